Source: an optimization exercise on an open RTL-to-GDS flow (aim: small area). Production flows keep margins and buffers that such runs may drop.
RTL that was checked went through simulation tests only; none was proved equivalent to the original.
Runs are listed by start time; runs that overlapped did not see each other's results, and the first one shown may already differ from the original design.
Some runs may be left out. An edit can pass the tests and still lose a function that they never use.
Only the layout flow was run in run 2; the RTL was not checked for function there.
Power is estimated from default activity; no workload was simulated.

[flow/config.mk]
export PLATFORM = sky130hd
export DESIGN_NAME = pqr5_core_top
export DESIGN_NICKNAME = pqr5_core_top
export VERILOG_FILES = /design/flow/design.v
export SDC_FILE = /design/flow/constraint.sdc
export NUM_CORES = 4
export LEC_CHECK = 0
export CAP_MARGIN = 35
export CORE_MARGIN = 2
export CORE_UTILIZATION = 40
export PLACE_DENSITY = 0.6
export SLEW_MARGIN = 35
[flow/constraint.sdc]
create_clock -name core_clock -period 10.0 [get_ports {clk}]
set_input_delay 2.0000 -clock core_clock [delete_from_list [all_inputs] [get_ports {clk}]]
set_output_delay 2.0000 -clock core_clock [all_outputs]
set_load 0.01 [all_outputs]
[flow/design.v]
package pqr5_core_pkg ;
localparam int   RSIZE  = 32 ;   
localparam int   DSIZE  = RSIZE ;   
localparam [1:0] BYTE   = 2'b00 ;   
localparam [1:0] HWORD  = 2'b01 ;   
localparam [1:0] WORD   = 2'b10 ;   
localparam [6:0] OP_LUI     = 7'b011_0111 ;   
localparam [6:0] OP_AUIPC   = 7'b001_0111 ;   
localparam [6:0] OP_JAL     = 7'b110_1111 ;   
localparam [6:0] OP_JALR    = 7'b110_0111 ;   
localparam [6:0] OP_BRANCH  = 7'b110_0011 ;   
localparam [6:0] OP_LOAD    = 7'b000_0011 ;   
localparam [6:0] OP_STORE   = 7'b010_0011 ;   
localparam [6:0] OP_ALU     = 7'b011_0011 ;   
localparam [6:0] OP_ALUI    = 7'b001_0011 ;   
localparam [2:0] F3_ADDX  = 3'b000 ;
localparam [2:0] F3_SUB   = 3'b000 ;
localparam [2:0] F3_SLTX  = 3'b010 ;
localparam [2:0] F3_SLTUX = 3'b011 ;
localparam [2:0] F3_XORX  = 3'b100 ;
localparam [2:0] F3_ORX   = 3'b110 ;
localparam [2:0] F3_ANDX  = 3'b111 ;
localparam [2:0] F3_SLLX  = 3'b001 ;
localparam [2:0] F3_SRXX  = 3'b101 ;
localparam [2:0] F3_JALR = 3'b000 ;
localparam [2:0] F3_BEQ  = 3'b000 ;
localparam [2:0] F3_BNE  = 3'b001 ;
localparam [2:0] F3_BLT  = 3'b100 ;
localparam [2:0] F3_BGE  = 3'b101 ;  
localparam [2:0] F3_BLTU = 3'b110 ;
localparam [2:0] F3_BGEU = 3'b111 ;
localparam [2:0] F3_LB   = 3'b000 ;
localparam [2:0] F3_LH   = 3'b001 ;
localparam [2:0] F3_LW   = 3'b010 ;
localparam [2:0] F3_LBU  = 3'b100 ;
localparam [2:0] F3_LHU  = 3'b101 ;
localparam [2:0] F3_SB   = 3'b000 ;
localparam [2:0] F3_SH   = 3'b001 ;
localparam [2:0] F3_SW   = 3'b010 ;
localparam [3:0] ALU_ADD  = 4'b0000 ;
localparam [3:0] ALU_SUB  = 4'b0001 ;
localparam [3:0] ALU_SLT  = 4'b010? ;
localparam [3:0] ALU_SLTU = 4'b011? ;
localparam [3:0] ALU_XOR  = 4'b100? ;
localparam [3:0] ALU_OR   = 4'b110? ;
localparam [3:0] ALU_AND  = 4'b111? ;
localparam [3:0] ALU_SLL  = 4'b001? ;
localparam [3:0] ALU_SRL  = 4'b1010 ;
localparam [3:0] ALU_SRA  = 4'b1011 ;
localparam [3:0] ALU_ILLG = 4'b1111 ;   
endpackage
module call_stack #(
   parameter  DPT   = 8  ,          
   parameter  DW    = 32 ,          
   localparam PTRW  = $clog2(DPT)   
)(
   input  logic            clk         ,   
   input  logic            aresetn     ,   
   input  logic            i_rbk_en       ,   
   input  logic [PTRW-1:0] i_rbk_ptr      ,   
   input  logic            i_rbk_full     ,   
   input  logic            i_rbk_incr_ptr ,   
   input  logic [1:0]      i_spec_state   ,   
   output logic [PTRW-1:0] o_stack_ptr ,   
   input  logic            i_push_en   ,   
   input  logic [DW-1:0]   i_push_data ,   
   output logic            o_full      ,   
   output logic            o_alm_full  ,   
   input  logic            i_pop_en    ,   
   output logic [DW-1:0]   o_pop_data  ,   
   output logic            o_empty         
);
localparam [PTRW:0] MAX_CNT = 2**(PTRW);
logic [DW-1:0]   stack [DPT];       
logic [PTRW-1:0] top_ptr_ff;        
logic [PTRW-1:0] top_ptr_m1;        
logic [PTRW-1:0] wr_ptr;            
logic            wr_en;             
logic [DW-1:0]   wr_data;           
logic [PTRW:0]   count_ff;          
logic            push_en, pop_en;   
logic [DW-1:0]   spare_buff[2];     
logic [PTRW-1:0] rbk_ptr_p1;
logic [PTRW-1:0] top_ptr_post_rbk;
always_ff @(posedge clk or negedge aresetn) begin
   if (!aresetn) begin
      top_ptr_ff <= '0 ;
      count_ff   <= '0 ;
   end  
   else if (i_rbk_en) begin
      top_ptr_ff <= top_ptr_post_rbk ;
      count_ff   <= i_rbk_full? MAX_CNT : {1'b0, top_ptr_post_rbk} ;   
   end
   else begin
      if      (push_en) top_ptr_ff <= top_ptr_ff + 1 ;   
      else if (pop_en)  top_ptr_ff <= top_ptr_ff - 1 ;   
      if      (push_en && !o_full) count_ff <= count_ff + 1 ;   
      else if (pop_en)             count_ff <= count_ff - 1 ;   
   end
end
assign rbk_ptr_p1       = i_rbk_ptr + 1 ;
assign top_ptr_post_rbk = i_rbk_incr_ptr? rbk_ptr_p1 : i_rbk_ptr ;
logic rbk_en_ff    ;   
logic rbk_en_gated ;   
logic rbk_en_extnd ;   
logic rbk_cyc_ff   ;   
logic is_rbk_2cyc;
assign is_rbk_2cyc = (i_spec_state == 2'b10);   
always_ff @(posedge clk or negedge aresetn) begin
   if (!aresetn) begin
      rbk_en_ff  <= 1'b0;
      rbk_cyc_ff <= 1'b0;
   end  
   else begin
      rbk_en_ff  <= is_rbk_2cyc? i_rbk_en : 1'b0 ;   
      rbk_cyc_ff <= i_rbk_en? 1'b1 : 1'b0 ;          
   end 
end
assign rbk_en_gated = i_rbk_en && (i_spec_state != 2'b00);   
assign rbk_en_extnd = rbk_en_gated | rbk_en_ff ;             
logic [PTRW-1:0] curr_rbk_ptr;            
logic            curr_rbk_sbuff_addr;     
logic [DW-1:0]   curr_rbk_sbuff;          
logic [PTRW-1:0] nxt_rbk_ptr_ff;          
logic            nxt_rbk_sbuff_addr_ff;   
always_comb begin
   if (~rbk_cyc_ff) begin
      case (i_spec_state)
         2'b01  : begin curr_rbk_ptr = i_rbk_ptr+0; curr_rbk_sbuff_addr = 1'b0; end
         2'b10  : begin curr_rbk_ptr = i_rbk_ptr+0; curr_rbk_sbuff_addr = 1'b1; end
         2'b11  : begin curr_rbk_ptr = i_rbk_ptr-1; curr_rbk_sbuff_addr = 1'b0; end
         default: begin curr_rbk_ptr = i_rbk_ptr+0; curr_rbk_sbuff_addr = 1'b0; end
      endcase  
   end
   else begin
      curr_rbk_ptr        = nxt_rbk_ptr_ff        ;
      curr_rbk_sbuff_addr = nxt_rbk_sbuff_addr_ff ;
   end 
end
assign curr_rbk_sbuff = spare_buff[curr_rbk_sbuff_addr];
always_ff @(posedge clk or negedge aresetn) begin
   if (!aresetn) begin
      nxt_rbk_ptr_ff        <= '0 ;
      nxt_rbk_sbuff_addr_ff <= '0 ;
   end  
   else if (i_rbk_en) begin
      nxt_rbk_ptr_ff        <= is_rbk_2cyc? rbk_ptr_p1 : nxt_rbk_ptr_ff ;   
      nxt_rbk_sbuff_addr_ff <= 1'b0 ;   
   end
end
always_ff @(posedge clk) begin
   if (wr_en) stack[wr_ptr] <= wr_data;
end
always_comb begin
   if (rbk_en_extnd) begin
      wr_ptr  = curr_rbk_ptr  ; 
      wr_data = curr_rbk_sbuff;
   end
   else begin
      wr_ptr  = top_ptr_ff ;
      wr_data = i_push_data;  
   end
end
assign wr_en = rbk_en_extnd | push_en ;   
assign top_ptr_m1 = top_ptr_ff-1 ;
assign o_pop_data = stack[top_ptr_m1]  ;
assign push_en     = i_push_en           ;   
assign pop_en      = i_pop_en & ~o_empty ;   
assign o_full     = (count_ff[PTRW] == 1'b1);   
assign o_empty    = (count_ff == 0);
assign o_alm_full = &count_ff[PTRW-1:0];   
always_ff @(posedge clk or negedge aresetn) begin
   if (!aresetn) begin
      spare_buff[0] <= '0 ;
      spare_buff[1] <= '0 ;
   end  
   else if (push_en && !i_rbk_en) begin
      spare_buff[0] <= stack[wr_ptr];
      spare_buff[1] <= spare_buff[0];
   end
end
assign o_stack_ptr = top_ptr_ff ;
endmodule
module ras_predictor #(
   parameter  ST_DPT   = 8,         
   parameter  ST_DW    = 32,            
   localparam ST_PTRW  = $clog2(ST_DPT)    
)(
   input  logic               clk           ,   
   input  logic               aresetn       ,   
   input  logic               i_st_rbk_en       ,   
   input  logic [ST_PTRW-1:0] i_st_rbk_ptr      ,   
   input  logic               i_st_rbk_full     ,   
   input  logic               i_st_rbk_incr_ptr ,   
   input  logic               i_is_call_fu        ,   
   input  logic               i_is_call_du        ,   
   input  logic               i_is_ret_taken_du   ,   
   input  logic [32-1:0]   i_pc          ,   
   input  logic               i_stall       ,   
   input  logic               i_is_call     ,   
   input  logic               i_is_ret      ,   
   input  logic               i_instr_valid ,   
   output logic [ST_PTRW-1:0] o_st_snap_ptr ,   
   output logic               o_st_snap_full,   
   output logic [32-1:0]   o_ret_addr    ,   
   output logic               o_ret_taken   ,   
   output logic               o_flush           
);
logic               is_call_valid       ;   
logic               is_ret_valid        ;   
logic               ret_taken           ;   
logic               ret_taken_rg        ;   
logic               ras_flush_rg        ;   
logic [32-1:0]   ret_addr_on_call    ;   
logic [32-1:0]   ret_addr_on_ret     ;   
logic [32-1:0]   ret_addr_on_ret_rg  ;   
logic               push_en, pop_en     ;   
logic               st_full,st_empty    ;   
logic               st_alm_full         ;   
logic [ST_PTRW-1:0] curr_st_ptr         ;   
logic [1:0]         cpu_spec_state      ;   
call_stack #(
   .DPT (ST_DPT),
   .DW  (ST_DW)
)  inst_call_stack (
   .clk            (clk),
   .aresetn        (aresetn),
   .i_rbk_en       (i_st_rbk_en),
   .i_rbk_ptr      (i_st_rbk_ptr),
   .i_rbk_full     (i_st_rbk_full),
   .i_rbk_incr_ptr (i_st_rbk_incr_ptr),
   .i_spec_state   (cpu_spec_state),
   .o_stack_ptr    (curr_st_ptr),
   .i_push_en      (push_en),
   .i_push_data    (ret_addr_on_call),
   .o_full         (st_full),
   .o_alm_full     (st_alm_full),
   .i_pop_en       (pop_en),
   .o_pop_data     (ret_addr_on_ret),
   .o_empty        (st_empty)
);
assign is_call_valid    = i_is_call & i_instr_valid ;
assign is_ret_valid     = i_is_ret  & i_instr_valid ;
assign push_en          = is_call_valid  & ~i_stall & ~ras_flush_rg ;
assign pop_en           = is_ret_valid   & ~i_stall & ~ras_flush_rg ;
assign ret_addr_on_call = i_pc + 32'(4);   
always_comb begin
   if   (i_is_ret_taken_du && i_is_call_fu) cpu_spec_state = 2'b11;
   else                                     cpu_spec_state = {1'b0, i_is_call_du} + {1'b0, i_is_call_fu};
end
logic [ST_PTRW-1:0] curr_st_ptr_p1;
logic [ST_PTRW-1:0] curr_st_ptr_m1;
always_ff @(posedge clk or negedge aresetn) begin
   if (!aresetn) begin
      o_st_snap_ptr <= '0;
      o_st_snap_full<= 1'b0;
   end
   else if (!i_stall) begin 
      o_st_snap_ptr <= i_is_call? curr_st_ptr_p1 : (ret_taken? curr_st_ptr_m1 : curr_st_ptr);
      o_st_snap_full<= i_is_call? st_alm_full : st_full ;
   end
end
assign curr_st_ptr_p1 = curr_st_ptr + 1;
assign curr_st_ptr_m1 = curr_st_ptr - 1;
always_ff @(posedge clk or negedge aresetn) begin
   if (!aresetn) begin
      ret_addr_on_ret_rg <= '0;
      ret_taken_rg       <= '0;
   end
   else if (!i_stall) begin 
      ret_addr_on_ret_rg <= ret_addr_on_ret ;   
      ret_taken_rg       <= ret_taken       ;   
   end
end
assign o_ret_addr  = ret_addr_on_ret_rg ;
assign o_ret_taken = ret_taken_rg       ;
assign ret_taken   = (is_ret_valid && !st_empty);   
always_ff @(posedge clk or negedge aresetn) begin
   if (!aresetn) begin
      ras_flush_rg <= 1'b0;
   end
   else begin
      if      (ras_flush_rg) begin ras_flush_rg <= 1'b0      ; end   
      else if (!i_stall)     begin ras_flush_rg <= ret_taken ; end   
   end
end
assign o_flush = ras_flush_rg ;
endmodule
module bhistory_table#(
   parameter  TGT    = "blkram",   
   parameter  DPT    = 64      ,   
   parameter  RSTVAL = 2'b10   ,   
   localparam ADW    = $clog2(DPT),   
   localparam DPT_2N = 2**ADW         
)
(
   input  logic           clk       ,   
   input  logic           aresetn   ,   
   input  logic           i_wren    ,   
   input  logic [ADW-1:0] i_waddr   ,   
   input  logic [1:0]     i_wdata   ,   
   input  logic           i_rden0  ,   
   input  logic [ADW-1:0] i_raddr0 ,   
   output logic [1:0]     o_rdata0 ,   
   input  logic           i_rden1  ,   
   input  logic [ADW-1:0] i_raddr1 ,   
   output logic [1:0]     o_rdata1     
);
logic [DPT_2N-1:0][1:0] ram ;   
logic [1:0] rdata0_rg, rdata1_rg ;   
always_ff @(posedge clk or negedge aresetn) begin
   if (!aresetn) begin
      ram <= {DPT_2N{RSTVAL}};
   end else begin
      for (integer i=0; i<DPT_2N; i=i+1) begin
         if (i_wren && (i_waddr == i[ADW-1:0])) ram[i] <= i_wdata ;
      end
   end
end
always_ff @(posedge clk) begin
   if (i_rden0) begin      
      rdata0_rg <= ram[i_raddr0];
   end
end
always_ff @(posedge clk) begin
   if (i_rden1) begin      
      rdata1_rg <= ram[i_raddr1];
   end
end
assign o_rdata0 = rdata0_rg ;
assign o_rdata1 = rdata1_rg ;
endmodule
module pqGshare_bpredictor#(
   parameter  GHRW     = (8+2),       
   parameter  BHT_IDW  = 8,    
   parameter  BHT_TYPE = "flops",   
   parameter  BHT_BIAS = 2'b10,   
   localparam BHT_DPT  = 2**BHT_IDW,  
   localparam BPCW     = BHT_IDW+2    
)(
   input  logic             clk               ,   
   input  logic             aresetn           ,   
   input  logic [32-1:0] i_req_pc          ,   
   input  logic             i_stall           ,   
   input  logic             i_is_op_jal       ,   
   input  logic             i_is_op_branch    ,   
   input  logic [32-1:0] i_immJ            ,   
   input  logic [32-1:0] i_immB            ,   
   input  logic             i_instr_valid     ,   
   output logic [32-1:0] o_branch_pc       ,   
   output logic             o_pred_btaken     ,   
   output logic [GHRW-1:0]  o_ghr_snapshot    ,   
   output logic             o_flush           ,   
   input  logic             i_upd_ghr         ,   
   input  logic             i_upd_bht         ,   
   input  logic [BPCW-1:0]  i_upd_idx_pc      ,   
   input  logic [GHRW-1:0]  i_upd_idx_ghr     ,   
   input  logic             i_actual_btaken       
);
logic [BPCW-1:0]    req_pc_lower    ;   
logic [BHT_IDW-1:0] req_idx         ;   
logic               req_en          ;   
logic               is_valid_branch ;   
logic               is_valid_jal    ;   
logic [1:0]         bhist           ;   
logic               is_bhist_taken  ;   
logic               en_bht_ff       ;   
logic               en_b_flush_ff   ;   
logic               is_jal_ff       ;   
logic               en_jal_flush_ff ;   
logic               bp_flush        ;   
logic [BPCW-1:0]    upd_pc_lower    ;   
logic [BHT_IDW-1:0] upd_idx         ;   
logic               upd_en          ;   
logic [1:0]         old_bhist       ;   
logic               upd_en_ff       ;   
logic [BHT_IDW-1:0] upd_idx_ff      ;   
logic               actual_btaken_ff;   
logic [1:0]         upd_bhist       ;   
logic [GHRW-1:0]    ghr_ff          ;   
logic [GHRW-1:0]    ghr_p1_ff       ;   
bhistory_table#(
   .TGT    (BHT_TYPE),
   .DPT    (BHT_DPT) ,
   .RSTVAL (BHT_BIAS) 
) inst_bhistory_table (
   .clk       (clk),
   .aresetn   (aresetn),
   .i_wren    (upd_en_ff) ,
   .i_waddr   (upd_idx_ff),
   .i_wdata   (upd_bhist) ,
   .i_rden0   (req_en)    ,
   .i_raddr0  (req_idx)   ,
   .o_rdata0  (bhist)     ,
   .i_rden1   (upd_en)    ,
   .i_raddr1  (upd_idx)   ,
   .o_rdata1  (old_bhist)
);
assign is_valid_branch = i_instr_valid & i_is_op_branch ;
assign is_valid_jal = i_instr_valid & i_is_op_jal ;
assign req_pc_lower = i_req_pc[BPCW-1:0];
assign req_idx      = hash_bht(req_pc_lower, ghr_ff);
assign req_en       = is_valid_branch & ~i_stall ;
always_ff @(posedge clk or negedge aresetn) begin
   if (!aresetn) begin
      en_bht_ff <= 1'b0 ; 
      is_jal_ff <= 1'b0 ;
      ghr_p1_ff <= '0   ;
   end  
   else if (!i_stall) begin
      en_bht_ff <= is_valid_branch ;   
      is_jal_ff <= is_valid_jal    ;
      ghr_p1_ff <= ghr_ff          ;
   end
end
always_ff @(posedge clk or negedge aresetn) begin
   if (!aresetn) begin
      en_b_flush_ff <= 1'b0 ; 
   end  
   else begin
      if      (bp_flush) begin en_b_flush_ff <= 1'b0            ; end   
      else if (!i_stall) begin en_b_flush_ff <= is_valid_branch ; end   
   end
end
always_ff @(posedge clk or negedge aresetn) begin
   if (!aresetn) begin
      en_jal_flush_ff <= 1'b0 ; 
   end  
   else begin
      if      (bp_flush) begin en_jal_flush_ff <= 1'b0         ; end   
      else if (!i_stall) begin en_jal_flush_ff <= is_valid_jal ; end   
   end
end
assign is_bhist_taken = (bhist[1] == 1'b1);                                      
assign o_pred_btaken  = (is_bhist_taken && en_bht_ff)     || is_jal_ff       ;   
assign bp_flush       = (is_bhist_taken && en_b_flush_ff) || en_jal_flush_ff ;   
assign o_flush        =  bp_flush ;
logic [32-1:0] req_pc_offset ;   
logic [32-1:0] branch_pc     ;   
always_comb begin   
   if      (i_is_op_jal)    begin req_pc_offset = i_immJ ; end   
   else if (i_is_op_branch) begin req_pc_offset = i_immB ; end   
   else                     begin req_pc_offset = '0     ; end   
end
assign branch_pc = i_req_pc + req_pc_offset ;
logic [32-1:0] branch_pc_rg ;   
always_ff @(posedge clk or negedge aresetn) begin
   if (!aresetn) begin
      branch_pc_rg <=  '0 ;
   end
   else if (!i_stall) begin  
      branch_pc_rg <= branch_pc ;
   end
end
assign o_branch_pc = branch_pc_rg ;
assign o_ghr_snapshot = ghr_p1_ff ;
always_ff @(posedge clk or negedge aresetn) begin
   if (!aresetn) begin
      ghr_ff <= '0;   
   end  
   else if (i_upd_ghr) begin
      ghr_ff <= {ghr_ff[GHRW-2:0], i_actual_btaken};   
   end
end
assign upd_pc_lower = i_upd_idx_pc ;
assign upd_idx      = hash_bht(upd_pc_lower, i_upd_idx_ghr);
assign upd_en       = i_upd_bht ; 
always_comb begin
   case ({actual_btaken_ff, old_bhist})
      3'b000  : upd_bhist = 2'b00 ;   
      3'b001  : upd_bhist = 2'b00 ;
      3'b010  : upd_bhist = 2'b01 ;
      3'b011  : upd_bhist = 2'b10 ;
      3'b100  : upd_bhist = 2'b01 ;
      3'b101  : upd_bhist = 2'b10 ;
      3'b110  : upd_bhist = 2'b11 ;
      default : upd_bhist = 2'b11 ;   
   endcase  
end
always_ff @(posedge clk or negedge aresetn) begin
   if (!aresetn) begin
      upd_idx_ff       <= '0   ;
      upd_en_ff        <= 1'b0 ;
      actual_btaken_ff <= 1'b0 ;
   end
   else begin
      upd_idx_ff       <= upd_idx ;
      upd_en_ff        <= upd_en  ;
      actual_btaken_ff <= i_actual_btaken ;
   end
end
function automatic logic [BHT_IDW-1:0] hash_bht (
   input logic [BPCW-1:0] pc,   
   input logic [GHRW-1:0] ghr
);
    logic [BHT_IDW-1:0] pc_part  ;
    logic [BHT_IDW-1:0] ghr_fold ;
begin
    pc_part = pc[BPCW-1:2];
    ghr_fold = '0;
    for (integer i=0; i<GHRW; i++) begin
        ghr_fold = ghr_fold ^ (ghr[i] << (i % BHT_IDW));
    end
    hash_bht = pc_part ^ ghr_fold;
end
endfunction
endmodule
module static_bpredictor (  
   input  logic             clk               ,   
   input  logic             aresetn           ,   
   input  logic [32-1:0] i_pc              ,   
   input  logic             i_stall           ,   
   input  logic             i_is_op_jal       ,   
   input  logic             i_is_op_branch    ,   
   input  logic [32-1:0] i_immJ            ,   
   input  logic [32-1:0] i_immB            ,   
   input  logic             i_instr_valid     ,   
   output logic [32-1:0] o_branch_pc       ,   
   output logic             o_branch_taken    ,   
   output logic             o_flush               
);
logic [32-1:0] pc_offset ;   
logic [32-1:0] branch_pc ;   
always_comb begin   
   if      (i_is_op_jal)    begin pc_offset = i_immJ ; end   
   else if (i_is_op_branch) begin pc_offset = i_immB ; end   
   else                     begin pc_offset = '0     ; end   
end
assign branch_pc = i_pc + pc_offset ;
logic branch_taken ;
assign branch_taken = (i_is_op_jal || (i_is_op_branch && i_immB[31])) & i_instr_valid ;  
logic             branch_taken_rg ;   
logic [32-1:0] branch_pc_rg    ;   
always_ff @(posedge clk or negedge aresetn) begin
   if (!aresetn) begin
      branch_taken_rg <= 1'b0 ;
      branch_pc_rg    <=  '0  ;
   end
   else if (!i_stall) begin 
      branch_taken_rg <= branch_taken ; 
      branch_pc_rg    <= branch_pc    ;
   end
end
assign o_branch_taken = branch_taken_rg ;
assign o_branch_pc    = branch_pc_rg    ;
logic bp_flush_rg ;
always_ff @(posedge clk or negedge aresetn) begin
   if (!aresetn) begin
      bp_flush_rg <= 1'b0 ;
   end
   else begin
      if      (bp_flush_rg) begin bp_flush_rg <= 1'b0         ; end   
      else if (!i_stall)    begin bp_flush_rg <= branch_taken ; end   
   end
end
assign o_flush = bp_flush_rg ;
endmodule
import pqr5_core_pkg :: * ;
module fetch_unit #(
   parameter PC_INIT         = 32'h0000_0000        ,   
   parameter EN_BPREDICT_DYN = 1,   
   parameter BHT_IDW         = 8        ,   
   parameter BHT_TYPE        = "flops"       ,   
   parameter BHT_BIAS        = 2'b10       ,   
   parameter GHRW            = (8+2)           ,   
   parameter EN_RAS          = 1         ,   
   parameter RAS_DPT         = 8        ,   
   localparam BPCW           = BHT_IDW+2       ,   
   localparam RPTW           = $clog2(RAS_DPT)     
)
(   
   input  logic             clk                ,   
   input  logic             aresetn            ,   
   output logic [32-1:0] o_imem_pc          ,   
   output logic             o_imem_pc_valid    ,   
   input  logic             i_imem_stall       ,   
   input  logic [32-1:0] i_imem_pc          ,   
   input  logic [32-1:0] i_imem_pkt         ,   
   input  logic             i_imem_pkt_valid   ,   
   output logic             o_imem_stall       ,   
   output logic             o_imem_flush       ,   
   output logic [32-1:0] o_du_pc            ,   
   output logic [32-1:0] o_du_instr         ,   
   output logic             o_du_br_taken      ,   
   output logic [GHRW-1:0]  o_du_ghr_snapshot  ,   
   input  logic             i_ras_rbk_en       ,   
   input  logic [RPTW-1:0]  i_ras_rbk_ptr      ,   
   input  logic             i_ras_rbk_full     ,   
   input  logic             i_ras_rbk_incr_ptr ,   
   input  logic             i_du_is_call       ,   
   input  logic             i_du_is_ret_taken  ,   
   output logic             o_du_is_call       ,   
   output logic [32-1:0] o_du_ras_ret_addr  ,   
   output logic             o_du_ras_ret_taken ,   
   output logic [RPTW-1:0]  o_du_ras_snap_ptr  ,   
   output logic             o_du_ras_snap_full ,   
   output logic             o_du_bubble        ,   
   input  logic             i_du_stall         ,   
   input  logic             i_exu_bp_upd_ghr   ,   
   input  logic             i_exu_bp_upd_bht   ,   
   input  logic [BPCW-1:0]  i_exu_bp_idx_pc    ,   
   input  logic [GHRW-1:0]  i_exu_bp_idx_ghr   ,   
   input  logic             i_exu_bp_sts_btaken,   
   input  logic             i_exu_bu_flush     ,   
   input  logic [32-1:0] i_exu_bu_pc            
);
logic [32-1:0] pc_rg              ;   
logic             pc_valid_rg        ;   
logic             pc_rst_flag_rg     ;   
logic [32-1:0] pc_plus_four       ;   
logic [32-1:0] nxt_pc             ;   
logic [32-1:0] instr_rg [1]       ;   
logic             instr_valid_rg [1] ;   
logic [32-1:0] instr_pc_rg [1]    ;   
logic             branch_taken       ;   
logic             bp_flush           ;   
logic [32-1:0] branch_pc          ;   
logic [32-1:0] instr              ;   
logic             instr_valid        ;   
logic [32-1:0] instr_pc           ;   
logic [6:0]       op                 ;   
logic [2:0]       funct3             ;   
logic [32-1:0] immJ, immB         ;   
logic             is_op_jal          ;   
logic             is_op_branch       ;   
logic [4:0]       rs0, rdt             ;   
logic             is_call, is_ret      ;   
logic [32-1:0] ras_ret_addr         ;   
logic             ras_ret_taken        ;   
logic is_call_rg, is_ret_rg            ;   
logic             ras_flush            ;   
logic             stall           ;   
logic             fu_stall_ext    ;   
logic             flush           ;   
logic             bu_or_ras_flush ;   
logic             bu_or_bp_flush  ;   
logic             bp_or_ras_flush ;   
logic             fu_flush_ext    ;   
always_ff @(posedge clk or negedge aresetn) begin
   if (!aresetn) begin
      pc_rg          <= '0   ; 
      pc_valid_rg    <= 1'b0 ; 
      pc_rst_flag_rg <= 1'b1 ;         
   end   
   else begin
      if      (i_exu_bu_flush) begin pc_rg <= i_exu_bu_pc ; end   
      else if (bp_flush)       begin pc_rg <= branch_pc   ; end   
      else if (ras_flush)      begin pc_rg <= ras_ret_addr; end   
      else if (!i_imem_stall)  begin pc_rg <= nxt_pc      ; end   
      if (!i_imem_stall) begin pc_valid_rg <= 1'b1 ;  end   
      if (!i_imem_stall) begin pc_rst_flag_rg <= 1'b0 ; end              
   end
end 
assign pc_plus_four = pc_rg + 32'(4) ;
assign nxt_pc       = pc_rst_flag_rg ? PC_INIT : pc_plus_four ;
always_ff @(posedge clk or negedge aresetn) begin
   if (!aresetn) begin
      instr_rg      [0] <= 32'h0000_0013 ;
      instr_valid_rg[0] <= 1'b0       ;
      instr_pc_rg   [0] <= PC_INIT    ;
   end
   else begin 
      if (!stall) begin instr_rg[0] <= i_imem_pkt ; end   
      if      (flush)                     begin instr_valid_rg[0] <= 1'b0 ; end               
      else if (bp_or_ras_flush && !stall) begin instr_valid_rg[0] <= 1'b0 ; end               
      else if (!stall)                    begin instr_valid_rg[0] <= i_imem_pkt_valid ; end   
      if (!stall) begin instr_pc_rg[0] <= i_imem_pc ; end             
   end
end
generate
if (!EN_BPREDICT_DYN) begin : GEN_BPREDICT_STT
   static_bpredictor inst_static_bpredictor(
      .clk            (clk)          ,
      .aresetn        (aresetn)      ,
      .i_pc           (instr_pc)     ,            
      .i_stall        (stall)        ,
      .i_is_op_jal    (is_op_jal)    ,    
      .i_is_op_branch (is_op_branch) ,   
      .i_immJ         (immJ)         ,      
      .i_immB         (immB)         , 
      .i_instr_valid  (instr_valid & ~bu_or_ras_flush),   
      .o_branch_pc    (branch_pc)    ,  
      .o_branch_taken (branch_taken) ,
      .o_flush        (bp_flush)
   );
end else begin : GEN_BPREDICT_DYN
   pqGshare_bpredictor#(
      .GHRW     (GHRW),
      .BHT_IDW  (BHT_IDW),
      .BHT_TYPE (BHT_TYPE),
      .BHT_BIAS (BHT_BIAS)
   ) inst_pqGshare_bpredictor (
      .clk            (clk)          ,
      .aresetn        (aresetn)      ,
      .i_req_pc       (instr_pc)     ,   
      .i_stall        (stall)        ,
      .i_is_op_jal    (is_op_jal)    ,    
      .i_is_op_branch (is_op_branch) ,  
      .i_immJ         (immJ)         ,      
      .i_immB         (immB)         ,  
      .i_instr_valid  (instr_valid & ~bu_or_ras_flush),   
      .o_branch_pc    (branch_pc)    ,
      .o_pred_btaken  (branch_taken) ,
      .o_ghr_snapshot (o_du_ghr_snapshot),   
      .o_flush        (bp_flush)     ,
      .i_upd_ghr      (i_exu_bp_upd_ghr),
      .i_upd_bht      (i_exu_bp_upd_bht),
      .i_upd_idx_pc   (i_exu_bp_idx_pc) ,
      .i_upd_idx_ghr  (i_exu_bp_idx_ghr),
      .i_actual_btaken(i_exu_bp_sts_btaken)
   );
end   
endgenerate
generate
if (EN_RAS) begin : GEN_RAS
ras_predictor #(
   .ST_DPT (RAS_DPT),
   .ST_DW  (32)
)  inst_ras_predictor (
   .clk               (clk),
   .aresetn           (aresetn),
   .i_st_rbk_en       (i_ras_rbk_en),
   .i_st_rbk_ptr      (i_ras_rbk_ptr),
   .i_st_rbk_full     (i_ras_rbk_full),
   .i_st_rbk_incr_ptr (i_ras_rbk_incr_ptr),
   .i_is_call_fu      (is_call_rg & instr_valid_rg[0]),   
   .i_is_call_du      (i_du_is_call),                     
   .i_is_ret_taken_du (i_du_is_ret_taken),                
   .i_pc              (instr_pc),
   .i_stall           (stall),
   .i_is_call         (is_call),
   .i_is_ret          (is_ret),
   .i_instr_valid     (instr_valid & ~bu_or_bp_flush),   
   .o_st_snap_ptr     (o_du_ras_snap_ptr),
   .o_st_snap_full    (o_du_ras_snap_full),
   .o_ret_addr        (ras_ret_addr),
   .o_ret_taken       (ras_ret_taken),
   .o_flush           (ras_flush)
);
assign rs0     = instr[19:15];
assign rdt     = instr[11:7];
assign is_call = ((op == OP_JALR) || (op == OP_JAL)) && (rdt == 5'd1);
assign is_ret  =  (op == OP_JALR) && (rs0 == 5'd1)   && (rdt == 5'd0);
always_ff @(posedge clk or negedge aresetn) begin
   if (!aresetn) begin
      is_call_rg <= 1'b0;
      is_ret_rg  <= 1'b0;
   end
   else if (!stall) begin 
      is_call_rg <= is_call ;
      is_ret_rg  <= is_ret  ;              
   end
end
end   
else begin : NO_RAS
   assign is_call_rg = 1'b0 ;   
   assign is_ret_rg  = 1'b0 ;   
   assign ras_flush  = 1'b0 ;   
end
endgenerate
assign instr        = i_imem_pkt        ;
assign instr_valid  = i_imem_pkt_valid  ;
assign instr_pc     = i_imem_pc         ;
assign immJ         = {{(32-20){instr[31]}}, instr[19:12], instr[20], instr[30:21], 1'b0} ;
assign immB         = {{(32-12){instr[31]}}, instr[7], instr[30:25], instr[11:8], 1'b0}   ;
assign op           = instr[6:0]        ;
assign funct3       = instr[14:12]      ;
assign is_op_jal    = (op == OP_JAL)    ;  
assign is_op_branch = (op == OP_BRANCH) && (funct3 != 3'b010) && (funct3 != 3'b011) ;
assign stall        = i_du_stall & instr_valid_rg[0] ;   
assign fu_stall_ext = stall        ;
assign o_imem_stall = fu_stall_ext ;   
assign flush           = i_exu_bu_flush             ;   
assign bu_or_ras_flush = flush    | ras_flush       ;
assign bu_or_bp_flush  = flush    | bp_flush        ; 
assign bp_or_ras_flush = bp_flush | ras_flush       ;
assign fu_flush_ext    = flush    | bp_or_ras_flush ;   
assign o_imem_flush    = fu_flush_ext               ;   
assign o_imem_pc       = pc_rg        ;
assign o_imem_pc_valid = pc_valid_rg  ;
assign o_du_pc       =  instr_pc_rg[0]    ; 
assign o_du_instr    =  instr_rg[0]       ;
assign o_du_br_taken =  branch_taken      ;
assign o_du_bubble   = ~instr_valid_rg[0] ;   
assign o_du_is_call       = is_call_rg    ;
assign o_du_ras_ret_addr  = ras_ret_addr  ;
assign o_du_ras_ret_taken = ras_ret_taken ;
endmodule
module opfwd_control (
   input  logic [32-1:0] i_rf_op0            ,   
   input  logic [32-1:0] i_rf_op1            ,   
   input  logic [32-1:0] i_du_pc             ,   
   input  logic [4:0]       i_du_rs0            ,   
   input  logic [4:0]       i_du_rs0_cpy        ,   
   input  logic [4:0]       i_du_rs1            ,   
   input  logic [4:0]       i_du_rs1_cpy        ,   
   input  logic             i_du_is_i_type      ,   
   input  logic [11:0]      i_du_i_type_imm     ,   
   input  logic             i_du_is_u_type      ,   
   input  logic [19:0]      i_du_u_type_imm     ,   
   input  logic             i_du_is_lui         ,   
   input  logic             i_du_instr_rsb      ,   
   input  logic             i_du_instr_risb     ,   
   input  logic [32-1:0] i_exu_result        ,   
   input  logic [4:0]       i_exu_rdt           ,   
   input  logic             i_exu_rdt_not_x0    ,   
   input  logic             i_exu_instr_riuj    ,   
   input  logic [32-1:0] i_dmem_load_data    ,   
   input  logic [32-1:0] i_maccu_wbdata      ,   
   input  logic             i_is_load           ,   
   input  logic [4:0]       i_maccu_rdt         ,   
   input  logic             i_maccu_rdt_not_x0  ,   
   input  logic             i_maccu_instr_riuj  ,   
   input  logic [32-1:0] i_wbu_result        ,   
   input  logic [4:0]       i_wbu_rdt           ,   
   input  logic             i_wbu_rdt_not_x0    ,   
   input  logic             i_wbu_instr_riuj    ,   
   output logic [32-1:0] o_fwd_op0           ,   
   output logic [32-1:0] o_fwd_op1               
);
logic [32-1:0] maccu_result           ;   
logic             is_exu_rdt_not_x0      ;   
logic             is_maccu_rdt_not_x0    ;   
logic             is_wbu_rdt_not_x0      ;   
logic             is_du_instr_rsb        ;   
logic             is_du_instr_risb       ;   
logic             is_exu_instr_riuj      ;   
logic             is_maccu_instr_riuj    ;   
logic             is_wbu_instr_riuj      ;   
logic             is_du_exu_op0_raw      ;   
logic             is_du_exu_op1_raw      ;   
logic             is_du_maccu_op0_raw    ;   
logic             is_du_maccu_op1_raw    ;   
logic             is_du_wbu_op0_raw      ;   
logic             is_du_wbu_op1_raw      ;   
logic [2:0]       is_op0_raw, is_op1_raw ;   
logic [32-1:0] rf_bypass_op0, rf_bypass_op1 ;   
logic [32-1:0] immI, immU ;                     
logic [32-1:0] DU_imm_op0 ;
logic             is_du_req_op0_bypass ;
assign is_du_req_op0_bypass = i_du_is_u_type;
assign DU_imm_op0           = i_du_is_lui? '0 : i_du_pc ;   
assign rf_bypass_op0        = is_du_req_op0_bypass? DU_imm_op0 : i_rf_op0 ;
logic [32-1:0] DU_imm_op1 ;
logic             is_du_req_op1_bypass ;
assign is_du_req_op1_bypass = i_du_is_i_type | i_du_is_u_type ;
assign DU_imm_op1           = i_du_is_i_type? immI : immU ;
assign rf_bypass_op1        = is_du_req_op1_bypass? DU_imm_op1 : i_rf_op1 ;
assign immI = {{(32-12){i_du_i_type_imm[11]}}, i_du_i_type_imm} ;   
assign immU = {i_du_u_type_imm, {(32-20){1'b0}}} ;   
assign is_du_exu_op0_raw = (is_exu_instr_riuj && is_du_instr_risb && (i_du_rs0 == i_exu_rdt) && is_exu_rdt_not_x0);
assign is_du_exu_op1_raw = (is_exu_instr_riuj && is_du_instr_rsb  && (i_du_rs1 == i_exu_rdt) && is_exu_rdt_not_x0);
assign maccu_result  = (i_is_load)? i_dmem_load_data : i_maccu_wbdata ;  
assign is_du_maccu_op0_raw = (is_maccu_instr_riuj && is_du_instr_risb && (i_du_rs0_cpy == i_maccu_rdt) && is_maccu_rdt_not_x0);
assign is_du_maccu_op1_raw = (is_maccu_instr_riuj && is_du_instr_rsb &&  (i_du_rs1_cpy == i_maccu_rdt) && is_maccu_rdt_not_x0);
assign is_du_wbu_op0_raw = (is_wbu_instr_riuj && is_du_instr_risb && (i_du_rs0_cpy == i_wbu_rdt) && is_wbu_rdt_not_x0);
assign is_du_wbu_op1_raw = (is_wbu_instr_riuj && is_du_instr_rsb &&  (i_du_rs1_cpy == i_wbu_rdt) && is_wbu_rdt_not_x0);
logic [32-1:0] fwd_op0_pre ;
always_comb begin 
   casez (is_op0_raw)
      3'b1??  : begin fwd_op0_pre = i_exu_result  ; end   
      3'b01?  : begin fwd_op0_pre = maccu_result  ; end   
      default : begin fwd_op0_pre = i_wbu_result  ; end   
   endcase
end
always_comb begin
   if (is_op0_raw == 3'b000) o_fwd_op0 = rf_bypass_op0 ;
   else                      o_fwd_op0 = fwd_op0_pre   ;
end
assign is_op0_raw = {is_du_exu_op0_raw, is_du_maccu_op0_raw, is_du_wbu_op0_raw} ;
logic [32-1:0] fwd_op1_pre ;
always_comb begin 
   casez (is_op1_raw)
      3'b1??  : begin fwd_op1_pre = i_exu_result  ; end   
      3'b01?  : begin fwd_op1_pre = maccu_result  ; end   
      default : begin fwd_op1_pre = i_wbu_result  ; end   
   endcase
end
always_comb begin
   if (is_op1_raw == 3'b000) o_fwd_op1 = rf_bypass_op1 ;
   else                      o_fwd_op1 = fwd_op1_pre   ;
end
assign is_op1_raw = {is_du_exu_op1_raw, is_du_maccu_op1_raw, is_du_wbu_op1_raw} ;
assign is_exu_rdt_not_x0   = i_exu_rdt_not_x0   ;
assign is_maccu_rdt_not_x0 = i_maccu_rdt_not_x0 ;
assign is_wbu_rdt_not_x0   = i_wbu_rdt_not_x0   ;
assign is_du_instr_rsb     = i_du_instr_rsb     ;
assign is_du_instr_risb    = i_du_instr_risb    ;
assign is_exu_instr_riuj   = i_exu_instr_riuj   ;
assign is_maccu_instr_riuj = i_maccu_instr_riuj ;
assign is_wbu_instr_riuj   = i_wbu_instr_riuj   ;
endmodule
module rf_rdctl (
   input  logic       i_du_rf_rden  ,   
   input  logic [4:0] i_du_rs0      ,   
   input  logic [4:0] i_du_rs1      ,   
   input  logic [4:0] i_pkt2exu_rs0 ,   
   input  logic [4:0] i_pkt2exu_rs1 ,   
   input  logic       i_du_stall    ,   
   input  logic [4:0] i_wbk_rdt     ,   
   input  logic       i_wbk_en      ,   
   output logic       o_rf_rden0    ,   
   output logic       o_rf_rden1    ,   
   output logic [4:0] o_rf_rs0_addr ,   
   output logic [4:0] o_rf_rs1_addr     
);
logic is_wbk_rdt_eq_pkt2exu_rs0, is_wbk_rdt_eq_pkt2exu_rs1;
logic rdbk_en_rs0, rdbk_en_rs1;
assign is_wbk_rdt_eq_pkt2exu_rs0 = (i_wbk_rdt == i_pkt2exu_rs0);           
assign is_wbk_rdt_eq_pkt2exu_rs1 = (i_wbk_rdt == i_pkt2exu_rs1);           
assign rdbk_en_rs0               = i_wbk_en & is_wbk_rdt_eq_pkt2exu_rs0;   
assign rdbk_en_rs1               = i_wbk_en & is_wbk_rdt_eq_pkt2exu_rs1;   
assign o_rf_rden0    = i_du_stall? rdbk_en_rs0 : i_du_rf_rden ;              
assign o_rf_rden1    = i_du_stall? rdbk_en_rs1 : i_du_rf_rden ;              
assign o_rf_rs0_addr = (i_du_stall && rdbk_en_rs0)? i_wbk_rdt : i_du_rs0 ;   
assign o_rf_rs1_addr = (i_du_stall && rdbk_en_rs1)? i_wbk_rdt : i_du_rs1 ;   
endmodule
module bram_dp_r2w1#(
   parameter  DTW = 32,   
   parameter  DPT = 32,   
   localparam ADW    = $clog2(DPT),   
   localparam DPT_2N = 2**ADW         
)
(
   input  logic clk,
   input  logic           i_wren  ,   
   input  logic [ADW-1:0] i_waddr ,   
   input  logic [DTW-1:0] i_wdata ,   
   input  logic           i_rden0  ,   
   input  logic [ADW-1:0] i_raddr0 ,   
   output logic [DTW-1:0] o_rdata0 ,   
   input  logic           i_rden1  ,   
   input  logic [ADW-1:0] i_raddr1 ,   
   output logic [DTW-1:0] o_rdata1     
);
(* ram_style = "block" *)
logic [DTW-1:0] ram [DPT_2N]         ;   
logic [DTW-1:0] rdata0_rg, rdata1_rg ;   
always_ff @(posedge clk) begin
   if (i_wren) begin
      ram[i_waddr] <= i_wdata ;
   end
end
always_ff @(posedge clk) begin
   if (i_rden0) begin      
      rdata0_rg <= ram[i_raddr0];
   end
end
always_ff @(posedge clk) begin
   if (i_rden1) begin      
      rdata1_rg <= ram[i_raddr1];
   end
end
assign o_rdata0 = rdata0_rg ;
assign o_rdata1 = rdata1_rg ;
endmodule
import pqr5_core_pkg :: * ;
module regfile #(
   parameter IS_RF_ON_BRAM = 0   
)(
   input  logic             clk        ,   
   input  logic             aresetn    ,   
   input  logic             i_rden0    ,   
   input  logic [4:0]       i_rs0_addr ,   
   output logic [32-1:0] o_rs0_data ,   
   input  logic             i_rden1    ,   
   input  logic [4:0]       i_rs1_addr ,   
   output logic [32-1:0] o_rs1_data ,   
   input  logic             i_wren     ,   
   input  logic [4:0]       i_rdt_addr ,   
   input  logic [32-1:0] i_rdt_data     
);
logic wren ;                          
logic rden0, rden1 ;                  
logic [32-1:0] reg_file [1:31] ;   
generate
if (IS_RF_ON_BRAM) begin : GEN_RF_ON_BRAM
logic [32-1:0] rdata0, rdata1 ;   
bram_dp_r2w1 #(
   .DTW (32),
   .DPT (32)
)  inst_bram_regfile (
   .clk      (clk),
   .i_wren   (wren),
   .i_waddr  (i_rdt_addr),
   .i_wdata  (i_rdt_data),
   .i_rden0  (rden0),      
   .i_raddr0 (i_rs0_addr),
   .o_rdata0 (rdata0),
   .i_rden1  (rden1),  
   .i_raddr1 (i_rs1_addr),
   .o_rdata1 (rdata1)
);
assign wren  = i_wren  ;   
assign rden0 = i_rden0 ;
assign rden1 = i_rden1 ;
logic is_rs0_not_x0_rg ;
always_ff @(posedge clk) begin
   if (rden0) begin      
      is_rs0_not_x0_rg <= |i_rs0_addr ;
   end
end
assign o_rs0_data = is_rs0_not_x0_rg? rdata0 : '0 ;   
logic is_rs1_not_x0_rg ;
always_ff @(posedge clk) begin
   if (rden1) begin      
      is_rs1_not_x0_rg <= |i_rs1_addr ;
   end
end
assign o_rs1_data = is_rs1_not_x0_rg? rdata1 : '0 ;   
end else begin : GEN_RF_ON_FLOPS
logic [32-1:0] rs0_data_rg   ;   
logic [32-1:0] rs1_data_rg   ;   
assign wren  = i_wren  ;   
assign rden0 = i_rden0 ;
assign rden1 = i_rden1 ;
always_ff @(posedge clk) begin
   if (wren) begin
      reg_file[i_rdt_addr] <= i_rdt_data ;
   end
end
always_ff @(posedge clk) begin
   if (rden0) begin      
      if (~|i_rs0_addr) begin rs0_data_rg <= '0                   ; end   
      else              begin rs0_data_rg <= reg_file[i_rs0_addr] ; end
   end
end
assign o_rs0_data = rs0_data_rg ;
always_ff @(posedge clk) begin
   if (rden1) begin
      if (~|i_rs1_addr) begin rs1_data_rg <= '0                   ; end   
      else              begin rs1_data_rg <= reg_file[i_rs1_addr] ; end
   end
end
assign o_rs1_data = rs1_data_rg ;
end   
endgenerate
endmodule
import pqr5_core_pkg :: * ;
module decode_unit #(
   parameter PC_INIT = 32'h0000_0000,   
   parameter GHRW    = (8+2),      
   parameter RPTW    = ($clog2(8))       
)
(
   input  logic             clk                ,   
   input  logic             aresetn            ,   
   input  logic [32-1:0] i_fu_pc            ,   
   input  logic [32-1:0] i_fu_instr         ,   
   input  logic             i_fu_br_taken      ,   
   input  logic [GHRW-1:0]  i_fu_ghr_snapshot  ,   
   input  logic             i_fu_is_call       ,   
   input  logic [32-1:0] i_fu_ras_ret_addr  ,   
   input  logic             i_fu_ras_ret_taken ,   
   input  logic [RPTW-1:0]  i_fu_ras_snap_ptr  ,   
   input  logic             i_fu_ras_snap_full ,   
   input  logic             i_fu_bubble        ,   
   output logic             o_fu_stall         ,   
   output logic             o_rf_rden          ,   
   output logic [4:0]       o_rf_rs0           ,   
   output logic [4:0]       o_rf_rs1           ,   
   input  logic             i_exu_bu_flush     ,   
   output logic             o_exu_bu_br_taken  ,   
   output logic [GHRW-1:0]  o_exu_ghr_snapshot ,   
   output logic [32-1:0] o_exu_pc           ,   
   output logic             o_exu_bubble       ,   
   output logic             o_exu_pkt_valid    ,   
   input  logic             i_exu_stall        ,   
   output logic             o_exu_is_call      ,   
   output logic [32-1:0] o_exu_ras_ret_addr ,   
   output logic             o_exu_ras_ret_taken,   
   output logic [RPTW-1:0]  o_exu_ras_snap_ptr ,   
   output logic             o_exu_ras_snap_full,   
   output logic             o_exu_is_alu_op    ,   
   output logic [3:0]       o_exu_alu_opcode   ,   
   output logic [4:0]       o_exu_rs0          ,   
   output logic [4:0]       o_exu_rs0_cpy_ff   ,   
   output logic [4:0]       o_exu_rs1          ,   
   output logic [4:0]       o_exu_rs1_cpy_ff   ,   
   output logic [4:0]       o_exu_rdt          ,   
   output logic             o_exu_rdt_not_x0   ,   
   output logic [2:0]       o_exu_funct3       ,   
   output logic             o_exu_is_r_type    ,   
   output logic             o_exu_is_i_type    ,   
   output logic             o_exu_is_s_type    ,   
   output logic             o_exu_is_b_type    ,   
   output logic             o_exu_is_u_type    ,   
   output logic             o_exu_is_rsb       ,   
   output logic             o_exu_is_risb      ,   
   output logic             o_exu_is_riuj      ,   
   output logic             o_exu_is_jalr      ,   
   output logic             o_exu_is_j_or_jalr ,   
   output logic             o_exu_is_load      ,   
   output logic             o_exu_is_lui       ,   
   output logic [11:0]      o_exu_i_type_imm   ,   
   output logic [11:0]      o_exu_s_type_imm   ,   
   output logic [11:0]      o_exu_b_type_imm   ,   
   output logic [19:0]      o_exu_u_type_imm       
);
logic [4:0]       rf_reg_src0         ;   
logic [4:0]       rf_reg_src1         ;   
logic [6:0]       fu_opcode           ;   
logic [2:0]       fu_funct3           ;   
logic [6:0]       fu_funct7           ;   
logic [5:0]       instr_type          ;   
logic [5:0]       instr_type_rg       ;   
logic             is_rsb              ;   
logic             is_rsb_rg           ;   
logic             is_risb             ;   
logic             is_risb_rg          ;   
logic             is_jal              ;   
logic             is_jalr             ;   
logic             is_jalr_rg          ;   
logic             is_j_or_jalr        ;   
logic             is_j_or_jalr_rg     ;   
logic             is_load             ;   
logic             is_load_rg          ;   
logic             is_alur             ;   
logic             is_alui             ;   
logic             is_alui_rg          ;   
logic             is_lui              ;   
logic             is_lui_rg           ;   
logic             is_auipc            ;   
logic             is_lui_or_auipc     ;   
logic             is_sli_sri          ;   
logic             is_illegal          ;   
logic             is_alu_op           ;   
logic             is_alu_op_rg        ;   
logic [3:0]       alu_opcode          ;   
logic [3:0]       alu_opcode_rg       ;   
logic             is_r_type           ;   
logic             is_i_type           ;   
logic             is_s_type           ;   
logic             is_b_type           ;   
logic             is_u_type           ;   
logic             is_j_type           ;   
logic [4:0]       reg_src0, reg_src1  ;   
logic [4:0]       reg_dest            ;   
logic [6:0]       du_opcode           ;   
logic [2:0]       funct3              ;   
logic [6:0]       funct7              ;   
logic [32-1:0] du_pc_rg            ;   
logic [32-1:0] du_instr_rg         ;   
logic             du_bubble_rg        ;   
logic             du_pkt_valid_rg     ;   
logic             du_br_taken_rg      ;   
logic             stall               ;   
logic             du_stall_ext        ;   
logic             flush               ;   
always_ff @(posedge clk or negedge aresetn) begin
   if (!aresetn) begin
      instr_type_rg   <= 6'b000000 ;   
      is_risb_rg      <= 1'b0 ; 
      is_rsb_rg       <= 1'b0 ;
      is_jalr_rg      <= 1'b0 ;
      is_j_or_jalr_rg <= 1'b0 ;
      is_load_rg      <= 1'b0 ;
      is_lui_rg       <= 1'b0 ;
      is_alui_rg      <= 1'b0 ;
   end
   else begin 
      if (!stall) begin
         instr_type_rg   <= instr_type   ;
         is_risb_rg      <= is_risb      ;
         is_rsb_rg       <= is_rsb       ;
         is_jalr_rg      <= is_jalr      ;
         is_j_or_jalr_rg <= is_j_or_jalr ;
         is_load_rg      <= is_load      ; 
         is_alui_rg      <= is_alui      ; 
         is_lui_rg       <= is_lui       ;
      end                   
   end
end
always_comb begin
   case (fu_opcode)  
      OP_ALU    : begin 
                     instr_type = 6'b100000    ;   
                     is_risb    = ~i_fu_bubble ;
                     is_rsb     = ~i_fu_bubble ; 
                  end
      OP_JALR,
      OP_LOAD,
      OP_ALUI   : begin 
                     instr_type = 6'b010000    ;   
                     is_risb    = ~i_fu_bubble ; 
                     is_rsb     = 1'b0         ; 
                  end
      OP_STORE  : begin 
                     instr_type = 6'b001000    ;   
                     is_risb    = ~i_fu_bubble ; 
                     is_rsb     = ~i_fu_bubble ;
                  end
      OP_BRANCH : begin 
                     instr_type = 6'b000100    ;   
                     is_risb    = ~i_fu_bubble ; 
                     is_rsb     = ~i_fu_bubble ; 
                  end
      OP_LUI,
      OP_AUIPC  : begin 
                     instr_type = 6'b000010    ;   
                     is_risb    = 1'b0         ; 
                     is_rsb     = 1'b0         ; 
                  end
      OP_JAL    : begin 
                     instr_type = 6'b000001    ;   
                     is_risb    = 1'b0         ; 
                     is_rsb     = 1'b0         ;
                  end
      default   : begin 
                     instr_type = 6'b000000    ;   
                     is_risb    = 1'b0         ; 
                     is_rsb     = 1'b0         ; 
                  end  
   endcase
end
assign is_jal          = (fu_opcode == OP_JAL)  ;
assign is_jalr         = (fu_opcode == OP_JALR) ;
assign is_j_or_jalr    = (is_jal || is_jalr)    ;
assign is_load         = (fu_opcode == OP_LOAD) ;
assign is_alur         = (fu_opcode == OP_ALU)  ;
assign is_alui         = (fu_opcode == OP_ALUI) ;
assign is_lui          = (fu_opcode == OP_LUI)  ;
assign is_auipc        = (fu_opcode == OP_AUIPC);
assign is_lui_or_auipc = (is_lui || is_auipc)   ;
assign is_sli_sri      = (fu_funct3 == F3_SLLX || fu_funct3 == F3_SRXX);
assign is_illegal      = ~|(instr_type);
always_ff @(posedge clk or negedge aresetn) begin
   if (!aresetn) begin
      is_alu_op_rg  <= 1'b0 ;
      alu_opcode_rg <= '0   ;
   end
   else begin 
      if (!stall) begin
         is_alu_op_rg  <= is_alu_op  ;
         alu_opcode_rg <= alu_opcode ;
      end 
   end
end
assign is_alu_op  = (is_alur || is_alui || is_lui_or_auipc);
always_comb begin
   case ({is_lui_or_auipc, (is_alui && !is_sli_sri)})
      2'b10   : alu_opcode = ALU_ADD ;                    
      2'b01   : alu_opcode = {fu_funct3, 1'b0} ;          
      default : alu_opcode = {fu_funct3, fu_funct7[5]};   
   endcase
end
always_ff @(posedge clk or negedge aresetn) begin
   if      (!aresetn) begin du_pc_rg <= PC_INIT ; end
   else if (!stall)   begin du_pc_rg <= i_fu_pc ; end   
end
always_ff @(posedge clk or negedge aresetn) begin
   if      (!aresetn) begin du_instr_rg <= 32'h0000_0013 ; end
   else if (!stall)   begin du_instr_rg <= i_fu_instr ; end   
end
always_ff @(posedge clk or negedge aresetn) begin
   if      (!aresetn) begin du_bubble_rg <= 1'b1        ; end
   else if (flush)    begin du_bubble_rg <= 1'b1        ; end   
   else if (!stall)   begin du_bubble_rg <= i_fu_bubble ; end   
end
always_ff @(posedge clk or negedge aresetn) begin
   if      (!aresetn) begin du_pkt_valid_rg <= 1'b0         ; end
   else if (flush)    begin du_pkt_valid_rg <= 1'b0         ; end   
   else if (!stall)   begin du_pkt_valid_rg <= ~i_fu_bubble ; end   
end
always_ff @(posedge clk or negedge aresetn) begin
   if      (!aresetn) begin du_br_taken_rg <= 1'b0          ; end
   else if (!stall)   begin du_br_taken_rg <= i_fu_br_taken ; end   
end
logic [GHRW-1:0] du_ghr_snapshot_rg ;   
always_ff @(posedge clk or negedge aresetn) begin
   if      (!aresetn) begin du_ghr_snapshot_rg <= '0 ; end
   else if (!stall)   begin du_ghr_snapshot_rg <= i_fu_ghr_snapshot ; end   
end
logic             du_is_call_rg      ;   
logic [32-1:0] du_ras_ret_addr_rg ;   
logic             du_ras_ret_taken_rg;   
logic [RPTW-1:0]  du_ras_snap_ptr_rg ;   
logic             du_ras_snap_full_rg;   
always_ff @(posedge clk or negedge aresetn) begin
   if (!aresetn) begin
      du_is_call_rg       <= 1'b0;
      du_ras_ret_addr_rg  <= '0  ;
      du_ras_ret_taken_rg <= 1'b0;
      du_ras_snap_ptr_rg  <= '0  ;
      du_ras_snap_full_rg <= 1'b0;
   end
   else if (!stall) begin   
      du_is_call_rg       <= i_fu_is_call       ;
      du_ras_ret_addr_rg  <= i_fu_ras_ret_addr  ;
      du_ras_ret_taken_rg <= i_fu_ras_ret_taken ;
      du_ras_snap_ptr_rg  <= i_fu_ras_snap_ptr  ;
      du_ras_snap_full_rg <= i_fu_ras_snap_full ;           
   end
end
always_ff @(posedge clk or negedge aresetn) begin
   if (!aresetn) begin 
      o_exu_rs0_cpy_ff <= '0; 
      o_exu_rs1_cpy_ff <= '0;
   end 
   else if (!stall)   begin
      o_exu_rs0_cpy_ff <= i_fu_instr[19:15]; 
      o_exu_rs1_cpy_ff <= i_fu_instr[24:20]; 
   end
end
assign stall        = i_exu_stall & du_pkt_valid_rg ;   
assign du_stall_ext = stall        ;
assign o_fu_stall   = du_stall_ext ;   
assign flush = i_exu_bu_flush ;   
assign fu_opcode  = i_fu_instr[6:0]    ;
assign fu_funct3  = i_fu_instr[14:12]  ;
assign fu_funct7  = i_fu_instr[31:25]  ;
assign reg_src0   = du_instr_rg[19:15] ;
assign reg_src1   = du_instr_rg[24:20] ;
assign reg_dest   = du_instr_rg[11:7]  ;
assign du_opcode  = du_instr_rg[6:0]   ;
assign is_r_type  = instr_type_rg[5]   ;
assign is_i_type  = instr_type_rg[4]   ;
assign is_s_type  = instr_type_rg[3]   ;
assign is_b_type  = instr_type_rg[2]   ;
assign is_u_type  = instr_type_rg[1]   ;
assign is_j_type  = instr_type_rg[0]   ;
assign funct3     = du_instr_rg[14:12] ;
assign funct7     = du_instr_rg[31:25] ;
assign o_rf_rden   = ~i_fu_bubble      ;   
assign rf_reg_src0 = i_fu_instr[19:15] ; 
assign rf_reg_src1 = i_fu_instr[24:20] ;
assign o_rf_rs0    = rf_reg_src0       ;   
assign o_rf_rs1    = rf_reg_src1       ;   
assign o_exu_pc           = du_pc_rg        ;
assign o_exu_bubble       = du_bubble_rg    ;
assign o_exu_pkt_valid    = du_pkt_valid_rg ;
assign o_exu_bu_br_taken  = du_br_taken_rg  ;
assign o_exu_ghr_snapshot = du_ghr_snapshot_rg ;
assign o_exu_is_alu_op    = is_alu_op_rg  ;
assign o_exu_alu_opcode   = alu_opcode_rg ;
assign o_exu_rs0          = reg_src0      ;
assign o_exu_rs1          = reg_src1      ;
assign o_exu_rdt          = reg_dest      ;
assign o_exu_rdt_not_x0   = |reg_dest     ;
assign o_exu_funct3       = funct3        ;
assign o_exu_is_r_type    = is_r_type  ;
assign o_exu_is_i_type    = is_i_type  ;
assign o_exu_is_s_type    = is_s_type  ;
assign o_exu_is_b_type    = is_b_type  ;
assign o_exu_is_u_type    = is_u_type  ;
assign o_exu_is_rsb       = is_rsb_rg  ;
assign o_exu_is_risb      = is_risb_rg ; 
assign o_exu_is_riuj      = is_r_type | is_i_type | is_u_type | is_j_type ;   
assign o_exu_is_jalr      = is_jalr_rg ;
assign o_exu_is_j_or_jalr = is_j_or_jalr_rg ;
assign o_exu_is_load      = is_load_rg ;
assign o_exu_is_lui       = is_lui_rg  ;
assign o_exu_is_call      = du_is_call_rg       ;
assign o_exu_ras_ret_addr = du_ras_ret_addr_rg  ;
assign o_exu_ras_ret_taken= du_ras_ret_taken_rg ;
assign o_exu_ras_snap_ptr = du_ras_snap_ptr_rg  ;
assign o_exu_ras_snap_full= du_ras_snap_full_rg ;
assign o_exu_i_type_imm   = {du_instr_rg[31:20]}                                                       ;
assign o_exu_s_type_imm   = {du_instr_rg[31:25], du_instr_rg[11:7]}                                    ;
assign o_exu_b_type_imm   = {du_instr_rg[31], du_instr_rg[7], du_instr_rg[30:25], du_instr_rg[11:8]}   ;
assign o_exu_u_type_imm   = {du_instr_rg[31:12]}                                                       ;
endmodule
import pqr5_core_pkg :: * ;
module exu_branch_unit #(
   parameter PC_INIT         = 32'h0000_0000,           
   parameter GHRW            = (8+2),              
   parameter BPCW            = 8+2          
)
(
   input  logic             clk              ,   
   input  logic             aresetn          ,   
   input  logic             i_stall          ,   
   input  logic [32-1:0] i_pc             ,   
   input  logic             i_bubble         ,   
   input  logic             i_is_b_type      ,   
   input  logic             i_is_jalr        ,   
   input  logic             i_is_j_or_jalr   ,   
   input  logic [2:0]       i_funct3         ,   
   input  logic [11:0]      i_immI           ,   
   input  logic [11:0]      i_immB           ,   
   input  logic [32-1:0] i_op0            ,   
   input  logic [32-1:0] i_op1            ,   
   input  logic             i_op0_lt_op1     ,   
   input  logic             i_sign_op0_lt_op1,   
   input  logic             i_branch_taken   ,   
   input  logic [32-1:0] i_ras_ret_addr   ,   
   input  logic             i_ras_ret_taken  ,   
   output logic             o_is_ras_mispred ,   
   input  logic [GHRW-1:0]  i_bp_ghr_snapshot,   
   output logic             o_bp_upd_ghr     ,   
   output logic             o_bp_upd_bht     ,   
   output logic [BPCW-1:0]  o_bp_idx_pc      ,   
   output logic [GHRW-1:0]  o_bp_idx_ghr     ,   
   output logic             o_bp_sts_btaken  ,   
   output logic [32-1:0] o_nxt_instr_pc   ,   
   output logic             o_bubble         ,   
   output logic             o_branch_taken   ,   
   output logic [32-1:0] o_branch_pc      ,   
   output logic             o_flush              
);
logic [32-1:0] nxt_instr_pc_rg               ;   
logic             branch_taken, branch_taken_rg ;   
logic             bp_branch_taken_rg            ;   
logic             en_branch_comp_rg             ;   
logic [32-1:0] branch_pc, branch_pc_rg       ;   
logic             bubble, bubble_rg             ;   
logic             flush                         ;   
logic [32-1:0] immI, immB                    ;   
logic [32-1:0] pc_plus_4                     ;   
logic [32-1:0] pc_plus_immB                  ;   
logic [32-1:0] op0_plus_immI                 ;   
logic [32-1:0] jalr_branch_addr              ;   
logic             is_op0_eq_op1, is_op0_lt_op1  ;   
logic             is_sign_op0_lt_op1            ;   
logic             is_branch_taken_diff          ;   
logic             ovr_bp_sts_btaken_rg          ;   
logic is_ras_pred_true ;   
always_ff @(posedge clk or negedge aresetn) begin
   if (!aresetn) begin
      nxt_instr_pc_rg    <= PC_INIT   ;
      bubble_rg          <= 1'b1      ;
      branch_taken_rg    <= 1'b0      ;
      bp_branch_taken_rg <= 1'b0      ;
      branch_pc_rg       <= PC_INIT   ;  
      ovr_bp_sts_btaken_rg <= 1'b0    ;
   end
   else if (!i_stall) begin 
      nxt_instr_pc_rg    <= pc_plus_4      ;
      bubble_rg          <= bubble         ;  
      branch_taken_rg    <= branch_taken   ;
      bp_branch_taken_rg <= i_ras_ret_taken? is_ras_pred_true : i_branch_taken ;
      branch_pc_rg       <= branch_pc      ;
      ovr_bp_sts_btaken_rg <= i_ras_ret_taken;   
   end
end
assign is_ras_pred_true = (i_ras_ret_addr == jalr_branch_addr);
assign o_is_ras_mispred = i_ras_ret_taken & ~is_ras_pred_true ;   
always_ff @(posedge clk or negedge aresetn) begin
   if (!aresetn) begin
      en_branch_comp_rg  <= 1'b0;
   end
   else if (flush)    begin en_branch_comp_rg <= 1'b0      ; end   
   else if (!i_stall) begin en_branch_comp_rg <= ~i_bubble ; end
end
always_comb begin
   case ({i_is_j_or_jalr, i_is_b_type})
      2'b10   : begin
                   branch_taken = 1'b1 ;
                end
      2'b01   : begin
                   case (i_funct3)
                      F3_BEQ  : branch_taken =  is_op0_eq_op1      ;                
                      F3_BNE  : branch_taken = ~is_op0_eq_op1      ; 
                      F3_BLT  : branch_taken =  is_sign_op0_lt_op1 ;
                      F3_BGE  : branch_taken = ~is_sign_op0_lt_op1 ;
                      F3_BLTU : branch_taken =  is_op0_lt_op1      ;
                      F3_BGEU : branch_taken = ~is_op0_lt_op1      ;
                      default : branch_taken =  1'b0               ;   
                   endcase
                end
      default : branch_taken = 1'b0 ;   
   endcase
end
assign is_op0_eq_op1        = (i_op0 == i_op1)  ;   
assign is_op0_lt_op1        = i_op0_lt_op1      ;   
assign is_sign_op0_lt_op1   = i_sign_op0_lt_op1 ;   
always_comb begin
   case ({i_is_jalr, i_is_b_type})
      2'b10   : branch_pc = jalr_branch_addr ;
      2'b01   : branch_pc = branch_taken ? pc_plus_immB : pc_plus_4 ;
      default : branch_pc = pc_plus_4 ;
   endcase
end
assign jalr_branch_addr = op0_plus_immI & {{32-1{1'b1}}, 1'b0} ;   
assign is_branch_taken_diff = branch_taken_rg ^ bp_branch_taken_rg     ;   
assign flush                = is_branch_taken_diff & en_branch_comp_rg ;   
assign bubble = i_is_j_or_jalr ? i_bubble : 1'b1 ;   
assign immI          = {{(32-12){i_immI[11]}}, i_immI}             ;   
assign immB          = {{(32-12){i_immB[11]}}, i_immB[10:0], 1'b0} ;   
assign pc_plus_4     = i_pc  + 32'(4) ;
assign op0_plus_immI = i_op0 + immI      ;
assign pc_plus_immB  = i_pc  + immB      ;
assign o_nxt_instr_pc = nxt_instr_pc_rg ;
assign o_branch_taken = branch_taken_rg ;
assign o_branch_pc    = branch_pc_rg    ;
assign o_bubble       = bubble_rg       ;
assign o_flush        = flush           ;
logic is_legal_branch     ;   
logic upd_ghr, upd_ghr_ff ;   
logic upd_bht, upd_bht_ff ;   
assign is_legal_branch = i_is_b_type && (i_funct3 != 3'b010) && (i_funct3 != 3'b011);
assign upd_ghr = (i_is_j_or_jalr || is_legal_branch) & ~i_bubble ;   
assign upd_bht = is_legal_branch & ~i_bubble ;                       
always_ff @(posedge clk or negedge aresetn) begin
   if (!aresetn) begin
      upd_ghr_ff <= 1'b0 ;
      upd_bht_ff <= 1'b0 ;
   end
   else begin 
      upd_ghr_ff <= i_stall ? 1'b0 : upd_ghr ;   
      upd_bht_ff <= i_stall ? 1'b0 : upd_bht ;   
   end
end
logic [BPCW-1:0] bp_idx_pc_rg  ;
logic [GHRW-1:0] bp_idx_ghr_rg ;
always_ff @(posedge clk or negedge aresetn) begin
   if (!aresetn) begin
      bp_idx_pc_rg  <= '0 ;
      bp_idx_ghr_rg <= '0 ;
   end
   else if (!i_stall) begin 
      bp_idx_pc_rg  <= i_pc[BPCW-1:0]    ; 
      bp_idx_ghr_rg <= i_bp_ghr_snapshot ;
   end
end
assign o_bp_upd_ghr    = upd_ghr_ff      ;
assign o_bp_upd_bht    = upd_bht_ff      ;
assign o_bp_idx_pc     = bp_idx_pc_rg    ;
assign o_bp_idx_ghr    = bp_idx_ghr_rg   ;
assign o_bp_sts_btaken = ovr_bp_sts_btaken_rg? 1'b1 : branch_taken_rg;   
endmodule
import pqr5_core_pkg :: * ;
module alu (
   input  logic             clk                 ,   
   input  logic             aresetn             ,   
   input  logic             i_stall             ,   
   input  logic             i_bubble            ,   
   input  logic             i_is_alu_op         ,   
   input  logic [32-1:0] i_op0               ,   
   input  logic [32-1:0] i_op1               ,   
   input  logic [3:0]       i_opcode            ,   
   output logic [32-1:0] o_result            ,   
   output logic             o_op0_lt_op1        ,   
   output logic             o_sign_op0_lt_op1   ,   
   output logic             o_bubble                
);
logic [32-1:0] result             ;   
logic             is_op0_lt_op1      ;   
logic             is_sign_op0_lt_op1 ;   
logic             bubble             ;   
always_comb begin
   casez (i_opcode)
      ALU_ADD  : result = i_op0 + i_op1 ; 
      ALU_SUB  : result = i_op0 - i_op1 ;
      ALU_SLT  : result = {{32-1{1'b0}}, is_sign_op0_lt_op1} ;
      ALU_SLTU : result = {{32-1{1'b0}}, is_op0_lt_op1} ;
      ALU_XOR  : result = i_op0 ^ i_op1 ;
      ALU_OR   : result = i_op0 | i_op1 ;
      ALU_AND  : result = i_op0 & i_op1 ;
      ALU_SLL  : result = i_op0 << i_op1[4:0] ;
      ALU_SRL  : result = i_op0 >> i_op1[4:0] ;
      ALU_SRA  : result = (signed'(i_op0)) >>> i_op1[4:0] ;
      default  : result = '0 ;   
   endcase
end
assign is_op0_lt_op1      = (i_op0 < i_op1) ;                     
assign is_sign_op0_lt_op1 = (signed'(i_op0) < signed'(i_op1)) ;   
assign bubble             = i_is_alu_op? i_bubble : 1'b1 ;   
logic [32-1:0] result_rg ;   
logic             bubble_rg ;   
always_ff @(posedge clk or negedge aresetn) begin
   if (!aresetn) begin
      result_rg <= '0   ;
      bubble_rg <= 1'b1 ;       
   end
   else if (!i_stall) begin
      result_rg <= result ;
      bubble_rg <= bubble ;
   end
end
assign o_result          = result_rg          ;
assign o_op0_lt_op1      = is_op0_lt_op1      ;
assign o_sign_op0_lt_op1 = is_sign_op0_lt_op1 ;
assign o_bubble          = bubble_rg          ;
endmodule
import pqr5_core_pkg :: * ;
module loadstore_unit (
   input  logic             clk         ,   
   input  logic             aresetn     ,   
   input  logic             i_stall     ,   
   input  logic             i_bubble    ,   
   input  logic             i_is_s_type ,   
   input  logic             i_is_load   ,   
   input  logic [2:0]       i_funct3    ,   
   input  logic [11:0]      i_immI      ,   
   input  logic [11:0]      i_immS      ,   
   input  logic [32-1:0] i_op0       ,   
   input  logic [32-1:0] i_op1       ,   
   output logic             o_mem_cmd   ,   
   output logic [32-1:0] o_mem_addr  ,   
   output logic [1:0]       o_mem_size  ,   
   output logic [32-1:0] o_mem_data  ,   
   output logic             o_bubble        
);
localparam LOAD  = 1'b0 ;
localparam STORE = 1'b1 ;
logic             mem_cmd_rg              ;   
logic [32-1:0] mem_addr_rg             ;   
logic [1:0]       mem_size_rg             ;   
logic [32-1:0] mem_data_rg             ;   
logic             bubble, bubble_rg       ;   
logic [32-1:0] immI, immS              ;   
logic [32-1:0] load_addr, store_addr   ;   
logic [32-1:0] store_data              ;   
logic [1:0]       memacc_size             ;   
logic             is_op_load, is_op_store ;   
always_ff @(posedge clk or negedge aresetn) begin
   if (!aresetn) begin
      mem_cmd_rg  <= LOAD  ; 
      mem_addr_rg <= '0    ;
      mem_size_rg <= BYTE  ;
      mem_data_rg <= '0    ;
      bubble_rg   <= 1'b1  ;            
   end
   else if (!i_stall) begin 
      mem_cmd_rg  <= is_op_store ;      
      mem_addr_rg <= is_op_store ? store_addr : load_addr ;  
      mem_size_rg <= memacc_size ;
      mem_data_rg <= is_op_store ? store_data : '0 ;
      bubble_rg   <= bubble ;          
   end
end
always_comb begin
   case (memacc_size)
      BYTE    : store_data = i_op1[7:0]  << (8 * store_addr[$clog2(32/8)-1:0]) ;   
      HWORD   : store_data = i_op1[15:0] << (8 * store_addr[$clog2(32/8)-1:0]) ;   
      WORD    : store_data = i_op1 ;                                        
      default : store_data = i_op1 ;                                        
   endcase      
end
assign is_op_load  = i_is_load    ;
assign is_op_store = i_is_s_type  ;
assign memacc_size = i_funct3[1:0];
assign bubble      = (is_op_load || is_op_store)? i_bubble : 1'b1 ;   
assign immI        = {{(32-12){i_immI[11]}}, i_immI} ;   
assign immS        = {{(32-12){i_immS[11]}}, i_immS} ;   
assign load_addr   = i_op0 + immI ;
assign store_addr  = i_op0 + immS ;
assign o_mem_cmd   = mem_cmd_rg  ;
assign o_mem_addr  = mem_addr_rg ;
assign o_mem_size  = mem_size_rg ;
assign o_mem_data  = mem_data_rg ;
assign o_bubble    = bubble_rg   ;
endmodule
import pqr5_core_pkg :: * ;
module execution_unit #(
   parameter PC_INIT         = 32'h0000_0000,           
   parameter GHRW            = (8+2) ,             
   parameter BPCW            = 8+2,         
   parameter RPTW            = ($clog2(8))               
)
(
   input  logic             clk                 ,   
   input  logic             aresetn             ,   
   input  logic [32-1:0] i_op0               ,   
   input  logic [32-1:0] i_op1               ,   
   output logic             o_exu_bu_flush      ,   
   output logic [32-1:0] o_exu_bu_pc         ,   
   input  logic             i_exu_bu_pred_btaken,   
   input  logic [GHRW-1:0]  i_du_ghr_snapshot   ,   
   output logic             o_bp_upd_ghr        ,   
   output logic             o_bp_upd_bht        ,   
   output logic [BPCW-1:0]  o_bp_idx_pc         ,   
   output logic [GHRW-1:0]  o_bp_idx_ghr        ,   
   output logic             o_bp_sts_btaken     ,   
   input  logic [32-1:0] i_du_pc             ,   
   input  logic             i_du_bubble         ,   
   input  logic             i_du_pkt_valid      ,   
   output logic             o_du_stall          ,   
   input  logic             i_du_is_call        ,   
   input  logic [32-1:0] i_du_ras_ret_addr   ,   
   input  logic             i_du_ras_ret_taken  ,   
   input  logic [RPTW-1:0]  i_du_ras_snap_ptr   ,   
   input  logic             i_du_ras_snap_full  ,   
   output logic             o_ras_rbk_en        ,   
   output logic [RPTW-1:0]  o_ras_rbk_ptr       ,   
   output logic             o_ras_rbk_full      ,   
   output logic             o_ras_rbk_incr_ptr  ,   
   input  logic             i_du_is_alu_op      ,   
   input  logic [3:0]       i_du_alu_opcode     ,   
   input  logic [4:0]       i_du_rs0            ,   
   input  logic [4:0]       i_du_rs1            ,   
   input  logic [4:0]       i_du_rdt            ,   
   input  logic             i_du_rdt_not_x0     ,   
   input  logic [2:0]       i_du_funct3         ,   
   input  logic             i_du_is_r_type      ,   
   input  logic             i_du_is_i_type      ,   
   input  logic             i_du_is_s_type      ,   
   input  logic             i_du_is_b_type      ,   
   input  logic             i_du_is_riuj        ,   
   input  logic             i_du_is_jalr        ,   
   input  logic             i_du_is_jal_or_jalr ,   
   input  logic             i_du_is_load        ,   
   input  logic [11:0]      i_du_i_type_imm     ,   
   input  logic [11:0]      i_du_s_type_imm     ,   
   input  logic [11:0]      i_du_b_type_imm     ,   
   output logic             o_maccu_is_riuj     ,   
   output logic [2:0]       o_maccu_funct3      ,   
   output logic             o_maccu_bubble      ,   
   input  logic             i_maccu_stall       ,   
   output logic [4:0]       o_maccu_rdt_addr    ,   
   output logic [32-1:0] o_maccu_rdt_data    ,   
   output logic             o_maccu_rdt_not_x0  ,   
   output logic             o_maccu_is_macc_op  ,   
   output logic             o_maccu_macc_cmd    ,   
   output logic [32-1:0] o_maccu_macc_addr   ,   
   output logic [1:0]       o_maccu_macc_size   ,   
   output logic [32-1:0] o_maccu_macc_data       
);
logic [32-1:0] bu_result          ;   
logic             bu_bubble          ;   
logic             bu_branch_taken    ;   
logic [32-1:0] bu_branch_pc       ;   
logic             bu_flush           ;   
logic [3:0]       alu_opcode         ;   
logic [32-1:0] alu_op0, alu_op1   ;   
logic [32-1:0] alu_result         ;   
logic             alu_bubble         ;   
logic             lsu_mem_cmd        ;   
logic [32-1:0] lsu_mem_addr       ;   
logic [1:0]       lsu_mem_size       ;   
logic [32-1:0] lsu_mem_data       ;   
logic             lsu_bubble         ;   
logic             du_bubble          ;   
logic [2:0]       exu_funct3_rg      ;   
logic             exu_is_riuj_rg     ;   
logic [4:0]       exu_rdt_rg         ;   
logic             exu_rdt_not_x0_rg  ;   
logic             exu_bubble         ;   
logic             exu_bubble_rg      ;   
logic [32-1:0] exu_result         ;   
logic             bubble_insert      ;   
logic             is_exu_instr_load    ;   
logic             is_src_eq_dest       ;   
logic             is_du_rs0_eq_exu_rdt ;   
logic             is_du_rs1_eq_exu_rdt ;   
logic             is_du_rsx_eq_exu_rdt ;   
logic             is_exu_rdt_not_x0    ;   
logic [3:0]       is_du_instr_risb     ;   
logic             is_du_instr_valid    ;   
logic             is_exu_result_wb     ;   
logic             is_exu_result_mem    ;   
logic             is_pipe_inlock       ;   
logic             stall         ;   
logic             exu_stall_ext ;   
logic             op0_lt_op1      ;   
logic             sign_op0_lt_op1 ;   
logic             is_ras_mispred  ;   
exu_branch_unit #(
   .PC_INIT         (PC_INIT),
   .GHRW            (GHRW),
   .BPCW            (BPCW)
)  inst_exu_branch_unit (
   .clk               (clk)     ,
   .aresetn           (aresetn) ,
   .i_stall           (stall)             ,
   .i_pc              (i_du_pc)           ,    
   .i_bubble          (du_bubble)         ,  
   .i_is_b_type       (i_du_is_b_type)    ,  
   .i_is_jalr         (i_du_is_jalr)      ,
   .i_is_j_or_jalr    (i_du_is_jal_or_jalr),
   .i_funct3          (i_du_funct3)       ,    
   .i_immI            (i_du_i_type_imm)   ,    
   .i_immB            (i_du_b_type_imm)   ,    
   .i_op0             (i_op0)             ,    
   .i_op1             (i_op1)             ,  
   .i_op0_lt_op1      (op0_lt_op1)        ,  
   .i_sign_op0_lt_op1 (sign_op0_lt_op1)   ,
   .i_branch_taken    (i_exu_bu_pred_btaken) ,
   .i_ras_ret_addr    (i_du_ras_ret_addr) ,
   .i_ras_ret_taken   (i_du_ras_ret_taken),
   .o_is_ras_mispred  (is_ras_mispred),
   .i_bp_ghr_snapshot (i_du_ghr_snapshot),
   .o_bp_upd_ghr      (o_bp_upd_ghr)    ,
   .o_bp_upd_bht      (o_bp_upd_bht)    ,
   .o_bp_idx_pc       (o_bp_idx_pc)     ,
   .o_bp_idx_ghr      (o_bp_idx_ghr)    ,
   .o_bp_sts_btaken   (o_bp_sts_btaken) ,
   .o_nxt_instr_pc    (bu_result)       ,  
   .o_bubble          (bu_bubble)       , 
   .o_branch_taken    (bu_branch_taken) ,
   .o_branch_pc       (bu_branch_pc)    , 
   .o_flush           (bu_flush)      
);
alu inst_alu (
   .clk               (clk)            , 
   .aresetn           (aresetn)        ,
   .i_stall           (stall)          ,
   .i_bubble          (du_bubble)      ,
   .i_is_alu_op       (i_du_is_alu_op) ,  
   .i_op0             (alu_op0)        , 
   .i_op1             (alu_op1)        , 
   .i_opcode          (alu_opcode)     ,
   .o_result          (alu_result)     ,
   .o_op0_lt_op1      (op0_lt_op1)     ,
   .o_sign_op0_lt_op1 (sign_op0_lt_op1) ,
   .o_bubble          (alu_bubble)
);
loadstore_unit inst_loadstore_unit (
   .clk         (clk)     ,
   .aresetn     (aresetn) ,
   .i_stall     (stall)           ,
   .i_bubble    (du_bubble)       ,
   .i_is_s_type (i_du_is_s_type)  ,
   .i_is_load   (i_du_is_load)    ,
   .i_funct3    (i_du_funct3)     ,
   .i_immI      (i_du_i_type_imm) ,
   .i_immS      (i_du_s_type_imm) ,
   .i_op0       (i_op0)           ,    
   .i_op1       (i_op1)           , 
   .o_mem_cmd   (lsu_mem_cmd)  ,
   .o_mem_addr  (lsu_mem_addr) ,
   .o_mem_size  (lsu_mem_size) ,
   .o_mem_data  (lsu_mem_data) ,    
   .o_bubble    (lsu_bubble)   
);
assign bubble_insert = bu_flush | is_pipe_inlock   ;
assign du_bubble     = i_du_bubble | bubble_insert ;
always_comb begin
   case ({i_du_is_jal_or_jalr, i_du_is_alu_op, i_du_is_s_type, i_du_is_load})
      4'b1000,
      4'b0100,
      4'b0010,
      4'b0001 : exu_bubble = du_bubble ;
      default : exu_bubble = 1'b1      ;   
   endcase   
end
always_ff @(posedge clk or negedge aresetn) begin
   if      (!aresetn) begin exu_bubble_rg <= 1'b1       ; end
   else if (!stall)   begin exu_bubble_rg <= exu_bubble ; end 
end
assign alu_op1    = i_op1 ;
assign alu_op0    = i_op0 ;
assign alu_opcode = i_du_alu_opcode ;
always_ff @(posedge clk or negedge aresetn) begin
   if (!aresetn) begin 
      exu_is_riuj_rg    <= 1'b0 ;
      exu_funct3_rg     <= 3'h0 ;
      exu_rdt_rg        <= '0   ; 
      exu_rdt_not_x0_rg <= 1'b0 ;
   end
   else if (!stall) begin   
      exu_is_riuj_rg    <= i_du_is_riuj & ~exu_bubble ; 
      exu_funct3_rg     <= i_du_funct3     ;
      exu_rdt_rg        <= i_du_rdt        ;  
      exu_rdt_not_x0_rg <= i_du_rdt_not_x0 ;
   end 
end
logic [RPTW-1:0] ras_rbk_ptr_rg      ;   
logic            ras_rbk_full_rg     ;   
logic            ras_rbk_incr_ptr_rg ;   
always_ff @(posedge clk or negedge aresetn) begin
   if (!aresetn) begin 
      ras_rbk_ptr_rg      <= '0;
      ras_rbk_full_rg     <= 1'b0;
      ras_rbk_incr_ptr_rg <= 1'b0;
   end
   else if (!stall) begin
      ras_rbk_ptr_rg      <= i_du_ras_snap_ptr;
      ras_rbk_full_rg     <= i_du_ras_snap_full;
      ras_rbk_incr_ptr_rg <= is_ras_mispred;   
   end 
end
assign o_ras_rbk_en       = bu_flush            ;   
assign o_ras_rbk_ptr      = ras_rbk_ptr_rg      ;
assign o_ras_rbk_full     = ras_rbk_full_rg     ; 
assign o_ras_rbk_incr_ptr = ras_rbk_incr_ptr_rg ;
always_comb begin
   case ({bu_bubble, alu_bubble})       
      2'b01   : exu_result = bu_result  ;
      2'b10   : exu_result = alu_result ;      
      default : exu_result = alu_result ;
   endcase   
end 
assign is_exu_result_wb  = ~bu_bubble | ~alu_bubble ;    
assign is_exu_result_mem = ~lsu_bubble  ;                
always_comb begin
   case (is_du_instr_risb)
      4'b1000 ,  
      4'b0010 ,  
      4'b0001 : is_src_eq_dest = is_du_rsx_eq_exu_rdt && is_exu_rdt_not_x0 ;   
      4'b0100 : is_src_eq_dest = is_du_rs0_eq_exu_rdt && is_exu_rdt_not_x0 ;   
      default : is_src_eq_dest = 1'b0 ;   
   endcase
end
assign is_du_rs0_eq_exu_rdt = (i_du_rs0 == exu_rdt_rg) ;
assign is_du_rs1_eq_exu_rdt = (i_du_rs1 == exu_rdt_rg) ;
assign is_du_rsx_eq_exu_rdt = is_du_rs0_eq_exu_rdt | is_du_rs1_eq_exu_rdt ;
assign is_exu_rdt_not_x0    = exu_rdt_not_x0_rg ;
assign is_du_instr_risb     = {i_du_is_r_type, i_du_is_i_type, i_du_is_s_type, i_du_is_b_type} ;
assign is_du_instr_valid    = i_du_pkt_valid ;
assign is_exu_instr_load    = ~lsu_mem_cmd  ;
assign is_pipe_inlock = (is_exu_result_mem && is_exu_instr_load && is_du_instr_valid && is_src_eq_dest) ;
assign stall         = i_maccu_stall           ;   
assign exu_stall_ext = stall | is_pipe_inlock  ;   
assign o_du_stall    = exu_stall_ext           ;   
assign o_exu_bu_flush = bu_flush     ;
assign o_exu_bu_pc    = bu_branch_pc ;
assign o_maccu_funct3     = exu_funct3_rg     ;
assign o_maccu_is_riuj    = exu_is_riuj_rg    ;
assign o_maccu_bubble     = exu_bubble_rg     ;
assign o_maccu_rdt_addr   = exu_rdt_rg        ;
assign o_maccu_rdt_data   = exu_result        ;
assign o_maccu_rdt_not_x0 = exu_rdt_not_x0_rg ;
assign o_maccu_is_macc_op = is_exu_result_mem ;
assign o_maccu_macc_cmd   = lsu_mem_cmd       ;
assign o_maccu_macc_addr  = lsu_mem_addr      ;
assign o_maccu_macc_size  = lsu_mem_size      ;
assign o_maccu_macc_data  = lsu_mem_data      ;
endmodule
import pqr5_core_pkg :: * ;
module memory_access_unit #(
   parameter PC_INIT = 32'h0000_0000   
)
( 
   input  logic             clk                ,   
   input  logic             aresetn            ,   
   input  logic             i_exu_is_riuj      ,   
   input  logic [2:0]       i_exu_funct3       ,   
   input  logic             i_exu_bubble       ,   
   output logic             o_exu_stall        ,   
   input  logic [4:0]       i_exu_rdt_addr     ,   
   input  logic [32-1:0] i_exu_rdt_data     ,   
   input  logic             i_exu_rdt_not_x0   ,   
   input  logic             i_exu_is_macc_op   ,   
   input  logic             i_exu_macc_cmd     ,   
   input  logic [32-1:0] i_exu_macc_addr    ,   
   input  logic [1:0]       i_exu_macc_size    ,   
   input  logic [32-1:0] i_exu_macc_data    ,   
   output logic             o_dmem_wen         ,   
   output logic [32-1:0] o_dmem_addr        ,   
   output logic [1:0]       o_dmem_size        ,   
   output logic [32-1:0] o_dmem_wdata       ,   
   output logic             o_dmem_req         ,   
   input  logic             i_dmem_stall       ,   
   output logic             o_dmem_flush       ,   
   output logic             o_wbu_is_riuj      ,   
   output logic [2:0]       o_wbu_funct3       ,   
   output logic             o_wbu_bubble       ,   
   input  logic             i_wbu_stall        ,   
   output logic [4:0]       o_wbu_rdt_addr     ,   
   output logic [32-1:0] o_wbu_rdt_data     ,   
   output logic             o_wbu_rdt_not_x0   ,   
   output logic             o_wbu_is_macc      ,   
   output logic             o_wbu_is_load      ,   
   output logic             o_wbu_is_dwback    ,   
   output logic [$clog2(32/8)-1:0] o_wbu_macc_addr_lsb    
);
localparam LOAD  = 1'b0 ;
localparam STORE = 1'b1 ;
logic             exu_bubble          ;   
logic [2:0]       maccu_funct3_rg     ;   
logic             maccu_is_riuj_rg    ;   
logic             maccu_bubble_rg     ;   
logic [4:0]       rdt_addr_rg         ;   
logic [32-1:0] rdt_data_rg         ;   
logic             rdt_not_x0_rg       ;   
logic             is_macc             ;   
logic             is_macc_rg          ;   
logic             is_cmd_load         ;   
logic             is_load             ;   
logic             is_load_rg          ;   
logic             is_store            ;   
logic             is_dwback           ;   
logic             is_dwback_rg        ;   
logic [$clog2(32/8)-1:0] macc_addr_lsb_rg    ;   
logic             stall           ;   
logic             maccu_stall_ext ;   
always_ff @(posedge clk or negedge aresetn) begin
   if (!aresetn) begin
      maccu_is_riuj_rg    <= 1'b0       ;
      maccu_funct3_rg     <= 3'h0       ;
      maccu_bubble_rg     <= 1'b1       ;
      rdt_addr_rg         <= '0         ;  
      rdt_data_rg         <= '0         ;
      rdt_not_x0_rg       <= 1'b0       ;
      is_macc_rg          <= 1'b0       ;
      is_load_rg          <= 1'b0       ;
      is_dwback_rg        <= 1'b0       ;
      macc_addr_lsb_rg    <= '0         ;
   end
   else if (!stall) begin   
      maccu_is_riuj_rg    <= i_exu_is_riuj & ~exu_bubble ;
      maccu_funct3_rg     <= i_exu_funct3     ;
      maccu_bubble_rg     <= exu_bubble       ;
      rdt_addr_rg         <= i_exu_rdt_addr   ;  
      rdt_data_rg         <= i_exu_rdt_data   ;
      rdt_not_x0_rg       <= i_exu_rdt_not_x0 ;
      is_macc_rg          <= is_macc          ;  
      is_load_rg          <= is_load          ;
      is_dwback_rg        <= is_dwback        ;
      macc_addr_lsb_rg    <= i_exu_macc_addr[$clog2(32/8)-1:0];
   end
end
assign exu_bubble  =  i_exu_bubble | i_wbu_stall ;     
assign is_macc     =  i_exu_is_macc_op & ~exu_bubble ;
assign is_cmd_load =  (i_exu_macc_cmd == LOAD);
assign is_load     =  is_macc &&  is_cmd_load ;
assign is_store    =  is_macc && !is_cmd_load ;
assign is_dwback   = ~i_exu_is_macc_op & ~exu_bubble ;
assign stall           = (i_wbu_stall | i_dmem_stall) & ~maccu_bubble_rg ;   
assign maccu_stall_ext = stall           ;  
assign o_exu_stall     = maccu_stall_ext ;   
assign o_dmem_wen   = is_store ;
assign o_dmem_addr  = i_exu_macc_addr ;
assign o_dmem_size  = i_exu_macc_size ;
assign o_dmem_wdata = i_exu_macc_data ;
assign o_dmem_req   = is_macc ;
assign o_dmem_flush = 1'b0 ;   
assign o_wbu_is_riuj       = maccu_is_riuj_rg    ;
assign o_wbu_funct3        = maccu_funct3_rg     ;
assign o_wbu_bubble        = maccu_bubble_rg     ;
assign o_wbu_rdt_addr      = rdt_addr_rg         ;
assign o_wbu_rdt_data      = rdt_data_rg         ;
assign o_wbu_rdt_not_x0    = rdt_not_x0_rg       ;
assign o_wbu_is_macc       = is_macc_rg          ;
assign o_wbu_is_load       = is_load_rg          ;
assign o_wbu_is_dwback     = is_dwback_rg        ;
assign o_wbu_macc_addr_lsb = macc_addr_lsb_rg    ;
endmodule
import pqr5_core_pkg :: * ;
module writeback_unit #(
   parameter PC_INIT = 32'h0000_0000   
)
(
   input  logic             clk                   ,   
   input  logic             aresetn               ,   
   input  logic [32-1:0] i_dmem_rdata          ,   
   input  logic             i_dmem_ack            ,   
   output logic             o_dmem_stall          ,   
   output logic [32-1:0] o_load_data           ,   
   input  logic             i_maccu_is_riuj       ,   
   input  logic [2:0]       i_maccu_funct3        ,   
   input  logic             i_maccu_bubble        ,   
   output logic             o_maccu_stall         ,   
   input  logic [4:0]       i_maccu_rdt_addr      ,   
   input  logic [32-1:0] i_maccu_rdt_data      ,   
   input  logic             i_maccu_rdt_not_x0    ,   
   input  logic             i_maccu_is_macc       ,   
   input  logic             i_maccu_is_load       ,   
   input  logic             i_maccu_is_dwback     ,   
   input  logic [$clog2(32/8)-1:0] i_maccu_macc_addr_lsb ,   
   output logic             o_rf_wren             ,   
   output logic [4:0]       o_rf_rdt_addr         ,   
   output logic [32-1:0] o_rf_rdt_data         ,   
   output logic             o_is_riuj             ,   
   output logic             o_rdt_wren            ,   
   output logic [4:0]       o_rdt_addr            ,   
   output logic [32-1:0] o_rdt_data            ,   
   output logic             o_rdt_not_x0          ,   
   output logic             o_pkt_valid           ,   
   input  logic             i_stall                   
);
logic             wbu_is_riuj_rg    ;   
logic             wbu_pkt_valid_rg  ;   
logic             is_dmem_acc      ;   
logic             is_dmem_acc_load ;   
logic             is_dir_writeback ;   
logic             is_usig_macc     ;   
logic [$clog2(32/8)-1:0] maddr_lsb        ;   
logic [1:0]       msize            ;   
logic [7:0]       load_byte        ;   
logic [15:0]      load_hword       ;   
logic [31:0]      load_word        ;   
logic [32-1:0] load_data        ;   
logic             rdt_wren         ;   
logic [4:0]       rdt_addr         ;   
logic [32-1:0] rdt_data         ;   
logic             rdt_wren_rg      ;   
logic [4:0]       rdt_addr_rg      ;   
logic [32-1:0] rdt_data_rg      ;   
logic             rdt_not_x0_rg    ;   
logic             ext_stall        ;   
logic             dmem_stall_ext   ;   
logic             dmem_acc_stall   ;   
logic             pipe_stall       ;   
logic             wbu_stall_ext    ;   
always_ff @(posedge clk or negedge aresetn) begin
   if (!aresetn) begin
      wbu_is_riuj_rg   <= 1'b0       ;
      wbu_pkt_valid_rg <= 1'b0       ;      
   end
   else if (!pipe_stall) begin
      wbu_is_riuj_rg   <= i_maccu_is_riuj & ~i_maccu_bubble ;
      wbu_pkt_valid_rg <= ~i_maccu_bubble ;      
   end
end
always_ff @(posedge clk or negedge aresetn) begin
   if (!aresetn) begin
      rdt_wren_rg   <= 1'b0 ;
      rdt_addr_rg   <= '0   ;
      rdt_data_rg   <= '0   ; 
      rdt_not_x0_rg <= 1'b0 ;     
   end
   else if (!pipe_stall) begin
      rdt_wren_rg   <= rdt_wren ;      	
      rdt_data_rg   <= rdt_data ;
      rdt_addr_rg   <= rdt_addr ;
      rdt_not_x0_rg <= i_maccu_rdt_not_x0 ;       
   end
end
assign rdt_wren = pipe_stall ? 1'b0 : ((is_dmem_acc_load | is_dir_writeback) && i_maccu_rdt_not_x0);
assign rdt_addr = i_maccu_rdt_addr ;
assign rdt_data = is_dmem_acc_load ? load_data : i_maccu_rdt_data ;   
always_comb begin
   case ({is_usig_macc, msize})
      {1'b0,  BYTE} : load_data = {{(32-8) {load_byte  [7]}}, load_byte } ;   
      {1'b0, HWORD} : load_data = {{(32-16){load_hword[15]}}, load_hword} ;   
      {1'b0,  WORD} : load_data = {                              load_word } ;   
      {1'b1,  BYTE} : load_data = {{(32-8) {          1'b0}}, load_byte } ;   
      {1'b1, HWORD} : load_data = {{(32-16){          1'b0}}, load_hword} ;   
      default       : load_data = {                              load_word } ;   
   endcase      
end
assign is_usig_macc = i_maccu_funct3[2]     ;
assign maddr_lsb    = i_maccu_macc_addr_lsb ;
assign msize        = i_maccu_funct3[1:0]   ;
always_comb begin
   case (maddr_lsb)   
      2'b00   : load_hword = i_dmem_rdata[15:0] ;
      2'b01   : load_hword = i_dmem_rdata[23:8] ;
      2'b10   : load_hword = i_dmem_rdata[31:16];
      default : load_hword = {8'h00, i_dmem_rdata[31:24]};        
   endcase
end
assign load_byte    = load_hword[7:0];
assign load_word    = i_dmem_rdata ;
assign o_load_data  = load_data ;
assign ext_stall      = i_stall                    ;   
assign dmem_stall_ext = ext_stall                  ;   
assign dmem_acc_stall = is_dmem_acc & ~i_dmem_ack  ;   
assign pipe_stall     = ext_stall | dmem_acc_stall ;   
assign wbu_stall_ext  = pipe_stall                 ;   
assign o_dmem_stall   = dmem_stall_ext             ;   
assign o_maccu_stall  = wbu_stall_ext              ;   
assign is_dmem_acc      = i_maccu_is_macc   ;   
assign is_dmem_acc_load = i_maccu_is_load   ;   
assign is_dir_writeback = i_maccu_is_dwback ;   
assign o_rf_wren     = rdt_wren ;
assign o_rf_rdt_addr = rdt_addr ;
assign o_rf_rdt_data = rdt_data ;
assign o_is_riuj     = wbu_is_riuj_rg   ;
assign o_rdt_wren    = rdt_wren_rg      ;
assign o_rdt_addr    = rdt_addr_rg      ;
assign o_rdt_data    = rdt_data_rg      ;
assign o_rdt_not_x0  = rdt_not_x0_rg    ;
assign o_pkt_valid   = wbu_pkt_valid_rg ;
endmodule
import pqr5_core_pkg :: * ;
module pqr5_core_top #(
   parameter PC_INIT         = 32'h0000_0000,           
   parameter IS_RF_ON_BRAM   = 0,     
   parameter EN_BPREDICT_DYN = 1,   
   parameter BHT_IDW         = 8,           
   parameter BHT_TYPE        = "flops",          
   parameter BHT_BIAS        = 2'b10,          
   parameter GHRW            = (8+2),              
   parameter EN_RAS          = 1,            
   parameter RAS_DPT         = 8            
)
(   
   input  logic             clk                 ,   
   input  logic             aresetn             ,   
   input  logic             i_ext_stall         ,   
   output logic [32-1:0] o_imem_pc           ,   
   output logic             o_imem_pc_valid     ,   
   input  logic             i_imem_stall        ,   
   input  logic [32-1:0] i_imem_pc           ,   
   input  logic [32-1:0] i_imem_pkt          ,   
   input  logic             i_imem_pkt_valid    ,   
   output logic             o_imem_stall        ,   
   output logic             o_imem_flush        ,   
   output logic             o_dmem_wen          ,   
   output logic [32-1:0] o_dmem_addr         ,   
   output logic [1:0]       o_dmem_size         ,   
   output logic [32-1:0] o_dmem_wdata        ,   
   output logic             o_dmem_req          ,   
   input  logic             i_dmem_stall        ,   
   output logic             o_dmem_flush        ,   
   input  logic [32-1:0] i_dmem_rdata        ,   
   input  logic             i_dmem_ack          ,   
   output logic             o_dmem_stall            
);
localparam BPCW  = BHT_IDW+2 ;         
localparam RPTW  = $clog2(RAS_DPT) ;   
logic [32-1:0] fu_du_pc          ;   
logic [32-1:0] fu_du_instr       ;   
logic             fu_du_br_taken    ;   
logic             fu_du_bubble      ;   
logic             du_fu_stall       ;   
logic             fu_du_is_call      ;   
logic [32-1:0] fu_du_ras_ret_addr ;   
logic             fu_du_ras_ret_taken;   
logic [RPTW-1:0]  fu_du_ras_snap_ptr ;   
logic             fu_du_ras_snap_full;   
logic             du_rf_rden        ;   
logic [4:0]       du_rf_rs0         ;   
logic [4:0]       du_rf_rs1         ;   
logic             rf_rden0          ;   
logic             rf_rden1          ;   
logic [4:0]       rf_rs0_addr       ;   
logic [4:0]       rf_rs1_addr       ;   
logic [32-1:0] opfwd_exu_op0     ;   
logic [32-1:0] opfwd_exu_op1     ;   
logic             exu_bu_flush          ;   
logic [32-1:0] exu_bu_pc             ;   
logic             du_exu_bu_pred_btaken ;   
logic [32-1:0] rf_exu_op0        ;   
logic [32-1:0] rf_exu_op1        ;   
logic [32-1:0] du_exu_pc         ;   
logic             du_exu_bubble     ;   
logic             du_exu_pkt_valid  ;   
logic             exu_du_stall      ;   
logic [6:0]       du_exu_opcode     ;   
logic             du_exu_is_alu_op  ;   
logic [3:0]       du_exu_alu_opcode ;   
logic [4:0]       du_exu_rs0        ;   
logic [4:0]       du_exu_rs0_cpy    ;   
logic [4:0]       du_exu_rs1        ;   
logic [4:0]       du_exu_rs1_cpy    ;   
logic [4:0]       du_exu_rdt        ;   
logic             du_exu_rdt_not_x0 ;   
logic [2:0]       du_exu_funct3     ;   
logic             du_exu_is_r_type    ;   
logic             du_exu_is_i_type    ;   
logic             du_exu_is_s_type    ;   
logic             du_exu_is_b_type    ;   
logic             du_exu_is_u_type    ;   
logic             du_exu_is_j_type    ;   
logic             du_exu_is_rsb       ;   
logic             du_exu_is_risb      ;   
logic             du_exu_is_riuj      ;   
logic             du_exu_is_j_or_jalr ;   
logic             du_exu_is_jalr      ;   
logic             du_exu_is_load      ;   
logic             du_exu_is_lui       ;   
logic             du_exu_is_call      ;   
logic [32-1:0] du_exu_ras_ret_addr ;   
logic             du_exu_ras_ret_taken;   
logic [RPTW-1:0]  du_exu_ras_snap_ptr ;   
logic             du_exu_ras_snap_full;   
logic [11:0]      du_exu_i_type_imm   ;   
logic [11:0]      du_exu_s_type_imm   ;   
logic [11:0]      du_exu_b_type_imm   ;   
logic [19:0]      du_exu_u_type_imm   ;   
logic [19:0]      du_exu_j_type_imm   ;   
logic             exu_maccu_is_riuj       ;   
logic [2:0]       exu_maccu_funct3        ;   
logic             exu_maccu_bubble        ;   
logic             maccu_exu_stall         ;   
logic [4:0]       exu_maccu_rdt_addr      ;   
logic [32-1:0] exu_maccu_rdt_data      ;   
logic             exu_maccu_rdt_not_x0    ;   
logic             exu_maccu_is_macc_op    ;   
logic             exu_maccu_cmd           ;   
logic [32-1:0] exu_maccu_addr          ;   
logic [1:0]       exu_maccu_size          ;   
logic [32-1:0] exu_maccu_data          ;   
logic             maccu_wbu_is_riuj       ;   
logic [2:0]       maccu_wbu_funct3        ;   
logic             maccu_wbu_bubble        ;   
logic             wbu_maccu_stall         ;   
logic [4:0]       maccu_wbu_rdt_addr      ;   
logic [32-1:0] maccu_wbu_rdt_data      ;   
logic             maccu_wbu_rdt_not_x0    ;   
logic             maccu_wbu_is_macc       ;   
logic             maccu_wbu_is_load       ;   
logic             maccu_wbu_is_dwback     ;   
logic [$clog2(32/8)-1:0] maccu_wbu_macc_addr_lsb ;   
logic [32-1:0] dmem_load_data          ;   
logic             wbu_rf_wren      ;   
logic [4:0]       wbu_rf_rdt_addr  ;   
logic [32-1:0] wbu_rf_rdt_data  ;   
logic             wbu_is_riuj_out      ;   
logic             wbu_pkt_valid_out    ;   
logic             wbu_rdt_wren_out     ;   
logic [4:0]       wbu_rdt_addr_out     ;   
logic [32-1:0] wbu_rdt_data_out     ;   
logic             wbu_rdt_not_x0_out   ;   
logic [GHRW-1:0] fu_du_ghr_snapshot  ;   
logic [GHRW-1:0] du_exu_ghr_snapshot ;   
logic            exu_bp_upd_ghr      ;   
logic            exu_bp_upd_bht      ;   
logic [BPCW-1:0] exu_bp_upd_pc       ;   
logic            exu_bp_sts_btaken   ;   
logic [BPCW-1:0] exu_bp_idx_pc       ;   
logic [GHRW-1:0] exu_bp_idx_ghr      ;   
logic             ras_rbk_en       ;   
logic [RPTW-1:0]  ras_rbk_ptr      ;   
logic             ras_rbk_full     ;   
logic             ras_rbk_incr_ptr ;   
fetch_unit #(
   .PC_INIT         (PC_INIT),
   .EN_BPREDICT_DYN (EN_BPREDICT_DYN),
   .BHT_IDW         (BHT_IDW),
   .BHT_TYPE        (BHT_TYPE),
   .BHT_BIAS        (BHT_BIAS),
   .GHRW            (GHRW),
   .EN_RAS          (EN_RAS),
   .RAS_DPT         (RAS_DPT)
)  inst_fetch_unit (
   .clk                 (clk),
   .aresetn             (aresetn),
   .o_imem_pc           (o_imem_pc),
   .o_imem_pc_valid     (o_imem_pc_valid) ,
   .i_imem_stall        (i_imem_stall),
   .i_imem_pc           (i_imem_pc),
   .i_imem_pkt          (i_imem_pkt),
   .i_imem_pkt_valid    (i_imem_pkt_valid),
   .o_imem_stall        (o_imem_stall),
   .o_imem_flush        (o_imem_flush),
   .o_du_pc             (fu_du_pc),
   .o_du_instr          (fu_du_instr),
   .o_du_br_taken       (fu_du_br_taken),
   .o_du_ghr_snapshot   (fu_du_ghr_snapshot),
   .i_ras_rbk_en        (ras_rbk_en),
   .i_ras_rbk_ptr       (ras_rbk_ptr),
   .i_ras_rbk_full      (ras_rbk_full),
   .i_ras_rbk_incr_ptr  (ras_rbk_incr_ptr),
   .i_du_is_call        (du_exu_is_call       & ~du_exu_bubble),   
   .i_du_is_ret_taken   (du_exu_ras_ret_taken & ~du_exu_bubble),   
   .o_du_is_call        (fu_du_is_call),
   .o_du_ras_ret_addr   (fu_du_ras_ret_addr),
   .o_du_ras_ret_taken  (fu_du_ras_ret_taken),
   .o_du_ras_snap_ptr   (fu_du_ras_snap_ptr),
   .o_du_ras_snap_full  (fu_du_ras_snap_full),
   .o_du_bubble         (fu_du_bubble),
   .i_du_stall          (du_fu_stall),
   .i_exu_bp_upd_ghr    (exu_bp_upd_ghr),
   .i_exu_bp_upd_bht    (exu_bp_upd_bht),
   .i_exu_bp_idx_pc     (exu_bp_idx_pc),
   .i_exu_bp_idx_ghr    (exu_bp_idx_ghr),
   .i_exu_bp_sts_btaken (exu_bp_sts_btaken),
   .i_exu_bu_flush      (exu_bu_flush),
   .i_exu_bu_pc         (exu_bu_pc)
);
decode_unit #(
   .PC_INIT (PC_INIT),
   .GHRW    (GHRW)   
)  inst_decode_unit (
   .clk               (clk),     
   .aresetn           (aresetn),
   .i_fu_pc           (fu_du_pc),      
   .i_fu_instr        (fu_du_instr),
   .i_fu_br_taken     (fu_du_br_taken),
   .i_fu_ghr_snapshot (fu_du_ghr_snapshot),
   .i_fu_is_call      (fu_du_is_call),
   .i_fu_ras_ret_addr (fu_du_ras_ret_addr),
   .i_fu_ras_ret_taken(fu_du_ras_ret_taken),
   .i_fu_ras_snap_ptr (fu_du_ras_snap_ptr),
   .i_fu_ras_snap_full(fu_du_ras_snap_full),
   .i_fu_bubble       (fu_du_bubble),
   .o_fu_stall        (du_fu_stall),
   .o_rf_rden         (du_rf_rden),      
   .o_rf_rs0          (du_rf_rs0),      
   .o_rf_rs1          (du_rf_rs1),      
   .i_exu_bu_flush    (exu_bu_flush),
   .o_exu_bu_br_taken (du_exu_bu_pred_btaken),
   .o_exu_ghr_snapshot(du_exu_ghr_snapshot),
   .o_exu_pc          (du_exu_pc),
   .o_exu_bubble      (du_exu_bubble),  
   .o_exu_pkt_valid   (du_exu_pkt_valid),
   .i_exu_stall       (exu_du_stall),
   .o_exu_is_call      (du_exu_is_call),
   .o_exu_ras_ret_addr (du_exu_ras_ret_addr),
   .o_exu_ras_ret_taken(du_exu_ras_ret_taken),
   .o_exu_ras_snap_ptr (du_exu_ras_snap_ptr),
   .o_exu_ras_snap_full(du_exu_ras_snap_full),
   .o_exu_is_alu_op   (du_exu_is_alu_op),
   .o_exu_alu_opcode  (du_exu_alu_opcode),
   .o_exu_rs0         (du_exu_rs0),
   .o_exu_rs0_cpy_ff  (du_exu_rs0_cpy),
   .o_exu_rs1         (du_exu_rs1),
   .o_exu_rs1_cpy_ff  (du_exu_rs1_cpy),
   .o_exu_rdt         (du_exu_rdt), 
   .o_exu_rdt_not_x0  (du_exu_rdt_not_x0),
   .o_exu_funct3      (du_exu_funct3), 
   .o_exu_is_r_type   (du_exu_is_r_type),
   .o_exu_is_i_type   (du_exu_is_i_type),
   .o_exu_is_s_type   (du_exu_is_s_type),
   .o_exu_is_b_type   (du_exu_is_b_type),
   .o_exu_is_u_type   (du_exu_is_u_type),
   .o_exu_is_rsb      (du_exu_is_rsb),
   .o_exu_is_risb     (du_exu_is_risb),
   .o_exu_is_riuj     (du_exu_is_riuj),
   .o_exu_is_jalr     (du_exu_is_jalr),
   .o_exu_is_j_or_jalr(du_exu_is_j_or_jalr),
   .o_exu_is_load     (du_exu_is_load),
   .o_exu_is_lui      (du_exu_is_lui),
   .o_exu_i_type_imm  (du_exu_i_type_imm),
   .o_exu_s_type_imm  (du_exu_s_type_imm),
   .o_exu_b_type_imm  (du_exu_b_type_imm),
   .o_exu_u_type_imm  (du_exu_u_type_imm) 
);
rf_rdctl inst_rf_rdctl (
   .i_du_rf_rden  (du_rf_rden),
   .i_du_rs0      (du_rf_rs0),
   .i_du_rs1      (du_rf_rs1),
   .i_du_stall    (du_fu_stall),
   .i_pkt2exu_rs0 (du_exu_rs0),
   .i_pkt2exu_rs1 (du_exu_rs1),
   .i_wbk_rdt     (wbu_rdt_addr_out),
   .i_wbk_en      (wbu_rdt_wren_out),
   .o_rf_rden0    (rf_rden0),
   .o_rf_rden1    (rf_rden1),
   .o_rf_rs0_addr (rf_rs0_addr),
   .o_rf_rs1_addr (rf_rs1_addr)
);
regfile #(
   .IS_RF_ON_BRAM (IS_RF_ON_BRAM)
)  inst_regfile (
   .clk        (clk),  
   .aresetn    (aresetn), 
   .i_rden0    (rf_rden0),
   .i_rs0_addr (rf_rs0_addr),  
   .o_rs0_data (rf_exu_op0),  
   .i_rden1    (rf_rden1),
   .i_rs1_addr (rf_rs1_addr),  
   .o_rs1_data (rf_exu_op1),  
   .i_wren     (wbu_rf_wren),
   .i_rdt_addr (wbu_rf_rdt_addr), 
   .i_rdt_data (wbu_rf_rdt_data)
);
opfwd_control inst_opfwd_control (
   .i_rf_op0            (rf_exu_op0)           ,   
   .i_rf_op1            (rf_exu_op1)           ,
   .i_du_pc             (du_exu_pc)            ,
   .i_du_rs0            (du_exu_rs0)           ,
   .i_du_rs0_cpy        (du_exu_rs0_cpy)       ,
   .i_du_rs1            (du_exu_rs1)           , 
   .i_du_rs1_cpy        (du_exu_rs1_cpy)       ,
   .i_du_is_i_type      (du_exu_is_i_type)     ,
   .i_du_i_type_imm     (du_exu_i_type_imm)    ,
   .i_du_is_u_type      (du_exu_is_u_type)     ,
   .i_du_u_type_imm     (du_exu_u_type_imm)    ,
   .i_du_is_lui         (du_exu_is_lui)        ,
   .i_du_instr_rsb      (du_exu_is_rsb)        ,
   .i_du_instr_risb     (du_exu_is_risb)       ,
   .i_exu_result        (exu_maccu_rdt_data)   ,  
   .i_exu_rdt           (exu_maccu_rdt_addr)   ,  
   .i_exu_rdt_not_x0    (exu_maccu_rdt_not_x0) ,
   .i_exu_instr_riuj    (exu_maccu_is_riuj)    ,  
   .i_dmem_load_data    (dmem_load_data)       ,
   .i_maccu_wbdata      (maccu_wbu_rdt_data)   ,
   .i_is_load           (maccu_wbu_is_load)    ,
   .i_maccu_rdt         (maccu_wbu_rdt_addr)   ,
   .i_maccu_rdt_not_x0  (maccu_wbu_rdt_not_x0) ,
   .i_maccu_instr_riuj  (maccu_wbu_is_riuj)    ,
   .i_wbu_result        (wbu_rdt_data_out)     ,  
   .i_wbu_rdt           (wbu_rdt_addr_out)     ,  
   .i_wbu_rdt_not_x0    (wbu_rdt_not_x0_out)   ,
   .i_wbu_instr_riuj    (wbu_is_riuj_out)      ,  
   .o_fwd_op0           (opfwd_exu_op0)        , 
   .o_fwd_op1           (opfwd_exu_op1) 
);
execution_unit #(
   .PC_INIT         (PC_INIT),
   .GHRW            (GHRW), 
   .BPCW            (BPCW)
)  inst_execution_unit (
   .clk                  (clk),          
   .aresetn              (aresetn),
   .i_op0                (opfwd_exu_op0),
   .i_op1                (opfwd_exu_op1),
   .o_exu_bu_flush       (exu_bu_flush),   
   .o_exu_bu_pc          (exu_bu_pc),  
   .i_exu_bu_pred_btaken (du_exu_bu_pred_btaken),
   .i_du_ghr_snapshot  (du_exu_ghr_snapshot),
   .o_bp_upd_ghr       (exu_bp_upd_ghr),
   .o_bp_upd_bht       (exu_bp_upd_bht),
   .o_bp_idx_pc        (exu_bp_idx_pc),
   .o_bp_idx_ghr       (exu_bp_idx_ghr),
   .o_bp_sts_btaken    (exu_bp_sts_btaken),
   .i_du_pc            (du_exu_pc),
   .i_du_bubble        (du_exu_bubble),
   .i_du_pkt_valid     (du_exu_pkt_valid),
   .o_du_stall         (exu_du_stall),
   .i_du_is_call       (du_exu_is_call),
   .i_du_ras_ret_addr  (du_exu_ras_ret_addr),
   .i_du_ras_ret_taken (du_exu_ras_ret_taken),
   .i_du_ras_snap_ptr  (du_exu_ras_snap_ptr),
   .i_du_ras_snap_full (du_exu_ras_snap_full),
   .o_ras_rbk_en       (ras_rbk_en),
   .o_ras_rbk_ptr      (ras_rbk_ptr),
   .o_ras_rbk_full     (ras_rbk_full),
   .o_ras_rbk_incr_ptr (ras_rbk_incr_ptr),
   .i_du_is_alu_op     (du_exu_is_alu_op),
   .i_du_alu_opcode    (du_exu_alu_opcode),
   .i_du_rs0           (du_exu_rs0),
   .i_du_rs1           (du_exu_rs1),
   .i_du_rdt           (du_exu_rdt),
   .i_du_rdt_not_x0    (du_exu_rdt_not_x0),
   .i_du_funct3        (du_exu_funct3),
   .i_du_is_r_type     (du_exu_is_r_type),
   .i_du_is_i_type     (du_exu_is_i_type),
   .i_du_is_s_type     (du_exu_is_s_type),
   .i_du_is_b_type     (du_exu_is_b_type),
   .i_du_is_riuj       (du_exu_is_riuj),
   .i_du_is_jal_or_jalr(du_exu_is_j_or_jalr),
   .i_du_is_jalr       (du_exu_is_jalr),
   .i_du_is_load       (du_exu_is_load),
   .i_du_i_type_imm    (du_exu_i_type_imm),
   .i_du_s_type_imm    (du_exu_s_type_imm),
   .i_du_b_type_imm    (du_exu_b_type_imm),
   .o_maccu_is_riuj    (exu_maccu_is_riuj),
   .o_maccu_funct3     (exu_maccu_funct3),
   .o_maccu_bubble     (exu_maccu_bubble),
   .i_maccu_stall      (maccu_exu_stall),
   .o_maccu_rdt_addr   (exu_maccu_rdt_addr),
   .o_maccu_rdt_data   (exu_maccu_rdt_data),
   .o_maccu_rdt_not_x0 (exu_maccu_rdt_not_x0),
   .o_maccu_is_macc_op (exu_maccu_is_macc_op), 
   .o_maccu_macc_cmd   (exu_maccu_cmd),
   .o_maccu_macc_addr  (exu_maccu_addr),
   .o_maccu_macc_size  (exu_maccu_size),
   .o_maccu_macc_data  (exu_maccu_data)
);
memory_access_unit #(
   .PC_INIT(PC_INIT)
)  inst_memory_access_unit (   
   .clk                 (clk)     ,
   .aresetn             (aresetn) ,
   .i_exu_is_riuj       (exu_maccu_is_riuj)    ,
   .i_exu_funct3        (exu_maccu_funct3)     ,
   .i_exu_bubble        (exu_maccu_bubble)     ,
   .o_exu_stall         (maccu_exu_stall)      ,
   .i_exu_rdt_addr      (exu_maccu_rdt_addr)   ,
   .i_exu_rdt_data      (exu_maccu_rdt_data)   ,
   .i_exu_rdt_not_x0    (exu_maccu_rdt_not_x0) ,
   .i_exu_is_macc_op    (exu_maccu_is_macc_op) ,
   .i_exu_macc_cmd      (exu_maccu_cmd)        ,
   .i_exu_macc_addr     (exu_maccu_addr)       ,
   .i_exu_macc_size     (exu_maccu_size)       ,
   .i_exu_macc_data     (exu_maccu_data)       ,
   .o_dmem_wen          (o_dmem_wen)           ,
   .o_dmem_addr         (o_dmem_addr)          ,
   .o_dmem_size         (o_dmem_size)          ,
   .o_dmem_wdata        (o_dmem_wdata)         ,
   .o_dmem_req          (o_dmem_req)           ,
   .i_dmem_stall        (i_dmem_stall)         ,
   .o_dmem_flush        (o_dmem_flush)         ,
   .o_wbu_is_riuj       (maccu_wbu_is_riuj)    ,
   .o_wbu_funct3        (maccu_wbu_funct3)     ,
   .o_wbu_bubble        (maccu_wbu_bubble)     ,
   .i_wbu_stall         (wbu_maccu_stall)      ,
   .o_wbu_rdt_addr      (maccu_wbu_rdt_addr)   ,
   .o_wbu_rdt_data      (maccu_wbu_rdt_data)   ,
   .o_wbu_rdt_not_x0    (maccu_wbu_rdt_not_x0) ,
   .o_wbu_is_macc       (maccu_wbu_is_macc)    ,
   .o_wbu_is_load       (maccu_wbu_is_load)    ,
   .o_wbu_is_dwback     (maccu_wbu_is_dwback)  ,
   .o_wbu_macc_addr_lsb (maccu_wbu_macc_addr_lsb)  
);
writeback_unit #(
   .PC_INIT(PC_INIT)
)  inst_writeback_unit ( 
   .clk                   (clk),
   .aresetn               (aresetn),
   .i_dmem_rdata          (i_dmem_rdata),
   .i_dmem_ack            (i_dmem_ack),
   .o_dmem_stall          (o_dmem_stall),
   .o_load_data           (dmem_load_data),
   .i_maccu_is_riuj       (maccu_wbu_is_riuj),
   .i_maccu_funct3        (maccu_wbu_funct3),
   .i_maccu_bubble        (maccu_wbu_bubble),
   .o_maccu_stall         (wbu_maccu_stall),
   .i_maccu_rdt_addr      (maccu_wbu_rdt_addr),
   .i_maccu_rdt_data      (maccu_wbu_rdt_data),
   .i_maccu_rdt_not_x0    (maccu_wbu_rdt_not_x0),
   .i_maccu_is_macc       (maccu_wbu_is_macc),
   .i_maccu_is_load       (maccu_wbu_is_load),
   .i_maccu_is_dwback     (maccu_wbu_is_dwback),
   .i_maccu_macc_addr_lsb (maccu_wbu_macc_addr_lsb),
   .o_rf_wren             (wbu_rf_wren),
   .o_rf_rdt_addr         (wbu_rf_rdt_addr),
   .o_rf_rdt_data         (wbu_rf_rdt_data),
   .o_is_riuj             (wbu_is_riuj_out),  
   .o_pkt_valid           (wbu_pkt_valid_out),
   .o_rdt_wren            (wbu_rdt_wren_out),
   .o_rdt_addr            (wbu_rdt_addr_out),
   .o_rdt_data            (wbu_rdt_data_out), 
   .o_rdt_not_x0          (wbu_rdt_not_x0_out), 
   .i_stall               (i_ext_stall)        
);
endmodule
[flow/run.sh]
#!/bin/bash
# synth_recipe.tcl (not shown) runs the flow's synth.tcl, then flattens the netlist and writes it again
# the make line also repeats each setting of config.mk as NAME=value (left out here)
make -C /OpenROAD-flow-scripts/flow DESIGN_CONFIG=/design/flow/config.mk WORK_HOME=/design/flow/orfs CLKGATE_MAP_FILE= SYNTH_SCRIPT=/design/flow/synth_recipe.tcl finish
==> results.cfg, run 1 <==
[setup_path]
path_cells = clkdlybuf4s50_1, mux4_2, a211oi_2, nor3_2, buf_4, a22o_1, a21oi_1, inv_1, ha_1, or4_1, nor3_1, a31oi_1, a31oi_1, a21oi_1, nor2_1, a21o_1, a211o_1, buf_4, mux2_2, a221oi_1, nor2_1
startpoint_type = input pin
crit_type = in -> reg
crit_fanout = 34
r2r-start = inst_decode_unit.du_instr_rg[21]
required_ns = 10.79
slowest_stage = or4_1
end_kind = flop
critPathMaxStageDelay_ns = 0.57
r2r_cells = 21
arrival_ns = 8.57
rrSetupSlack_ns = 2.33

[global_routing]
grt_pass1_vias = 100900
grt_max_degree = 156
track_usage_pct = 30.4
grt_overflow = 0
grt_pass1_wl_mm = 753
antenna_found_initial = 43

[cts]
clkSlewWorstSetupHoldPaths_ns = 0.06
cts_tree = built
cts_max_path_buffers = 4
numClockSinks = 2523
postCtsHoldBufs = 0
htreeDepth = 5
cts_root_buf = clkbuf_16
cts_buffers = 284
cts_resized = 0
clk_latency_ns = 0.94
cts_setup_buffers = 0

[placed_design]
place.gp.congestion = 1.01
dpl_cell_area_mm2 = 0.143
pre_cts_slack_ns = 1.36
dpl.hpwl_mm = 349
dp_cells = 16445
portBuffers = 206

[logic_synthesis]
async_flop_share_pct = 47.9
synthesis.nets = 12555
syn_inst = 12237
yosysUniqueCellTypes = 114
ys_seq_area_share_pct = 51.8
dominantRegCellSynth = edfxtp_1
synth-edff-count = 1315
syn_avg_cell_area_um2 = 11.0
synth_warnings = 24
mappedNetlistArea_mm2 = 0.135
synth-seq-cells = 2523

[routing]
vias = 105430
dr.first_iter.drc_count = 13687
drc = 0
drtPass1Iterations = 8
drt-total-wl_mm = 529
via_per_inst = 6.20
routedWlPerCell_um = 31.1
ant_nets = 0

[final_layout]
syn_to_final_growth_pct = 13.4
stdcell_area_mm2 = 0.153
final_layout_size_suffix_gt1_share_pct = 18.2
finalNetCount = 12547
instances_no_fill = 16998

[sta]
worst_pin_slew_ns = 1.06
grt_setup_unrepaired = no
fin_ws_ns = 2.22
fin_worst_hold_slack_ns = 0.442
slew_viol_final = 0
fmax_ghz = 0.128
finalCritPeriodShare_pct = 77.8
clock_skew_ns = 0.0670
relSlewSlack_pct = 28.4
timing.final.crit_period_ns = 7.78
setup_tns_ns = 0
hold_viol = 0
setup_viol = 0

[hold_path]
hp-class = reg -> reg
whs_path_depth = 2
hold_path_end = inst_decode_unit.du_instr_rg[27]
min_from = inst_fetch_unit.instr_rg[0][27]

[floorplanning]
rows = 213
die_area_mm2 = 0.343
core_area_mm2 = 0.337
fp.dieW_um = 585
die_height_um = 585
start_util_pct = 40.2
io_pins = 208

[power_and_ir_drop]
power_density_mw_per_mm2 = 220
ir_worst_vdd_uv = 156
leakagePower_nw = 58.4

[outcome]
status = finished clean

[flow_run]
maxCapViolations = 0
## power by group
part	switching (W)	total (W)	internal [W]
sequential	0.00103	0.0133	0.0122
combinational	0.00638	0.00962	0.00324
clock	0.00454	0.0109	0.00633
total	0.0120	0.0337	0.0218
## worst max-delay path by stage
stage                                start  endpoint  slack (ns)  cells after the start
after floorplan           i_dmem_rdata[15]      flop        2.55                     18
after global placement    i_dmem_rdata[31]      flop        1.34                     21
after detailed placement  i_dmem_rdata[31]      flop        1.36                     21
after CTS                 i_dmem_rdata[31]      flop        2.33                     21
after global routing      i_dmem_rdata[23]      flop        1.86                     20
final                     i_dmem_rdata[23]      flop        2.22                     21
## logic make-up after synthesis
| logic type | Yosys count | share of synthesized area, % |
|---|---|---|
| buffers and inverters | 1033 | 3.14 |
| DFF | 2523 | 51.8 |
| muxes | 1276 | 15.4 |
| xor gates and xnor gates | 329 | 2.27 |
| AOI/OAI and AO/OA | 2353 | 11.3 |
| adders and majority gates | 215 | 2.03 |
| other | 1 | 0.00277 |
| and+or+nand+nor | 4507 | 14.0 |
## layer usage
layer,GRT usage (%),vias up,part of all wire (%)
li1,-,45037,-
met1,41.1,53150,39
met2,45.2,5907,44
met3,6.94,1322,10
met4,17.0,14,6.6
met5,0,-,0.016
## worst max-delay path, delay by kind of cell
kind | cells | cell delay (ns)
adder cells (fa/ha/maj) | 1 | 0.49
AO/OA/AOI/OAI | 9 | 2.79
buffers and inverters | 4 | 1.22
AND/OR/NAND/NOR | 5 | 1.12
multiplexers | 2 | 0.91
## cell usage in the layout, fill, tap and decap left out, drive strengths merged, types with 62 or more instances in the layout
cell	netlist	layout
nand2	2592	2592
edfxtp	1315	1315
dfrtp	942	942
nor2	856	856
o21ai	628	628
mux4	602	602
a21oi	545	545
nand3	511	511
clkbuf	594	380
mux2	366	366
buf	260	355
mux2i	308	308
dfstp	266	266
ha	208	208
clkdlybuf4s50	0	205
inv	175	192
xnor2	191	191
a31oi	165	165
xor2	126	126
nor3	125	125
a22oi	116	116
and3	100	100
a221oi	97	97
a32oi	93	93
a211oi	91	91
o211ai	89	89
clkinv	4	87
a21o	72	72
a22o	63	63
nor2b	62	62
## Yosys cell counts, types with 33 or more instances
master    number  share of area [%]
a22oi_1      115               0.64
ha_1         208                1.9
o21bai_1      38               0.21
nor2_1       851                2.4
a211oi_1      86               0.48
nand3_1      509                1.9
clkbuf_1     594                1.6
xnor2_1      188                1.2
a31oi_1      165               0.76
nand2_1     2592                7.2
nand2b_1      51               0.24
nor2b_1       62               0.29
nor3_1       124               0.46
nand4_1       37               0.17
mux4_2       602                 10
a221oi_1      96               0.62
a22o_1        63               0.41
mux2_2       357                3.0
a32oi_1       93               0.60
and3_1       100               0.46
mux2i_1      306                2.3
o22ai_1       38               0.18
buf_1         88               0.24
inv_1        159               0.44
o211ai_1      84               0.47
edfxtp_1    1315                 29
xor2_1       126               0.82
buf_2        132               0.49
a32o_1        33               0.24
dfrtp_1      942                 17
a21oi_1      544                2.0
o21ai_0      603                2.2
a311oi_1      45               0.29
o22a_1        43               0.28
a21o_1        72               0.40
dfstp_2      266                5.2
## layout make-up
class / instances / area (µm²)
Tap cell: 4515 / 5650
Multi-Input combinational cell: 8681 / 62100
Sequential cell: 2523 / 70100
Clock buffer: 380 / 7950
Timing Repair Buffer: 560 / 5230
Antenna cell: 21 / 52.6
Clock inverter: 139 / 1570
Inverter: 179 / 677
Fill cell: 30713 / 183000
## stage by stage
stage / power [W] / util [%]
after floorplan: 0.0185 / -
after global placement: 0.0227 / 42.5
after detailed placement: 0.0227 / 42.6
after CTS: 0.0335 / 45.4
after global routing: 0.0348 / 45.5
final: 0.0337 / 45.5
==> inputs of run 2 (changes only) <==
--- a/flow/design.v
+++ b/flow/design.v
@@ -265,12 +265,13 @@
 always_ff @(posedge clk or negedge aresetn) begin
    if (!aresetn) begin
-      ret_addr_on_ret_rg <= '0;
       ret_taken_rg       <= '0;
    end
    else if (!i_stall) begin 
-      ret_addr_on_ret_rg <= ret_addr_on_ret ;   
       ret_taken_rg       <= ret_taken       ;   
    end
 end
+always_ff @(posedge clk) begin
+   if (!i_stall) ret_addr_on_ret_rg <= ret_addr_on_ret ;   
+end
 assign o_ret_addr  = ret_addr_on_ret_rg ;
 assign o_ret_taken = ret_taken_rg       ;
@@ -288,100 +289,95 @@
 endmodule
 module bhistory_table#(
-   parameter  TGT    = "blkram",   
-   parameter  DPT    = 64      ,   
-   parameter  RSTVAL = 2'b10   ,   
-   localparam ADW    = $clog2(DPT),   
-   localparam DPT_2N = 2**ADW         
+   parameter  TGT    = "flops" ,
+   parameter  DPT    = 64      ,
+   parameter  RSTVAL = 2'b10   ,
+   localparam ADW    = $clog2(DPT),
+   localparam DPT_2N = 2**ADW
 )
 (
-   input  logic           clk       ,   
-   input  logic           aresetn   ,   
-   input  logic           i_wren    ,   
-   input  logic [ADW-1:0] i_waddr   ,   
-   input  logic [1:0]     i_wdata   ,   
-   input  logic           i_rden0  ,   
-   input  logic [ADW-1:0] i_raddr0 ,   
-   output logic [1:0]     o_rdata0 ,   
-   input  logic           i_rden1  ,   
-   input  logic [ADW-1:0] i_raddr1 ,   
-   output logic [1:0]     o_rdata1     
+   input  logic           clk       ,
+   input  logic           aresetn   ,
+   input  logic           i_wren    ,
+   input  logic [ADW-1:0] i_waddr   ,
+   input  logic [1:0]     i_wdata   ,
+   input  logic           i_rden0  ,
+   input  logic [ADW-1:0] i_raddr0 ,
+   output logic [1:0]     o_rdata0 ,
+   input  logic           i_rden1  ,
+   input  logic [ADW-1:0] i_raddr1 ,
+   output logic [1:0]     o_rdata1
 );
-logic [DPT_2N-1:0][1:0] ram ;   
-logic [1:0] rdata0_rg, rdata1_rg ;   
+logic [DPT_2N-1:0][1:0] ram ;
+logic [1:0] rdata0_rg, rdata1_rg ;
 always_ff @(posedge clk or negedge aresetn) begin
    if (!aresetn) begin
-      ram <= {DPT_2N{RSTVAL}};
+      ram <= '0;
    end else begin
       for (integer i=0; i<DPT_2N; i=i+1) begin
-         if (i_wren && (i_waddr == i[ADW-1:0])) ram[i] <= i_wdata ;
+         if (i_wren && (i_waddr == i[ADW-1:0])) ram[i] <= i_wdata ^ RSTVAL ;
       end
    end
 end
 always_ff @(posedge clk) begin
-   if (i_rden0) begin      
+   if (i_rden0) begin
       rdata0_rg <= ram[i_raddr0];
    end
 end
 always_ff @(posedge clk) begin
-   if (i_rden1) begin      
+   if (i_rden1) begin
       rdata1_rg <= ram[i_raddr1];
    end
 end
-assign o_rdata0 = rdata0_rg ;
-assign o_rdata1 = rdata1_rg ;
+assign o_rdata0 = rdata0_rg ^ RSTVAL ;
+assign o_rdata1 = rdata1_rg ^ RSTVAL ;
 endmodule
 module pqGshare_bpredictor#(
-   parameter  GHRW     = (8+2),       
-   parameter  BHT_IDW  = 8,    
-   parameter  BHT_TYPE = "flops",   
-   parameter  BHT_BIAS = 2'b10,   
-   localparam BHT_DPT  = 2**BHT_IDW,  
-   localparam BPCW     = BHT_IDW+2    
+   parameter  GHRW     = (8+2),
+   parameter  BHT_IDW  = 8,
+   parameter  BHT_TYPE = "flops",
+   parameter  BHT_BIAS = 2'b10,
+   localparam BHT_DPT  = 2**BHT_IDW,
+   localparam BPCW     = BHT_IDW+2
 )(
-   input  logic             clk               ,   
-   input  logic             aresetn           ,   
-   input  logic [32-1:0] i_req_pc          ,   
-   input  logic             i_stall           ,   
-   input  logic             i_is_op_jal       ,   
-   input  logic             i_is_op_branch    ,   
-   input  logic [32-1:0] i_immJ            ,   
-   input  logic [32-1:0] i_immB            ,   
-   input  logic             i_instr_valid     ,   
-   output logic [32-1:0] o_branch_pc       ,   
-   output logic             o_pred_btaken     ,   
-   output logic [GHRW-1:0]  o_ghr_snapshot    ,   
-   output logic             o_flush           ,   
-   input  logic             i_upd_ghr         ,   
-   input  logic             i_upd_bht         ,   
-   input  logic [BPCW-1:0]  i_upd_idx_pc      ,   
-   input  logic [GHRW-1:0]  i_upd_idx_ghr     ,   
-   input  logic             i_actual_btaken       
-);
-logic [BPCW-1:0]    req_pc_lower    ;   
-logic [BHT_IDW-1:0] req_idx         ;   
-logic               req_en          ;   
-logic               is_valid_branch ;   
-logic               is_valid_jal    ;   
-logic [1:0]         bhist           ;   
-logic               is_bhist_taken  ;   
-logic               en_bht_ff       ;   
-logic               en_b_flush_ff   ;   
-logic               is_jal_ff       ;   
-logic               en_jal_flush_ff ;   
-logic               bp_flush        ;   
-logic [BPCW-1:0]    upd_pc_lower    ;   
-logic [BHT_IDW-1:0] upd_idx         ;   
-logic               upd_en          ;   
-logic [1:0]         old_bhist       ;   
-logic               upd_en_ff       ;   
-logic [BHT_IDW-1:0] upd_idx_ff      ;   
-logic               actual_btaken_ff;   
-logic [1:0]         upd_bhist       ;   
-logic [GHRW-1:0]    ghr_ff          ;   
-logic [GHRW-1:0]    ghr_p1_ff       ;   
+   input  logic             clk               ,
+   input  logic             aresetn           ,
+   input  logic [32-1:0] i_req_pc          ,
+   input  logic             i_stall           ,
+   input  logic             i_is_op_jal       ,
+   input  logic             i_is_op_branch    ,
+   input  logic             i_instr_valid     ,
+   output logic             o_pred_btaken     ,
+   output logic [GHRW-1:0]  o_ghr_snapshot    ,
+   output logic             o_flush           ,
+   input  logic             i_upd_ghr         ,
+   input  logic             i_upd_bht         ,
+   input  logic [BPCW-1:0]  i_upd_idx_pc      ,
+   input  logic [GHRW-1:0]  i_upd_idx_ghr     ,
+   input  logic             i_actual_btaken
+);
+logic [BHT_IDW-1:0] req_idx         ;
+logic               req_en          ;
+logic               is_valid_branch ;
+logic               is_valid_jal    ;
+logic [1:0]         bhist           ;
+logic               is_bhist_taken  ;
+logic               en_bht_ff       ;
+logic               en_b_flush_ff   ;
+logic               is_jal_ff       ;
+logic               en_jal_flush_ff ;
+logic               bp_flush        ;
+logic [BHT_IDW-1:0] upd_idx         ;
+logic               upd_en          ;
+logic [1:0]         old_bhist       ;
+logic               upd_en_ff       ;
+logic [BHT_IDW-1:0] upd_idx_ff      ;
+logic               actual_btaken_ff;
+logic [1:0]         upd_bhist       ;
+logic [GHRW-1:0]    ghr_ff          ;
+logic [GHRW-1:0]    ghr_p1_ff       ;
 bhistory_table#(
    .TGT    (BHT_TYPE),
    .DPT    (BHT_DPT) ,
-   .RSTVAL (BHT_BIAS) 
+   .RSTVAL (BHT_BIAS)
 ) inst_bhistory_table (
    .clk       (clk),
@@ -398,75 +394,52 @@
 );
 assign is_valid_branch = i_instr_valid & i_is_op_branch ;
-assign is_valid_jal = i_instr_valid & i_is_op_jal ;
-assign req_pc_lower = i_req_pc[BPCW-1:0];
-assign req_idx      = hash_bht(req_pc_lower, ghr_ff);
-assign req_en       = is_valid_branch & ~i_stall ;
+assign is_valid_jal    = i_instr_valid & i_is_op_jal ;
+assign req_idx         = hash_bht(i_req_pc[BPCW-1:0], ghr_ff);
+assign req_en          = is_valid_branch & ~i_stall ;
 always_ff @(posedge clk or negedge aresetn) begin
    if (!aresetn) begin
-      en_bht_ff <= 1'b0 ; 
+      en_bht_ff <= 1'b0 ;
       is_jal_ff <= 1'b0 ;
-      ghr_p1_ff <= '0   ;
-   end  
+   end
    else if (!i_stall) begin
-      en_bht_ff <= is_valid_branch ;   
+      en_bht_ff <= is_valid_branch ;
       is_jal_ff <= is_valid_jal    ;
-      ghr_p1_ff <= ghr_ff          ;
    end
 end
-always_ff @(posedge clk or negedge aresetn) begin
-   if (!aresetn) begin
-      en_b_flush_ff <= 1'b0 ; 
-   end  
-   else begin
-      if      (bp_flush) begin en_b_flush_ff <= 1'b0            ; end   
-      else if (!i_stall) begin en_b_flush_ff <= is_valid_branch ; end   
+always_ff @(posedge clk) begin
+   if (!i_stall) begin
+      ghr_p1_ff <= ghr_ff ;
    end
 end
 always_ff @(posedge clk or negedge aresetn) begin
    if (!aresetn) begin
-      en_jal_flush_ff <= 1'b0 ; 
-   end  
+      en_b_flush_ff   <= 1'b0 ;
+      en_jal_flush_ff <= 1'b0 ;
+   end
    else begin
-      if      (bp_flush) begin en_jal_flush_ff <= 1'b0         ; end   
-      else if (!i_stall) begin en_jal_flush_ff <= is_valid_jal ; end   
+      if      (bp_flush) begin en_b_flush_ff <= 1'b0            ; end
+      else if (!i_stall) begin en_b_flush_ff <= is_valid_branch ; end
+      if      (bp_flush) begin en_jal_flush_ff <= 1'b0         ; end
+      else if (!i_stall) begin en_jal_flush_ff <= is_valid_jal ; end
    end
 end
-assign is_bhist_taken = (bhist[1] == 1'b1);                                      
-assign o_pred_btaken  = (is_bhist_taken && en_bht_ff)     || is_jal_ff       ;   
-assign bp_flush       = (is_bhist_taken && en_b_flush_ff) || en_jal_flush_ff ;   
+assign is_bhist_taken = bhist[1] ;
+assign o_pred_btaken  = (is_bhist_taken && en_bht_ff)     || is_jal_ff       ;
+assign bp_flush       = (is_bhist_taken && en_b_flush_ff) || en_jal_flush_ff ;
 assign o_flush        =  bp_flush ;
-logic [32-1:0] req_pc_offset ;   
-logic [32-1:0] branch_pc     ;   
-always_comb begin   
-   if      (i_is_op_jal)    begin req_pc_offset = i_immJ ; end   
-   else if (i_is_op_branch) begin req_pc_offset = i_immB ; end   
-   else                     begin req_pc_offset = '0     ; end   
-end
-assign branch_pc = i_req_pc + req_pc_offset ;
-logic [32-1:0] branch_pc_rg ;   
-always_ff @(posedge clk or negedge aresetn) begin
-   if (!aresetn) begin
-      branch_pc_rg <=  '0 ;
-   end
-   else if (!i_stall) begin  
-      branch_pc_rg <= branch_pc ;
-   end
-end
-assign o_branch_pc = branch_pc_rg ;
 assign o_ghr_snapshot = ghr_p1_ff ;
 always_ff @(posedge clk or negedge aresetn) begin
    if (!aresetn) begin
-      ghr_ff <= '0;   
-   end  
+      ghr_ff <= '0;
+   end
    else if (i_upd_ghr) begin
-      ghr_ff <= {ghr_ff[GHRW-2:0], i_actual_btaken};   
+      ghr_ff <= {ghr_ff[GHRW-2:0], i_actual_btaken};
    end
 end
-assign upd_pc_lower = i_upd_idx_pc ;
-assign upd_idx      = hash_bht(upd_pc_lower, i_upd_idx_ghr);
-assign upd_en       = i_upd_bht ; 
+assign upd_idx = hash_bht(i_upd_idx_pc, i_upd_idx_ghr);
+assign upd_en  = i_upd_bht ;
 always_comb begin
    case ({actual_btaken_ff, old_bhist})
-      3'b000  : upd_bhist = 2'b00 ;   
+      3'b000  : upd_bhist = 2'b00 ;
       3'b001  : upd_bhist = 2'b00 ;
       3'b010  : upd_bhist = 2'b01 ;
@@ -475,21 +448,21 @@
       3'b101  : upd_bhist = 2'b10 ;
       3'b110  : upd_bhist = 2'b11 ;
-      default : upd_bhist = 2'b11 ;   
-   endcase  
+      default : upd_bhist = 2'b11 ;
+   endcase
 end
 always_ff @(posedge clk or negedge aresetn) begin
    if (!aresetn) begin
-      upd_idx_ff       <= '0   ;
-      upd_en_ff        <= 1'b0 ;
-      actual_btaken_ff <= 1'b0 ;
+      upd_en_ff <= 1'b0 ;
    end
    else begin
-      upd_idx_ff       <= upd_idx ;
-      upd_en_ff        <= upd_en  ;
-      actual_btaken_ff <= i_actual_btaken ;
+      upd_en_ff <= upd_en ;
    end
 end
+always_ff @(posedge clk) begin
+   upd_idx_ff       <= upd_idx ;
+   actual_btaken_ff <= i_actual_btaken ;
+end
 function automatic logic [BHT_IDW-1:0] hash_bht (
-   input logic [BPCW-1:0] pc,   
+   input logic [BPCW-1:0] pc,
    input logic [GHRW-1:0] ghr
 );
@@ -558,160 +531,143 @@
 import pqr5_core_pkg :: * ;
 module fetch_unit #(
-   parameter PC_INIT         = 32'h0000_0000        ,   
-   parameter EN_BPREDICT_DYN = 1,   
-   parameter BHT_IDW         = 8        ,   
-   parameter BHT_TYPE        = "flops"       ,   
-   parameter BHT_BIAS        = 2'b10       ,   
-   parameter GHRW            = (8+2)           ,   
-   parameter EN_RAS          = 1         ,   
-   parameter RAS_DPT         = 8        ,   
-   localparam BPCW           = BHT_IDW+2       ,   
-   localparam RPTW           = $clog2(RAS_DPT)     
+   parameter PC_INIT         = 32'h0000_0000        ,
+   parameter EN_BPREDICT_DYN = 1,
+   parameter BHT_IDW         = 8        ,
+   parameter BHT_TYPE        = "flops"       ,
+   parameter BHT_BIAS        = 2'b10       ,
+   parameter GHRW            = (8+2)           ,
+   parameter EN_RAS          = 1         ,
+   parameter RAS_DPT         = 8        ,
+   localparam BPCW           = BHT_IDW+2       ,
+   localparam RPTW           = $clog2(RAS_DPT)
 )
-(   
-   input  logic             clk                ,   
-   input  logic             aresetn            ,   
-   output logic [32-1:0] o_imem_pc          ,   
-   output logic             o_imem_pc_valid    ,   
-   input  logic             i_imem_stall       ,   
-   input  logic [32-1:0] i_imem_pc          ,   
-   input  logic [32-1:0] i_imem_pkt         ,   
-   input  logic             i_imem_pkt_valid   ,   
-   output logic             o_imem_stall       ,   
-   output logic             o_imem_flush       ,   
-   output logic [32-1:0] o_du_pc            ,   
-   output logic [32-1:0] o_du_instr         ,   
-   output logic             o_du_br_taken      ,   
-   output logic [GHRW-1:0]  o_du_ghr_snapshot  ,   
-   input  logic             i_ras_rbk_en       ,   
-   input  logic [RPTW-1:0]  i_ras_rbk_ptr      ,   
-   input  logic             i_ras_rbk_full     ,   
-   input  logic             i_ras_rbk_incr_ptr ,   
-   input  logic             i_du_is_call       ,   
-   input  logic             i_du_is_ret_taken  ,   
-   output logic             o_du_is_call       ,   
-   output logic [32-1:0] o_du_ras_ret_addr  ,   
-   output logic             o_du_ras_ret_taken ,   
-   output logic [RPTW-1:0]  o_du_ras_snap_ptr  ,   
-   output logic             o_du_ras_snap_full ,   
-   output logic             o_du_bubble        ,   
-   input  logic             i_du_stall         ,   
-   input  logic             i_exu_bp_upd_ghr   ,   
-   input  logic             i_exu_bp_upd_bht   ,   
-   input  logic [BPCW-1:0]  i_exu_bp_idx_pc    ,   
-   input  logic [GHRW-1:0]  i_exu_bp_idx_ghr   ,   
-   input  logic             i_exu_bp_sts_btaken,   
-   input  logic             i_exu_bu_flush     ,   
-   input  logic [32-1:0] i_exu_bu_pc            
-);
-logic [32-1:0] pc_rg              ;   
-logic             pc_valid_rg        ;   
-logic             pc_rst_flag_rg     ;   
-logic [32-1:0] pc_plus_four       ;   
-logic [32-1:0] nxt_pc             ;   
-logic [32-1:0] instr_rg [1]       ;   
-logic             instr_valid_rg [1] ;   
-logic [32-1:0] instr_pc_rg [1]    ;   
-logic             branch_taken       ;   
-logic             bp_flush           ;   
-logic [32-1:0] branch_pc          ;   
-logic [32-1:0] instr              ;   
-logic             instr_valid        ;   
-logic [32-1:0] instr_pc           ;   
-logic [6:0]       op                 ;   
-logic [2:0]       funct3             ;   
-logic [32-1:0] immJ, immB         ;   
-logic             is_op_jal          ;   
-logic             is_op_branch       ;   
-logic [4:0]       rs0, rdt             ;   
-logic             is_call, is_ret      ;   
-logic [32-1:0] ras_ret_addr         ;   
-logic             ras_ret_taken        ;   
-logic is_call_rg, is_ret_rg            ;   
-logic             ras_flush            ;   
-logic             stall           ;   
-logic             fu_stall_ext    ;   
-logic             flush           ;   
-logic             bu_or_ras_flush ;   
-logic             bu_or_bp_flush  ;   
-logic             bp_or_ras_flush ;   
-logic             fu_flush_ext    ;   
+(
+   input  logic             clk                ,
+   input  logic             aresetn            ,
+   output logic [32-1:0] o_imem_pc          ,
+   output logic             o_imem_pc_valid    ,
+   input  logic             i_imem_stall       ,
+   input  logic [32-1:0] i_imem_pc          ,
+   input  logic [32-1:0] i_imem_pkt         ,
+   input  logic             i_imem_pkt_valid   ,
+   output logic             o_imem_stall       ,
+   output logic             o_imem_flush       ,
+   output logic [32-1:0] o_du_pc            ,
+   output logic [32-1:0] o_du_instr         ,
+   output logic             o_du_br_taken      ,
+   output logic [GHRW-1:0]  o_du_ghr_snapshot  ,
+   input  logic             i_ras_rbk_en       ,
+   input  logic [RPTW-1:0]  i_ras_rbk_ptr      ,
+   input  logic             i_ras_rbk_full     ,
+   input  logic             i_ras_rbk_incr_ptr ,
+   input  logic             i_du_is_call       ,
+   input  logic             i_du_is_ret_taken  ,
+   output logic             o_du_is_call       ,
+   output logic [32-1:0] o_du_ras_ret_addr  ,
+   output logic             o_du_ras_ret_taken ,
+   output logic [RPTW-1:0]  o_du_ras_snap_ptr  ,
+   output logic             o_du_ras_snap_full ,
+   output logic             o_du_bubble        ,
+   input  logic             i_du_stall         ,
+   input  logic             i_exu_bp_upd_ghr   ,
+   input  logic             i_exu_bp_upd_bht   ,
+   input  logic [BPCW-1:0]  i_exu_bp_idx_pc    ,
+   input  logic [GHRW-1:0]  i_exu_bp_idx_ghr   ,
+   input  logic             i_exu_bp_sts_btaken,
+   input  logic             i_exu_bu_flush     ,
+   input  logic [32-1:0] i_exu_bu_pc
+);
+logic [32-1:0] pc_rg           ;
+logic             pc_valid_rg     ;
+logic             pc_rst_flag_rg  ;
+logic [32-1:0] nxt_pc          ;
+logic [32-1:0] instr_rg        ;
+logic             instr_valid_rg  ;
+logic [32-1:0] instr_pc_rg     ;
+logic             branch_taken    ;
+logic             bp_flush        ;
+logic [32-1:0] branch_pc       ;
+logic [32-1:0] instr           ;
+logic             instr_valid     ;
+logic [32-1:0] instr_pc        ;
+logic [6:0]       op              ;
+logic [2:0]       funct3          ;
+logic [32-1:0] immJ, immB      ;
+logic             is_op_jal       ;
+logic             is_op_branch    ;
+logic             is_call, is_ret ;
+logic             is_call_rg      ;
+logic [32-1:0] ras_ret_addr    ;
+logic             ras_ret_taken   ;
+logic             ras_flush       ;
+logic             stall           ;
+logic             flush           ;
+logic             bu_or_ras_flush ;
+logic             bu_or_bp_flush  ;
+logic             bp_or_ras_flush ;
+always_ff @(posedge clk) begin
+   if      (i_exu_bu_flush) begin pc_rg <= i_exu_bu_pc ; end
+   else if (bp_flush)       begin pc_rg <= branch_pc   ; end
+   else if (ras_flush)      begin pc_rg <= ras_ret_addr; end
+   else if (!i_imem_stall)  begin pc_rg <= nxt_pc      ; end
+end
 always_ff @(posedge clk or negedge aresetn) begin
    if (!aresetn) begin
-      pc_rg          <= '0   ; 
-      pc_valid_rg    <= 1'b0 ; 
-      pc_rst_flag_rg <= 1'b1 ;         
-   end   
+      pc_valid_rg    <= 1'b0 ;
+      pc_rst_flag_rg <= 1'b1 ;
+   end
    else begin
-      if      (i_exu_bu_flush) begin pc_rg <= i_exu_bu_pc ; end   
-      else if (bp_flush)       begin pc_rg <= branch_pc   ; end   
-      else if (ras_flush)      begin pc_rg <= ras_ret_addr; end   
-      else if (!i_imem_stall)  begin pc_rg <= nxt_pc      ; end   
-      if (!i_imem_stall) begin pc_valid_rg <= 1'b1 ;  end   
-      if (!i_imem_stall) begin pc_rst_flag_rg <= 1'b0 ; end              
-   end
-end 
-assign pc_plus_four = pc_rg + 32'(4) ;
-assign nxt_pc       = pc_rst_flag_rg ? PC_INIT : pc_plus_four ;
+      if (!i_imem_stall) begin pc_valid_rg    <= 1'b1 ; end
+      if (!i_imem_stall) begin pc_rst_flag_rg <= 1'b0 ; end
+   end
+end
+assign nxt_pc = pc_rst_flag_rg ? PC_INIT : (pc_rg + 32'(4)) ;
+always_ff @(posedge clk) begin
+   if (!stall) begin
+      instr_rg    <= i_imem_pkt ;
+      instr_pc_rg <= i_imem_pc  ;
+   end
+end
 always_ff @(posedge clk or negedge aresetn) begin
    if (!aresetn) begin
-      instr_rg      [0] <= 32'h0000_0013 ;
-      instr_valid_rg[0] <= 1'b0       ;
-      instr_pc_rg   [0] <= PC_INIT    ;
+      instr_valid_rg <= 1'b0 ;
    end
-   else begin 
-      if (!stall) begin instr_rg[0] <= i_imem_pkt ; end   
-      if      (flush)                     begin instr_valid_rg[0] <= 1'b0 ; end               
-      else if (bp_or_ras_flush && !stall) begin instr_valid_rg[0] <= 1'b0 ; end               
-      else if (!stall)                    begin instr_valid_rg[0] <= i_imem_pkt_valid ; end   
-      if (!stall) begin instr_pc_rg[0] <= i_imem_pc ; end             
-   end
-end
-generate
-if (!EN_BPREDICT_DYN) begin : GEN_BPREDICT_STT
-   static_bpredictor inst_static_bpredictor(
-      .clk            (clk)          ,
-      .aresetn        (aresetn)      ,
-      .i_pc           (instr_pc)     ,            
-      .i_stall        (stall)        ,
-      .i_is_op_jal    (is_op_jal)    ,    
-      .i_is_op_branch (is_op_branch) ,   
-      .i_immJ         (immJ)         ,      
-      .i_immB         (immB)         , 
-      .i_instr_valid  (instr_valid & ~bu_or_ras_flush),   
-      .o_branch_pc    (branch_pc)    ,  
-      .o_branch_taken (branch_taken) ,
-      .o_flush        (bp_flush)
-   );
-end else begin : GEN_BPREDICT_DYN
-   pqGshare_bpredictor#(
-      .GHRW     (GHRW),
-      .BHT_IDW  (BHT_IDW),
-      .BHT_TYPE (BHT_TYPE),
-      .BHT_BIAS (BHT_BIAS)
-   ) inst_pqGshare_bpredictor (
-      .clk            (clk)          ,
-      .aresetn        (aresetn)      ,
-      .i_req_pc       (instr_pc)     ,   
-      .i_stall        (stall)        ,
-      .i_is_op_jal    (is_op_jal)    ,    
-      .i_is_op_branch (is_op_branch) ,  
-      .i_immJ         (immJ)         ,      
-      .i_immB         (immB)         ,  
-      .i_instr_valid  (instr_valid & ~bu_or_ras_flush),   
-      .o_branch_pc    (branch_pc)    ,
-      .o_pred_btaken  (branch_taken) ,
-      .o_ghr_snapshot (o_du_ghr_snapshot),   
-      .o_flush        (bp_flush)     ,
-      .i_upd_ghr      (i_exu_bp_upd_ghr),
-      .i_upd_bht      (i_exu_bp_upd_bht),
-      .i_upd_idx_pc   (i_exu_bp_idx_pc) ,
-      .i_upd_idx_ghr  (i_exu_bp_idx_ghr),
-      .i_actual_btaken(i_exu_bp_sts_btaken)
-   );
-end   
-endgenerate
-generate
-if (EN_RAS) begin : GEN_RAS
+   else begin
+      if      (flush)                     begin instr_valid_rg <= 1'b0 ; end
+      else if (bp_or_ras_flush && !stall) begin instr_valid_rg <= 1'b0 ; end
+      else if (!stall)                    begin instr_valid_rg <= i_imem_pkt_valid ; end
+   end
+end
+pqGshare_bpredictor#(
+   .GHRW     (GHRW),
+   .BHT_IDW  (BHT_IDW),
+   .BHT_TYPE (BHT_TYPE),
+   .BHT_BIAS (BHT_BIAS)
+) inst_pqGshare_bpredictor (
+   .clk            (clk)          ,
+   .aresetn        (aresetn)      ,
+   .i_req_pc       (instr_pc)     ,
+   .i_stall        (stall)        ,
+   .i_is_op_jal    (is_op_jal)    ,
+   .i_is_op_branch (is_op_branch) ,
+   .i_instr_valid  (instr_valid & ~bu_or_ras_flush),
+   .o_pred_btaken  (branch_taken) ,
+   .o_ghr_snapshot (o_du_ghr_snapshot),
+   .o_flush        (bp_flush)     ,
+   .i_upd_ghr      (i_exu_bp_upd_ghr),
+   .i_upd_bht      (i_exu_bp_upd_bht),
+   .i_upd_idx_pc   (i_exu_bp_idx_pc) ,
+   .i_upd_idx_ghr  (i_exu_bp_idx_ghr),
+   .i_actual_btaken(i_exu_bp_sts_btaken)
+);
+logic [6:0]       op_rg ;
+logic [32-1:0] br_offset ;
+assign op_rg = instr_rg[6:0] ;
+always_comb begin
+   if      (op_rg == OP_JAL)    br_offset = {{(32-20){instr_rg[31]}}, instr_rg[19:12], instr_rg[20], instr_rg[30:21], 1'b0} ;
+   else if (op_rg == OP_BRANCH) br_offset = {{(32-12){instr_rg[31]}}, instr_rg[7], instr_rg[30:25], instr_rg[11:8], 1'b0} ;
+   else                         br_offset = '0 ;
+end
+assign branch_pc = instr_pc_rg + br_offset ;
 ras_predictor #(
    .ST_DPT (RAS_DPT),
@@ -724,12 +680,12 @@
    .i_st_rbk_full     (i_ras_rbk_full),
    .i_st_rbk_incr_ptr (i_ras_rbk_incr_ptr),
-   .i_is_call_fu      (is_call_rg & instr_valid_rg[0]),   
-   .i_is_call_du      (i_du_is_call),                     
-   .i_is_ret_taken_du (i_du_is_ret_taken),                
+   .i_is_call_fu      (is_call_rg & instr_valid_rg),
+   .i_is_call_du      (i_du_is_call),
+   .i_is_ret_taken_du (i_du_is_ret_taken),
    .i_pc              (instr_pc),
    .i_stall           (stall),
    .i_is_call         (is_call),
    .i_is_ret          (is_ret),
-   .i_instr_valid     (instr_valid & ~bu_or_bp_flush),   
+   .i_instr_valid     (instr_valid & ~bu_or_bp_flush),
    .o_st_snap_ptr     (o_du_ras_snap_ptr),
    .o_st_snap_full    (o_du_ras_snap_full),
@@ -738,52 +694,30 @@
    .o_flush           (ras_flush)
 );
-assign rs0     = instr[19:15];
-assign rdt     = instr[11:7];
-assign is_call = ((op == OP_JALR) || (op == OP_JAL)) && (rdt == 5'd1);
-assign is_ret  =  (op == OP_JALR) && (rs0 == 5'd1)   && (rdt == 5'd0);
-always_ff @(posedge clk or negedge aresetn) begin
-   if (!aresetn) begin
-      is_call_rg <= 1'b0;
-      is_ret_rg  <= 1'b0;
-   end
-   else if (!stall) begin 
-      is_call_rg <= is_call ;
-      is_ret_rg  <= is_ret  ;              
-   end
-end
-end   
-else begin : NO_RAS
-   assign is_call_rg = 1'b0 ;   
-   assign is_ret_rg  = 1'b0 ;   
-   assign ras_flush  = 1'b0 ;   
-end
-endgenerate
+assign is_call = ((op == OP_JALR) || (op == OP_JAL)) && (instr[11:7] == 5'd1);
+assign is_ret  =  (op == OP_JALR) && (instr[19:15] == 5'd1) && (instr[11:7] == 5'd0);
+assign is_call_rg = ((op_rg == OP_JALR) || (op_rg == OP_JAL)) && (instr_rg[11:7] == 5'd1);
 assign instr        = i_imem_pkt        ;
 assign instr_valid  = i_imem_pkt_valid  ;
 assign instr_pc     = i_imem_pc         ;
-assign immJ         = {{(32-20){instr[31]}}, instr[19:12], instr[20], instr[30:21], 1'b0} ;
-assign immB         = {{(32-12){instr[31]}}, instr[7], instr[30:25], instr[11:8], 1'b0}   ;
 assign op           = instr[6:0]        ;
 assign funct3       = instr[14:12]      ;
-assign is_op_jal    = (op == OP_JAL)    ;  
+assign is_op_jal    = (op == OP_JAL)    ;
 assign is_op_branch = (op == OP_BRANCH) && (funct3 != 3'b010) && (funct3 != 3'b011) ;
-assign stall        = i_du_stall & instr_valid_rg[0] ;   
-assign fu_stall_ext = stall        ;
-assign o_imem_stall = fu_stall_ext ;   
-assign flush           = i_exu_bu_flush             ;   
+assign stall           = i_du_stall & instr_valid_rg ;
+assign o_imem_stall    = stall ;
+assign flush           = i_exu_bu_flush             ;
 assign bu_or_ras_flush = flush    | ras_flush       ;
-assign bu_or_bp_flush  = flush    | bp_flush        ; 
+assign bu_or_bp_flush  = flush    | bp_flush        ;
 assign bp_or_ras_flush = bp_flush | ras_flush       ;
-assign fu_flush_ext    = flush    | bp_or_ras_flush ;   
-assign o_imem_flush    = fu_flush_ext               ;   
-assign o_imem_pc       = pc_rg        ;
-assign o_imem_pc_valid = pc_valid_rg  ;
-assign o_du_pc       =  instr_pc_rg[0]    ; 
-assign o_du_instr    =  instr_rg[0]       ;
-assign o_du_br_taken =  branch_taken      ;
-assign o_du_bubble   = ~instr_valid_rg[0] ;   
-assign o_du_is_call       = is_call_rg    ;
-assign o_du_ras_ret_addr  = ras_ret_addr  ;
-assign o_du_ras_ret_taken = ras_ret_taken ;
+assign o_imem_flush    = flush    | bp_or_ras_flush ;
+assign o_imem_pc          = pc_rg          ;
+assign o_imem_pc_valid    = pc_valid_rg    ;
+assign o_du_pc            = instr_pc_rg    ;
+assign o_du_instr         = instr_rg       ;
+assign o_du_br_taken      = branch_taken   ;
+assign o_du_bubble        = ~instr_valid_rg ;
+assign o_du_is_call       = is_call_rg     ;
+assign o_du_ras_ret_addr  = ras_ret_addr   ;
+assign o_du_ras_ret_taken = ras_ret_taken  ;
 endmodule
 module opfwd_control (
@@ -956,13 +890,8 @@
 endmodule
 import pqr5_core_pkg :: * ;
-module regfile #(
-   parameter IS_RF_ON_BRAM = 0   
-)(
+module regfile (
    input  logic             clk        ,   
-   input  logic             aresetn    ,   
-   input  logic             i_rden0    ,   
    input  logic [4:0]       i_rs0_addr ,   
    output logic [32-1:0] o_rs0_data ,   
-   input  logic             i_rden1    ,   
    input  logic [4:0]       i_rs1_addr ,   
    output logic [32-1:0] o_rs1_data ,   
@@ -971,69 +900,18 @@
    input  logic [32-1:0] i_rdt_data     
 );
-logic wren ;                          
-logic rden0, rden1 ;                  
-logic [32-1:0] reg_file [1:31] ;   
-generate
-if (IS_RF_ON_BRAM) begin : GEN_RF_ON_BRAM
-logic [32-1:0] rdata0, rdata1 ;   
-bram_dp_r2w1 #(
-   .DTW (32),
-   .DPT (32)
-)  inst_bram_regfile (
-   .clk      (clk),
-   .i_wren   (wren),
-   .i_waddr  (i_rdt_addr),
-   .i_wdata  (i_rdt_data),
-   .i_rden0  (rden0),      
-   .i_raddr0 (i_rs0_addr),
-   .o_rdata0 (rdata0),
-   .i_rden1  (rden1),  
-   .i_raddr1 (i_rs1_addr),
-   .o_rdata1 (rdata1)
-);
-assign wren  = i_wren  ;   
-assign rden0 = i_rden0 ;
-assign rden1 = i_rden1 ;
-logic is_rs0_not_x0_rg ;
-always_ff @(posedge clk) begin
-   if (rden0) begin      
-      is_rs0_not_x0_rg <= |i_rs0_addr ;
-   end
-end
-assign o_rs0_data = is_rs0_not_x0_rg? rdata0 : '0 ;   
-logic is_rs1_not_x0_rg ;
+logic [32-1:0] reg_file [1:31] ;
 always_ff @(posedge clk) begin
-   if (rden1) begin      
-      is_rs1_not_x0_rg <= |i_rs1_addr ;
-   end
-end
-assign o_rs1_data = is_rs1_not_x0_rg? rdata1 : '0 ;   
-end else begin : GEN_RF_ON_FLOPS
-logic [32-1:0] rs0_data_rg   ;   
-logic [32-1:0] rs1_data_rg   ;   
-assign wren  = i_wren  ;   
-assign rden0 = i_rden0 ;
-assign rden1 = i_rden1 ;
-always_ff @(posedge clk) begin
-   if (wren) begin
+   if (i_wren) begin
       reg_file[i_rdt_addr] <= i_rdt_data ;
    end
 end
-always_ff @(posedge clk) begin
-   if (rden0) begin      
-      if (~|i_rs0_addr) begin rs0_data_rg <= '0                   ; end   
-      else              begin rs0_data_rg <= reg_file[i_rs0_addr] ; end
-   end
-end
-assign o_rs0_data = rs0_data_rg ;
-always_ff @(posedge clk) begin
-   if (rden1) begin
-      if (~|i_rs1_addr) begin rs1_data_rg <= '0                   ; end   
-      else              begin rs1_data_rg <= reg_file[i_rs1_addr] ; end
+always_comb begin
+   o_rs0_data = '0 ;
+   o_rs1_data = '0 ;
+   for (int i = 1; i < 32; i++) begin
+      if (i_rs0_addr == 5'(i)) o_rs0_data = reg_file[i] ;
+      if (i_rs1_addr == 5'(i)) o_rs1_data = reg_file[i] ;
    end
 end
-assign o_rs1_data = rs1_data_rg ;
-end   
-endgenerate
 endmodule
 import pqr5_core_pkg :: * ;
@@ -1245,11 +1123,9 @@
    endcase
 end
-always_ff @(posedge clk or negedge aresetn) begin
-   if      (!aresetn) begin du_pc_rg <= PC_INIT ; end
-   else if (!stall)   begin du_pc_rg <= i_fu_pc ; end   
+always_ff @(posedge clk) begin
+   if (!stall) begin du_pc_rg <= i_fu_pc ; end   
 end
-always_ff @(posedge clk or negedge aresetn) begin
-   if      (!aresetn) begin du_instr_rg <= 32'h0000_0013 ; end
-   else if (!stall)   begin du_instr_rg <= i_fu_instr ; end   
+always_ff @(posedge clk) begin
+   if (!stall) begin du_instr_rg <= i_fu_instr ; end   
 end
 always_ff @(posedge clk or negedge aresetn) begin
@@ -1258,9 +1134,5 @@
    else if (!stall)   begin du_bubble_rg <= i_fu_bubble ; end   
 end
-always_ff @(posedge clk or negedge aresetn) begin
-   if      (!aresetn) begin du_pkt_valid_rg <= 1'b0         ; end
-   else if (flush)    begin du_pkt_valid_rg <= 1'b0         ; end   
-   else if (!stall)   begin du_pkt_valid_rg <= ~i_fu_bubble ; end   
-end
+assign du_pkt_valid_rg = ~du_bubble_rg ;   
 always_ff @(posedge clk or negedge aresetn) begin
    if      (!aresetn) begin du_br_taken_rg <= 1'b0          ; end
@@ -1268,7 +1140,6 @@
 end
 logic [GHRW-1:0] du_ghr_snapshot_rg ;   
-always_ff @(posedge clk or negedge aresetn) begin
-   if      (!aresetn) begin du_ghr_snapshot_rg <= '0 ; end
-   else if (!stall)   begin du_ghr_snapshot_rg <= i_fu_ghr_snapshot ; end   
+always_ff @(posedge clk) begin
+   if (!stall) begin du_ghr_snapshot_rg <= i_fu_ghr_snapshot ; end   
 end
 logic             du_is_call_rg      ;   
@@ -1280,5 +1151,4 @@
    if (!aresetn) begin
       du_is_call_rg       <= 1'b0;
-      du_ras_ret_addr_rg  <= '0  ;
       du_ras_ret_taken_rg <= 1'b0;
       du_ras_snap_ptr_rg  <= '0  ;
@@ -1287,5 +1157,4 @@
    else if (!stall) begin   
       du_is_call_rg       <= i_fu_is_call       ;
-      du_ras_ret_addr_rg  <= i_fu_ras_ret_addr  ;
       du_ras_ret_taken_rg <= i_fu_ras_ret_taken ;
       du_ras_snap_ptr_rg  <= i_fu_ras_snap_ptr  ;
@@ -1293,4 +1162,7 @@
    end
 end
+always_ff @(posedge clk) begin
+   if (!stall) du_ras_ret_addr_rg <= i_fu_ras_ret_addr ;   
+end
 always_ff @(posedge clk or negedge aresetn) begin
    if (!aresetn) begin 
@@ -1645,176 +1517,171 @@
 import pqr5_core_pkg :: * ;
 module execution_unit #(
-   parameter PC_INIT         = 32'h0000_0000,           
-   parameter GHRW            = (8+2) ,             
-   parameter BPCW            = 8+2,         
-   parameter RPTW            = ($clog2(8))               
+   parameter PC_INIT         = 32'h0000_0000,
+   parameter GHRW            = (8+2) ,
+   parameter BPCW            = 8+2,
+   parameter RPTW            = ($clog2(8))
 )
 (
-   input  logic             clk                 ,   
-   input  logic             aresetn             ,   
-   input  logic [32-1:0] i_op0               ,   
-   input  logic [32-1:0] i_op1               ,   
-   output logic             o_exu_bu_flush      ,   
-   output logic [32-1:0] o_exu_bu_pc         ,   
-   input  logic             i_exu_bu_pred_btaken,   
-   input  logic [GHRW-1:0]  i_du_ghr_snapshot   ,   
-   output logic             o_bp_upd_ghr        ,   
-   output logic             o_bp_upd_bht        ,   
-   output logic [BPCW-1:0]  o_bp_idx_pc         ,   
-   output logic [GHRW-1:0]  o_bp_idx_ghr        ,   
-   output logic             o_bp_sts_btaken     ,   
-   input  logic [32-1:0] i_du_pc             ,   
-   input  logic             i_du_bubble         ,   
-   input  logic             i_du_pkt_valid      ,   
-   output logic             o_du_stall          ,   
-   input  logic             i_du_is_call        ,   
-   input  logic [32-1:0] i_du_ras_ret_addr   ,   
-   input  logic             i_du_ras_ret_taken  ,   
-   input  logic [RPTW-1:0]  i_du_ras_snap_ptr   ,   
-   input  logic             i_du_ras_snap_full  ,   
-   output logic             o_ras_rbk_en        ,   
-   output logic [RPTW-1:0]  o_ras_rbk_ptr       ,   
-   output logic             o_ras_rbk_full      ,   
-   output logic             o_ras_rbk_incr_ptr  ,   
-   input  logic             i_du_is_alu_op      ,   
-   input  logic [3:0]       i_du_alu_opcode     ,   
-   input  logic [4:0]       i_du_rs0            ,   
-   input  logic [4:0]       i_du_rs1            ,   
-   input  logic [4:0]       i_du_rdt            ,   
-   input  logic             i_du_rdt_not_x0     ,   
-   input  logic [2:0]       i_du_funct3         ,   
-   input  logic             i_du_is_r_type      ,   
-   input  logic             i_du_is_i_type      ,   
-   input  logic             i_du_is_s_type      ,   
-   input  logic             i_du_is_b_type      ,   
-   input  logic             i_du_is_riuj        ,   
-   input  logic             i_du_is_jalr        ,   
-   input  logic             i_du_is_jal_or_jalr ,   
-   input  logic             i_du_is_load        ,   
-   input  logic [11:0]      i_du_i_type_imm     ,   
-   input  logic [11:0]      i_du_s_type_imm     ,   
-   input  logic [11:0]      i_du_b_type_imm     ,   
-   output logic             o_maccu_is_riuj     ,   
-   output logic [2:0]       o_maccu_funct3      ,   
-   output logic             o_maccu_bubble      ,   
-   input  logic             i_maccu_stall       ,   
-   output logic [4:0]       o_maccu_rdt_addr    ,   
-   output logic [32-1:0] o_maccu_rdt_data    ,   
-   output logic             o_maccu_rdt_not_x0  ,   
-   output logic             o_maccu_is_macc_op  ,   
-   output logic             o_maccu_macc_cmd    ,   
-   output logic [32-1:0] o_maccu_macc_addr   ,   
-   output logic [1:0]       o_maccu_macc_size   ,   
-   output logic [32-1:0] o_maccu_macc_data       
-);
-logic [32-1:0] bu_result          ;   
-logic             bu_bubble          ;   
-logic             bu_branch_taken    ;   
-logic [32-1:0] bu_branch_pc       ;   
-logic             bu_flush           ;   
-logic [3:0]       alu_opcode         ;   
-logic [32-1:0] alu_op0, alu_op1   ;   
-logic [32-1:0] alu_result         ;   
-logic             alu_bubble         ;   
-logic             lsu_mem_cmd        ;   
-logic [32-1:0] lsu_mem_addr       ;   
-logic [1:0]       lsu_mem_size       ;   
-logic [32-1:0] lsu_mem_data       ;   
-logic             lsu_bubble         ;   
-logic             du_bubble          ;   
-logic [2:0]       exu_funct3_rg      ;   
-logic             exu_is_riuj_rg     ;   
-logic [4:0]       exu_rdt_rg         ;   
-logic             exu_rdt_not_x0_rg  ;   
-logic             exu_bubble         ;   
-logic             exu_bubble_rg      ;   
-logic [32-1:0] exu_result         ;   
-logic             bubble_insert      ;   
-logic             is_exu_instr_load    ;   
-logic             is_src_eq_dest       ;   
-logic             is_du_rs0_eq_exu_rdt ;   
-logic             is_du_rs1_eq_exu_rdt ;   
-logic             is_du_rsx_eq_exu_rdt ;   
-logic             is_exu_rdt_not_x0    ;   
-logic [3:0]       is_du_instr_risb     ;   
-logic             is_du_instr_valid    ;   
-logic             is_exu_result_wb     ;   
-logic             is_exu_result_mem    ;   
-logic             is_pipe_inlock       ;   
-logic             stall         ;   
-logic             exu_stall_ext ;   
-logic             op0_lt_op1      ;   
-logic             sign_op0_lt_op1 ;   
-logic             is_ras_mispred  ;   
-exu_branch_unit #(
-   .PC_INIT         (PC_INIT),
-   .GHRW            (GHRW),
-   .BPCW            (BPCW)
-)  inst_exu_branch_unit (
-   .clk               (clk)     ,
-   .aresetn           (aresetn) ,
-   .i_stall           (stall)             ,
-   .i_pc              (i_du_pc)           ,    
-   .i_bubble          (du_bubble)         ,  
-   .i_is_b_type       (i_du_is_b_type)    ,  
-   .i_is_jalr         (i_du_is_jalr)      ,
-   .i_is_j_or_jalr    (i_du_is_jal_or_jalr),
-   .i_funct3          (i_du_funct3)       ,    
-   .i_immI            (i_du_i_type_imm)   ,    
-   .i_immB            (i_du_b_type_imm)   ,    
-   .i_op0             (i_op0)             ,    
-   .i_op1             (i_op1)             ,  
-   .i_op0_lt_op1      (op0_lt_op1)        ,  
-   .i_sign_op0_lt_op1 (sign_op0_lt_op1)   ,
-   .i_branch_taken    (i_exu_bu_pred_btaken) ,
-   .i_ras_ret_addr    (i_du_ras_ret_addr) ,
-   .i_ras_ret_taken   (i_du_ras_ret_taken),
-   .o_is_ras_mispred  (is_ras_mispred),
-   .i_bp_ghr_snapshot (i_du_ghr_snapshot),
-   .o_bp_upd_ghr      (o_bp_upd_ghr)    ,
-   .o_bp_upd_bht      (o_bp_upd_bht)    ,
-   .o_bp_idx_pc       (o_bp_idx_pc)     ,
-   .o_bp_idx_ghr      (o_bp_idx_ghr)    ,
-   .o_bp_sts_btaken   (o_bp_sts_btaken) ,
-   .o_nxt_instr_pc    (bu_result)       ,  
-   .o_bubble          (bu_bubble)       , 
-   .o_branch_taken    (bu_branch_taken) ,
-   .o_branch_pc       (bu_branch_pc)    , 
-   .o_flush           (bu_flush)      
-);
-alu inst_alu (
-   .clk               (clk)            , 
-   .aresetn           (aresetn)        ,
-   .i_stall           (stall)          ,
-   .i_bubble          (du_bubble)      ,
-   .i_is_alu_op       (i_du_is_alu_op) ,  
-   .i_op0             (alu_op0)        , 
-   .i_op1             (alu_op1)        , 
-   .i_opcode          (alu_opcode)     ,
-   .o_result          (alu_result)     ,
-   .o_op0_lt_op1      (op0_lt_op1)     ,
-   .o_sign_op0_lt_op1 (sign_op0_lt_op1) ,
-   .o_bubble          (alu_bubble)
-);
-loadstore_unit inst_loadstore_unit (
-   .clk         (clk)     ,
-   .aresetn     (aresetn) ,
-   .i_stall     (stall)           ,
-   .i_bubble    (du_bubble)       ,
-   .i_is_s_type (i_du_is_s_type)  ,
-   .i_is_load   (i_du_is_load)    ,
-   .i_funct3    (i_du_funct3)     ,
-   .i_immI      (i_du_i_type_imm) ,
-   .i_immS      (i_du_s_type_imm) ,
-   .i_op0       (i_op0)           ,    
-   .i_op1       (i_op1)           , 
-   .o_mem_cmd   (lsu_mem_cmd)  ,
-   .o_mem_addr  (lsu_mem_addr) ,
-   .o_mem_size  (lsu_mem_size) ,
-   .o_mem_data  (lsu_mem_data) ,    
-   .o_bubble    (lsu_bubble)   
-);
-assign bubble_insert = bu_flush | is_pipe_inlock   ;
-assign du_bubble     = i_du_bubble | bubble_insert ;
+   input  logic             clk                 ,
+   input  logic             aresetn             ,
+   input  logic [32-1:0] i_op0               ,
+   input  logic [32-1:0] i_op1               ,
+   output logic             o_exu_bu_flush      ,
+   output logic [32-1:0] o_exu_bu_pc         ,
+   input  logic             i_exu_bu_pred_btaken,
+   input  logic [GHRW-1:0]  i_du_ghr_snapshot   ,
+   output logic             o_bp_upd_ghr        ,
+   output logic             o_bp_upd_bht        ,
+   output logic [BPCW-1:0]  o_bp_idx_pc         ,
+   output logic [GHRW-1:0]  o_bp_idx_ghr        ,
+   output logic             o_bp_sts_btaken     ,
+   input  logic [32-1:0] i_du_pc             ,
+   input  logic             i_du_bubble         ,
+   input  logic             i_du_pkt_valid      ,
+   output logic             o_du_stall          ,
+   input  logic             i_du_is_call        ,
+   input  logic [32-1:0] i_du_ras_ret_addr   ,
+   input  logic             i_du_ras_ret_taken  ,
+   input  logic [RPTW-1:0]  i_du_ras_snap_ptr   ,
+   input  logic             i_du_ras_snap_full  ,
+   output logic             o_ras_rbk_en        ,
+   output logic [RPTW-1:0]  o_ras_rbk_ptr       ,
+   output logic             o_ras_rbk_full      ,
+   output logic             o_ras_rbk_incr_ptr  ,
+   input  logic             i_du_is_alu_op      ,
+   input  logic [3:0]       i_du_alu_opcode     ,
+   input  logic [4:0]       i_du_rs0            ,
+   input  logic [4:0]       i_du_rs1            ,
+   input  logic [4:0]       i_du_rdt            ,
+   input  logic             i_du_rdt_not_x0     ,
+   input  logic [2:0]       i_du_funct3         ,
+   input  logic             i_du_is_r_type      ,
+   input  logic             i_du_is_i_type      ,
+   input  logic             i_du_is_s_type      ,
+   input  logic             i_du_is_b_type      ,
+   input  logic             i_du_is_riuj        ,
+   input  logic             i_du_is_jalr        ,
+   input  logic             i_du_is_jal_or_jalr ,
+   input  logic             i_du_is_load        ,
+   input  logic [11:0]      i_du_i_type_imm     ,
+   input  logic [11:0]      i_du_s_type_imm     ,
+   input  logic [11:0]      i_du_b_type_imm     ,
+   output logic             o_maccu_is_riuj     ,
+   output logic [2:0]       o_maccu_funct3      ,
+   output logic             o_maccu_bubble      ,
+   input  logic             i_maccu_stall       ,
+   output logic [4:0]       o_maccu_rdt_addr    ,
+   output logic [32-1:0] o_maccu_rdt_data    ,
+   output logic             o_maccu_rdt_not_x0  ,
+   output logic             o_maccu_is_macc_op  ,
+   output logic             o_maccu_macc_cmd    ,
+   output logic [32-1:0] o_maccu_macc_addr   ,
+   output logic [1:0]       o_maccu_macc_size   ,
+   output logic [32-1:0] o_maccu_macc_data
+);
+logic             stall          ;
+logic             flush          ;
+logic             is_pipe_inlock ;
+logic             du_bubble      ;
+logic             exu_bubble     ;
+logic             sub_mode ;
+logic [32-1:0] immS, immB ;
+logic [32-1:0] add_b ;
+logic [32:0]   sum_full ;
+logic [32-1:0] sum ;
+logic             ltu, lts, eq ;
+assign immS     = {{(32-12){i_du_s_type_imm[11]}}, i_du_s_type_imm} ;
+assign immB     = {{(32-12){i_du_b_type_imm[11]}}, i_du_b_type_imm[10:0], 1'b0} ;
+assign sub_mode = i_du_is_b_type | (i_du_is_alu_op & ((i_du_alu_opcode == ALU_SUB) | (i_du_alu_opcode[3:2] == 2'b01))) ;
+assign add_b    = i_du_is_s_type ? immS : (sub_mode ? ~i_op1 : i_op1) ;
+assign sum_full = {1'b0, i_op0} + {1'b0, add_b} + {{32{1'b0}}, sub_mode} ;
+assign sum      = sum_full[32-1:0] ;
+assign ltu      = ~sum_full[32] ;
+assign lts      = (i_op0[32-1] ^ i_op1[32-1]) ? i_op0[32-1] : sum[32-1] ;
+assign eq       = (sum == '0) ;
+logic             shl ;
+logic [32-1:0] sh_in, sh_out, sh_res ;
+logic [2*32-1:0] sh_ext ;
+assign shl = (i_du_alu_opcode[3:1] == 3'b001) ;
+always_comb begin
+   for (int i = 0; i < 32; i++) sh_in[i] = shl ? i_op0[32-1-i] : i_op0[i] ;
+end
+assign sh_ext = {{32{i_du_alu_opcode[0] & ~shl & i_op0[32-1]}}, sh_in} ;
+assign sh_out = sh_ext[i_op1[4:0] +: 32] ;
+always_comb begin
+   for (int i = 0; i < 32; i++) sh_res[i] = shl ? sh_out[32-1-i] : sh_out[i] ;
+end
+logic [32-1:0] alu_result ;
+always_comb begin
+   casez (i_du_alu_opcode)
+      ALU_ADD  : alu_result = sum ;
+      ALU_SUB  : alu_result = sum ;
+      ALU_SLT  : alu_result = {{32-1{1'b0}}, lts} ;
+      ALU_SLTU : alu_result = {{32-1{1'b0}}, ltu} ;
+      ALU_XOR  : alu_result = i_op0 ^ i_op1 ;
+      ALU_OR   : alu_result = i_op0 | i_op1 ;
+      ALU_AND  : alu_result = i_op0 & i_op1 ;
+      default  : alu_result = sh_res ;   
+   endcase
+end
+logic             branch_taken ;
+logic             b_taken ;
+logic [32-1:0] pc_add ;
+logic [32-1:0] jalr_addr ;
+logic             is_ras_pred_true ;
+logic             is_ras_mispred ;
+always_comb begin
+   case (i_du_funct3)
+      F3_BEQ  : b_taken =  eq  ;
+      F3_BNE  : b_taken = ~eq  ;
+      F3_BLT  : b_taken =  lts ;
+      F3_BGE  : b_taken = ~lts ;
+      F3_BLTU : b_taken =  ltu ;
+      F3_BGEU : b_taken = ~ltu ;
+      default : b_taken = 1'b0 ;
+   endcase
+end
+always_comb begin
+   case ({i_du_is_jal_or_jalr, i_du_is_b_type})
+      2'b10   : branch_taken = 1'b1    ;
+      2'b01   : branch_taken = b_taken ;
+      default : branch_taken = 1'b0    ;
+   endcase
+end
+assign pc_add    = i_du_pc + ((i_du_is_b_type & b_taken) ? immB : 32'(4)) ;
+assign jalr_addr = {sum[32-1:1], 1'b0} ;
+assign is_ras_pred_true = (i_du_ras_ret_addr == jalr_addr) ;
+assign is_ras_mispred   = i_du_ras_ret_taken & ~is_ras_pred_true ;
+logic [32-1:0] store_data ;
+always_comb begin
+   case (i_du_funct3[1:0])
+      BYTE    : store_data = i_op1[7:0]  << (8 * sum[$clog2(32/8)-1:0]) ;
+      HWORD   : store_data = i_op1[15:0] << (8 * sum[$clog2(32/8)-1:0]) ;
+      default : store_data = i_op1 ;
+   endcase
+end
+logic [32-1:0] res_rg  ;
+logic [32-1:0] addr_rg ;
+logic             lsu_bubble_rg ;
+logic             mem_cmd_rg ;
+logic             exu_bubble_rg ;
+logic             exu_is_riuj_rg ;
+logic [2:0]       exu_funct3_rg ;
+logic [4:0]       exu_rdt_rg ;
+logic             branch_taken_rg ;
+logic             bp_branch_taken_rg ;
+logic             ovr_bp_sts_btaken_rg ;
+logic             en_branch_comp_rg ;
+logic [RPTW-1:0]  ras_rbk_ptr_rg ;
+logic             ras_rbk_full_rg ;
+logic             ras_rbk_incr_ptr_rg ;
+logic             upd_ghr, upd_ghr_ff ;
+logic             upd_bht, upd_bht_ff ;
+logic             is_legal_branch ;
+logic [BPCW-1:0]  bp_idx_pc_rg  ;
+logic [GHRW-1:0]  bp_idx_ghr_rg ;
+logic             lsu_bubble ;
+assign du_bubble  = i_du_bubble | flush | is_pipe_inlock ;
+assign lsu_bubble = (i_du_is_load || i_du_is_s_type) ? du_bubble : 1'b1 ;
 always_comb begin
    case ({i_du_is_jal_or_jalr, i_du_is_alu_op, i_du_is_s_type, i_du_is_load})
@@ -1823,89 +1690,104 @@
       4'b0010,
       4'b0001 : exu_bubble = du_bubble ;
-      default : exu_bubble = 1'b1      ;   
-   endcase   
+      default : exu_bubble = 1'b1      ;
+   endcase
 end
-always_ff @(posedge clk or negedge aresetn) begin
-   if      (!aresetn) begin exu_bubble_rg <= 1'b1       ; end
-   else if (!stall)   begin exu_bubble_rg <= exu_bubble ; end 
+always_ff @(posedge clk) begin
+   if (!stall) begin
+      res_rg  <= i_du_is_jal_or_jalr ? pc_add : (i_du_is_s_type ? store_data : alu_result) ;
+      addr_rg <= (i_du_is_load | i_du_is_s_type | i_du_is_jalr) ? {sum[32-1:1], sum[0] & ~i_du_is_jalr} : pc_add ;
+      bp_idx_pc_rg  <= i_du_pc[BPCW-1:0] ;
+      bp_idx_ghr_rg <= i_du_ghr_snapshot ;
+   end
 end
-assign alu_op1    = i_op1 ;
-assign alu_op0    = i_op0 ;
-assign alu_opcode = i_du_alu_opcode ;
 always_ff @(posedge clk or negedge aresetn) begin
-   if (!aresetn) begin 
-      exu_is_riuj_rg    <= 1'b0 ;
-      exu_funct3_rg     <= 3'h0 ;
-      exu_rdt_rg        <= '0   ; 
-      exu_rdt_not_x0_rg <= 1'b0 ;
+   if (!aresetn) begin
+      exu_bubble_rg        <= 1'b1 ;
+      lsu_bubble_rg        <= 1'b1 ;
+      mem_cmd_rg           <= 1'b0 ;
+      exu_is_riuj_rg       <= 1'b0 ;
+      exu_funct3_rg        <= 3'h0 ;
+      exu_rdt_rg           <= '0   ;
+      branch_taken_rg      <= 1'b0 ;
+      bp_branch_taken_rg   <= 1'b0 ;
+      ovr_bp_sts_btaken_rg <= 1'b0 ;
+      ras_rbk_ptr_rg       <= '0   ;
+      ras_rbk_full_rg      <= 1'b0 ;
+      ras_rbk_incr_ptr_rg  <= 1'b0 ;
+   end
+   else if (!stall) begin
+      exu_bubble_rg        <= exu_bubble ;
+      lsu_bubble_rg        <= lsu_bubble ;
+      mem_cmd_rg           <= i_du_is_s_type ;
+      exu_is_riuj_rg       <= i_du_is_riuj & ~exu_bubble ;
+      exu_funct3_rg        <= i_du_funct3 ;
+      exu_rdt_rg           <= i_du_rdt ;
+      branch_taken_rg      <= branch_taken ;
+      bp_branch_taken_rg   <= i_du_ras_ret_taken ? is_ras_pred_true : i_exu_bu_pred_btaken ;
+      ovr_bp_sts_btaken_rg <= i_du_ras_ret_taken ;
+      ras_rbk_ptr_rg       <= i_du_ras_snap_ptr ;
+      ras_rbk_full_rg      <= i_du_ras_snap_full ;
+      ras_rbk_incr_ptr_rg  <= is_ras_mispred ;
    end
-   else if (!stall) begin   
-      exu_is_riuj_rg    <= i_du_is_riuj & ~exu_bubble ; 
-      exu_funct3_rg     <= i_du_funct3     ;
-      exu_rdt_rg        <= i_du_rdt        ;  
-      exu_rdt_not_x0_rg <= i_du_rdt_not_x0 ;
-   end 
 end
-logic [RPTW-1:0] ras_rbk_ptr_rg      ;   
-logic            ras_rbk_full_rg     ;   
-logic            ras_rbk_incr_ptr_rg ;   
 always_ff @(posedge clk or negedge aresetn) begin
-   if (!aresetn) begin 
-      ras_rbk_ptr_rg      <= '0;
-      ras_rbk_full_rg     <= 1'b0;
-      ras_rbk_incr_ptr_rg <= 1'b0;
+   if (!aresetn)      begin en_branch_comp_rg <= 1'b0 ; end
+   else if (flush)    begin en_branch_comp_rg <= 1'b0 ; end
+   else if (!stall)   begin en_branch_comp_rg <= ~du_bubble ; end
+end
+assign is_legal_branch = i_du_is_b_type && (i_du_funct3 != 3'b010) && (i_du_funct3 != 3'b011) ;
+assign upd_ghr = (i_du_is_jal_or_jalr || is_legal_branch) & ~du_bubble ;
+assign upd_bht = is_legal_branch & ~du_bubble ;
+always_ff @(posedge clk or negedge aresetn) begin
+   if (!aresetn) begin
+      upd_ghr_ff <= 1'b0 ;
+      upd_bht_ff <= 1'b0 ;
+   end
+   else begin
+      upd_ghr_ff <= stall ? 1'b0 : upd_ghr ;
+      upd_bht_ff <= stall ? 1'b0 : upd_bht ;
    end
-   else if (!stall) begin
-      ras_rbk_ptr_rg      <= i_du_ras_snap_ptr;
-      ras_rbk_full_rg     <= i_du_ras_snap_full;
-      ras_rbk_incr_ptr_rg <= is_ras_mispred;   
-   end 
 end
-assign o_ras_rbk_en       = bu_flush            ;   
-assign o_ras_rbk_ptr      = ras_rbk_ptr_rg      ;
-assign o_ras_rbk_full     = ras_rbk_full_rg     ; 
-assign o_ras_rbk_incr_ptr = ras_rbk_incr_ptr_rg ;
+assign flush = (branch_taken_rg ^ bp_branch_taken_rg) & en_branch_comp_rg ;
+logic       is_src_eq_dest ;
+logic       is_du_rs0_eq_exu_rdt, is_du_rs1_eq_exu_rdt ;
+logic       exu_rdt_not_x0 ;
+assign exu_rdt_not_x0       = |exu_rdt_rg ;
+assign is_du_rs0_eq_exu_rdt = (i_du_rs0 == exu_rdt_rg) ;
+assign is_du_rs1_eq_exu_rdt = (i_du_rs1 == exu_rdt_rg) ;
 always_comb begin
-   case ({bu_bubble, alu_bubble})       
-      2'b01   : exu_result = bu_result  ;
-      2'b10   : exu_result = alu_result ;      
-      default : exu_result = alu_result ;
-   endcase   
-end 
-assign is_exu_result_wb  = ~bu_bubble | ~alu_bubble ;    
-assign is_exu_result_mem = ~lsu_bubble  ;                
-always_comb begin
-   case (is_du_instr_risb)
-      4'b1000 ,  
-      4'b0010 ,  
-      4'b0001 : is_src_eq_dest = is_du_rsx_eq_exu_rdt && is_exu_rdt_not_x0 ;   
-      4'b0100 : is_src_eq_dest = is_du_rs0_eq_exu_rdt && is_exu_rdt_not_x0 ;   
-      default : is_src_eq_dest = 1'b0 ;   
+   case ({i_du_is_r_type, i_du_is_i_type, i_du_is_s_type, i_du_is_b_type})
+      4'b1000 ,
+      4'b0010 ,
+      4'b0001 : is_src_eq_dest = (is_du_rs0_eq_exu_rdt | is_du_rs1_eq_exu_rdt) && exu_rdt_not_x0 ;
+      4'b0100 : is_src_eq_dest = is_du_rs0_eq_exu_rdt && exu_rdt_not_x0 ;
+      default : is_src_eq_dest = 1'b0 ;
    endcase
 end
-assign is_du_rs0_eq_exu_rdt = (i_du_rs0 == exu_rdt_rg) ;
-assign is_du_rs1_eq_exu_rdt = (i_du_rs1 == exu_rdt_rg) ;
-assign is_du_rsx_eq_exu_rdt = is_du_rs0_eq_exu_rdt | is_du_rs1_eq_exu_rdt ;
-assign is_exu_rdt_not_x0    = exu_rdt_not_x0_rg ;
-assign is_du_instr_risb     = {i_du_is_r_type, i_du_is_i_type, i_du_is_s_type, i_du_is_b_type} ;
-assign is_du_instr_valid    = i_du_pkt_valid ;
-assign is_exu_instr_load    = ~lsu_mem_cmd  ;
-assign is_pipe_inlock = (is_exu_result_mem && is_exu_instr_load && is_du_instr_valid && is_src_eq_dest) ;
-assign stall         = i_maccu_stall           ;   
-assign exu_stall_ext = stall | is_pipe_inlock  ;   
-assign o_du_stall    = exu_stall_ext           ;   
-assign o_exu_bu_flush = bu_flush     ;
-assign o_exu_bu_pc    = bu_branch_pc ;
-assign o_maccu_funct3     = exu_funct3_rg     ;
-assign o_maccu_is_riuj    = exu_is_riuj_rg    ;
-assign o_maccu_bubble     = exu_bubble_rg     ;
-assign o_maccu_rdt_addr   = exu_rdt_rg        ;
-assign o_maccu_rdt_data   = exu_result        ;
-assign o_maccu_rdt_not_x0 = exu_rdt_not_x0_rg ;
-assign o_maccu_is_macc_op = is_exu_result_mem ;
-assign o_maccu_macc_cmd   = lsu_mem_cmd       ;
-assign o_maccu_macc_addr  = lsu_mem_addr      ;
-assign o_maccu_macc_size  = lsu_mem_size      ;
-assign o_maccu_macc_data  = lsu_mem_data      ;
+assign is_pipe_inlock = ~lsu_bubble_rg & ~mem_cmd_rg & i_du_pkt_valid & is_src_eq_dest ;
+assign stall      = i_maccu_stall ;
+assign o_du_stall = stall | is_pipe_inlock ;
+assign o_exu_bu_flush     = flush ;
+assign o_exu_bu_pc        = addr_rg ;
+assign o_bp_upd_ghr       = upd_ghr_ff ;
+assign o_bp_upd_bht       = upd_bht_ff ;
+assign o_bp_idx_pc        = bp_idx_pc_rg ;
+assign o_bp_idx_ghr       = bp_idx_ghr_rg ;
+assign o_bp_sts_btaken    = ovr_bp_sts_btaken_rg ? 1'b1 : branch_taken_rg ;
+assign o_ras_rbk_en       = flush ;
+assign o_ras_rbk_ptr      = ras_rbk_ptr_rg ;
+assign o_ras_rbk_full     = ras_rbk_full_rg ;
+assign o_ras_rbk_incr_ptr = ras_rbk_incr_ptr_rg ;
+assign o_maccu_is_riuj    = exu_is_riuj_rg ;
+assign o_maccu_funct3     = exu_funct3_rg ;
+assign o_maccu_bubble     = exu_bubble_rg ;
+assign o_maccu_rdt_addr   = exu_rdt_rg ;
+assign o_maccu_rdt_data   = res_rg ;
+assign o_maccu_rdt_not_x0 = exu_rdt_not_x0 ;
+assign o_maccu_is_macc_op = ~lsu_bubble_rg ;
+assign o_maccu_macc_cmd   = mem_cmd_rg ;
+assign o_maccu_macc_addr  = addr_rg ;
+assign o_maccu_macc_size  = exu_funct3_rg[1:0] ;
+assign o_maccu_macc_data  = res_rg ;
 endmodule
 import pqr5_core_pkg :: * ;
@@ -1970,27 +1852,26 @@
    if (!aresetn) begin
       maccu_is_riuj_rg    <= 1'b0       ;
-      maccu_funct3_rg     <= 3'h0       ;
       maccu_bubble_rg     <= 1'b1       ;
-      rdt_addr_rg         <= '0         ;  
-      rdt_data_rg         <= '0         ;
-      rdt_not_x0_rg       <= 1'b0       ;
       is_macc_rg          <= 1'b0       ;
       is_load_rg          <= 1'b0       ;
       is_dwback_rg        <= 1'b0       ;
-      macc_addr_lsb_rg    <= '0         ;
    end
    else if (!stall) begin   
       maccu_is_riuj_rg    <= i_exu_is_riuj & ~exu_bubble ;
-      maccu_funct3_rg     <= i_exu_funct3     ;
       maccu_bubble_rg     <= exu_bubble       ;
-      rdt_addr_rg         <= i_exu_rdt_addr   ;  
-      rdt_data_rg         <= i_exu_rdt_data   ;
-      rdt_not_x0_rg       <= i_exu_rdt_not_x0 ;
       is_macc_rg          <= is_macc          ;  
       is_load_rg          <= is_load          ;
       is_dwback_rg        <= is_dwback        ;
-      macc_addr_lsb_rg    <= i_exu_macc_addr[$clog2(32/8)-1:0];
    end
 end
+always_ff @(posedge clk) begin
+   if (!stall) begin
+      maccu_funct3_rg  <= i_exu_funct3 ;
+      rdt_addr_rg      <= i_exu_rdt_addr ;
+      rdt_data_rg      <= i_exu_rdt_data ;
+      macc_addr_lsb_rg <= i_exu_macc_addr[$clog2(32/8)-1:0] ;
+   end
+end
+assign rdt_not_x0_rg = |rdt_addr_rg ;
 assign exu_bubble  =  i_exu_bubble | i_wbu_stall ;     
 assign is_macc     =  i_exu_is_macc_op & ~exu_bubble ;
@@ -2393,31 +2274,12 @@
    .o_exu_u_type_imm  (du_exu_u_type_imm) 
 );
-rf_rdctl inst_rf_rdctl (
-   .i_du_rf_rden  (du_rf_rden),
-   .i_du_rs0      (du_rf_rs0),
-   .i_du_rs1      (du_rf_rs1),
-   .i_du_stall    (du_fu_stall),
-   .i_pkt2exu_rs0 (du_exu_rs0),
-   .i_pkt2exu_rs1 (du_exu_rs1),
-   .i_wbk_rdt     (wbu_rdt_addr_out),
-   .i_wbk_en      (wbu_rdt_wren_out),
-   .o_rf_rden0    (rf_rden0),
-   .o_rf_rden1    (rf_rden1),
-   .o_rf_rs0_addr (rf_rs0_addr),
-   .o_rf_rs1_addr (rf_rs1_addr)
-);
-regfile #(
-   .IS_RF_ON_BRAM (IS_RF_ON_BRAM)
-)  inst_regfile (
-   .clk        (clk),  
-   .aresetn    (aresetn), 
-   .i_rden0    (rf_rden0),
-   .i_rs0_addr (rf_rs0_addr),  
-   .o_rs0_data (rf_exu_op0),  
-   .i_rden1    (rf_rden1),
-   .i_rs1_addr (rf_rs1_addr),  
-   .o_rs1_data (rf_exu_op1),  
+regfile inst_regfile (
+   .clk        (clk),
+   .i_rs0_addr (du_exu_rs0),
+   .o_rs0_data (rf_exu_op0),
+   .i_rs1_addr (du_exu_rs1),
+   .o_rs1_data (rf_exu_op1),
    .i_wren     (wbu_rf_wren),
-   .i_rdt_addr (wbu_rf_rdt_addr), 
+   .i_rdt_addr (wbu_rf_rdt_addr),
    .i_rdt_data (wbu_rf_rdt_data)
 );
@@ -2427,7 +2289,7 @@
    .i_du_pc             (du_exu_pc)            ,
    .i_du_rs0            (du_exu_rs0)           ,
-   .i_du_rs0_cpy        (du_exu_rs0_cpy)       ,
+   .i_du_rs0_cpy        (du_exu_rs0)       ,
    .i_du_rs1            (du_exu_rs1)           , 
-   .i_du_rs1_cpy        (du_exu_rs1_cpy)       ,
+   .i_du_rs1_cpy        (du_exu_rs1)       ,
    .i_du_is_i_type      (du_exu_is_i_type)     ,
    .i_du_i_type_imm     (du_exu_i_type_imm)    ,
@@ -2450,5 +2312,5 @@
    .i_wbu_rdt           (wbu_rdt_addr_out)     ,  
    .i_wbu_rdt_not_x0    (wbu_rdt_not_x0_out)   ,
-   .i_wbu_instr_riuj    (wbu_is_riuj_out)      ,  
+   .i_wbu_instr_riuj    (1'b0)      ,  
    .o_fwd_op0           (opfwd_exu_op0)        , 
    .o_fwd_op1           (opfwd_exu_op1) 
--- a/flow/config.mk
+++ b/flow/config.mk
@@ -8,5 +8,5 @@
 export CAP_MARGIN = 35
 export CORE_MARGIN = 2
-export CORE_UTILIZATION = 40
-export PLACE_DENSITY = 0.6
+export CORE_UTILIZATION = 60
+export PLACE_DENSITY = 0.7
 export SLEW_MARGIN = 35
==> run 2 against run 1 <==
Compared with the run above:
- the flow now stops in 5_1_grt
- synthesized cell count shrank 15%
- area after synthesis shrank 12%
==> results.cfg, run 2 <==
[logic_synthesis]
synthAdderAreaFrac_pct = 1.85
yosysUniqueCellTypes = 127
synth_top_area_share_pct = 40.8
ys_seq_area_share_pct = 54.9
synthMostInstantiatedCell = edfxtp_1
dominantRegCellSynth = edfxtp_1
synth_top_family_by_area = compound AO/OA/AOI/OAI gates
synth_warnings = 18
syn_avg_cell_area_um2 = 11.4
synthesis.nets = 10719
mappedNetlistArea_mm2 = 0.119
yosys-top-cells-count = edfxtp_1, nand2_1, nor2_1
synth_mux_area_share_pct = 9.07
synthTopCellsByArea = edfxtp_1, dfrtp_1, mux4_2
synth-xor-area-share_pct = 1.80
synth-seq-cells = 2286
synth_top_area_cell = edfxtp_1
synth-edff-count = 1612
syn_inst = 10444
synth-simple-area-share_pct = 12.7
async_flop_share_pct = 29.1
synth_compound_area_share_pct = 16.5

[sta]
crit_endpoint = inst_execution_unit.res_rg[31]$_DFFE_PN_/D
worstEndpointType = sequential cell input

[placed_design]
place.gp.congestion = 1.19
dpl.hpwl_mm = 437
dpl_cell_area_mm2 = 0.136
dp_cells = 14192
portBuffers = 206

[cts]
numClockSinks = 2286
cts_max_path_buffers = 3
htreeDepth = 4
postCtsHoldBufs = 0
cts_buffers = 230
cts_root_buf = clkbuf_16

[global_routing]
track_usage_pct = 77.1
antenna_found_initial = 144
grt_max_degree = 189
grt_overflow = 246

[floorplanning]
rows = 163
start_util_pct = 60.3
io_pins = 208
die_height_um = 449
fp.dieW_um = 449

[outcome]
status = stopped before the end
haltStage = 5_1_grt
tool.error = [ERROR GRT-0232] Routing congestion too high. Check the congestion heatmap in the GUI.
==> run 2: how the worst min path moves through the flow <==
stage          depth (start not counted)  slack [ns]                                                  to
4_1_cts                                0        0.42              inst_decode_unit.du_ghr_snapshot_rg[6]
3_5_place_dp                           0        0.40              inst_decode_unit.du_ghr_snapshot_rg[0]
3_3_place_gp                           0        0.40              inst_decode_unit.du_ghr_snapshot_rg[8]
2_1_floorplan                          0        0.39  inst_fetch_unit.inst_pqGshare_bpredictor.upd_en_ff
==> run 2: what timing repair did <==
action | 4_1_cts
buffers inserted | 45
gates resized for setup | 162
setup endpoints to repair | 47
gates cloned | 1
pin swaps | 64
==> run 2: logic make-up after synthesis <==
kind of cell / Yosys count
DFF: 2286
other: 1
buffers and inverters: 879
xor gates and xnor gates: 242
AOI/OAI and AO/OA: 2961
adders and majority gates: 173
muxes: 657
and+or+nand+nor: 3245
==> run 2: layer usage <==
layer  track usage, %  GRT overflow
met5             39.1             1
met4             70.2           102
met3             64.9            30
met2             88.6            77
met1             81.4            36
==> run 2: power groups by stage <==
stage | clock network, W | logic [W] | registers, W
after floorplan | 0 | 0.00429 | 0.0117
after global placement | 0 | 0.00868 | 0.0120
after detailed placement | 0 | 0.00885 | 0.0121
after CTS | 0.00939 | 0.00921 | 0.0119
==> run 2: stage by stage <==
stage               TNS (ns)  util (%)  setup slack [ns]
CTS                        0      73.7           0.00229
detailed placement    -78.56      69.0             -2.23
global placement      -77.65      68.8             -2.22
floorplan              -2.39         -            -0.435

what the ideal ports hide:
The flow's constraints put no driver on any port. The routed layout listed below was extracted and timed again, unchanged, in two steps. Step 1, drivers: a clkbuf_16 drives clk and a buf_2 each remaining input, both assumed. Step 2 also shifts input and output timing later by t, the mid clock arrival at the registers, as if the neighbouring blocks saw the same clock. Slacks: ideal / step 1 / step 2; pairs: ideal / step 1.
run: run 1
t (ns): 1.015
setup slack, ns: 2.218 / 2.287 / 1.272
clock arrival spread, ns: 0.075 / 0.075
cell pins on the clock port's net: 1
After both steps setup and hold are still met in run 1. The setup slack of run 1 moves by +0.069 ns with the drivers and by -0.946 ns with both steps.
